Source: an optimization exercise on an open RTL-to-GDS flow (aim: a short achievable clock period and few clock cycles). Production flows keep margins and buffers that such runs may drop.
At most, simulation tests tie the RTL to the original design; equivalence was not proved.
The runs stand in the order in which they began. Some may have run side by side, so a run need not build on the results above it, and the first need not be the original design.
Some runs may be left out. An edit can pass the tests and still lose a function that they never use.
The RTL of run 2 was laid out without a check of its function.
Power and IR drop assume default switching activity.

$ cat design/flow/design.v
module CPU(
    input clk,
    input reset,reset_btb,
    input [31:0] idata,    
    output [31:0] iaddr,   
    input [31:0] drdata,   
    output [31:0] daddr,   
    output [31:0] dwdata,  
    output [3:0] we,       
    output [31:0] x31,
    output [31:0] pc    
);  
wire stall;
wire [2:0] pc_sel_ex;
    wire [95:0] wire1;
    wire [193:0] wire2;
    wire [142:0] wire3;
    wire [37:0] wire4;
    reg [95:0] buf1;
    reg [193:0] buf2;
    reg [109:0] buf3;
    reg [37:0] buf4;
assign daddr = buf3[102:71];
    stage1 I1(.clk(clk),.reset(reset),.idata(idata),.idata_out(wire1[63:32]),.reset_btb(reset_btb), 
        .address_predicted(wire1[95:64]),.branch_taken(wire3[110]),.pc_ex(buf2[150:119]),
        .branch_addr(wire3[142:111]),.iaddr(iaddr),.pc(wire1[31:0]),.stall(stall),
        .pc_sel_ex(buf2[153:151]));
    stage2 I2 (.idata(buf1[63:32]),.branch_taken(wire3[110]),.state1(buf2[0]),
        .rd_sel(wire2[155:154]),.pc_sel(wire2[153:151]),.alu_in2_sel(wire2[7]),.op(wire2[6:1]),
        .imm(wire2[39:8]),.ld_st(wire2[161:157]),.rs1(wire2[108:104]),.rs2(wire2[113:109]),.rd(wire2[118:114]),
        .we_rf(wire2[156]),.next_state1(wire2[0]),
        .we_rf_prev(buf2[156]),.rd_sel_prev(buf2[155:154]),.rd_prev(buf2[118:114]),.stall(stall));
    RF R1(.rs1(wire2[108:104]),.rs2(wire2[113:109]),
        .clk(clk),.rv1(wire2[71:40]),.rv2(wire2[103:72]),.x31(x31),
        .rd(wire4[4:0]),.we(wire4[37]),.rwdata(wire4[36:5]));
    stage3 I3(.op(buf2[6:1]),
              .alu_in2_sel(buf2[7]),
              .imm(buf2[39:8]),
              .alu_out(wire3[102:71]),
              .rv1(buf2[71:40]),
              .rv2(buf2[103:72]),
              .rs1(buf2[108:104]),
              .rs2(buf2[113:109]),
              .rd_em(buf3[4:0]),
              .rwdata_em(buf3[36:5]),
              .rd_valid_em(buf3[37]),
              .rd_mw(buf4[4:0]),
              .rwdata_mw(buf4[36:5]),
              .rd_valid_mw(buf4[37]),
              .frv2(wire3[70:39]),
              .we_rf(buf2[156]),
              .rd_sel(buf2[155:154]),
              .rd_valid(wire3[37]),
              .rwdata(wire3[36:5]),
              .pc(buf2[150:119]),
              .pc_sel(buf2[153:151]),
              .branch_taken(wire3[110]),
              .branch_address(wire3[142:111]),
              .address_predicted(buf2[193:162])
              );
    stage4 I4(.rd_sel(buf3[109:108]),
              .rwdata_em(buf3[36:5]),
              .rv2(buf3[70:39]),
              .rwdata(wire4[36:5]),
              .ld_st(buf3[107:103]),
              .drdata(drdata),
              .we(we),
              .daddr(buf3[102:71]),
              .dwdata(dwdata)
              );
assign pc = wire1[31:0];
assign wire2[193:162] = buf1[95:64]; 
assign wire2[150:119] = buf1[31:0]; 
assign wire3[4:0] = buf2[118:114]; 
assign wire3[38] = buf2[156]; 
assign wire3[107:103] = buf2[161:157]; 
assign wire3[109:108] = buf2[155:154]; 
assign wire4[4:0] = buf3[4:0]; 
assign wire4[37] = buf3[38]; 
always @(posedge clk) begin
    if(reset) begin
        buf1 <= 96'd4 << 64;
        buf2 <= 194'd7 << 151;
        buf3 <= 0;
        buf4 <= 0;
    end else begin
        if(stall) begin 
            buf1 <= wire1;
        end
            buf2 <= wire2;
            buf3 <= wire3[109:0];
            buf4 <= wire4;
    end
end
endmodule
module stage1(
    input clk,reset,reset_btb,
    input stall, 
    input [31:0] idata, 
    output [31:0] idata_out, 
    input branch_taken, 
    input [31:0] branch_addr, 
    input [31:0] pc_ex,
    input [2:0] pc_sel_ex,
    output [31:0] iaddr,
    output reg [31:0] pc,
    output [31:0] address_predicted 
);
    reg [31:0] imm;
    wire instr_found;
    wire [31:0] btb_prediction;
    cam btb(
    .clk(clk),
    .reset(reset_btb),
    .we(branch_taken&&(pc_sel_ex==3'b011)), 
    .rkey(pc),
    .wkey(pc_ex),
    .wvalue(branch_addr),
    .instr_found(instr_found),
    .rvalue(btb_prediction)
);
    assign iaddr = pc;
    assign idata_out = idata;
    assign address_predicted = (instr_found&&idata[6:0]==7'b1100011) ? btb_prediction : pc + imm;
    always @(*) begin
        case(idata[6:0])
            7'b1101111 : imm <= {{12{idata[31]}},idata[19:12],idata[20],idata[30:21],1'b0}; 
            7'b1100011 : imm <= {{20{idata[31]}},idata[7],idata[30:25],idata[11:8],1'b0}; 
            default : imm <= 32'h00000004;
        endcase
    end
    always @(posedge clk) begin
        if(reset) begin
            pc <= 0;
        end else begin
            casez ({stall,branch_taken})
                2'b0z : pc <= pc;                
                2'b11 : pc <= branch_addr;       
                2'b10 : pc <= address_predicted; 
            endcase
        end
    end
endmodule
module stage2(
	input [31:0] idata, 
	input branch_taken, state1,  
    output [1:0] rd_sel,
    output reg [2:0] pc_sel,
	output alu_in2_sel,
	output [5:0] op,
	output [31:0] imm,
	output reg [4:0] ld_st,
  	output [4:0] rs1,rs2,rd,
    output reg we_rf,            
	output reg next_state1,
	input we_rf_prev,
	input [1:0] rd_sel_prev,
	input [4:0] rd_prev,
	output reg stall
);
	reg set_nop;
	wire [4:0] ld_st_d; 
	wire we_rf_d;	    
	wire [1:0] pc_sel_d; 
	Decoder dut(.idata(idata),.op(op),.alu_in2_sel(alu_in2_sel),.imm(imm),
			.ld_st(ld_st_d),.rd_sel(rd_sel),.pc_sel(pc_sel_d),.we_rf(we_rf_d));
	assign rs1 = idata[19:15];
	assign rs2 = idata[24:20];
	assign rd  = idata[11:7];
	always @ (*) begin
		case((rd_sel_prev==1)&&(we_rf_prev)&&((rs1==rd_prev)||((alu_in2_sel==0||ld_st_d[1:0]!=0)&&(rs2==rd_prev))))
			1'b0 : stall <= 1;  
			1'b1 : stall <= 0;  
		endcase
		casez({branch_taken,state1}) 
			2'b1z : begin next_state1 <= 1; set_nop <= 1; end
			2'b01 : begin next_state1 <= 0; set_nop <= 1; end
			2'b00 : begin next_state1 <= 0; set_nop <= 0; end		
		endcase
		case({set_nop,stall}) 
			2'b01: begin we_rf<=we_rf_d; ld_st<=ld_st_d;pc_sel<=pc_sel_d; end
			default: begin we_rf<=0; ld_st<=0;pc_sel<=7; end
		endcase
	end
endmodule
module stage3(
    input [5:0] op,
    input alu_in2_sel,
    input [31:0] imm,  
    output [31:0] alu_out,
    input [31:0] rv1, rv2,
    input [4:0] rs1,rs2,
    input [4:0] rd_em,
    input [31:0] rwdata_em,
    input rd_valid_em,  
    input [4:0] rd_mw,
    input [31:0] rwdata_mw,
    input rd_valid_mw,
    output reg [31:0] frv2, 
    input we_rf, 
    input [1:0] rd_sel,
    output reg rd_valid,
    output reg [31:0] rwdata,
    input [31:0] pc,
    input [2:0] pc_sel,
    input [31:0] address_predicted,
    output reg branch_taken,
    output reg [31:0] branch_address
);
    reg [31:0] in2;
    reg [31:0] frv1;
    wire [1:0] rv1_sel,rv2_sel;
    ALU32 a1(.in1(frv1),.in2(in2),.op(op),.out(alu_out));
    forwarder alu_f1(.rs1(rs1),.rs2(rs2),.rd1(rd_em),.rd2(rd_mw),
        .rd_valid1(rd_valid_em),.rd_valid2(rd_valid_mw),
        .rv1_sel(rv1_sel),.rv2_sel(rv2_sel));
    always @(*) begin
        case(rv1_sel)
            1: frv1 <= rwdata_em;
            2: frv1 <= rwdata_mw;
            default: frv1 <= rv1;
        endcase
        case(rv2_sel)
            1: frv2 <= rwdata_em;
            2: frv2 <= rwdata_mw;
            default: frv2 <= rv2;
        endcase
        case(alu_in2_sel)
            1'b0: in2<=frv2;
            1'b1: in2<=imm;
        endcase
        rd_valid <= 0;
        rwdata <= 0;
            case({we_rf,rd_sel})
                3'b100 : begin rd_valid<=1; rwdata<=alu_out; end           
                3'b110 : begin rd_valid<=1; rwdata<=pc+4; end  
                3'b111 : begin rd_valid<=1; rwdata<=pc+imm; end  
            endcase
        branch_taken <= 0;  
        casez(pc_sel)
            3'b000 : begin branch_address <= pc+4; end 
            3'b001 : begin branch_address <= pc+imm; end 
            3'b010 : begin branch_address <= (alu_out)&32'hfffffffe; end  
            default : begin branch_address <= pc+4; end
            3'b011 : case (alu_out[0])
                        1'b0: branch_address <= pc+4;
                        1'b1: branch_address <= pc + imm;
                    endcase
        endcase
        branch_taken <= (pc_sel!=7)&&(branch_address!=address_predicted);
    end
endmodule
module stage4(
	input [1:0] rd_sel,
	input [31:0] rwdata_em,
	input [31:0] rv2,
	output reg [31:0] rwdata,
	input [31:0] daddr,
    input [4:0] ld_st,
	input [31:0] drdata,
	output [3:0] we,
	output [31:0] dwdata
);
	wire [31:0] mod_drdata;
	shifter s1(.rv2(rv2),.mod_drdata(mod_drdata),.ld_st(ld_st),.daddr(daddr),
			   .drdata(drdata),.we(we),.dwdata(dwdata));
	always @(*) begin
		casez(rd_sel)
			2'b01 : rwdata <= mod_drdata;
			default : rwdata <= rwdata_em;
		endcase
	end
endmodule
module cam(
	input clk,
	input reset,
	input we,
	input [31:0] wkey, rkey,
	input [31:0] wvalue,
	output reg instr_found, 
	output reg [31:0] rvalue 
);
parameter ADDR_WIDTH = 3;
parameter LENGTH = 1<<ADDR_WIDTH;
reg instr_found_w;
reg [0:0] is_valid [0:LENGTH-1];
reg [31:0] cam_key [0:LENGTH-1];
reg [31:0] cam_val [0:LENGTH-1];
reg [ADDR_WIDTH-1:0] write_ptr,hit_addr_w;
wire [ADDR_WIDTH-1:0] write_addr;
assign write_addr = (instr_found_w)? hit_addr_w : write_ptr;
integer i;
always @(*) begin
	instr_found <= 0;
	rvalue <= 0;
	for (i = 0; i < LENGTH; i = i + 1) begin
		if(is_valid[i]&&(cam_key[i] == rkey)) begin
			instr_found <= 1;
			rvalue <= cam_val[i];
		end
	end
	instr_found_w <=0;
	hit_addr_w <= 0;
	for (i = 0; i < LENGTH; i = i + 1) begin
		if(is_valid[i]&&(cam_key[i] == wkey)) begin
			instr_found_w <= 1;
			hit_addr_w <= i;
		end
	end
end
always @(posedge clk) begin
	casez ({reset,we})
		2'b1z: begin
				for(i=0;i<LENGTH;i=i+1) begin
					is_valid[i] <=0 ;
				end
				write_ptr <= 1;
			end 
		2'b01: begin
				cam_key[write_addr] <= wkey;
				cam_val[write_addr] <= wvalue;
				is_valid[write_addr] <= 1;
				if(!instr_found_w) begin 
					write_ptr <= write_ptr + 1;
				end
			end
	endcase
end
endmodule
module Decoder (
    input [31:0] idata,
    output reg [5:0] op,         
    output reg alu_in2_sel,
    output reg [31:0] imm,
    output reg [4:0] ld_st,     
    output reg [1:0] rd_sel,
    output we_rf,            
    output reg [1:0] pc_sel     
);
    reg rf_we;
    assign we_rf = rf_we&(idata[11:7]!=0);
    always @(*) begin
        imm<=0;
        op<=0;
        alu_in2_sel<=1; 
        rd_sel<=0;   
        rf_we<=0;    
        pc_sel<=0;   
        ld_st<=0;
        casez (idata[6:0])
            7'b0110111: begin  
                            imm <= idata&32'hfffff000;
                            op <= 15;
                            rf_we<=1;
                        end
            7'b0010111: begin  
                            imm <= idata&32'hfffff000;
                            rd_sel <= 3;
                            rf_we<=1;
                        end 
            7'b1101111: begin   
                            rf_we <= 1;
                            rd_sel <= 2;
                            pc_sel <= 1;
                            imm <= {{12{idata[31]}},idata[19:12],idata[20],idata[30:21],1'b0};
                        end
            7'b1100111: begin  
                            rf_we <= 1;
                            rd_sel <= 2;
                            pc_sel <= 2;  
                            op<=1;        
                            imm <= {{20{idata[31]}},idata[31:20]};
                        end
            7'b1100011: begin
                            imm <= {{20{idata[31]}},idata[7],idata[30:25],idata[11:8],1'b0};
                            case (idata[14:12])
                                3'b000 : op<=11;     
                                3'b001 : op<=12;     
                                3'b100 : op<=9;      
                                3'b101 : op<=13;     
                                3'b110 : op<=10;      
                                3'b111 : op<=14;     
                                default: op<=0;
                            endcase
                            alu_in2_sel<=0;  
                            pc_sel <=3;  
                        end
            7'b0000011: begin 
                        imm <= {{20{idata[31]}},idata[31:20]}; 
                        op<=1 ;  
                        rd_sel<=1;
                        ld_st[4]<=idata[14];  
                        rf_we<=1;  
                        casez (idata[14:12])
                            3'bz00: ld_st[3:2]<=1;  
                            3'bz01: ld_st[3:2]<=2;  
                            3'b010: ld_st[3:2]<=3;    
                            default: begin ld_st[3:2]<=0;
                                        rf_we<=0; 
                                     end
                        endcase
                        end
            7'b0100011: begin  
                        imm <= {{20{idata[31]}},idata[31:25],idata[11:7]};
                        op<=1;
                        case (idata[14:12])
                            3'b000: ld_st[1:0]<=1;
                            3'b001: ld_st[1:0]<=2;
                            3'b010: ld_st[1:0]<=3;
                            default: begin ld_st[1:0]<=0;
                                     end
                        endcase                     
                        end
            7'b0010011: begin
                rf_we <= 1;  
                rd_sel <= 0;  
                alu_in2_sel <=1; 
                casez({idata[31:25],idata[14:12]})
                    10'bzzzzzzz000: begin op<=1;  
                                        imm <= {{20{idata[31]}},idata[31:20]};
                                    end
                    10'bzzzzzzz010: begin op<=9;  
                                        imm <= {{20{idata[31]}},idata[31:20]};
                                    end
                    10'bzzzzzzz011: begin op<=10;  
                                        imm <= {20'b0,idata[31:20]};  
                                    end
                    10'bzzzzzzz100: begin op<=5;  
                                        imm <= {20'b0,idata[31:20]};  
                                    end
                    10'bzzzzzzz110: begin op<=4;  
                                        imm <= {20'b0,idata[31:20]};
                                    end
                    10'bzzzzzzz111: begin op<=3;  
                                        imm <= {20'b0,idata[31:20]};
                                    end
                    10'b0000000001: begin op<=6;  
                                        imm <= {27'b0,idata[24:20]};
                                    end 
                    10'b0000000101: begin op<=7;  
                                        imm <= {27'b0,idata[24:20]};
                                    end
                    10'b0100000101: begin op<=8;  
                                        imm <= {27'b0,idata[24:20]};
                                    end
                    default: rf_we <= 0; 
                endcase
                end
            7'b0110011: begin
                rf_we <= 1;
                rd_sel <= 0;  
                alu_in2_sel <=0;
                case({idata[31:25],idata[14:12]})
                    10'b0000000000: op<=1;  
                    10'b0100000000: op<=2;  
                    17'b0000000001: op<=6;  
                    17'b0000000010: op<=9;  
                    17'b0000000011: op<=10;  
                    17'b0000000100: op<=5;  
                    17'b0000000101: op<=7;  
                    17'b0100000101: op<=8;  
                    17'b0000000110: op<=4;  
                    17'b0000000111: op<=3;  
                    default: rf_we<=0;
                endcase
                end
            default: op<=0;
        endcase
    end
endmodule
module ALU32 (
    in1, in2, op, out
);
    input wire [31:0] in1, in2;
    input wire [5:0] op;
    output reg [31:0] out;
    always @(*) begin
        case(op)
				1: out <= in1+in2;							 
				2: out <= in1-in2;							 
				3: out <= in1&in2;							 
				4: out <= in1|in2;							 
				5: out <= in1^in2;							 
				6: out <= in1<<in2[4:0];					 
				7: out <= in1>>in2[4:0];					 
				8: out <= $signed(in1)>>>in2[4:0];			 
				9: out <= ($signed(in1)<$signed(in2))? 1:0;	 
				10: out <= (in1<in2)? 1:0;					 
				11: out <= (in1==in2) ? 1:0; 					 
				12: out <= (in1!=in2) ? 1:0; 					 
				13: out <= ($signed(in1)>=$signed(in2))? 1:0;	 
				14: out <= (in1>=in2)? 1:0;					 
				15: out <= in2;
				default: out <= 0;
		  endcase
    end
endmodule
module forwarder(
	input [4:0] rs1,rs2,   
	input [4:0] rd1,rd2,		 
	input rd_valid1,rd_valid2,	
	output reg [1:0] rv1_sel,rv2_sel
);
	always @(*) begin
		if (rs1==rd1 && rd_valid1==1)
			rv1_sel<=1;
		else if (rs1==rd2 && rd_valid2==1) 
			rv1_sel<=2;	
		else
			rv1_sel<=0;
		if (rs2==rd1 && rd_valid1==1)
			rv2_sel<=1; 
		else if (rs2==rd2 && rd_valid2==1) 
			rv2_sel<=2; 
		else
			rv2_sel<=0; 
	end
endmodule
module shifter(
    input [31:0] rv2,
    output reg [31:0] mod_drdata,
    input [4:0] ld_st,
    input [31:0] daddr,
    input [31:0] drdata,
    output reg [3:0] we,
    output reg [31:0] dwdata
);
    always @(*) begin
    dwdata<=0;
    mod_drdata<=0;
    we<=0;
    casez({ld_st[1:0],daddr[1:0]}) 
        4'b0100: begin dwdata[7:0]  <=rv2[7:0];  we<=1; end
        4'b0101: begin dwdata[15:8] <=rv2[7:0];  we<=2; end
        4'b0110: begin dwdata[23:16]<=rv2[7:0];  we<=4; end
        4'b0111: begin dwdata[31:24]<=rv2[7:0];  we<=8; end
        4'b100z: begin dwdata[15:0] <=rv2[15:0]; we<=3; end
        4'b101z: begin dwdata[31:16]<=rv2[15:0]; we<=12; end
        4'b11zz: begin dwdata<=rv2; we<=15; end
    endcase
    casez({ld_st[3:2],daddr[1:0]}) 
        4'b0100: mod_drdata <= {{24{ld_st[4]? 1'b0:drdata[7]}},drdata[7:0]};
        4'b0101: mod_drdata <= {{24{ld_st[4]? 1'b0:drdata[15]}},drdata[15:8]};
        4'b0110: mod_drdata <= {{24{ld_st[4]? 1'b0:drdata[23]}},drdata[23:16]};
        4'b0111: mod_drdata <= {{24{ld_st[4]? 1'b0:drdata[31]}},drdata[31:24]};
        4'b100z: mod_drdata <= {{16{ld_st[4]? 1'b0:drdata[15]}},drdata[15:0]};
        4'b101z: mod_drdata <= {{16{ld_st[4]? 1'b0:drdata[31]}},drdata[31:16]};
        4'b11zz: mod_drdata <= drdata;
    endcase
    end
endmodule
module RF (
    input wire [4:0] rs1,rs2,rd,
    input wire we,
    input clk,
    input wire [31:0] rwdata,
    output wire [31:0] rv1,rv2,x31
);
    reg[31:0] rf_mem [0:31];
    assign x31 = rf_mem[5'b11111];
    assign rv1 = (rs1 == 0) ? 32'd0 : rf_mem[rs1];
    assign rv2 = (rs2 == 0) ? 32'd0 : rf_mem[rs2];
    always @(posedge clk) begin
        if (we==1) begin
            if(rd)
                rf_mem[rd]<=rwdata;
            else
                rf_mem[rd]<=0;
        end
    end
endmodule
$ cat design/flow/run.sh
#!/bin/bash
# synth_recipe.tcl (not shown) runs the flow's synth.tcl, then flattens the netlist and writes it again
# the make line also repeats each setting of config.mk as NAME=value (left out here)
make -C /OpenROAD-flow-scripts/flow DESIGN_CONFIG=/design/flow/config.mk WORK_HOME=/design/flow/orfs CLKGATE_MAP_FILE= SYNTH_SCRIPT=/design/flow/synth_recipe.tcl finish
$ cat design/flow/config.mk
export PLATFORM = sky130hd
export DESIGN_NAME = CPU
export DESIGN_NICKNAME = CPU
export VERILOG_FILES = /design/flow/design.v
export SDC_FILE = /design/flow/constraint.sdc
export NUM_CORES = 4
export LEC_CHECK = 0
export CAP_MARGIN = 20
export CORE_MARGIN = 2
export CORE_UTILIZATION = 40
export SLEW_MARGIN = 20
$ cat design/flow/constraint.sdc
create_clock -name core_clock -period 10.0 [get_ports {clk}]
set_input_delay 2.0000 -clock core_clock [delete_from_list [all_inputs] [get_ports {clk}]]
set_output_delay 2.0000 -clock core_clock [all_outputs]
set_load 0.01 [all_outputs]
==> results.py, run 1 <==
metrics = {
    "outcome": {
        "status": "no timing/DRC/antenna violations",
    },
    "drt": {
        "final_antenna_net_count": 0,
        "initialDrtViolationCount": 11200,
        "vias": 81900,
        "drt_wl_total_um": 471000,
        "drc": 0,
        "post_drt_wl_per_cell_um": 37.5,
        "firstDrtPassIters": 9,
        "vias_per_cell": 6.52,
    },
    "place": {
        "gp_congestion": 1.09,
        "io_buffers": 230,
        "place_ws_ps": 556,
        "placed_area_um2": 114000,
        "dpl.hpwl_um": 327000,
        "place_inst": 12100,
    },
    "pwr": {
        "total_power_mw": 19.9,
        "power.density_nw_per_um2": 164,
        "leakage_nw": 40.6,
        "peakVddDrop_mv": 0.141,
    },
    "global_route": {
        "grt_pass1_wl_um": 649000,
        "grt_max_degree": 103,
        "overflow": 0,
        "grt_pass1_vias": 79600,
        "antenna_found_initial": 40,
        "grt_util_all_layers": 0.341,
    },
    "setup_path": {
        "cp.arrival_ps": 10130,
        "crit_path_frequent_cell": "buf_4",
        "crit_type": "flip-flop to flip-flop",
        "crit_path_start_kind": "flip-flop",
        "r2r-start": "buf4[2]$_SDFF_PP0_",
        "crit_required_ps": 10550,
        "max_stage_delay_ps": 610,
        "r2r_cells": 30,
        "crit_fanout": 26,
        "critPathLaunch": "buf4[2]$_SDFF_PP0_",
        "cp-endpoint": "I1.btb.cam_key[4][21]$_DFFE_PP_",
        "reg2reg_slack_ps": 420,
        "worstSetupEndpointType": "flip-flop",
        "slowest_stage": "mux2i_1",
        "r2r-end": "I1.btb.cam_key[4][21]$_DFFE_PP_",
    },
    "sta": {
        "finalSetupTns_ps": 0,
        "final_max_slew_viol_count": 0,
        "hold_viol": 0,
        "worst_slew_pin_slew_ps": 1290,
        "rsz0062_at_grt": "no",
        "slew_headroom": 0.130,
        "period_minus_slack_ps": 9580,
        "fin_crit_sh": 0.958,
        "fmax_mhz": 104,
        "whs_ps": 392,
        "fin_skew_ps": 139,
        "finalSetupViolations": 0,
        "finalWorstSetupSlack_ps": 420,
    },
    "synthesis": {
        "syn_area_per_cell_um2": 12.2,
        "synth_top_cell_area_share": 0.438,
        "synth.most_common_cell": "edfxtp_1",
        "syn-cell-area_um2": 106000,
        "synth_edf_count": 1539,
        "synth_commonest_cells": "edfxtp_1, nor2_1, xnor2_1",
        "yosys-top-cells-area": "edfxtp_1, mux4_2, dfxtp_1",
        "ys_types": 102,
        "yosysTopAreaCell": "edfxtp_1",
        "synth_async_sr_flop_share": 0,
        "synth_flop_cell": "edfxtp_1",
        "synthCells": 8642,
        "ys_ff_latch": 2015,
        "synth-seq-area-share": 0.528,
        "synth_warnings": 11,
    },
    "clock_tree": {
        "cts_sinks": 2015,
        "postCtsSetupRepairBufs": 0,
        "clock_tree.root_cell": "clkbuf_16",
        "cts_buffer_depth": 4,
        "cts_tree": "built",
        "worstSkewPairLatency_ps": 920,
        "cts_buffers": 219,
        "htreeDepth": 4,
        "cts.clk_slew.worst_paths_ps": 60,
    },
    "floorplan": {
        "die_x_um": 518,
        "die-area_um2": 268000,
        "num_rows": 188,
        "die_h_um": 518,
        "pin_count": 231,
        "initial_utilization": 0.402,
        "coreArea_um2": 263000,
    },
    "cells_and_area": {
        "area_delta_synth_final_pct": 14.5,
        "num-nets-final": 9081,
        "drive_gt1_frac": 0.175,
        "utilization": 0.461,
        "fin_area_um2": 121000,
        "stdcell_count": 12600,
    },
    "run": {
        "cap_violations": 0,
    },
    "worst_hold_path": {
        "hp-class": "flip-flop to flip-flop",
    },
}
==> area by class of cell <==
class	instances	area, µm²
Fill cell	23700	142000
Sequential cell	2015	55800
Multi-Input combinational cell	5794	47300
Clock buffer	314	6300
Timing Repair Buffer	661	5830
Tap cell	3515	4400
Clock inverter	79	644
Inverter	159	597
Antenna cell	15	37.5
==> layer usage <==
layer / vias up / track usage / routed length [µm]
met4: 28 / 0.188 / 31100
met3: 1184 / 0.0753 / 46900
met2: 5046 / 0.526 / 210000
met1: 41900 / 0.447 / 182000
li1: 33700 / - / -
met5: - / 0 / 180
==> power by group <==
group | total [mW] | leakage [nW] | switching, mW | internal (mW)
Combinational | 2.67 | 18.9 | 1.84 | 0.837
Sequential | 9.25 | 18.3 | 0.174 | 9.07
Clock | 7.95 | 3.42 | 3.39 | 4.56
==> logic make-up (layout without fill, tap and decap cells) <==
family          count (synthesis)  count (layout)  synth area share
compound gates               1795            1795             0.115
xor+xnor                      648             648            0.0538
fa+ha+maj                     164             164            0.0197
buf+inv                       833            1213            0.0317
flops                        2015            2015             0.528
mux                           908             908             0.147
other cells                     0              15                 0
simple gates                 2279            2279             0.105
==> registers in the layout, summed over array words and instances, names as in the netlist <==
name	cells
buf4	38
buf2	192
I1.pc	32
I1.btb.is_valid	8
buf1	96
I1.btb.cam_val	256
buf3	110
I1.btb.cam_key	256
R1.rf_mem	1024
I1.btb.write_ptr	3
==> worst min-delay path by stage <==
stage / end / depth (start not counted) / slack (ps) / start
floorplan: buf3[103]$_SDFF_PP0_ / 1 / 410 / buf2[157]$_SDFF_PP0_
global placement: buf1[16]$_SDFFE_PP0N_ / 2 / 430 / buf1[16]$_SDFFE_PP0N_
detailed placement: buf3[104]$_SDFF_PP0_ / 1 / 440 / buf2[158]$_SDFF_PP0_
CTS: buf2[177]$_SDFF_PP0_ / 1 / 390 / buf1[79]$_SDFFE_PP0N_
global route: buf2[177]$_SDFF_PP0_ / 1 / 400 / buf1[79]$_SDFFE_PP0N_
finish: buf2[177]$_SDFF_PP0_ / 1 / 390 / buf1[79]$_SDFFE_PP0N_
==> critical path: cells and delay by family (launching register included) <==
kind                     cells  cell delay [ps]
adder cells (fa/ha/maj)      1              420
buffers and inverters        5             1080
AO/OA/AOI/OAI                8             2470
XOR/XNOR                     1              220
multiplexers                 2              890
AND/OR/NAND/NOR             13             3770
flip-flops                   1              330
==> layout by cell type (no fill, tap or decap), drive strengths merged, types with 47 or more instances in the layout <==
cell,count
nor4,75
nor3,169
a221oi,74
xnor2,514
nand2,471
clkinv,59
nor2,685
a21o,51
and2,78
inv,164
ha,160
or3,47
a21oi,501
nor2b,131
a211oi,93
a31oi,120
mux2i,314
xor2,134
clkdlybuf4s50,229
o211ai,79
mux4,506
buf,432
nand3,246
clkbuf,314
edfxtp,1539
o221ai,68
dfxtp,476
nand4,161
o22ai,86
o21ai,286
mux2,88
==> what timing repair did <==
item                                    in CTS  in global routing
hold buffers                                 0                  0
resized for setup                            0                  2
endpoints found under the setup margin       0                 76
Testbench counts, summed over its fixed seeds: cycles 80,726.
==> inputs of run 2 (changes only) <==
==> design/flow/design.v (replaced) <==
module CPU(
    input clk,
    input reset, reset_btb,
    input [31:0] idata,
    output [31:0] iaddr,
    input [31:0] drdata,
    output [31:0] daddr,
    output [31:0] dwdata,
    output [3:0] we,
    output [31:0] x31,
    output [31:0] pc
);
    localparam NB = 16;       
    localparam NBL = 4;
    localparam TW = 12;       
    reg [31:0] pc_f;
    reg        d_v;
    reg [31:0] d_ins;
    reg [31:0] d_pc;
    reg [31:0] d_pn;         
    reg        d_hit;        
    reg [NBL-1:0] d_hidx;
    reg [1:0]  d_ctr;
    reg        e_v;
    reg        e_wen;
    reg [4:0]  e_rd;
    reg        e_ld, e_st, e_br, e_jal, e_jalr;
    reg [2:0]  e_f3;
    reg        e_useimm;
    reg [31:0] e_a, e_b, e_i, e_pre;
    reg        e_fa_em, e_fa_mw, e_fb_em, e_fb_mw;
    reg        e_s_add, e_s_sub, e_s_and, e_s_or, e_s_xor, e_s_sll, e_s_srl, e_s_sra, e_s_slt, e_s_sltu, e_s_pre;
    reg [31:0] e_seq, e_tgt;
    reg        e_m_t, e_m_nt;
    reg [31:0] e_pn;
    reg [31:0] e_pc;
    reg        e_hit;
    reg [NBL-1:0] e_hidx;
    reg [1:0]  e_ctr;
    reg        m_wen;
    reg [4:0]  m_rd;
    reg        m_ld;
    reg [2:0]  m_f3;
    reg [31:0] m_res;
    reg [31:0] m_addr;
    reg [31:0] m_wd;
    reg [3:0]  m_we;
    reg        u_v;
    reg        u_br;
    reg        u_ctl;
    reg        u_tk;
    reg        u_alloc;
    reg [31:0] u_pc;
    reg [31:0] u_tgt;
    reg        u_hit;
    reg [NBL-1:0] u_hidx;
    reg [1:0]  u_ctr;
    reg        w_wen;
    reg [4:0]  w_rd;
    reg [31:0] w_res;
    reg [31:0] rf [1:31];
    assign iaddr = pc_f;
    assign pc = pc_f;
    assign daddr = m_addr;
    assign dwdata = m_wd;
    assign we = m_we;
    assign x31 = rf[31];
    reg [NB-1:0]  b_val;
    reg [TW-1:0]  b_tag [0:NB-1];
    reg [31:0]    b_tgt [0:NB-1];
    reg [1:0]     b_ctr [0:NB-1];
    reg [NBL-1:0] b_ptr;
    reg [NB-1:0] f_hv;
    reg          f_hit;
    reg [NBL-1:0] f_hidx;
    reg [31:0]   f_btgt;
    reg [1:0]    f_ctr;
    integer k;
    always @(*) begin
        f_hit = 1'b0;
        f_hidx = 0;
        f_btgt = 32'd0;
        f_ctr = 2'd0;
        for (k = 0; k < NB; k = k + 1) begin
            f_hv[k] = b_val[k] && (b_tag[k] == pc_f[TW+1:2]);
            if (f_hv[k]) begin
                f_hit = 1'b1;
                f_hidx = k;
            end
            f_btgt = f_btgt | ({32{f_hv[k]}} & b_tgt[k]);
            f_ctr = f_ctr | ({2{f_hv[k]}} & b_ctr[k]);
        end
    end
    wire f_take = f_hit & f_ctr[1];
    wire [31:0] f_seq = pc_f + 32'd4;
    wire [31:0] f_pn = f_take ? f_btgt : f_seq;
    wire [31:0] ins = d_ins;
    wire [6:0] opc = ins[6:0];
    wire [2:0] f3 = ins[14:12];
    wire [6:0] f7 = ins[31:25];
    wire [4:0] rs1 = ins[19:15];
    wire [4:0] rs2 = ins[24:20];
    wire [4:0] rd  = ins[11:7];
    wire o_lui   = opc == 7'b0110111;
    wire o_auipc = opc == 7'b0010111;
    wire o_jal   = opc == 7'b1101111;
    wire o_jalr  = opc == 7'b1100111;
    wire o_br    = opc == 7'b1100011;
    wire o_ld    = opc == 7'b0000011;
    wire o_st    = opc == 7'b0100011;
    wire o_imm   = opc == 7'b0010011;
    wire o_op    = opc == 7'b0110011;
    wire [31:0] imm_i = {{20{ins[31]}}, ins[31:20]};
    wire [31:0] imm_iz = {20'd0, ins[31:20]};
    wire [31:0] imm_s = {{20{ins[31]}}, ins[31:25], ins[11:7]};
    wire [31:0] imm_b = {{20{ins[31]}}, ins[7], ins[30:25], ins[11:8], 1'b0};
    wire [31:0] imm_j = {{12{ins[31]}}, ins[19:12], ins[20], ins[30:21], 1'b0};
    wire [31:0] imm_u = {ins[31:12], 12'd0};
    reg s_add, s_sub, s_and, s_or, s_xor, s_sll, s_srl, s_sra, s_slt, s_sltu, s_pre;
    reg wr, useimm;
    reg [31:0] ialu;
    always @(*) begin
        s_add = 0; s_sub = 0; s_and = 0; s_or = 0; s_xor = 0; s_sll = 0; s_srl = 0; s_sra = 0;
        s_slt = 0; s_sltu = 0; s_pre = 0;
        wr = 0; useimm = 1; ialu = imm_i;
        if (o_lui | o_auipc | o_jal | o_jalr) begin
            s_pre = 1; wr = 1;
        end
        if (o_ld) begin
            s_add = 1;
            wr = (f3 == 3'd0) | (f3 == 3'd1) | (f3 == 3'd2) | (f3 == 3'd4) | (f3 == 3'd5);
        end
        if (o_st) ialu = imm_s;
        if (o_br) useimm = 0;
        if (o_imm) begin
            wr = 1;
            case (f3)
                3'd0: s_add = 1;
                3'd2: s_slt = 1;
                3'd3: begin s_sltu = 1; ialu = imm_iz; end
                3'd4: begin s_xor = 1; ialu = imm_iz; end
                3'd6: begin s_or = 1; ialu = imm_iz; end
                3'd7: begin s_and = 1; ialu = imm_iz; end
                3'd1: begin s_sll = 1; wr = (f7 == 7'h00); end
                default: begin
                    s_srl = (f7 == 7'h00); s_sra = (f7 == 7'h20);
                    wr = (f7 == 7'h00) | (f7 == 7'h20);
                end
            endcase
        end
        if (o_op) begin
            useimm = 0;
            wr = 1;
            case (f3)
                3'd0: begin
                    s_add = (f7 == 7'h00); s_sub = (f7 == 7'h20);
                    wr = (f7 == 7'h00) | (f7 == 7'h20);
                end
                3'd5: begin
                    s_srl = (f7 == 7'h00); s_sra = (f7 == 7'h20);
                    wr = (f7 == 7'h00) | (f7 == 7'h20);
                end
                3'd1: begin s_sll = 1; wr = (f7 == 7'h00); end
                3'd2: begin s_slt = 1; wr = (f7 == 7'h00); end
                3'd3: begin s_sltu = 1; wr = (f7 == 7'h00); end
                3'd4: begin s_xor = 1; wr = (f7 == 7'h00); end
                3'd6: begin s_or = 1; wr = (f7 == 7'h00); end
                default: begin s_and = 1; wr = (f7 == 7'h00); end
            endcase
        end
    end
    wire wen_d = wr & (rd != 5'd0);
    wire use1 = ~(o_lui | o_auipc | o_jal);
    wire use2 = o_br | o_st | o_op;
    wire [31:0] d_seq = d_pc + 32'd4;
    wire [31:0] timm = o_jal ? imm_j : o_br ? imm_b : imm_u;
    wire [31:0] d_tg = d_pc + timm;
    wire [31:0] pre_d = o_lui ? imm_u : o_auipc ? d_tg : d_seq;
    wire stall = d_v & e_v & e_ld & e_wen &
                 ((use1 & (rs1 == e_rd)) | (use2 & (rs2 == e_rd)));
    reg st_take;
    always @(*) begin
        st_take = 1'b0;
        if (o_jal) st_take = 1'b1;
        if (o_br) begin
            if (rs1 == rs2)
                st_take = (f3 == 3'd0) | (f3 == 3'd5) | (f3 == 3'd7);
            else
                st_take = ins[31] | (f3 == 3'd1);
        end
    end
    wire id_redir_c = d_v & ~d_hit & st_take;
    wire ex_mis;
    wire [31:0] ex_tgt;
    wire id_redir = id_redir_c & ~stall & ~ex_mis;
    wire [31:0] pn_d = (~d_hit & st_take) ? d_tg : d_pn;
    wire [31:0] rv1 = (rs1 == 5'd0) ? 32'd0 : (w_wen && w_rd == rs1) ? w_res : rf[rs1];
    wire [31:0] rv2 = (rs2 == 5'd0) ? 32'd0 : (w_wen && w_rd == rs2) ? w_res : rf[rs2];
    wire fa_em = e_v & e_wen & (e_rd == rs1);
    wire fa_mw = ~fa_em & m_wen & (m_rd == rs1);
    wire fb_em = e_v & e_wen & (e_rd == rs2);
    wire fb_mw = ~fb_em & m_wen & (m_rd == rs2);
    wire [31:0] fa = e_fa_em ? m_res : e_fa_mw ? w_res : e_a;
    wire [31:0] fb = e_fb_em ? m_res : e_fb_mw ? w_res : e_b;
    wire [31:0] in2 = e_useimm ? e_i : fb;
    wire [31:0] sum = fa + in2;
    wire [31:0] dif = fa - in2;
    wire lt  = $signed(fa) < $signed(in2);
    wire ltu = fa < in2;
    wire eq  = fa == in2;
    wire [31:0] sh_l = fa << in2[4:0];
    wire [31:0] sh_r = fa >> in2[4:0];
    wire [31:0] sh_a = $signed(fa) >>> in2[4:0];
    wire [31:0] res = ({32{e_s_add}} & sum) | ({32{e_s_sub}} & dif) |
                      ({32{e_s_and}} & (fa & in2)) | ({32{e_s_or}} & (fa | in2)) |
                      ({32{e_s_xor}} & (fa ^ in2)) |
                      ({32{e_s_sll}} & sh_l) | ({32{e_s_srl}} & sh_r) | ({32{e_s_sra}} & sh_a) |
                      {31'd0, (e_s_slt & lt) | (e_s_sltu & ltu)} |
                      ({32{e_s_pre}} & e_pre);
    reg cond;
    always @(*) begin
        case (e_f3)
            3'd0: cond = eq;
            3'd1: cond = ~eq;
            3'd4: cond = lt;
            3'd5: cond = ~lt;
            3'd6: cond = ltu;
            3'd7: cond = ~ltu;
            default: cond = 1'b0;
        endcase
    end
    wire take = e_jal | (e_br & cond);
    wire [31:0] jp = {e_pn[31:1], fa[0] ^ e_i[0]};
    wire [31:0] jk = {(fa[30:0] & e_i[30:0]) | ((fa[30:0] | e_i[30:0]) & ~jp[30:0]), 1'b0};
    wire jalr_ok = ((fa ^ e_i ^ jp) == jk);
    assign ex_mis = e_v & (e_jalr ? ~jalr_ok : (take ? e_m_t : e_m_nt));
    assign ex_tgt = e_jalr ? {sum[31:1], 1'b0} : (take ? e_tgt : e_seq);
    reg [31:0] wd;
    reg [3:0] wm;
    always @(*) begin
        wd = fb;
        wm = 4'd0;
        case (e_f3[1:0])
            2'd0: begin wd = {4{fb[7:0]}}; wm = 4'b0001 << sum[1:0]; end
            2'd1: begin wd = {2{fb[15:0]}}; wm = sum[1] ? 4'b1100 : 4'b0011; end
            2'd2: begin wd = fb; wm = 4'b1111; end
            default: begin wd = fb; wm = 4'b0000; end
        endcase
        if (!(e_v & e_st) | e_f3[2]) wm = 4'd0;
    end
    reg [31:0] ldv;
    always @(*) begin
        case (m_f3[1:0])
            2'd0: begin
                case (m_addr[1:0])
                    2'd0: ldv = {{24{~m_f3[2] & drdata[7]}}, drdata[7:0]};
                    2'd1: ldv = {{24{~m_f3[2] & drdata[15]}}, drdata[15:8]};
                    2'd2: ldv = {{24{~m_f3[2] & drdata[23]}}, drdata[23:16]};
                    default: ldv = {{24{~m_f3[2] & drdata[31]}}, drdata[31:24]};
                endcase
            end
            2'd1: ldv = m_addr[1] ? {{16{~m_f3[2] & drdata[31]}}, drdata[31:16]}
                                  : {{16{~m_f3[2] & drdata[15]}}, drdata[15:0]};
            default: ldv = drdata;
        endcase
    end
    wire [31:0] m_out = m_ld ? ldv : m_res;
    wire [31:0] pc_next = ex_mis ? ex_tgt : stall ? pc_f : id_redir ? d_tg : f_pn;
    always @(posedge clk) begin
        if (reset) begin
            pc_f <= 32'd0;
            d_v <= 1'b0;
            e_v <= 1'b0;
            e_wen <= 1'b0;
            m_wen <= 1'b0;
            m_we <= 4'd0;
            w_wen <= 1'b0;
            u_v <= 1'b0;
        end else begin
            pc_f <= pc_next;
            if (ex_mis | id_redir) d_v <= 1'b0;
            else if (!stall) d_v <= 1'b1;
            e_v <= d_v & ~stall & ~ex_mis;
            e_wen <= d_v & ~stall & ~ex_mis & wen_d;
            m_wen <= e_v & e_wen;
            m_we <= wm;
            w_wen <= m_wen;
            u_v <= e_v & (e_br | e_jal | e_jalr | e_hit);
        end
        if (!stall) begin
            d_ins <= idata;
            d_pc <= pc_f;
            d_pn <= f_pn;
            d_hit <= f_hit;
            d_hidx <= f_hidx;
            d_ctr <= f_ctr;
        end
        e_rd <= rd;
        e_ld <= o_ld;
        e_st <= o_st;
        e_br <= o_br;
        e_jal <= o_jal;
        e_jalr <= o_jalr;
        e_f3 <= f3;
        e_useimm <= useimm;
        e_a <= rv1;
        e_b <= rv2;
        e_i <= ialu;
        e_pre <= pre_d;
        e_fa_em <= fa_em & use1;
        e_fa_mw <= fa_mw & use1;
        e_fb_em <= fb_em & use2;
        e_fb_mw <= fb_mw & use2;
        e_s_add <= s_add; e_s_sub <= s_sub; e_s_and <= s_and; e_s_or <= s_or; e_s_xor <= s_xor;
        e_s_sll <= s_sll; e_s_srl <= s_srl; e_s_sra <= s_sra; e_s_slt <= s_slt; e_s_sltu <= s_sltu;
        e_s_pre <= s_pre;
        e_seq <= d_seq;
        e_tgt <= d_tg;
        e_m_t <= pn_d != d_tg;
        e_m_nt <= o_jal ? (pn_d != d_tg) : (pn_d != d_seq);
        e_pn <= pn_d;
        e_pc <= d_pc;
        e_hit <= d_hit;
        e_hidx <= d_hidx;
        e_ctr <= d_ctr;
        m_rd <= e_rd;
        m_ld <= e_ld;
        m_f3 <= e_f3;
        m_res <= res;
        m_addr <= sum;
        m_wd <= wd;
        u_br <= e_br;
        u_ctl <= e_br | e_jal | e_jalr;
        u_tk <= take | e_jalr;
        u_alloc <= ~e_hit & (take | e_jalr | ex_mis);
        u_pc <= e_pc;
        u_tgt <= e_jalr ? {sum[31:1], 1'b0} : e_tgt;
        u_hit <= e_hit;
        u_hidx <= e_hidx;
        u_ctr <= e_ctr;
        w_rd <= m_rd;
        w_res <= m_out;
        if (w_wen) rf[w_rd] <= w_res;
    end
    wire [1:0] ctr_inc = (u_ctr == 2'd3) ? 2'd3 : u_ctr + 2'd1;
    wire [1:0] ctr_dec = (u_ctr == 2'd0) ? 2'd0 : u_ctr - 2'd1;
    always @(posedge clk) begin
        if (reset_btb) begin
            b_val <= 0;
            b_ptr <= 0;
        end else if (u_v & ~reset) begin
            if (u_hit) begin
                if (!u_ctl) b_val[u_hidx] <= 1'b0;
                else begin
                    b_ctr[u_hidx] <= !u_br ? 2'd3 : u_tk ? ctr_inc : ctr_dec;
                    if (u_tk) b_tgt[u_hidx] <= u_tgt;
                end
            end else if (u_alloc) begin
                b_val[b_ptr] <= 1'b1;
                b_tag[b_ptr] <= u_pc[TW+1:2];
                b_tgt[b_ptr] <= u_tgt;
                b_ctr[b_ptr] <= !u_br ? 2'd3 : u_tk ? 2'd2 : 2'd1;
                b_ptr <= b_ptr + 1'b1;
            end
        end
    end
endmodule
==> run 2 against run 1 <==
Against the previous run:
- sequential power grew about 20%
- total power grew 19%
- via count shrank 4.1%
- combinational power grew 15%
- wire length shrank 8.5%
- maximum frequency grew 30%
- final cell count shrank 0.29%
- global-route usage shrank 4.3 points
- hold slack lost 87 ps
- sequential share of layout area grew 5.5 points
==> results.py, run 2 <==
metrics = {
    "floorplan": {
        "num_rows": 193,
        "coreArea_um2": 276000,
        "initial_utilization": 0.401,
        "die_x_um": 530,
        "die-area_um2": 281000,
        "die_h_um": 530,
        "pin_count": 231,
    },
    "drt": {
        "post_drt_wl_per_cell_um": 34.4,
        "drc": 0,
        "firstDrtPassIters": 6,
        "initialDrtViolationCount": 10700,
        "vias_per_cell": 6.27,
        "vias": 78500,
        "final_antenna_net_count": 0,
        "drt_wl_total_um": 430000,
    },
    "clock_tree": {
        "cts_hold_buf": 0,
        "postCtsSetupRepairBufs": 0,
        "cts_buffer_depth": 4,
        "clock_tree.root_cell": "clkbuf_16",
        "cts_resized": 0,
        "cts.clk_slew.worst_paths_ps": 70,
        "cts_buffers": 244,
        "htreeDepth": 4,
        "cts_tree": "built",
        "worstSkewPairLatency_ps": 940,
        "cts_sinks": 2343,
    },
    "setup_path": {
        "crit_path_frequent_cell": "a21oi_1",
        "crit_required_ps": 10830,
        "critPathLaunch": "d_ins[5]$_DFFE_PN_",
        "cp.depth": 18,
        "worstSetupEndpointType": "flip-flop",
        "r2r-start": "d_ins[5]$_DFFE_PN_",
        "crit_type": "flip-flop to flip-flop",
        "max_stage_delay_ps": 930,
        "slowest_stage": "a211oi_1",
        "crit_path_start_kind": "flip-flop",
        "crit_fanout": 52,
        "r2r_cells": 18,
        "path_delay_family": "simple AND/OR/NAND/NOR gates",
        "crit_chain": "buf_4 -> and3b_1 -> nand3_1 -> clkinv_1 -> and2_1 -> a21o_1 -> ha_1 -> nand2_1 -> nor2_1 -> a21oi_1 -> a21oi_1 -> o21ai_0 -> a211oi_1 -> xor2_1 -> or4_1 -> nor3_1 -> a41oi_1 -> o21a_1",
        "critPathBufInv": 2,
        "cp.arrival_ps": 8210,
    },
    "sta": {
        "hold_viol": 0,
        "slew_headroom": 0.151,
        "whs_ps": 306,
        "finalSetupTns_ps": 0,
        "rsz0062_at_grt": "no",
        "fin_skew_ps": 79.6,
        "finalSetupViolations": 0,
        "worst_slew_pin_slew_ps": 1270,
        "final_max_slew_viol_count": 0,
        "period_minus_slack_ps": 7380,
        "fin_crit_sh": 0.738,
        "fmax_mhz": 135,
    },
    "synthesis": {
        "synth.most_common_cell": "edfxtp_1",
        "synth_commonest_cells": "edfxtp_1, nor2_1, dfxtp_1",
        "synth_async_sr_flop_share": 0,
        "yosys-top-cells-area": "edfxtp_1, dfxtp_1, mux4_2",
        "syn_area_per_cell_um2": 13.1,
        "ys_ff_latch": 2343,
        "synth_edf_count": 1831,
        "ys_types": 99,
        "synth-seq-area-share": 0.589,
        "synth_warnings": 1,
        "yosysTopAreaCell": "edfxtp_1",
        "synth_top_cell_area_share": 0.496,
        "syn-cell-area_um2": 111000,
        "synth_flop_cell": "edfxtp_1",
        "synthCells": 8432,
    },
    "global_route": {
        "top_usage_layer": "met2",
        "grt_pass1_vias": 74500,
        "use_met1": 0.407,
        "grt.met2_usage": 0.462,
        "grt_max_degree": 94,
        "grt_pass1_wl_um": 594000,
        "antenna_found_initial": 32,
        "grt_util_all_layers": 0.298,
        "met3_usage": 0.0467,
        "overflow": 0,
    },
    "cells_and_area": {
        "fill_cells": 24400,
        "top_regs": "rf (992), b_tgt (512), b_tag (192)",
        "final_common_cell": "edfxtp_1",
        "regMostFlops": "rf",
        "final_cell_mix": "edfxtp_1, nor2_1, nand2_1",
        "num-nets-final": 8828,
        "drive_gt1_frac": 0.149,
        "largest_reg_flops": 992,
        "stdcell_count": 12500,
        "area_delta_synth_final_pct": 14.1,
    },
    "run": {
        "cap_violations": 0,
    },
    "place": {
        "place_inst": 12000,
        "dpl.hpwl_um": 290000,
        "gp_congestion": 1.00,
        "io_buffers": 230,
    },
    "pwr": {
        "peakVddDrop_mv": 0.169,
        "power.density_nw_per_um2": 186,
        "leakage_nw": 43.9,
    },
    "outcome": {
        "status": "no timing/DRC/antenna violations",
    },
    "worst_hold_path": {
        "hp-class": "flip-flop to flip-flop",
        "hold_start": "d_ctr[1]$_DFFE_PN_",
        "holdPathStages": 0,
    },
}
[run 2: logic make-up after synthesis]
kind of cell	Yosys count	share of synthesized area
flops	2343	0.589
compound gates	1879	0.114
simple gates	1814	0.0759
mux	939	0.134
buf+inv	835	0.0299
xor+xnor	451	0.0361
fa+ha+maj	171	0.0214
[run 2: area by class of cell]
type / count / area [µm²] / area share
Antenna cell: 10 / 25.0 / 0.000198
Clock buffer: 328 / 6820 / 0.0539
Clock inverter: 127 / 1410 / 0.0112
Inverter: 230 / 866 / 0.00685
Multi-Input combinational cell: 5254 / 42900 / 0.339
Sequential cell: 2343 / 65300 / 0.516
Tap cell: 3705 / 4640 / 0.0367
Timing Repair Buffer: 518 / 4580 / 0.0362
[run 2: through the flow]
| stage | utilization | power, mW | worst slack (ps) | instance area (µm²) |
|---|---|---|---|---|
| final | 0.458 | 23.6 | 2620 | 126000 |
| after global routing | 0.458 | 24.2 | 2370 | 126000 |
| after CTS | 0.458 | 23.6 | 2790 | 126000 |
| after detailed placement | 0.428 | 14.3 | 2780 | 118000 |
| after global placement | 0.428 | 14.3 | 2860 | 118000 |
| after floorplan | - | 12.8 | 4270 | 111000 |
[run 2: path summary, 6_finish.rpt]
kind	slack (ps)	endpoint
max reg2reg	2620	e_m_nt$_DFF_P_
min reg2reg	310	e_ctr[1]$_DFF_P_
max	2620	e_m_nt$_DFF_P_
min	310	e_ctr[1]$_DFF_P_
[run 2: power breakdown]
group	total, mW	internal (mW)	switching, mW	leakage, nW
registers	11.1	10.8	0.350	21.7
clock network	9.38	5.39	3.99	4.00
logic	3.06	1.06	2.00	18.2
[run 2: per-layer routing]
layer,share of wire,vias up
met4,0.057,22
met1,0.40,40200
li1,-,32800
met3,0.087,882
met2,0.45,4543
met5,0.00037,-
==> inputs of run 3 (changes only) <==
--- a/design/flow/design.v
+++ b/design/flow/design.v
@@ -11,6 +11,6 @@
     output [31:0] pc
 );
-    localparam NB = 16;       
-    localparam NBL = 4;
+    localparam NB = 8;        
+    localparam NBL = 3;
     localparam TW = 12;       
     reg [31:0] pc_f;
@@ -19,5 +19,8 @@
     reg [31:0] d_pc;
     reg [31:0] d_pn;         
-    reg        d_hit;        
+    reg [21:0] d_jlo;        
+    reg [13:0] d_blo;        
+    reg [31:0] d_seq;        
+    reg        d_hit;
     reg [NBL-1:0] d_hidx;
     reg [1:0]  d_ctr;
@@ -27,7 +30,5 @@
     reg        e_ld, e_st, e_br, e_jal, e_jalr;
     reg [2:0]  e_f3;
-    reg        e_useimm;
-    reg [31:0] e_a, e_b, e_i, e_pre;
-    reg        e_fa_em, e_fa_mw, e_fb_em, e_fb_mw;
+    reg [31:0] e_a, e_b, e_sd, e_i, e_pre;
     reg        e_s_add, e_s_sub, e_s_and, e_s_or, e_s_xor, e_s_sll, e_s_srl, e_s_sra, e_s_slt, e_s_sltu, e_s_pre;
     reg [31:0] e_seq, e_tgt;
@@ -92,7 +93,9 @@
         end
     end
-    wire f_take = f_hit & f_ctr[1];
+    wire [21:0] f_jlo;
+    wire [13:0] f_blo;
+    ifadd u_ifadd(.pc(pc_f[20:0]), .ins(idata), .jlo(f_jlo), .blo(f_blo));
     wire [31:0] f_seq = pc_f + 32'd4;
-    wire [31:0] f_pn = f_take ? f_btgt : f_seq;
+    wire [31:0] f_pn = (f_hit & f_ctr[1]) ? f_btgt : f_seq;
     wire [31:0] ins = d_ins;
     wire [6:0] opc = ins[6:0];
@@ -114,6 +117,4 @@
     wire [31:0] imm_iz = {20'd0, ins[31:20]};
     wire [31:0] imm_s = {{20{ins[31]}}, ins[31:25], ins[11:7]};
-    wire [31:0] imm_b = {{20{ins[31]}}, ins[7], ins[30:25], ins[11:8], 1'b0};
-    wire [31:0] imm_j = {{12{ins[31]}}, ins[19:12], ins[20], ins[30:21], 1'b0};
     wire [31:0] imm_u = {ins[31:12], 12'd0};
     reg s_add, s_sub, s_and, s_or, s_xor, s_sll, s_srl, s_sra, s_slt, s_sltu, s_pre;
@@ -173,77 +174,52 @@
     wire use1 = ~(o_lui | o_auipc | o_jal);
     wire use2 = o_br | o_st | o_op;
-    wire [31:0] d_seq = d_pc + 32'd4;
-    wire [31:0] timm = o_jal ? imm_j : o_br ? imm_b : imm_u;
-    wire [31:0] d_tg = d_pc + timm;
-    wire [31:0] pre_d = o_lui ? imm_u : o_auipc ? d_tg : d_seq;
+    wire [31:0] d_au = {d_pc[31:12] + ins[31:12], d_pc[11:0]};
+    wire [31:0] d_tgj, d_tgb;
+    hisel #(11) u_hj(.hi(d_pc[31:21]), .c(d_jlo[21]), .s(ins[31]), .o(d_tgj[31:21]));
+    hisel #(19) u_hb(.hi(d_pc[31:13]), .c(d_blo[13]), .s(ins[31]), .o(d_tgb[31:13]));
+    assign d_tgj[20:0] = d_jlo[20:0];
+    assign d_tgb[12:0] = d_blo[12:0];
+    wire [31:0] d_tg = o_jal ? d_tgj : d_tgb;
+    wire [31:0] pre_d = o_lui ? imm_u : o_auipc ? d_au : d_seq;
+    wire d_st = o_jal | (o_br & ((rs1 == rs2) ? ((f3 == 3'd0) | (f3 == 3'd5) | (f3 == 3'd7))
+                                              : (ins[31] | (f3 == 3'd1))));
+    wire d_red = ~d_hit & d_st;
     wire stall = d_v & e_v & e_ld & e_wen &
                  ((use1 & (rs1 == e_rd)) | (use2 & (rs2 == e_rd)));
-    reg st_take;
-    always @(*) begin
-        st_take = 1'b0;
-        if (o_jal) st_take = 1'b1;
-        if (o_br) begin
-            if (rs1 == rs2)
-                st_take = (f3 == 3'd0) | (f3 == 3'd5) | (f3 == 3'd7);
-            else
-                st_take = ins[31] | (f3 == 3'd1);
-        end
-    end
-    wire id_redir_c = d_v & ~d_hit & st_take;
-    wire ex_mis;
-    wire [31:0] ex_tgt;
-    wire id_redir = id_redir_c & ~stall & ~ex_mis;
-    wire [31:0] pn_d = (~d_hit & st_take) ? d_tg : d_pn;
-    wire [31:0] rv1 = (rs1 == 5'd0) ? 32'd0 : (w_wen && w_rd == rs1) ? w_res : rf[rs1];
-    wire [31:0] rv2 = (rs2 == 5'd0) ? 32'd0 : (w_wen && w_rd == rs2) ? w_res : rf[rs2];
-    wire fa_em = e_v & e_wen & (e_rd == rs1);
-    wire fa_mw = ~fa_em & m_wen & (m_rd == rs1);
-    wire fb_em = e_v & e_wen & (e_rd == rs2);
-    wire fb_mw = ~fb_em & m_wen & (m_rd == rs2);
-    wire [31:0] fa = e_fa_em ? m_res : e_fa_mw ? w_res : e_a;
-    wire [31:0] fb = e_fb_em ? m_res : e_fb_mw ? w_res : e_b;
-    wire [31:0] in2 = e_useimm ? e_i : fb;
-    wire [31:0] sum = fa + in2;
-    wire [31:0] dif = fa - in2;
-    wire lt  = $signed(fa) < $signed(in2);
-    wire ltu = fa < in2;
-    wire eq  = fa == in2;
-    wire [31:0] sh_l = fa << in2[4:0];
-    wire [31:0] sh_r = fa >> in2[4:0];
-    wire [31:0] sh_a = $signed(fa) >>> in2[4:0];
-    wire [31:0] res = ({32{e_s_add}} & sum) | ({32{e_s_sub}} & dif) |
-                      ({32{e_s_and}} & (fa & in2)) | ({32{e_s_or}} & (fa | in2)) |
-                      ({32{e_s_xor}} & (fa ^ in2)) |
-                      ({32{e_s_sll}} & sh_l) | ({32{e_s_srl}} & sh_r) | ({32{e_s_sra}} & sh_a) |
-                      {31'd0, (e_s_slt & lt) | (e_s_sltu & ltu)} |
-                      ({32{e_s_pre}} & e_pre);
-    reg cond;
-    always @(*) begin
-        case (e_f3)
-            3'd0: cond = eq;
-            3'd1: cond = ~eq;
-            3'd4: cond = lt;
-            3'd5: cond = ~lt;
-            3'd6: cond = ltu;
-            3'd7: cond = ~ltu;
-            default: cond = 1'b0;
-        endcase
-    end
+    wire [31:0] m_out;
+    wire [31:0] rv1 = (rs1 == 5'd0) ? 32'd0 :
+                      (m_wen && m_rd == rs1) ? m_out :
+                      (w_wen && w_rd == rs1) ? w_res : rf[rs1];
+    wire [31:0] rv2 = (rs2 == 5'd0) ? 32'd0 :
+                      (m_wen && m_rd == rs2) ? m_out :
+                      (w_wen && w_rd == rs2) ? w_res : rf[rs2];
+    wire fa_em = e_v & e_wen & (e_rd == rs1) & use1;
+    wire fb_em = e_v & e_wen & (e_rd == rs2) & use2;
+    wire [31:0] res;
+    wire [31:0] fa = e_a;
+    wire [31:0] in2 = e_b;
+    wire [31:0] sd = e_sd;
+    wire [31:0] sum;
+    wire cond;
+    alu u_alu(.a(fa), .b(in2), .f3(e_f3),
+              .s_add(e_s_add), .s_sub(e_s_sub), .s_and(e_s_and), .s_or(e_s_or), .s_xor(e_s_xor),
+              .s_sll(e_s_sll), .s_srl(e_s_srl), .s_sra(e_s_sra), .s_slt(e_s_slt), .s_sltu(e_s_sltu),
+              .s_pre(e_s_pre), .pre(e_pre), .res(res), .sum(sum), .cond(cond));
     wire take = e_jal | (e_br & cond);
     wire [31:0] jp = {e_pn[31:1], fa[0] ^ e_i[0]};
     wire [31:0] jk = {(fa[30:0] & e_i[30:0]) | ((fa[30:0] | e_i[30:0]) & ~jp[30:0]), 1'b0};
     wire jalr_ok = ((fa ^ e_i ^ jp) == jk);
-    assign ex_mis = e_v & (e_jalr ? ~jalr_ok : (take ? e_m_t : e_m_nt));
-    assign ex_tgt = e_jalr ? {sum[31:1], 1'b0} : (take ? e_tgt : e_seq);
+    wire ex_mis = e_v & (e_jalr ? ~jalr_ok : (take ? e_m_t : e_m_nt));
+    wire [31:0] ex_tgt = e_jalr ? {sum[31:1], 1'b0} : (take ? e_tgt : e_seq);
     reg [31:0] wd;
     reg [3:0] wm;
     always @(*) begin
-        wd = fb;
+        wd = sd;
         wm = 4'd0;
         case (e_f3[1:0])
-            2'd0: begin wd = {4{fb[7:0]}}; wm = 4'b0001 << sum[1:0]; end
-            2'd1: begin wd = {2{fb[15:0]}}; wm = sum[1] ? 4'b1100 : 4'b0011; end
-            2'd2: begin wd = fb; wm = 4'b1111; end
-            default: begin wd = fb; wm = 4'b0000; end
+            2'd0: begin wd = {4{sd[7:0]}}; wm = 4'b0001 << sum[1:0]; end
+            2'd1: begin wd = {2{sd[15:0]}}; wm = sum[1] ? 4'b1100 : 4'b0011; end
+            2'd2: begin wd = sd; wm = 4'b1111; end
+            default: begin wd = sd; wm = 4'b0000; end
         endcase
         if (!(e_v & e_st) | e_f3[2]) wm = 4'd0;
@@ -265,5 +241,6 @@
         endcase
     end
-    wire [31:0] m_out = m_ld ? ldv : m_res;
+    assign m_out = m_ld ? ldv : m_res;
+    wire id_redir = d_v & d_red & ~stall & ~ex_mis;
     wire [31:0] pc_next = ex_mis ? ex_tgt : stall ? pc_f : id_redir ? d_tg : f_pn;
     always @(posedge clk) begin
@@ -292,4 +269,7 @@
             d_pc <= pc_f;
             d_pn <= f_pn;
+            d_jlo <= f_jlo;
+            d_blo <= f_blo;
+            d_seq <= f_seq;
             d_hit <= f_hit;
             d_hidx <= f_hidx;
@@ -303,13 +283,9 @@
         e_jalr <= o_jalr;
         e_f3 <= f3;
-        e_useimm <= useimm;
-        e_a <= rv1;
-        e_b <= rv2;
+        e_a <= fa_em ? res : rv1;
+        e_b <= useimm ? ialu : fb_em ? res : rv2;
+        e_sd <= fb_em ? res : rv2;
         e_i <= ialu;
         e_pre <= pre_d;
-        e_fa_em <= fa_em & use1;
-        e_fa_mw <= fa_mw & use1;
-        e_fb_em <= fb_em & use2;
-        e_fb_mw <= fb_mw & use2;
         e_s_add <= s_add; e_s_sub <= s_sub; e_s_and <= s_and; e_s_or <= s_or; e_s_xor <= s_xor;
         e_s_sll <= s_sll; e_s_srl <= s_srl; e_s_sra <= s_sra; e_s_slt <= s_slt; e_s_sltu <= s_sltu;
@@ -317,7 +293,7 @@
         e_seq <= d_seq;
         e_tgt <= d_tg;
-        e_m_t <= pn_d != d_tg;
-        e_m_nt <= o_jal ? (pn_d != d_tg) : (pn_d != d_seq);
-        e_pn <= pn_d;
+        e_m_t <= ~d_red & (d_pn != d_tg);
+        e_m_nt <= o_jal ? ~d_red & (d_pn != d_tg) : d_red ? (d_tg != d_seq) : (d_pn != d_seq);
+        e_pn <= d_pn;
         e_pc <= d_pc;
         e_hit <= d_hit;
@@ -349,5 +325,5 @@
             b_val <= 0;
             b_ptr <= 0;
-        end else if (u_v & ~reset) begin
+        end else if (u_v) begin
             if (u_hit) begin
                 if (!u_ctl) b_val[u_hidx] <= 1'b0;
@@ -366,2 +342,57 @@
     end
 endmodule
+module hisel #(parameter W = 8) (
+    input [W-1:0] hi,
+    input c, s,
+    output [W-1:0] o
+);
+    wire [W-1:0] hp = hi + 1'b1;
+    wire [W-1:0] hm = hi - 1'b1;
+    wire p = c & ~s;
+    wire m = ~c & s;
+    assign o = ({W{p}} & hp) | ({W{m}} & hm) | ({W{~(p | m)}} & hi);
+endmodule
+module ifadd(
+    input [20:0] pc,
+    input [31:0] ins,
+    output [21:0] jlo,
+    output [13:0] blo
+);
+    assign jlo = {1'b0, pc[20:0]} + {1'b0, ins[31], ins[19:12], ins[20], ins[30:21], 1'b0};
+    assign blo = {1'b0, pc[12:0]} + {1'b0, ins[31], ins[7], ins[30:25], ins[11:8], 1'b0};
+endmodule
+module alu(
+    input [31:0] a, b,
+    input [2:0] f3,
+    input s_add, s_sub, s_and, s_or, s_xor, s_sll, s_srl, s_sra, s_slt, s_sltu, s_pre,
+    input [31:0] pre,
+    output [31:0] res,
+    output [31:0] sum,
+    output reg cond
+);
+    assign sum = a + b;
+    wire [31:0] dif = a - b;
+    wire lt  = $signed(a) < $signed(b);
+    wire ltu = a < b;
+    wire eq  = a == b;
+    wire [31:0] sh_l = a << b[4:0];
+    wire [31:0] sh_r = a >> b[4:0];
+    wire [31:0] sh_a = $signed(a) >>> b[4:0];
+    assign res = ({32{s_add}} & sum) | ({32{s_sub}} & dif) |
+                 ({32{s_and}} & (a & b)) | ({32{s_or}} & (a | b)) |
+                 ({32{s_xor}} & (a ^ b)) |
+                 ({32{s_sll}} & sh_l) | ({32{s_srl}} & sh_r) | ({32{s_sra}} & sh_a) |
+                 {31'd0, (s_slt & lt) | (s_sltu & ltu)} |
+                 ({32{s_pre}} & pre);
+    always @(*) begin
+        case (f3)
+            3'd0: cond = eq;
+            3'd1: cond = ~eq;
+            3'd4: cond = lt;
+            3'd5: cond = ~lt;
+            3'd6: cond = ltu;
+            3'd7: cond = ~ltu;
+            default: cond = 1'b0;
+        endcase
+    end
+endmodule
==> design/flow/flow/run.sh (new file) <==
#!/bin/bash
set -euo pipefail
cd "$(dirname "$0")/.."
MARGIN=6.5
bash standard.sh synth > synth.log 2>&1
sed "s/\"\${@:-finish}\"/SETUP_SLACK_MARGIN=$MARGIN \"\${@:-finish}\"/" standard.sh > standard_margin.sh
grep -q "SETUP_SLACK_MARGIN=$MARGIN" standard_margin.sh
bash standard_margin.sh finish > layout.log 2>&1
test -f out/final.def
==> design/flow/standard.sh (new file) <==
#!/bin/bash
# synth_recipe.tcl (not shown) runs the flow's synth.tcl, then flattens the netlist and writes it again
# the make line also repeats each setting of config.mk as NAME=value (left out here)
make -C /OpenROAD-flow-scripts/flow DESIGN_CONFIG=/design/flow/config.mk WORK_HOME=/design/flow/orfs CLKGATE_MAP_FILE= SYNTH_SCRIPT=/design/flow/synth_recipe.tcl "${@:-finish}"
--- a/design/flow/config.mk
+++ b/design/flow/config.mk
@@ -10,2 +10,3 @@
 export CORE_UTILIZATION = 40
 export SLEW_MARGIN = 20
+export SYNTH_HIERARCHICAL = 1
removed: design/flow/run.sh
==> run 3 against run 2 <==
Against the previous run:
- via count fell by 8.0%
- first-iteration DRC count fell by 8.1%
- largest power group unchanged
- die area fell by 9.5%
- clock-buffer cell count fell by 66
- clock power fell by 9.9%
- total power fell by 7.1%
- critical path depth rose by 1
- design area fell by 2.6%
- hold slack got worse by 12 ps
- worst setup slack improved by 3300 ps
- still clean
==> results.py, run 3 <==
metrics = {
    "outcome": {
        "status": "no timing/DRC/antenna violations",
    },
    "worst_hold_path": {
        "holdPathStages": 0,
        "hp-class": "flip-flop to flip-flop",
        "hold_start": "e_pc[5]$_DFF_P_",
        "holdPathEnd": "u_pc[5]$_DFF_P_",
    },
    "pwr": {
        "total_power_mw": 21.9,
        "leakage_nw": 43.3,
        "power.density_nw_per_um2": 178,
        "peakVddDrop_mv": 0.168,
    },
    "floorplan": {
        "num_rows": 183,
        "die_x_um": 505,
        "die_h_um": 505,
        "die-area_um2": 255000,
        "initial_utilization": 0.403,
        "coreArea_um2": 249000,
        "pin_count": 231,
    },
    "setup_path": {
        "r2r_cells": 19,
        "crit_fanout": 7,
        "worstSetupEndpointType": "flip-flop",
        "crit_required_ps": 10810,
        "critPathLaunch": "e_a[0]$_DFF_P_",
        "cp.arrival_ps": 4930,
        "r2r-start": "e_a[0]$_DFF_P_",
        "crit_path_start_kind": "flip-flop",
        "r2r-end": "e_wen$_SDFF_PP0_",
        "crit_type": "flip-flop to flip-flop",
        "reg2reg_slack_ps": 5880,
    },
    "synthesis": {
        "synthCells": 7391,
        "synth_flop_cell": "edfxtp_1",
        "synth_commonest_cells": "edfxtp_1, mux4_2, dfxtp_1",
        "syn-cell-area_um2": 100000,
        "synth-seq-area-share": 0.566,
        "synth_warnings": 8,
        "synth.most_common_cell": "edfxtp_1",
        "ys_types": 125,
        "syn_area_per_cell_um2": 13.6,
        "synth_async_sr_flop_share": 0,
        "synth_edf_count": 1528,
        "synth_top_cell_area_share": 0.458,
        "yosysTopAreaCell": "edfxtp_1",
        "ys_ff_latch": 2067,
        "yosys-top-cells-area": "edfxtp_1, mux4_2, dfxtp_1",
    },
    "drt": {
        "post_drt_wl_per_cell_um": 33.7,
        "firstDrtPassIters": 8,
        "initialDrtViolationCount": 9820,
        "final_antenna_net_count": 0,
        "vias": 72200,
        "drc": 0,
        "drt_wl_total_um": 389000,
        "vias_per_cell": 6.26,
    },
    "clock_tree": {
        "clock_tree.root_cell": "clkbuf_16",
        "cts_sinks": 2067,
        "htreeDepth": 4,
        "cts.clk_slew.worst_paths_ps": 60,
        "worstSkewPairLatency_ps": 910,
        "cts_tree": "built",
        "cts_buffers": 214,
        "cts_hold_buf": 0,
        "cts_buffer_depth": 3,
    },
    "cells_and_area": {
        "top_regs": "rf (992), b_tgt (256), b_tag (96)",
        "num-nets-final": 8254,
        "stdcell_count": 11500,
        "seqCellArea_um2": 57000,
        "final_cell_mix": "edfxtp_1, mux4_2, buf_4",
        "largest_reg_flops": 992,
        "utilization": 0.495,
        "fill_cells": 21200,
        "area_delta_synth_final_pct": 23.0,
        "drive_gt1_frac": 0.314,
        "multi_input_area_um2": 43800,
        "regMostFlops": "rf",
        "final_common_cell": "edfxtp_1",
    },
    "sta": {
        "fin_crit_sh": 0.412,
        "hold_viol": 0,
        "finalSetupViolations": 0,
        "period_minus_slack_ps": 4120,
        "worst_slew_pin_slew_ps": 1380,
        "slew_headroom": 0.0718,
        "fmax_mhz": 243,
        "rsz0062_at_grt": "yes",
        "fin_skew_ps": 103,
        "finalSetupTns_ps": 0,
        "final_max_slew_viol_count": 0,
    },
    "place": {
        "io_buffers": 230,
        "gp_congestion": 1.05,
        "place_inst": 10600,
        "dpl.hpwl_um": 251000,
    },
    "global_route": {
        "antenna_found_initial": 26,
        "grt_max_degree": 82,
        "grt_pass1_vias": 69400,
        "overflow": 0,
        "grt_util_all_layers": 0.295,
        "grt_pass1_wl_um": 537000,
    },
    "run": {
        "cap_violations": 0,
    },
}
[run 3: cell types whose count changed in the layout (fill, tap and decap cells not counted), sizes merged, moves of 53 or more]
cell	before	now
nand3	164	87
inv	230	283
mux2	47	101
xnor2	367	234
buf	287	781
mux4	430	559
clkbuf	329	275
mux2i	462	268
nand2	505	406
nor2	601	477
edfxtp	1831	1528
o21a	70	15
a211oi	163	216
clkdlybuf4s50	230	45
[run 3: critical path: stages (launching register included)]
cell and delay, ps:
dfxtp_4 390, clkinvlp_4 150, buf_4 180, ha_4 310, or4_4 540, nor4_4 310
xnor2_1 160, o31ai_1 110, a21oi_2 200, nand3_4 160, a21o_4 250, buf_12 130
nor2_4 70, nor2_2 40, o21ai_2 200, a31oi_4 70, buf_12 200, nor3_4 210
and2_4 230, o311a_1 160
[run 3: Yosys stat by module (local to each module, per instance), a selection]
module / cells / cell area [µm²] / flops+latches / copies in the design
alu: 1359 / 9350 / 0 / 1
ifadd: 184 / 1360 / 0 / 1
CPU: 5595 / 87800 / 2067 / 1
[run 3: cells by family after synthesis]
family / Yosys count / synth area share
AO/OA/AOI/OAI: 1648 / 0.112
XOR/XNOR: 347 / 0.0303
buffers and inverters: 826 / 0.0360
AND/OR/NAND/NOR: 1379 / 0.0654
multiplexers: 928 / 0.164
adder cells (fa/ha/maj): 196 / 0.0271
flip-flops: 2067 / 0.566
[run 3: how the worst max path moves through the flow]
stage | endpoint | slack [ps] | cells past startpoint
after detailed placement | pc_f[6]$_SDFFE_PP0P_ | 3550 | 19
after floorplan | pc_f[26]$_SDFFE_PP0P_ | 5980 | 24
after global routing | pc_f[25]$_SDFFE_PP0P_ | 5820 | 20
after CTS | e_wen$_SDFF_PP0_ | 5910 | 21
after global placement | pc_f[8]$_SDFFE_PP0P_ | 3630 | 20
final | e_wen$_SDFF_PP0_ | 5880 | 19
[run 3: timing repair]
action,CTS,global route
cloned,28,8
hold endpoints to repair,0,0
resized for setup,1332,359
setup buffers,292,184
pin swaps,117,126
setup endpoints to repair,957,630
[run 3: area by class of cell]
| class | instances | area share |
|---|---|---|
| diodes | 15 | 0.000305 |
| clock buffers | 262 | 0.0464 |
| clock inverters | 146 | 0.0145 |
| inverters | 282 | 0.00954 |
| multi-input cells | 4501 | 0.355 |
| flip-flops and latches | 2067 | 0.462 |
| well taps | 3330 | 0.0338 |
| repair buffers | 924 | 0.0775 |
| repair inverters | 2 | 0.000112 |
[run 3: layer usage]
metal	GRT usage	wire length, µm	vias up
li1	-	-	30000
met1	0.393	150000	37000
met2	0.445	173000	4267
met3	0.0631	38900	885
met4	0.171	26500	14
met5	0	112	-
[run 3: per-stage QoR]
step / setup slack, ps / hold WS [ps] / cell area, µm²
2_1_floorplan: 5980 / 310 / 101000
3_3_place_gp: 3630 / 312 / 106000
3_5_place_dp: 3550 / 313 / 107000
4_1_cts: 5910 / 304 / 120000
5_1_grt: 5820 / 304 / 123000
6_report: 5880 / 293 / 123000
[run 3: power by group]
group	leakage (nW)	switching [mW]	internal, mW
clock network	3.64	3.61	4.84
registers	18.9	0.432	9.57
logic	20.8	2.02	1.43
total	43.3	6.07	15.8
Testbench counts for the RTL of run 3, summed over its fixed seeds: cycles 80,066.
==> inputs of run 4 (changes only) <==
--- a/design/flow/design.v
+++ b/design/flow/design.v
@@ -61,10 +61,15 @@
     reg [31:0] w_res;
     reg [31:0] rf [1:31];
-    assign iaddr = pc_f;
-    assign pc = pc_f;
-    assign daddr = m_addr;
+    wire [31:0] pc_next, sum;
+    wire [31:0] pc_q, daddr_q, x31_q;
+    oreg u_opc(.clk(clk), .d(reset ? 32'd0 : pc_next), .q(pc_q));
+    oreg u_odaddr(.clk(clk), .d(sum), .q(daddr_q));
+    oreg u_ox31(.clk(clk), .d((w_wen && w_rd == 5'd31) ? w_res : x31_q), .q(x31_q));
+    assign iaddr = pc_q;
+    assign pc = pc_q;
+    assign daddr = daddr_q;
     assign dwdata = m_wd;
     assign we = m_we;
-    assign x31 = rf[31];
+    assign x31 = x31_q;
     reg [NB-1:0]  b_val;
     reg [TW-1:0]  b_tag [0:NB-1];
@@ -200,16 +205,27 @@
     wire [31:0] in2 = e_b;
     wire [31:0] sd = e_sd;
-    wire [31:0] sum;
-    wire cond;
-    alu u_alu(.a(fa), .b(in2), .f3(e_f3),
+    wire z_src = o_br & (f3[2:1] == 2'b00) & (rs2 == 5'd0) & (rs1 != 5'd0) &
+                 e_v & e_wen & (e_rd == rs1) & e_s_add & ~e_ld;
+    wire z_zero = ((e_a ^ e_b) == {e_a[30:0] | e_b[30:0], 1'b0});
+    wire z_tk = f3[0] ? ~z_zero : z_zero;
+    wire pn_tg = d_pn == d_tg;
+    wire pn_seq = d_pn == d_seq;
+    wire d_redir = z_src ? (z_tk ? ~pn_tg : ~pn_seq) : d_red;
+    wire [31:0] d_rtgt = (z_src & ~z_tk) ? d_seq : d_tg;
+    wire id_redir_c = d_v & d_redir & ~stall;
+    wire [31:0] pc_early = stall ? pc_f : id_redir_c ? d_rtgt : f_pn;
+    wire dv_early = ~id_redir_c & (stall ? d_v : 1'b1);
+    wire ev_early = d_v & ~stall;
+    wire ewen_early = d_v & ~stall & wen_d;
+    wire take, ex_mis, dv_next, ev_next, ewen_next;
+    exu u_exu(.a(fa), .b(in2), .f3(e_f3),
               .s_add(e_s_add), .s_sub(e_s_sub), .s_and(e_s_and), .s_or(e_s_or), .s_xor(e_s_xor),
               .s_sll(e_s_sll), .s_srl(e_s_srl), .s_sra(e_s_sra), .s_slt(e_s_slt), .s_sltu(e_s_sltu),
-              .s_pre(e_s_pre), .pre(e_pre), .res(res), .sum(sum), .cond(cond));
-    wire take = e_jal | (e_br & cond);
-    wire [31:0] jp = {e_pn[31:1], fa[0] ^ e_i[0]};
-    wire [31:0] jk = {(fa[30:0] & e_i[30:0]) | ((fa[30:0] | e_i[30:0]) & ~jp[30:0]), 1'b0};
-    wire jalr_ok = ((fa ^ e_i ^ jp) == jk);
-    wire ex_mis = e_v & (e_jalr ? ~jalr_ok : (take ? e_m_t : e_m_nt));
-    wire [31:0] ex_tgt = e_jalr ? {sum[31:1], 1'b0} : (take ? e_tgt : e_seq);
+              .s_pre(e_s_pre), .pre(e_pre),
+              .v(e_v), .br(e_br), .jal(e_jal), .jalr(e_jalr), .m_t(e_m_t), .m_nt(e_m_nt),
+              .imm(e_i), .pn(e_pn), .tgt(e_tgt), .seq(e_seq),
+              .pc_early(pc_early), .dv_early(dv_early), .ev_early(ev_early), .ewen_early(ewen_early),
+              .res(res), .sum(sum), .take(take), .mis(ex_mis), .pc_next(pc_next),
+              .dv_next(dv_next), .ev_next(ev_next), .ewen_next(ewen_next));
     reg [31:0] wd;
     reg [3:0] wm;
@@ -242,6 +258,4 @@
     end
     assign m_out = m_ld ? ldv : m_res;
-    wire id_redir = d_v & d_red & ~stall & ~ex_mis;
-    wire [31:0] pc_next = ex_mis ? ex_tgt : stall ? pc_f : id_redir ? d_tg : f_pn;
     always @(posedge clk) begin
         if (reset) begin
@@ -256,8 +270,7 @@
         end else begin
             pc_f <= pc_next;
-            if (ex_mis | id_redir) d_v <= 1'b0;
-            else if (!stall) d_v <= 1'b1;
-            e_v <= d_v & ~stall & ~ex_mis;
-            e_wen <= d_v & ~stall & ~ex_mis & wen_d;
+            d_v <= dv_next;
+            e_v <= ev_next;
+            e_wen <= ewen_next;
             m_wen <= e_v & e_wen;
             m_we <= wm;
@@ -293,6 +306,6 @@
         e_seq <= d_seq;
         e_tgt <= d_tg;
-        e_m_t <= ~d_red & (d_pn != d_tg);
-        e_m_nt <= o_jal ? ~d_red & (d_pn != d_tg) : d_red ? (d_tg != d_seq) : (d_pn != d_seq);
+        e_m_t <= ~z_src & ~d_red & ~pn_tg;
+        e_m_nt <= ~z_src & (o_jal ? ~d_red & ~pn_tg : d_red ? (d_tg != d_seq) : ~pn_seq);
         e_pn <= d_pn;
         e_pc <= d_pc;
@@ -362,12 +375,19 @@
     assign blo = {1'b0, pc[12:0]} + {1'b0, ins[31], ins[7], ins[30:25], ins[11:8], 1'b0};
 endmodule
-module alu(
+module exu(
     input [31:0] a, b,
     input [2:0] f3,
     input s_add, s_sub, s_and, s_or, s_xor, s_sll, s_srl, s_sra, s_slt, s_sltu, s_pre,
     input [31:0] pre,
+    input v, br, jal, jalr, m_t, m_nt,
+    input [31:0] imm, pn, tgt, seq,
+    input [31:0] pc_early,
+    input dv_early, ev_early, ewen_early,
     output [31:0] res,
     output [31:0] sum,
-    output reg cond
+    output take,
+    output mis,
+    output [31:0] pc_next,
+    output dv_next, ev_next, ewen_next
 );
     assign sum = a + b;
@@ -385,4 +405,5 @@
                  {31'd0, (s_slt & lt) | (s_sltu & ltu)} |
                  ({32{s_pre}} & pre);
+    reg cond;
     always @(*) begin
         case (f3)
@@ -396,3 +417,20 @@
         endcase
     end
+    assign take = jal | (br & cond);
+    wire [31:0] jp = {pn[31:1], a[0] ^ imm[0]};
+    wire [31:0] jk = {(a[30:0] & imm[30:0]) | ((a[30:0] | imm[30:0]) & ~jp[30:0]), 1'b0};
+    wire jalr_ok = ((a ^ imm ^ jp) == jk);
+    assign mis = v & (jalr ? ~jalr_ok : (take ? m_t : m_nt));
+    wire [31:0] ex_tgt = jalr ? {sum[31:1], 1'b0} : (take ? tgt : seq);
+    assign pc_next = mis ? ex_tgt : pc_early;
+    assign dv_next = ~mis & dv_early;
+    assign ev_next = ~mis & ev_early;
+    assign ewen_next = ~mis & ewen_early;
+endmodule
+module oreg(
+    input clk,
+    input [31:0] d,
+    output reg [31:0] q
+);
+    always @(posedge clk) q <= d;
 endmodule
==> run 4 against run 3 <==
Against the previous run:
- global-route usage decreased by 0.67 points
- clock power grew 2.4%
- sequential share of layout area rose by 0.38 points
- die area is 3.5% higher
- hold slack got worse by 3.3 ps
- utilization fell by 0.90 points
- via count increased by 2.9%
- worst setup slack lost 490 ps
- final cell count grew 2.6%
- clock skew is 8.2 ps lower
- maximum frequency fell by 11%
- highest routed layer unchanged
==> results.py, run 4 <==
metrics = {
    "drt": {
        "post_drt_wl_per_cell_um": 33.2,
        "final_antenna_net_count": 0,
        "drt_wl_total_um": 392000,
        "drc": 0,
        "initialDrtViolationCount": 10100,
        "firstDrtPassIters": 6,
        "vias_per_cell": 6.29,
        "vias": 74300,
    },
    "cells_and_area": {
        "final_cell_mix": "edfxtp_1, mux4_2, dfxtp_1",
        "drive_gt1_frac": 0.300,
        "fill_cells": 22000,
        "largest_reg_flops": 992,
        "area_delta_synth_final_pct": 20.6,
        "seqCellArea_um2": 58300,
        "multi_input_area_um2": 45700,
        "stdcell_count": 11800,
        "top_regs": "rf (992), b_tgt (256), b_tag (96)",
        "final_common_cell": "edfxtp_1",
        "regMostFlops": "rf",
        "num-nets-final": 8526,
    },
    "pwr": {
        "leakage_nw": 45.1,
        "power.density_nw_per_um2": 179,
        "peakVddDrop_mv": 0.188,
    },
    "synthesis": {
        "syn_area_per_cell_um2": 13.4,
        "synthCells": 7772,
        "syn-cell-area_um2": 104000,
        "synth_warnings": 9,
    },
    "setup_path": {
        "worstSetupEndpointType": "flip-flop",
        "crit_required_ps": 10720,
        "crit_path_start_kind": "flip-flop",
        "crit_type": "flip-flop to flip-flop",
        "crit_fanout": 8,
        "cp.arrival_ps": 5330,
    },
    "global_route": {
        "overflow": 0,
        "antenna_found_initial": 24,
        "grt_max_degree": 113,
        "grt_pass1_wl_um": 544000,
        "grt_pass1_vias": 71600,
        "grt_util_all_layers": 0.288,
    },
    "place": {
        "place_inst": 11000,
        "dpl.hpwl_um": 248000,
        "place_ws_ps": 4600,
        "io_buffers": 230,
        "gp_congestion": 1.04,
    },
    "sta": {
        "whs_ps": 290,
        "period_minus_slack_ps": 4610,
        "slew_headroom": 0.114,
        "worst_slew_pin_slew_ps": 1330,
        "fin_crit_sh": 0.461,
        "finalSetupTns_ps": 0,
        "rsz0062_at_grt": "yes",
        "finalWorstSetupSlack_ps": 5390,
        "fin_skew_ps": 95.2,
        "hold_viol": 0,
        "final_max_slew_viol_count": 0,
        "fmax_mhz": 217,
        "finalSetupViolations": 0,
    },
    "clock_tree": {
        "clock_tree.root_cell": "clkbuf_16",
        "cts_buffers": 219,
        "cts_sinks": 2133,
        "cts.clk_slew.worst_paths_ps": 60,
        "htreeDepth": 4,
        "cts_tree": "built",
        "cts_buffer_depth": 3,
        "worstSkewPairLatency_ps": 910,
    },
    "run": {
        "cap_violations": 0,
    },
    "outcome": {
        "status": "no timing/DRC/antenna violations",
    },
    "floorplan": {
        "num_rows": 186,
        "initial_utilization": 0.403,
        "die-area_um2": 263000,
        "die_x_um": 513,
        "coreArea_um2": 257000,
        "die_h_um": 513,
        "pin_count": 231,
    },
    "worst_hold_path": {
        "hp-class": "flip-flop to flip-flop",
    },
}
[run 4: cell types whose count changed in the layout (fill, tap and decap cells not counted), moves of 32 or more]
cell / change
nand2_1: +43
a21oi_1: -100
dfxtp_1: +57
o21ai_1: +42
nand3_1: +54
mux2_2: +72
dlygate4sd2_1: +37
o22ai_1: -32
buf_4: -97
xor2_1: +77
inv_1: +41
[run 4: repair_timing]
action | CTS | global route
pin swaps | 147 | 135
hold buffers | 0 | 0
endpoints found under the setup margin | 986 | 418
setup buffers | 263 | 89
resized for setup | 1162 | 321
gates cloned | 22 | 5
[run 4: final timing paths]
path | start | to | slack (ps) | cells after the start
max | d_pc[13]$_DFFE_PN_ | u_opc.q[28]$_DFF_P_ | 5390 | 17
min reg2reg | e_pc[12]$_DFF_P_ | u_pc[12]$_DFF_P_ | 290 | 0
max reg2reg | d_pc[13]$_DFFE_PN_ | u_opc.q[28]$_DFF_P_ | 5390 | 17
min | e_pc[12]$_DFF_P_ | u_pc[12]$_DFF_P_ | 290 | 0
[run 4: layer usage]
metal	global-route usage	wire length, µm	vias up
li1	-	-	30800
met1	0.390	153000	38100
met2	0.440	176000	4495
met3	0.0539	38000	974
met4	0.156	25100	10
met5	0	58	-
[run 4: where the power goes]
part	switching, mW	total, mW	internal (mW)
combinational	2.04	3.47	1.43
sequential	0.443	10.3	9.82
clock	3.69	8.65	4.96
[run 4: area by class of cell]
cell class / count / area share
clock buffer: 292 / 0.0503
sequential: 2133 / 0.466
timing repair buffer: 789 / 0.0617
clock inverter: 126 / 0.0119
tap: 3384 / 0.0338
multi-input combinational: 4768 / 0.366
timing repair inverter: 3 / 0.000200
inverter: 320 / 0.0102
antenna: 8 / 0.000160
[run 4: per-stage QoR]
stage,area (µm²),total power [mW],util
2_1_floorplan,104000,11.9,-
3_5_place_dp,110000,13.2,0.429
6_report,125000,22.4,0.486
3_3_place_gp,110000,13.2,0.429
5_1_grt,125000,23.0,0.486
4_1_cts,123000,22.2,0.478
[run 4: critical path: stages (launching register included)]
cell      delay [ps]
edfxtp_1         500
buf_4            190
ha_4             150
nand3_1          120
nor3_2           290
nand3_1          130
xor2_1           180
o221ai_1         400
mux2i_1          320
xnor2_1          380
nor4_4           120
o31a_4           310
buf_12           140
buf_4            140
a21bo_2          340
a221o_1          330
mux2_4           260
nor2b_4          130
Testbench counts for the RTL of run 4, summed over its fixed seeds: cycles 79,097.
==> inputs of run 5 (changes only) <==
--- a/design/flow/design.v
+++ b/design/flow/design.v
@@ -205,14 +205,6 @@
     wire [31:0] in2 = e_b;
     wire [31:0] sd = e_sd;
-    wire z_src = o_br & (f3[2:1] == 2'b00) & (rs2 == 5'd0) & (rs1 != 5'd0) &
-                 e_v & e_wen & (e_rd == rs1) & e_s_add & ~e_ld;
-    wire z_zero = ((e_a ^ e_b) == {e_a[30:0] | e_b[30:0], 1'b0});
-    wire z_tk = f3[0] ? ~z_zero : z_zero;
-    wire pn_tg = d_pn == d_tg;
-    wire pn_seq = d_pn == d_seq;
-    wire d_redir = z_src ? (z_tk ? ~pn_tg : ~pn_seq) : d_red;
-    wire [31:0] d_rtgt = (z_src & ~z_tk) ? d_seq : d_tg;
-    wire id_redir_c = d_v & d_redir & ~stall;
-    wire [31:0] pc_early = stall ? pc_f : id_redir_c ? d_rtgt : f_pn;
+    wire id_redir_c = d_v & d_red & ~stall;
+    wire [31:0] pc_early = stall ? pc_f : id_redir_c ? d_tg : f_pn;
     wire dv_early = ~id_redir_c & (stall ? d_v : 1'b1);
     wire ev_early = d_v & ~stall;
@@ -306,6 +298,6 @@
         e_seq <= d_seq;
         e_tgt <= d_tg;
-        e_m_t <= ~z_src & ~d_red & ~pn_tg;
-        e_m_nt <= ~z_src & (o_jal ? ~d_red & ~pn_tg : d_red ? (d_tg != d_seq) : ~pn_seq);
+        e_m_t <= ~d_red & (d_pn != d_tg);
+        e_m_nt <= o_jal ? ~d_red & (d_pn != d_tg) : d_red ? (d_tg != d_seq) : (d_pn != d_seq);
         e_pn <= d_pn;
         e_pc <= d_pc;
==> run 5 against run 4 <==
Against the previous run:
- non-clock buffer count is 35 lower
- critical endpoint is now u_opc.q[23]$_DFF_P_
- synthesized cell count shrank 4.2%
- sequential share of layout area up 0.91 points
- still clean
- combinational power is 2% lower
==> results.py, run 5 <==
metrics = {
    "drt": {
        "drt_wl_total_um": 396000,
        "vias_per_cell": 6.30,
        "firstDrtPassIters": 8,
        "initialDrtViolationCount": 9072,
        "drc": 0,
        "post_drt_wl_per_cell_um": 34.6,
        "vias": 72100,
        "final_antenna_net_count": 0,
    },
    "sta": {
        "fin_crit_sh": 0.405,
        "rsz0062_at_grt": "yes",
        "finalSetupViolations": 0,
        "fin_skew_ps": 116,
        "hold_viol": 0,
        "finalSetupTns_ps": 0,
        "finalWorstSetupSlack_ps": 5950,
        "slew_headroom": 0.167,
        "worst_slew_pin_slew_ps": 1250,
        "period_minus_slack_ps": 4050,
        "final_max_slew_viol_count": 0,
        "fmax_mhz": 247,
    },
    "outcome": {
        "status": "no timing/DRC/antenna violations",
    },
    "setup_path": {
        "worstSetupEndpointType": "flip-flop",
        "crit_path_frequent_cell": "buf_12",
        "r2r_cells": 15,
        "r2r-end": "u_opc.q[23]$_DFF_P_",
        "crit_chain": "buf_12 -> inv_1 -> ha_1 -> nor4_1 -> nand3_2 -> xor2_2 -> nor4b_2 -> a311o_2 -> buf_12 -> mux2i_4 -> a21oi_4 -> buf_8 -> buf_16 -> mux2_4 -> nor2b_1",
        "reg2reg_slack_ps": 5950,
        "crit_type": "flip-flop to flip-flop",
        "cp.depth": 15,
        "crit_fanout": 7,
        "crit_required_ps": 10750,
        "r2r-start": "e_b[0]$_DFF_P_",
        "cp.arrival_ps": 4800,
        "crit_path_start_kind": "flip-flop",
        "slowest_stage": "nor4_1",
        "critPathBufInv": 5,
        "max_stage_delay_ps": 550,
        "path_delay_family": "simple AND/OR/NAND/NOR gates",
    },
    "clock_tree": {
        "clock_tree.root_cell": "clkbuf_16",
        "cts_buffer_depth": 3,
        "worstSkewPairLatency_ps": 930,
        "cts_hold_buf": 0,
        "htreeDepth": 4,
        "cts.clk_slew.worst_paths_ps": 60,
        "cts_tree": "built",
        "cts_buffers": 218,
        "cts_sinks": 2133,
    },
    "floorplan": {
        "pin_count": 231,
        "die-area_um2": 259000,
        "num_rows": 185,
        "die_x_um": 509,
        "coreArea_um2": 254000,
        "initial_utilization": 0.402,
        "die_h_um": 509,
    },
    "cells_and_area": {
        "multi_input_area_um2": 44000,
        "area_delta_synth_final_pct": 20.3,
        "final_cell_mix": "edfxtp_1, mux4_2, dfxtp_1",
        "drive_gt1_frac": 0.306,
        "final_common_cell": "edfxtp_1",
        "top_regs": "rf (992), b_tgt (256), b_tag (96)",
        "fin_area_um2": 123000,
        "fill_cells": 21800,
        "num-nets-final": 8142,
        "regMostFlops": "rf",
        "largest_reg_flops": 992,
        "seqCellArea_um2": 58300,
    },
    "pwr": {
        "leakage_nw": 42.9,
        "total_power_mw": 22.3,
        "power.density_nw_per_um2": 182,
        "peakVddDrop_mv": 0.167,
    },
    "run": {
        "cap_violations": 0,
    },
    "place": {
        "io_buffers": 230,
        "place_ws_ps": 4190,
        "dpl.hpwl_um": 253000,
        "gp_congestion": 0.989,
        "placed_area_um2": 108000,
    },
    "worst_hold_path": {
        "holdPathEnd": "u_pc[2]$_DFF_P_",
        "hold_start": "e_pc[2]$_DFF_P_",
        "hp-class": "flip-flop to flip-flop",
        "holdPathStages": 0,
    },
    "global_route": {
        "antenna_found_initial": 21,
        "grt_util_all_layers": 0.298,
        "grt_pass1_vias": 69700,
        "grt_max_degree": 81,
        "overflow": 0,
        "grt_pass1_wl_um": 546000,
    },
    "synthesis": {
        "synth_warnings": 9,
        "synthCells": 7444,
        "syn_area_per_cell_um2": 13.7,
        "syn-cell-area_um2": 102000,
    },
}
==> run 5: area by class of cell <==
type                    instances  share of cell area
flip-flops and latches       2133               0.475
multi-input cells            4506               0.359
repair buffers                754              0.0591
clock buffers                 295              0.0499
well taps                    3366              0.0343
clock inverters               119              0.0132
inverters                     265             0.00887
repair inverters                3            0.000336
diodes                         14            0.000286
==> run 5: per-stage QoR <==
step | util | cells | hold WS (ps)
after detailed placement | 0.427 | 10700 | 312
after CTS | 0.476 | 11300 | 327
after floorplan | - | 7444 | 310
after global placement | 0.427 | 10700 | 313
after global routing | 0.483 | 11400 | 330
final | 0.483 | 11500 | 325
==> run 5: what timing repair did <==
action	in CTS	in global routing
setup buffers	222	87
setup endpoints to repair	921	439
pin swaps	137	131
cloned	24	5
resized for setup	1299	242
==> run 5: per-layer routing <==
layer  vias up  routed length [µm]  share of wire  GRT usage
met5         -                  46        0.00012          0
met4         8               24200          0.061      0.160
met3       792               34300          0.087     0.0529
met2      3959              181000           0.46      0.460
met1     37600              157000           0.40      0.401
li1      29800                   -              -          -
==> run 5: how the worst max path moves through the flow <==
stage,end,from
global route,u_opc.q[1]$_DFF_P_,e_a[31]$_DFF_P_
detailed placement,u_opc.q[3]$_DFF_P_,e_b[2]$_DFF_P_
global placement,pc_f[2]$_DFF_P_,e_b[2]$_DFF_P_
CTS,pc_f[23]$_DFF_P_,e_a[3]$_DFF_P_
floorplan,d_jlo[21]$_DFFE_PN_,idata[21]
finish,u_opc.q[23]$_DFF_P_,e_b[0]$_DFF_P_
==> run 5: power by group <==
| part | total, mW | switching, mW | internal [mW] |
|---|---|---|---|
| logic | 3.39 | 2.04 | 1.35 |
| clock network | 8.68 | 3.67 | 5.01 |
| registers | 10.2 | 0.396 | 9.84 |
Testbench counts for the RTL of run 5, summed over its fixed seeds: cycles 80,066.
==> inputs of run 6 (changes only) <==
--- a/design/flow/design.v
+++ b/design/flow/design.v
@@ -21,4 +21,6 @@
     reg [21:0] d_jlo;        
     reg [13:0] d_blo;        
+    reg [10:0] d_jhp, d_jhm;  
+    reg [18:0] d_bhp, d_bhm;  
     reg [31:0] d_seq;        
     reg        d_hit;
@@ -63,5 +65,5 @@
     wire [31:0] pc_next, sum;
     wire [31:0] pc_q, daddr_q, x31_q;
-    oreg u_opc(.clk(clk), .d(reset ? 32'd0 : pc_next), .q(pc_q));
+    oreg u_opc(.clk(clk), .d(pc_next), .q(pc_q));
     oreg u_odaddr(.clk(clk), .d(sum), .q(daddr_q));
     oreg u_ox31(.clk(clk), .d((w_wen && w_rd == 5'd31) ? w_res : x31_q), .q(x31_q));
@@ -100,7 +102,13 @@
     wire [21:0] f_jlo;
     wire [13:0] f_blo;
-    ifadd u_ifadd(.pc(pc_f[20:0]), .ins(idata), .jlo(f_jlo), .blo(f_blo));
+    addw #(21) u_fja(.a(pc_f[20:0]), .b({idata[31], idata[19:12], idata[20], idata[30:21], 1'b0}), .s(f_jlo));
+    addw #(13) u_fba(.a(pc_f[12:0]), .b({idata[31], idata[7], idata[30:25], idata[11:8], 1'b0}), .s(f_blo));
     wire [31:0] f_seq = pc_f + 32'd4;
-    wire [31:0] f_pn = (f_hit & f_ctr[1]) ? f_btgt : f_seq;
+    wire [31:0] f_pn0 = (f_hit & f_ctr[1]) ? f_btgt : f_seq;
+    wire [18:0] f_bhp, f_bhm;
+    incdec #(19) u_fbh(.x(pc_f[31:13]), .p(f_bhp), .m(f_bhm));
+    wire [10:0] f_jhp, f_jhm;
+    incdec #(11) u_fjh(.x(pc_f[31:21]), .p(f_jhp), .m(f_jhm));
+    wire [31:0] f_pn = f_pn0;
     wire [31:0] ins = d_ins;
     wire [6:0] opc = ins[6:0];
@@ -181,6 +189,6 @@
     wire [31:0] d_au = {d_pc[31:12] + ins[31:12], d_pc[11:0]};
     wire [31:0] d_tgj, d_tgb;
-    hisel #(11) u_hj(.hi(d_pc[31:21]), .c(d_jlo[21]), .s(ins[31]), .o(d_tgj[31:21]));
-    hisel #(19) u_hb(.hi(d_pc[31:13]), .c(d_blo[13]), .s(ins[31]), .o(d_tgb[31:13]));
+    sel3 #(11) u_hj(.x(d_pc[31:21]), .p(d_jhp), .m(d_jhm), .c(d_jlo[21]), .s(ins[31]), .o(d_tgj[31:21]));
+    sel3 #(19) u_hb(.x(d_pc[31:13]), .p(d_bhp), .m(d_bhm), .c(d_blo[13]), .s(ins[31]), .o(d_tgb[31:13]));
     assign d_tgj[20:0] = d_jlo[20:0];
     assign d_tgb[12:0] = d_blo[12:0];
@@ -205,19 +213,43 @@
     wire [31:0] in2 = e_b;
     wire [31:0] sd = e_sd;
+    wire [31:0] imm_b = {{20{ins[31]}}, ins[7], ins[30:25], ins[11:8], 1'b0};
+    wire [31:0] imm_j = {{12{ins[31]}}, ins[19:12], ins[20], ins[30:21], 1'b0};
+    wire pn_tg;
+    eqsum u_pntg(.a(d_pc), .b(o_jal ? imm_j : imm_b), .c(d_pn), .eq(pn_tg));
+    wire pn_seq = d_pn == d_seq;
     wire id_redir_c = d_v & d_red & ~stall;
-    wire [31:0] pc_early = stall ? pc_f : id_redir_c ? d_tg : f_pn;
+    wire [31:0] pc_rest = reset ? 32'd0 : stall ? pc_f : f_pn0;
+    wire [31:0] pc_e;
+    mux2w u_pce(.s(id_redir_c & ~reset), .a(d_tg), .b(pc_rest), .o(pc_e));
     wire dv_early = ~id_redir_c & (stall ? d_v : 1'b1);
     wire ev_early = d_v & ~stall;
     wire ewen_early = d_v & ~stall & wen_d;
-    wire take, ex_mis, dv_next, ev_next, ewen_next;
-    exu u_exu(.a(fa), .b(in2), .f3(e_f3),
+    wire [31:0] a_d, b_d, sd_d;
+    wire [31:0] e_ash;
+    wire [4:0] e_bsh;
+    regw #(32) u_ash(.clk(clk), .d(a_d), .q(e_ash));
+    regw #(5) u_bsh(.clk(clk), .d(b_d[4:0]), .q(e_bsh));
+    wire cond, jalr_ok;
+    exalu u_exalu(.a(fa), .b(in2), .f3(e_f3),
               .s_add(e_s_add), .s_sub(e_s_sub), .s_and(e_s_and), .s_or(e_s_or), .s_xor(e_s_xor),
               .s_sll(e_s_sll), .s_srl(e_s_srl), .s_sra(e_s_sra), .s_slt(e_s_slt), .s_sltu(e_s_sltu),
-              .s_pre(e_s_pre), .pre(e_pre),
-              .v(e_v), .br(e_br), .jal(e_jal), .jalr(e_jalr), .m_t(e_m_t), .m_nt(e_m_nt),
-              .imm(e_i), .pn(e_pn), .tgt(e_tgt), .seq(e_seq),
-              .pc_early(pc_early), .dv_early(dv_early), .ev_early(ev_early), .ewen_early(ewen_early),
-              .res(res), .sum(sum), .take(take), .mis(ex_mis), .pc_next(pc_next),
-              .dv_next(dv_next), .ev_next(ev_next), .ewen_next(ewen_next));
+              .s_pre(e_s_pre), .pre(e_pre), .imm(e_i), .pn(e_pn), .ash(e_ash), .bsh(e_bsh),
+              .rv1(rv1), .rv2(rv2), .ialu(ialu), .fa_em(fa_em), .fb_em(fb_em), .useimm(useimm),
+              .res(res), .sum(sum), .cond(cond), .jalr_ok(jalr_ok),
+              .a_d(a_d), .b_d(b_d), .sd_d(sd_d));
+    wire mis_t = e_v & e_m_t;
+    wire mis_nt = e_v & e_m_nt;
+    wire mis_o = e_v & (e_jal ? e_m_t : e_m_nt);
+    wire [31:0] pc_a, pc_b, pc_o;
+    mux2w u_pca(.s(mis_t & ~reset), .a(e_tgt), .b(pc_e), .o(pc_a));
+    mux2w u_pcb(.s(mis_nt & ~reset), .a(e_seq), .b(pc_e), .o(pc_b));
+    mux2w u_pco(.s(mis_o & ~reset), .a(e_jal ? e_tgt : e_seq), .b(pc_e), .o(pc_o));
+    wire ex_mis, dv_next, ev_next, ewen_next, take_j, alloc;
+    pcfin u_pcfin(.br(e_br), .jalr(e_jalr), .cond(cond), .jok(jalr_ok), .v(e_v), .reset(reset),
+                  .pc_a(pc_a), .pc_b(pc_b), .pc_o(pc_o), .pc_e(pc_e), .sum(sum),
+                  .mis_t(mis_t), .mis_nt(mis_nt), .mis_o(mis_o),
+                  .dv_early(dv_early), .ev_early(ev_early), .ewen_early(ewen_early),
+                  .jal(e_jal), .hit(e_hit), .take_j(take_j), .alloc(alloc),
+                  .pc_next(pc_next), .mis(ex_mis), .dv_next(dv_next), .ev_next(ev_next), .ewen_next(ewen_next));
     reg [31:0] wd;
     reg [3:0] wm;
@@ -252,5 +284,4 @@
     always @(posedge clk) begin
         if (reset) begin
-            pc_f <= 32'd0;
             d_v <= 1'b0;
             e_v <= 1'b0;
@@ -261,5 +292,4 @@
             u_v <= 1'b0;
         end else begin
-            pc_f <= pc_next;
             d_v <= dv_next;
             e_v <= ev_next;
@@ -270,4 +300,5 @@
             u_v <= e_v & (e_br | e_jal | e_jalr | e_hit);
         end
+        pc_f <= pc_next;
         if (!stall) begin
             d_ins <= idata;
@@ -276,4 +307,8 @@
             d_jlo <= f_jlo;
             d_blo <= f_blo;
+            d_jhp <= f_jhp;
+            d_jhm <= f_jhm;
+            d_bhp <= f_bhp;
+            d_bhm <= f_bhm;
             d_seq <= f_seq;
             d_hit <= f_hit;
@@ -288,7 +323,7 @@
         e_jalr <= o_jalr;
         e_f3 <= f3;
-        e_a <= fa_em ? res : rv1;
-        e_b <= useimm ? ialu : fb_em ? res : rv2;
-        e_sd <= fb_em ? res : rv2;
+        e_a <= a_d;
+        e_b <= b_d;
+        e_sd <= sd_d;
         e_i <= ialu;
         e_pre <= pre_d;
@@ -298,6 +333,6 @@
         e_seq <= d_seq;
         e_tgt <= d_tg;
-        e_m_t <= ~d_red & (d_pn != d_tg);
-        e_m_nt <= o_jal ? ~d_red & (d_pn != d_tg) : d_red ? (d_tg != d_seq) : (d_pn != d_seq);
+        e_m_t <= ~d_red & ~pn_tg;
+        e_m_nt <= o_jal ? ~d_red & ~pn_tg : d_red ? (imm_b != 32'd4) : ~pn_seq;
         e_pn <= d_pn;
         e_pc <= d_pc;
@@ -313,6 +348,6 @@
         u_br <= e_br;
         u_ctl <= e_br | e_jal | e_jalr;
-        u_tk <= take | e_jalr;
-        u_alloc <= ~e_hit & (take | e_jalr | ex_mis);
+        u_tk <= take_j;
+        u_alloc <= alloc;
         u_pc <= e_pc;
         u_tgt <= e_jalr ? {sum[31:1], 1'b0} : e_tgt;
@@ -347,39 +382,24 @@
     end
 endmodule
-module hisel #(parameter W = 8) (
-    input [W-1:0] hi,
-    input c, s,
-    output [W-1:0] o
+module addw #(parameter W = 8) (
+    input [W-1:0] a, b,
+    output [W:0] s
 );
-    wire [W-1:0] hp = hi + 1'b1;
-    wire [W-1:0] hm = hi - 1'b1;
-    wire p = c & ~s;
-    wire m = ~c & s;
-    assign o = ({W{p}} & hp) | ({W{m}} & hm) | ({W{~(p | m)}} & hi);
-endmodule
-module ifadd(
-    input [20:0] pc,
-    input [31:0] ins,
-    output [21:0] jlo,
-    output [13:0] blo
-);
-    assign jlo = {1'b0, pc[20:0]} + {1'b0, ins[31], ins[19:12], ins[20], ins[30:21], 1'b0};
-    assign blo = {1'b0, pc[12:0]} + {1'b0, ins[31], ins[7], ins[30:25], ins[11:8], 1'b0};
+    assign s = {1'b0, a} + {1'b0, b};
 endmodule
-module exu(
+module exalu(
     input [31:0] a, b,
     input [2:0] f3,
     input s_add, s_sub, s_and, s_or, s_xor, s_sll, s_srl, s_sra, s_slt, s_sltu, s_pre,
-    input [31:0] pre,
-    input v, br, jal, jalr, m_t, m_nt,
-    input [31:0] imm, pn, tgt, seq,
-    input [31:0] pc_early,
-    input dv_early, ev_early, ewen_early,
+    input [31:0] pre, imm, pn,
+    input [31:0] ash,
+    input [4:0] bsh,
+    input [31:0] rv1, rv2, ialu,
+    input fa_em, fb_em, useimm,
     output [31:0] res,
     output [31:0] sum,
-    output take,
-    output mis,
-    output [31:0] pc_next,
-    output dv_next, ev_next, ewen_next
+    output cond,
+    output jalr_ok,
+    output [31:0] a_d, b_d, sd_d
 );
     assign sum = a + b;
@@ -387,8 +407,7 @@
     wire lt  = $signed(a) < $signed(b);
     wire ltu = a < b;
-    wire eq  = a == b;
-    wire [31:0] sh_l = a << b[4:0];
-    wire [31:0] sh_r = a >> b[4:0];
-    wire [31:0] sh_a = $signed(a) >>> b[4:0];
+    wire [31:0] sh_l = ash << bsh;
+    wire [31:0] sh_r = ash >> bsh;
+    wire [31:0] sh_a = $signed(ash) >>> bsh;
     assign res = ({32{s_add}} & sum) | ({32{s_sub}} & dif) |
                  ({32{s_and}} & (a & b)) | ({32{s_or}} & (a | b)) |
@@ -397,5 +416,99 @@
                  {31'd0, (s_slt & lt) | (s_sltu & ltu)} |
                  ({32{s_pre}} & pre);
-    reg cond;
+    bcond u_bc(.a(a), .b(b), .f3(f3), .cond(cond));
+    jalrchk u_jc(.a(a), .imm(imm), .pn(pn), .ok(jalr_ok));
+    assign a_d = fa_em ? res : rv1;
+    assign b_d = useimm ? ialu : fb_em ? res : rv2;
+    assign sd_d = fb_em ? res : rv2;
+endmodule
+module pcfin(
+    input br, jalr, cond, jok, v, reset,
+    input [31:0] pc_a, pc_b, pc_o, pc_e, sum,
+    input mis_t, mis_nt, mis_o,
+    input dv_early, ev_early, ewen_early,
+    input jal, hit,
+    output take_j, alloc,
+    output [31:0] pc_next,
+    output mis,
+    output dv_next, ev_next, ewen_next
+);
+    wire mis_j = v & ~jok;
+    wire [31:0] pc_j;
+    mux2w u_pcj(.s(mis_j & ~reset), .a({sum[31:1], 1'b0}), .b(pc_e), .o(pc_j));
+    ao4w u_pcn(.s0(br & cond), .s1(br & ~cond), .s2(~br & jalr), .s3(~br & ~jalr),
+               .d0(pc_a), .d1(pc_b), .d2(pc_j), .d3(pc_o), .o(pc_next));
+    wire mis_x = jalr ? mis_j : mis_o;
+    csel u_mis(.br(br), .c(cond), .t(mis_t), .n(mis_nt), .x(mis_x), .o(mis));
+    csel u_tk(.br(br), .c(cond), .t(1'b1), .n(1'b0), .x(jal | jalr), .o(take_j));
+    csel u_al(.br(br), .c(cond), .t(~hit), .n(~hit & mis_nt), .x(~hit & (jal | jalr | mis_x)), .o(alloc));
+    csel u_dv(.br(br), .c(cond), .t(~mis_t & dv_early), .n(~mis_nt & dv_early), .x(~mis_x & dv_early), .o(dv_next));
+    csel u_ev(.br(br), .c(cond), .t(~mis_t & ev_early), .n(~mis_nt & ev_early), .x(~mis_x & ev_early), .o(ev_next));
+    csel u_ew(.br(br), .c(cond), .t(~mis_t & ewen_early), .n(~mis_nt & ewen_early), .x(~mis_x & ewen_early), .o(ewen_next));
+endmodule
+module oreg(
+    input clk,
+    input [31:0] d,
+    output reg [31:0] q
+);
+    always @(posedge clk) q <= d;
+endmodule
+module mux2w #(parameter W = 32) (
+    input s,
+    input [W-1:0] a, b,
+    output [W-1:0] o
+);
+    assign o = s ? a : b;
+endmodule
+module ao4w #(parameter W = 32) (
+    input s0, s1, s2, s3,
+    input [W-1:0] d0, d1, d2, d3,
+    output [W-1:0] o
+);
+    assign o = ({W{s0}} & d0) | ({W{s1}} & d1) | ({W{s2}} & d2) | ({W{s3}} & d3);
+endmodule
+module incdec #(parameter W = 8) (
+    input [W-1:0] x,
+    output [W-1:0] p, m
+);
+    assign p = x + 1'b1;
+    assign m = x - 1'b1;
+endmodule
+module sel3 #(parameter W = 8) (
+    input [W-1:0] x, p, m,
+    input c, s,
+    output [W-1:0] o
+);
+    wire up = c & ~s;
+    wire dn = ~c & s;
+    assign o = ({W{up}} & p) | ({W{dn}} & m) | ({W{~(up | dn)}} & x);
+endmodule
+module eqsum(
+    input [31:0] a, b, c,
+    output eq
+);
+    wire [31:0] k = {(a[30:0] & b[30:0]) | ((a[30:0] | b[30:0]) & ~c[30:0]), 1'b0};
+    assign eq = (a ^ b ^ c) == k;
+endmodule
+module regw #(parameter W = 32) (
+    input clk,
+    input [W-1:0] d,
+    output reg [W-1:0] q
+);
+    always @(posedge clk) q <= d;
+endmodule
+module csel(
+    input br, c, t, n, x,
+    output o
+);
+    assign o = br ? (c ? t : n) : x;
+endmodule
+module bcond(
+    input [31:0] a, b,
+    input [2:0] f3,
+    output reg cond
+);
+    wire lt  = $signed(a) < $signed(b);
+    wire ltu = a < b;
+    wire eq  = a == b;
     always @(*) begin
         case (f3)
@@ -409,20 +522,11 @@
         endcase
     end
-    assign take = jal | (br & cond);
-    wire [31:0] jp = {pn[31:1], a[0] ^ imm[0]};
-    wire [31:0] jk = {(a[30:0] & imm[30:0]) | ((a[30:0] | imm[30:0]) & ~jp[30:0]), 1'b0};
-    wire jalr_ok = ((a ^ imm ^ jp) == jk);
-    assign mis = v & (jalr ? ~jalr_ok : (take ? m_t : m_nt));
-    wire [31:0] ex_tgt = jalr ? {sum[31:1], 1'b0} : (take ? tgt : seq);
-    assign pc_next = mis ? ex_tgt : pc_early;
-    assign dv_next = ~mis & dv_early;
-    assign ev_next = ~mis & ev_early;
-    assign ewen_next = ~mis & ewen_early;
 endmodule
-module oreg(
-    input clk,
-    input [31:0] d,
-    output reg [31:0] q
+module jalrchk(
+    input [31:0] a, imm, pn,
+    output ok
 );
-    always @(posedge clk) q <= d;
+    wire [31:0] jp = {pn[31:1], a[0] ^ imm[0]};
+    wire [31:0] jk = {(a[30:0] & imm[30:0]) | ((a[30:0] | imm[30:0]) & ~jp[30:0]), 1'b0};
+    assign ok = ((a ^ imm ^ jp) == jk);
 endmodule
==> run 6 against run 5 <==
Against the previous run:
- design area grew 6.6%
- synthesized area increased by 8.8%
- register-to-register slack better by 450 ps
- first-iteration DRC count grew 14%
- largest power group unchanged
- worst setup slack gained 420 ps
- die area is 8.8% higher
- flip-flop and latch count is 97 higher
- sequential share of layout area down 0.99 points
- synthesized cell count grew 9.6%
- non-clock buffer count fell by 97
- via count is 6.8% higher
- utilization is 0.99 points lower
==> results.py, run 6 <==
metrics = {
    "floorplan": {
        "pin_count": 231,
        "initial_utilization": 0.402,
        "coreArea_um2": 276000,
        "die-area_um2": 282000,
        "num_rows": 193,
        "die_h_um": 531,
        "die_x_um": 531,
    },
    "setup_path": {
        "worstSetupEndpointType": "flip-flop",
        "cp.arrival_ps": 4440,
        "crit_type": "primary input to flip-flop",
        "crit_required_ps": 10800,
        "crit_fanout": 2,
        "r2r_cells": 20,
        "crit_path_start_kind": "primary input",
    },
    "drt": {
        "final_antenna_net_count": 0,
        "post_drt_wl_per_cell_um": 32.9,
        "drt_wl_total_um": 409000,
        "vias": 77100,
        "vias_per_cell": 6.21,
        "drc": 0,
        "firstDrtPassIters": 9,
        "initialDrtViolationCount": 10300,
    },
    "synthesis": {
        "syn_area_per_cell_um2": 13.6,
        "synth_warnings": 11,
        "synthCells": 8162,
        "syn-cell-area_um2": 111000,
    },
    "place": {
        "place_ws_ps": 4220,
        "dpl.hpwl_um": 263000,
        "gp_congestion": 0.970,
        "io_buffers": 230,
    },
    "cells_and_area": {
        "final_common_cell": "edfxtp_1",
        "fill_cells": 24100,
        "regMostFlops": "rf",
        "final_cell_mix": "edfxtp_1, mux4_2, dfxtp_1",
        "top_regs": "rf (992), b_tgt (256), b_tag (96)",
        "num-nets-final": 8824,
        "largest_reg_flops": 992,
        "utilization": 0.473,
        "area_delta_synth_final_pct": 17.8,
        "drive_gt1_frac": 0.294,
    },
    "global_route": {
        "grt_max_degree": 85,
        "overflow": 0,
        "grt_pass1_wl_um": 569000,
        "grt_util_all_layers": 0.282,
        "grt_pass1_vias": 75000,
        "antenna_found_initial": 28,
    },
    "pwr": {
        "peakVddDrop_mv": 0.148,
        "leakage_nw": 46.8,
        "power.density_nw_per_um2": 177,
    },
    "clock_tree": {
        "cts.clk_slew.worst_paths_ps": 60,
        "cts_tree": "built",
        "htreeDepth": 4,
        "cts_sinks": 2230,
        "cts_buffers": 235,
        "worstSkewPairLatency_ps": 950,
        "clock_tree.root_cell": "clkbuf_16",
        "cts_buffer_depth": 4,
    },
    "worst_hold_path": {
        "hp-class": "flip-flop to flip-flop",
        "holdPathStages": 0,
    },
    "sta": {
        "finalSetupTns_ps": 0,
        "rsz0062_at_grt": "yes",
        "finalWorstSetupSlack_ps": 6370,
        "worst_slew_pin_slew_ps": 1330,
        "finalSetupViolations": 0,
        "fmax_mhz": 275,
        "slew_headroom": 0.114,
        "fin_skew_ps": 123,
        "period_minus_slack_ps": 3630,
        "final_max_slew_viol_count": 0,
        "fin_crit_sh": 0.363,
        "hold_viol": 0,
    },
    "outcome": {
        "status": "no timing/DRC/antenna violations",
    },
    "run": {
        "cap_violations": 0,
    },
}
==> run 6: power breakdown <==
| part | switching (mW) | internal (mW) |
|---|---|---|
| clock network | 3.78 | 5.25 |
| registers | 0.496 | 10.3 |
| logic | 2.02 | 1.34 |
==> run 6: metrics by stage <==
step	hold slack (ps)	area [µm²]	instances	power, mW
4_1_cts	322	129000	12300	23.1
3_5_place_dp	312	117000	11700	14.0
6_report	314	131000	12400	23.2
3_3_place_gp	314	117000	11700	13.9
2_1_floorplan	310	111000	8165	12.5
5_1_grt	329	131000	12400	23.8
==> run 6: worst paths after layout <==
check / startpoint / end / slack (ps)
hold reg to reg: e_pc[8]$_DFF_P_ / u_pc[8]$_DFF_P_ / 310
setup / recovery: drdata[4] / u_bsh.q[4]$_DFF_P_ / 6370
setup reg to reg: d_ins[5]$_DFFE_PN_ / u_opc.q[18]$_DFF_P_ / 6400
hold / removal: e_pc[8]$_DFF_P_ / u_pc[8]$_DFF_P_ / 310
==> run 6: area by class of cell <==
type	count	area [µm²]	share of cell area
timing repair inverter	2	32.5	0.000249
inverter	367	1420	0.0108
timing repair buffer	657	6910	0.0528
tap	3705	4640	0.0355
sequential	2230	60900	0.465
multi-input combinational	5000	48800	0.374
clock inverter	100	1050	0.00806
clock buffer	342	6990	0.0534
antenna	15	37.5	0.000287
==> run 6: routing by layer <==
layer  vias to the layer above  GRT usage  wire [µm]
li1                      32100          -          -
met1                     39800      0.378     159000
met2                      4329      0.438     186000
met3                       892     0.0502      38500
met4                        10      0.147      24600
met5                         -          0         73
==> run 6: timing repair <==
item / CTS / global route
buffers inserted: 121 / 78
pin swaps: 72 / 99
resized for setup: 1109 / 269
endpoints found under the hold margin: 0 / 0
cloned: 30 / 10
hold buffers: 0 / 0
endpoints found under the setup margin: 1030 / 234
==> run 6: worst max-delay path, cell delays in order <==
cell and delay [ps]:
clkdlybuf4s50_1 450, a222oi_1 950, nor2_1 170, a21oi_2 190
o22ai_1 130, nor2_1 150, a21oi_1 70, mux2_4 320
Testbench counts for the RTL of run 6, summed over its fixed seeds: cycles 80,066.
==> inputs of run 7 (changes only) <==
--- a/design/flow/design.v
+++ b/design/flow/design.v
@@ -25,4 +25,6 @@
     reg [31:0] d_seq;        
     reg        d_hit;
+    reg        d_use1, d_use2;   
+    reg        d_stp;        
     reg [NBL-1:0] d_hidx;
     reg [1:0]  d_ctr;
@@ -111,4 +113,13 @@
     incdec #(11) u_fjh(.x(pc_f[31:21]), .p(f_jhp), .m(f_jhm));
     wire [31:0] f_pn = f_pn0;
+    wire [6:0] f_op = idata[6:0];
+    wire f_jal = f_op == 7'b1101111;
+    wire f_br = f_op == 7'b1100011;
+    wire [2:0] f_f3 = idata[14:12];
+    wire f_use1 = ~((f_op == 7'b0110111) | (f_op == 7'b0010111) | f_jal);
+    wire f_use2 = f_br | (f_op == 7'b0100011) | (f_op == 7'b0110011);
+    wire f_stp = f_jal | (f_br & ((idata[19:15] == idata[24:20]) ?
+                                  ((f_f3 == 3'd0) | (f_f3 == 3'd5) | (f_f3 == 3'd7)) :
+                                  (idata[31] | (f_f3 == 3'd1))));
     wire [31:0] ins = d_ins;
     wire [6:0] opc = ins[6:0];
@@ -185,6 +196,6 @@
     end
     wire wen_d = wr & (rd != 5'd0);
-    wire use1 = ~(o_lui | o_auipc | o_jal);
-    wire use2 = o_br | o_st | o_op;
+    wire use1 = d_use1;
+    wire use2 = d_use2;
     wire [31:0] d_au = {d_pc[31:12] + ins[31:12], d_pc[11:0]};
     wire [31:0] d_tgj, d_tgb;
@@ -195,8 +206,6 @@
     wire [31:0] d_tg = o_jal ? d_tgj : d_tgb;
     wire [31:0] pre_d = o_lui ? imm_u : o_auipc ? d_au : d_seq;
-    wire d_st = o_jal | (o_br & ((rs1 == rs2) ? ((f3 == 3'd0) | (f3 == 3'd5) | (f3 == 3'd7))
-                                              : (ins[31] | (f3 == 3'd1))));
-    wire d_red = ~d_hit & d_st;
-    wire stall = d_v & e_v & e_ld & e_wen &
+    wire d_red = ~d_hit & d_stp;
+    wire stall = d_v & e_ld & e_wen &
                  ((use1 & (rs1 == e_rd)) | (use2 & (rs2 == e_rd)));
     wire [31:0] m_out;
@@ -313,4 +322,7 @@
             d_seq <= f_seq;
             d_hit <= f_hit;
+            d_use1 <= f_use1;
+            d_use2 <= f_use2;
+            d_stp <= f_stp;
             d_hidx <= f_hidx;
             d_ctr <= f_ctr;
==> run 7 against run 6 <==
Against the previous run:
- still clean on timing, DRC and antenna
- flip-flop and latch count up 3
- worst setup slack worse by 17 ps
- die area shrank 0.59%
- synthesized area decreased by 0.60%
- register-to-register slack worse by 50 ps
- clock-buffer cell count down 32
- sequential share of layout area is 0.25 points higher
- clock skew shrank 18 ps
- sequential power about the same
- critical path type is now flip-flop to flip-flop
- critical endpoint is now u_opc.q[25]$_DFF_P_
==> results.py, run 7 <==
metrics = {
    "outcome": {
        "status": "no timing/DRC/antenna violations",
    },
    "clock_tree": {
        "clock_tree.root_cell": "clkbuf_16",
        "cts_sinks": 2233,
        "cts_tree": "built",
        "htreeDepth": 4,
        "cts_buffers": 235,
        "cts.clk_slew.worst_paths_ps": 60,
        "worstSkewPairLatency_ps": 970,
        "cts_buffer_depth": 4,
    },
    "sta": {
        "hold_viol": 0,
        "finalWorstSetupSlack_ps": 6350,
        "fin_skew_ps": 105,
        "finalSetupViolations": 0,
        "fmax_mhz": 274,
        "worst_slew_pin_slew_ps": 1380,
        "rsz0062_at_grt": "yes",
        "slew_headroom": 0.0770,
        "fin_crit_sh": 0.365,
        "finalSetupTns_ps": 0,
        "period_minus_slack_ps": 3650,
        "final_max_slew_viol_count": 0,
    },
    "pwr": {
        "switchingPower_mw": 6.33,
        "power_frac_seq": 0.462,
        "leakage_nw": 46.9,
        "p_int_mw": 17.0,
        "p_comb_frac": 0.143,
        "clock_power_share": 0.395,
        "power.density_nw_per_um2": 179,
        "peakVddDrop_mv": 0.159,
        "swShare": 0.271,
    },
    "global_route": {
        "overflow": 0,
        "grt_pass1_vias": 73000,
        "grt_max_degree": 87,
        "grt_util_all_layers": 0.279,
        "grt_pass1_wl_um": 558000,
        "antenna_found_initial": 20,
    },
    "drt": {
        "initialDrtViolationCount": 10100,
        "final_antenna_net_count": 0,
        "vias_per_cell": 6.17,
        "drt_wl_total_um": 406000,
        "drc": 0,
        "vias": 75700,
        "post_drt_wl_per_cell_um": 33.1,
        "firstDrtPassIters": 10,
    },
    "floorplan": {
        "num_rows": 192,
        "initial_utilization": 0.403,
        "die_h_um": 529,
        "die_x_um": 529,
        "pin_count": 231,
        "die-area_um2": 280000,
        "coreArea_um2": 274000,
    },
    "place": {
        "gp_congestion": 0.983,
        "io_buffers": 230,
        "place_inst": 11600,
        "dpl.hpwl_um": 255000,
        "place_ws_ps": 4860,
    },
    "cells_and_area": {
        "final_common_cell": "edfxtp_1",
        "final_cell_mix": "edfxtp_1, mux4_2, nor2_1",
        "num-nets-final": 8711,
        "drive_gt1_frac": 0.303,
        "regMostFlops": "rf",
        "area_delta_synth_final_pct": 18.2,
        "top_regs": "rf (992), b_tgt (256), b_tag (96)",
        "largest_reg_flops": 992,
        "stdcell_count": 12300,
        "fill_cells": 23700,
    },
    "setup_path": {
        "crit_fanout": 8,
        "crit_path_start_kind": "flip-flop",
        "slowest_stage": "dfxtp_4",
        "crit_type": "flip-flop to flip-flop",
        "cp.arrival_ps": 4450,
        "crit_chain": "buf_12 -> xnor2_2 -> nand4_1 -> nor4_4 -> buf_12 -> a22oi_2 -> nand4_4 -> buf_16 -> buf_12 -> buf_6 -> mux2_4 -> mux2i_1 -> nor2_1 -> mux2_4 -> mux2_4 -> a22oi_1 -> nand2_1",
        "max_stage_delay_ps": 430,
        "crit_required_ps": 10800,
        "worstSetupEndpointType": "flip-flop",
    },
    "synthesis": {
        "syn_area_per_cell_um2": 13.7,
        "synth_warnings": 11,
        "syn-cell-area_um2": 110000,
        "synthCells": 8064,
    },
    "worst_hold_path": {
        "hp-class": "flip-flop to flip-flop",
    },
    "run": {
        "cap_violations": 0,
    },
}
==> run 7: path summary, 6_finish.rpt <==
kind	start	slack, ps	endpoint	cells past startpoint
worst max-delay path	pc_f[10]$_DFF_P_	6350	u_opc.q[25]$_DFF_P_	17
worst min-delay path	e_hidx[2]$_DFF_P_	270	u_hidx[2]$_DFF_P_	0
worst max register to register	pc_f[10]$_DFF_P_	6350	u_opc.q[25]$_DFF_P_	17
worst min register to register	e_hidx[2]$_DFF_P_	270	u_hidx[2]$_DFF_P_	0
==> run 7: per-stage QoR <==
step,area (µm²),power [mW],utilization,hold slack (ps)
floorplan,111000,12.5,-,310
global placement,116000,13.8,0.425,312
detailed placement,116000,13.9,0.425,314
CTS,128000,23.2,0.467,273
global route,130000,23.9,0.476,288
finish,130000,23.3,0.476,275
==> run 7: layer usage <==
metal,share of wire,GRT usage,up-vias
met5,0.000027,0,-
met1,0.39,0.375,39000
met3,0.093,0.0527,814
li1,-,-,31700
met4,0.059,0.142,2
met2,0.46,0.432,4218
==> run 7: cell type report <==
cell class | count | area, µm² | share of cell area
Clock inverter | 132 | 1530 | 0.0117
Inverter | 344 | 1300 | 0.00996
Clock buffer | 310 | 6640 | 0.0510
Tap cell | 3686 | 4610 | 0.0354
Timing Repair Buffer | 646 | 6940 | 0.0532
Antenna cell | 10 | 25.0 | 0.000192
Sequential cell | 2233 | 61000 | 0.468
Multi-Input combinational cell | 4920 | 48300 | 0.371
==> run 7: power by group through the flow <==
| stage | combinational, mW | sequential (mW) | clock [mW] |
|---|---|---|---|
| 2_1_floorplan | 1.75 | 10.8 | 0 |
| 3_3_place_gp | 2.86 | 11.0 | 0 |
| 3_5_place_dp | 2.89 | 11.0 | 0 |
| 4_1_cts | 3.10 | 10.8 | 9.31 |
| 5_1_grt | 3.46 | 10.8 | 9.68 |
| 6_report | 3.33 | 10.8 | 9.22 |
==> run 7: critical path, delay by kind of cell (launching register included) <==
kind	cells	cell delay (ps)
AO/OA/AOI/OAI	2	270
XOR/XNOR	1	110
buffers and inverters	5	740
flip-flops	1	430
multiplexers	4	1010
AND/OR/NAND/NOR	5	940
==> run 7: repair_timing <==
item | in CTS | in global routing
buffers inserted | 108 | 74
hold buffers | 0 | 0
endpoints found under the setup margin | 913 | 220
pin swaps | 81 | 164
gates resized for setup | 1221 | 284
cloned | 28 | 15
Testbench counts for the RTL of run 7, summed over its fixed seeds: cycles 80,066.
==> inputs of run 8 (changes only) <==
--- a/design/flow/design.v
+++ b/design/flow/design.v
@@ -210,12 +210,16 @@
                  ((use1 & (rs1 == e_rd)) | (use2 & (rs2 == e_rd)));
     wire [31:0] m_out;
-    wire [31:0] rv1 = (rs1 == 5'd0) ? 32'd0 :
-                      (m_wen && m_rd == rs1) ? m_out :
-                      (w_wen && w_rd == rs1) ? w_res : rf[rs1];
-    wire [31:0] rv2 = (rs2 == 5'd0) ? 32'd0 :
-                      (m_wen && m_rd == rs2) ? m_out :
-                      (w_wen && w_rd == rs2) ? w_res : rf[rs2];
+    reg [31:0] ldv;
+    wire m_f1 = m_wen & (m_rd == rs1);
+    wire m_f2 = m_wen & (m_rd == rs2);
+    wire w_f1 = w_wen & (w_rd == rs1);
+    wire w_f2 = w_wen & (w_rd == rs2);
     wire fa_em = e_v & e_wen & (e_rd == rs1) & use1;
     wire fb_em = e_v & e_wen & (e_rd == rs2) & use2;
+    wire [4:0] sa = {fa_em, ~fa_em & m_f1 & m_ld, ~fa_em & m_f1 & ~m_ld, ~fa_em & ~m_f1 & w_f1,
+                     ~fa_em & ~m_f1 & ~w_f1 & (rs1 != 5'd0)};
+    wire [4:0] ss = {fb_em, ~fb_em & m_f2 & m_ld, ~fb_em & m_f2 & ~m_ld, ~fb_em & ~m_f2 & w_f2,
+                     ~fb_em & ~m_f2 & ~w_f2 & (rs2 != 5'd0)};
+    wire [4:0] sb = useimm ? 5'd0 : ss;
     wire [31:0] res;
     wire [31:0] fa = e_a;
@@ -228,7 +232,7 @@
     wire pn_seq = d_pn == d_seq;
     wire id_redir_c = d_v & d_red & ~stall;
-    wire [31:0] pc_rest = reset ? 32'd0 : stall ? pc_f : f_pn0;
     wire [31:0] pc_e;
-    mux2w u_pce(.s(id_redir_c & ~reset), .a(d_tg), .b(pc_rest), .o(pc_e));
+    ao4w u_pce(.s0(~reset & stall), .s1(~reset & id_redir_c), .s2(~reset & ~stall & ~id_redir_c), .s3(1'b0),
+               .d0(pc_f), .d1(d_tg), .d2(f_pn0), .d3(32'd0), .o(pc_e));
     wire dv_early = ~id_redir_c & (stall ? d_v : 1'b1);
     wire ev_early = d_v & ~stall;
@@ -244,5 +248,6 @@
               .s_sll(e_s_sll), .s_srl(e_s_srl), .s_sra(e_s_sra), .s_slt(e_s_slt), .s_sltu(e_s_sltu),
               .s_pre(e_s_pre), .pre(e_pre), .imm(e_i), .pn(e_pn), .ash(e_ash), .bsh(e_bsh),
-              .rv1(rv1), .rv2(rv2), .ialu(ialu), .fa_em(fa_em), .fb_em(fb_em), .useimm(useimm),
+              .ldv(ldv), .m_res(m_res), .w_res(w_res), .rf1(rf[rs1]), .rf2(rf[rs2]), .ialu(ialu),
+              .sa(sa), .sb(sb), .ss(ss), .useimm(useimm),
               .res(res), .sum(sum), .cond(cond), .jalr_ok(jalr_ok),
               .a_d(a_d), .b_d(b_d), .sd_d(sd_d));
@@ -274,5 +279,4 @@
         if (!(e_v & e_st) | e_f3[2]) wm = 4'd0;
     end
-    reg [31:0] ldv;
     always @(*) begin
         case (m_f3[1:0])
@@ -407,6 +411,7 @@
     input [31:0] ash,
     input [4:0] bsh,
-    input [31:0] rv1, rv2, ialu,
-    input fa_em, fb_em, useimm,
+    input [31:0] ldv, m_res, w_res, rf1, rf2, ialu,
+    input [4:0] sa, sb, ss,
+    input useimm,
     output [31:0] res,
     output [31:0] sum,
@@ -430,7 +435,10 @@
     bcond u_bc(.a(a), .b(b), .f3(f3), .cond(cond));
     jalrchk u_jc(.a(a), .imm(imm), .pn(pn), .ok(jalr_ok));
-    assign a_d = fa_em ? res : rv1;
-    assign b_d = useimm ? ialu : fb_em ? res : rv2;
-    assign sd_d = fb_em ? res : rv2;
+    assign a_d = ({32{sa[4]}} & res) | ({32{sa[3]}} & ldv) | ({32{sa[2]}} & m_res) |
+                 ({32{sa[1]}} & w_res) | ({32{sa[0]}} & rf1);
+    assign b_d = ({32{sb[4]}} & res) | ({32{sb[3]}} & ldv) | ({32{sb[2]}} & m_res) |
+                 ({32{sb[1]}} & w_res) | ({32{sb[0]}} & rf2) | ({32{useimm}} & ialu);
+    assign sd_d = ({32{ss[4]}} & res) | ({32{ss[3]}} & ldv) | ({32{ss[2]}} & m_res) |
+                  ({32{ss[1]}} & w_res) | ({32{ss[0]}} & rf2);
 endmodule
 module pcfin(
==> run 8 against run 7 <==
Against the previous run:
- critical path type unchanged
- via count decreased by 0.74%
- largest cell class unchanged
- non-clock buffer count is 42 lower
- still clean on timing, DRC and antenna
- clock power rose by 3.3%
==> results.py, run 8 <==
metrics = {
    "pwr": {
        "power.density_nw_per_um2": 199,
        "peakVddDrop_mv": 0.170,
        "total_power_mw": 25.8,
        "leakage_nw": 46.6,
    },
    "cells_and_area": {
        "utilization": 0.473,
        "fin_area_um2": 129000,
        "final_common_cell": "edfxtp_1",
        "num-nets-final": 8472,
        "regMostFlops": "rf",
        "final_cell_mix": "edfxtp_1, mux4_2, dfxtp_1",
        "area_delta_synth_final_pct": 17.6,
        "drive_gt1_frac": 0.306,
        "top_regs": "rf (992), b_tgt (256), b_tag (96)",
        "largest_reg_flops": 992,
    },
    "place": {
        "dpl.hpwl_um": 261000,
        "place_ws_ps": 5040,
        "io_buffers": 230,
        "placed_area_um2": 116000,
        "gp_congestion": 0.993,
    },
    "setup_path": {
        "crit_path_start_kind": "flip-flop",
        "crit_type": "flip-flop to flip-flop",
        "reg2reg_slack_ps": 6420,
        "max_stage_delay_ps": 740,
        "crit_required_ps": 10770,
        "crit_fanout": 41,
        "cp.arrival_ps": 4360,
        "slowest_stage": "nand2b_1",
        "worstSetupEndpointType": "flip-flop",
        "crit_chain": "buf_4 -> nand2b_1 -> nor2_1 -> o311ai_0 -> o211ai_1 -> a31oi_1 -> nand2_1 -> a221o_2 -> a21o_1",
    },
    "floorplan": {
        "num_rows": 192,
        "coreArea_um2": 274000,
        "die_x_um": 529,
        "die-area_um2": 279000,
        "initial_utilization": 0.402,
        "pin_count": 231,
        "die_h_um": 529,
    },
    "drt": {
        "drt_wl_total_um": 402000,
        "initialDrtViolationCount": 10600,
        "drc": 0,
        "final_antenna_net_count": 0,
        "firstDrtPassIters": 9,
        "post_drt_wl_per_cell_um": 33.6,
        "vias": 75200,
        "vias_per_cell": 6.29,
    },
    "synthesis": {
        "syn-cell-area_um2": 110000,
        "synth_warnings": 11,
        "synthCells": 7794,
        "syn_area_per_cell_um2": 14.1,
    },
    "global_route": {
        "grt_util_all_layers": 0.278,
        "antenna_found_initial": 30,
        "overflow": 0,
        "grt_pass1_vias": 72500,
        "grt_max_degree": 160,
        "grt_pass1_wl_um": 556000,
    },
    "sta": {
        "fin_skew_ps": 98.9,
        "hold_viol": 0,
        "finalWorstSetupSlack_ps": 6420,
        "period_minus_slack_ps": 3580,
        "fmax_mhz": 279,
        "rsz0062_at_grt": "yes",
        "finalSetupTns_ps": 0,
        "fin_crit_sh": 0.358,
        "worst_slew_pin_slew_ps": 1110,
        "slew_headroom": 0.257,
        "final_max_slew_viol_count": 0,
        "finalSetupViolations": 0,
    },
    "clock_tree": {
        "cts_tree": "built",
        "cts_buffers": 238,
        "clock_tree.root_cell": "clkbuf_16",
        "worstSkewPairLatency_ps": 930,
        "cts_buffer_depth": 4,
        "cts_sinks": 2233,
        "cts_hold_buf": 0,
        "cts.clk_slew.worst_paths_ps": 60,
        "htreeDepth": 4,
    },
    "run": {
        "cap_violations": 0,
    },
    "worst_hold_path": {
        "hp-class": "flip-flop to flip-flop",
    },
    "outcome": {
        "status": "no timing/DRC/antenna violations",
    },
}
## run 8: critical path, delay by kind of cell, from the launching register on
kind	cells	cell delay, ps
buffers and inverters	1	430
flip-flops	1	310
AND/OR/NAND/NOR	3	1200
AO/OA/AOI/OAI	5	1450
## run 8: routing by layer
| metal | up-vias | track usage | share of wire |
|---|---|---|---|
| met4 | 2 | 0.150 | 0.063 |
| met3 | 895 | 0.0526 | 0.093 |
| met1 | 38800 | 0.372 | 0.39 |
| met5 | - | 0 | 0.000032 |
| li1 | 31100 | - | - |
| met2 | 4367 | 0.429 | 0.45 |
## run 8: final cells by class
| type | count | area, µm² |
|---|---|---|
| sequential | 2233 | 60900 |
| timing repair inverter | 2 | 10.0 |
| clock inverter | 125 | 1600 |
| clock buffer | 324 | 6930 |
| tap | 3589 | 4490 |
| antenna | 19 | 47.5 |
| fill | 23400 | 144000 |
| timing repair buffer | 604 | 6050 |
| multi-input combinational | 4770 | 48300 |
| inverter | 292 | 1130 |
## run 8: timing repair
action	4_1_cts	5_1_grt
gates cloned	18	7
gates resized for setup	1041	293
buffers inserted	69	91
endpoints found under the hold margin	0	0
setup endpoints to repair	818	521
pin swaps	43	183
## run 8: metrics by stage
stage          hold WS, ps  std cells
3_3_place_gp           312      11300
4_1_cts                313      11800
3_5_place_dp           312      11300
5_1_grt                320      11900
6_report               307      12000
2_1_floorplan          310       7834
## run 8: worst paths after layout
check,startpoint,endpoint,cells after the start
max,u_bsh.q[4]$_DFF_P_,u_ash.q[30]$_DFF_P_,9
min,e_pc[7]$_DFF_P_,u_pc[7]$_DFF_P_,0
max reg2reg,u_bsh.q[4]$_DFF_P_,u_ash.q[30]$_DFF_P_,9
min reg2reg,e_pc[7]$_DFF_P_,u_pc[7]$_DFF_P_,0
## run 8: power breakdown
group          internal [mW]  switching, mW  leakage (nW)
clock network           5.62           3.90          4.18
registers               10.7          0.836          20.3
logic                   1.92           2.76          22.1
total                   18.3           7.50          46.6
Testbench counts for the RTL of run 8, summed over its fixed seeds: cycles 80,066.
==> inputs of run 9 (changes only) <==
--- a/design/flow/design.v
+++ b/design/flow/design.v
@@ -27,4 +27,5 @@
     reg        d_use1, d_use2;   
     reg        d_stp;        
+    reg [31:1] d_oh1;        
     reg [NBL-1:0] d_hidx;
     reg [1:0]  d_ctr;
@@ -35,4 +36,5 @@
     reg [2:0]  e_f3;
     reg [31:0] e_a, e_b, e_sd, e_i, e_pre;
+    reg        e_zok, e_zz;  
     reg        e_s_add, e_s_sub, e_s_and, e_s_or, e_s_xor, e_s_sll, e_s_srl, e_s_sra, e_s_slt, e_s_sltu, e_s_pre;
     reg [31:0] e_seq, e_tgt;
@@ -114,4 +116,8 @@
     wire [31:0] f_pn = f_pn0;
     wire [6:0] f_op = idata[6:0];
+    reg [31:1] f_oh1;
+    integer q;
+    always @(*)
+        for (q = 1; q < 32; q = q + 1) f_oh1[q] = idata[19:15] == q;
     wire f_jal = f_op == 7'b1101111;
     wire f_br = f_op == 7'b1100011;
@@ -231,8 +237,23 @@
     eqsum u_pntg(.a(d_pc), .b(o_jal ? imm_j : imm_b), .c(d_pn), .eq(pn_tg));
     wire pn_seq = d_pn == d_seq;
-    wire id_redir_c = d_v & d_red & ~stall;
+    wire zp_ok = o_imm & (f3 == 3'd0) & ~fa_em & ~(m_f1 & m_ld);
+    reg [31:0] rf1_oh;
+    always @(*) begin
+        rf1_oh = 32'd0;
+        for (q = 1; q < 32; q = q + 1) rf1_oh = rf1_oh | ({32{d_oh1[q]}} & rf[q]);
+    end
+    wire [31:0] zp_a = ({32{sa[2]}} & m_res) | ({32{sa[1]}} & w_res) | ({32{sa[0]}} & rf1_oh);
+    wire [31:0] zp_neg = 32'd0 - imm_i;
+    wire zp_zero = zp_a == zp_neg;
+    wire z_src = o_br & (f3[2:1] == 2'b00) & (rs2 == 5'd0) & (rs1 != 5'd0) &
+                 e_wen & (e_rd == rs1) & e_zok;
+    wire z_tk = f3[0] ? ~e_zz : e_zz;
+    wire z_red = z_src & (z_tk ^ (d_hit & d_ctr[1]));
+    wire d_redir = z_src ? z_red : d_red;
+    wire [31:0] d_rtgt = (z_src & ~z_tk) ? d_seq : d_tg;
+    wire id_redir_c = d_v & d_redir & ~stall;
     wire [31:0] pc_e;
     ao4w u_pce(.s0(~reset & stall), .s1(~reset & id_redir_c), .s2(~reset & ~stall & ~id_redir_c), .s3(1'b0),
-               .d0(pc_f), .d1(d_tg), .d2(f_pn0), .d3(32'd0), .o(pc_e));
+               .d0(pc_f), .d1(d_rtgt), .d2(f_pn0), .d3(32'd0), .o(pc_e));
     wire dv_early = ~id_redir_c & (stall ? d_v : 1'b1);
     wire ev_early = d_v & ~stall;
@@ -248,5 +269,5 @@
               .s_sll(e_s_sll), .s_srl(e_s_srl), .s_sra(e_s_sra), .s_slt(e_s_slt), .s_sltu(e_s_sltu),
               .s_pre(e_s_pre), .pre(e_pre), .imm(e_i), .pn(e_pn), .ash(e_ash), .bsh(e_bsh),
-              .ldv(ldv), .m_res(m_res), .w_res(w_res), .rf1(rf[rs1]), .rf2(rf[rs2]), .ialu(ialu),
+              .ldv(ldv), .m_res(m_res), .w_res(w_res), .rf1(rf1_oh), .rf2(rf[rs2]), .ialu(ialu),
               .sa(sa), .sb(sb), .ss(ss), .useimm(useimm),
               .res(res), .sum(sum), .cond(cond), .jalr_ok(jalr_ok),
@@ -327,4 +348,5 @@
             d_hit <= f_hit;
             d_use1 <= f_use1;
+            d_oh1 <= f_oh1;
             d_use2 <= f_use2;
             d_stp <= f_stp;
@@ -349,6 +371,8 @@
         e_seq <= d_seq;
         e_tgt <= d_tg;
-        e_m_t <= ~d_red & ~pn_tg;
-        e_m_nt <= o_jal ? ~d_red & ~pn_tg : d_red ? (imm_b != 32'd4) : ~pn_seq;
+        e_m_t <= ~z_red & ~(d_red & ~z_src) & ~pn_tg;
+        e_m_nt <= ~z_red & (o_jal ? ~d_red & ~pn_tg : (d_red & ~z_src) ? (imm_b != 32'd4) : ~pn_seq);
+        e_zok <= zp_ok;
+        e_zz <= zp_zero;
         e_pn <= d_pn;
         e_pc <= d_pc;
==> run 9 against run 8 <==
Against the previous run:
- register-to-register slack better by 50 ps
- first-iteration DRC count grew 41%
- clock power decreased by 2.2%
- combinational power is 7.5% higher
- critical path depth increased by 2
- wire length increased by 19%
- clock skew decreased by 5.3 ps
- design area is 2.8% higher
- total power rose by 1.6%
- critical path type unchanged
- critical endpoint is now e_zz$_DFF_P_
- largest power group unchanged
==> results.py, run 9 <==
metrics = {
    "synthesis": {
        "synthCells": 8364,
        "syn_area_per_cell_um2": 13.3,
        "syn-cell-area_um2": 111000,
        "synth_warnings": 11,
    },
    "cells_and_area": {
        "num-nets-final": 9168,
        "largest_reg_flops": 1024,
        "drive_gt1_frac": 0.282,
        "final_cell_mix": "edfxtp_1, a22oi_1, dfxtp_1",
        "top_regs": "rf (1024), b_tgt (256), b_tag (96)",
        "stdcell_count": 12800,
        "regMostFlops": "rf",
        "fill_cells": 23900,
        "final_common_cell": "edfxtp_1",
        "area_delta_synth_final_pct": 19.6,
    },
    "setup_path": {
        "cp.arrival_ps": 4330,
        "crit_fanout": 20,
        "reg2reg_slack_ps": 6460,
        "crit_path_start_kind": "flip-flop",
        "crit_type": "flip-flop to flip-flop",
        "crit_required_ps": 10790,
        "worstSetupEndpointType": "flip-flop",
    },
    "pwr": {
        "leakage_nw": 48.0,
        "power.density_nw_per_um2": 197,
        "peakVddDrop_mv": 0.144,
    },
    "floorplan": {
        "die-area_um2": 282000,
        "die_h_um": 531,
        "initial_utilization": 0.402,
        "die_x_um": 531,
        "coreArea_um2": 276000,
        "pin_count": 231,
        "num_rows": 193,
    },
    "clock_tree": {
        "worstSkewPairLatency_ps": 950,
        "cts_buffers": 240,
        "cts_hold_buf": 0,
        "clock_tree.root_cell": "clkbuf_16",
        "cts_tree": "built",
        "cts.clk_slew.worst_paths_ps": 70,
        "cts_buffer_depth": 4,
        "htreeDepth": 4,
        "cts_sinks": 2293,
    },
    "global_route": {
        "grt_util_all_layers": 0.322,
        "met3_usage": 0.0813,
        "use_met1": 0.412,
        "grt_pass1_wl_um": 646000,
        "grt_max_degree": 74,
        "overflow": 0,
        "grt_pass1_vias": 81000,
        "top_usage_layer": "met2",
        "grt.met2_usage": 0.482,
        "antenna_found_initial": 27,
    },
    "sta": {
        "rsz0062_at_grt": "yes",
        "worst_slew_pin_slew_ps": 1230,
        "final_max_slew_viol_count": 0,
        "hold_viol": 0,
        "slew_headroom": 0.171,
        "fin_skew_ps": 93.5,
        "fmax_mhz": 283,
        "period_minus_slack_ps": 3540,
        "finalSetupViolations": 0,
        "finalSetupTns_ps": 0,
        "fin_crit_sh": 0.354,
    },
    "place": {
        "gp_congestion": 0.998,
        "io_buffers": 230,
        "dpl.hpwl_um": 295000,
        "place_inst": 12000,
    },
    "drt": {
        "initialDrtViolationCount": 15000,
        "drt_wl_total_um": 478000,
        "vias": 85100,
        "vias_per_cell": 6.67,
        "drc": 0,
        "final_antenna_net_count": 0,
        "post_drt_wl_per_cell_um": 37.5,
        "firstDrtPassIters": 9,
    },
    "outcome": {
        "status": "no timing/DRC/antenna violations",
    },
    "worst_hold_path": {
        "hp-class": "flip-flop to flip-flop",
    },
    "run": {
        "cap_violations": 0,
    },
}
-- run 9: path summary, 6_finish.rpt --
| path | startpoint | endpoint | cells after the start |
|---|---|---|---|
| hold reg to reg | e_ctr[0]$_DFF_P_ | u_ctr[0]$_DFF_P_ | 0 |
| setup / recovery | d_oh1[4]$_DFFE_PN_ | e_zz$_DFF_P_ | 11 |
| setup reg to reg | d_oh1[4]$_DFFE_PN_ | e_zz$_DFF_P_ | 11 |
| hold / removal | e_ctr[0]$_DFF_P_ | u_ctr[0]$_DFF_P_ | 0 |
-- run 9: critical path, stage by stage, from the launching register on --
cell and delay (ps):
edfxtp_1 440, buf_12 230, buf_8 220, a222oi_1 410, nand3_1 140, or4_1 790, a22oi_1 280, nand2_1 150
nor2_1 110, nand3_1 90, o31a_1 190, nor4_2 300
-- run 9: layout make-up --
class / count / area, µm² / area share
timing repair inverter: 2 / 20.0 / 0.000150
multi-input combinational: 5212 / 48200 / 0.362
clock buffer: 319 / 6730 / 0.0506
sequential: 2293 / 62800 / 0.472
antenna: 13 / 32.5 / 0.000244
timing repair buffer: 764 / 8110 / 0.0610
inverter: 322 / 1270 / 0.00952
tap: 3705 / 4640 / 0.0348
clock inverter: 127 / 1340 / 0.0101
-- run 9: stage by stage --
stage / cell area, µm² / power [mW] / setup WS, ps / utilization / hold slack [ps]
final: 133000 / 26.2 / 6460 / 0.481 / 324
after global routing: 133000 / 26.8 / 6330 / 0.481 / 331
after CTS: 130000 / 25.8 / 6390 / 0.469 / 325
after detailed placement: 118000 / 16.4 / 4970 / 0.427 / 313
after global placement: 118000 / 16.4 / 4920 / 0.427 / 311
after floorplan: 112000 / 14.3 / 3670 / - / 310
-- run 9: per-layer routing --
layer	part of all wire	routed length [µm]
met1	0.36	173000
met2	0.43	207000
met3	0.12	59000
met4	0.082	39100
met5	0.00027	128
-- run 9: repair_timing --
item,4_1_cts,5_1_grt
buffers inserted,129,124
endpoints found under the hold margin,0,0
gates resized for setup,1123,434
endpoints found under the setup margin,1036,516
cloned,22,18
pin swaps,61,179
-- run 9: power by group --
group          internal, mW  leakage, nW  total (mW)  switching, mW
clock                  5.34         3.95        9.31           3.97
combinational          2.02         23.0        5.04           3.02
sequential             11.0         21.0        11.9          0.850
total                  18.4         48.0        26.2           7.84
Testbench counts for the RTL of run 9, summed over its fixed seeds: cycles 79,097.

[static timing again, ports no longer ideal]
The results above use ideal ports. As a check the final layouts listed here were re-extracted and re-timed, cells and wires unchanged. Step 1 assumes that a clkbuf_16 drives the clock port and a buf_2 every other input. Step 2 moves the port delays by t, midway between the first and last clock arrival at a register: inputs arrive t later, outputs are due t later. That takes back most of the time a late clock gives input paths. Three values: ideal, step 1, step 2; two values: the first two.
run	shift t [ns]	setup slack, ns	latest minus earliest clock arrival (ns)
run 1	0.951	0.420 / 0.420 / 0.420	0.147 / 0.147
run 2	1.003	2.617 / 2.617 / 2.617	0.083 / 0.083
run 3	0.956	5.881 / 5.881 / 5.398	0.106 / 0.106
run 4	0.960	5.390 / 5.390 / 5.390	0.096 / 0.096
run 5	0.965	5.949 / 5.949 / 5.513	0.117 / 0.116
run 6	0.986	6.368 / 6.401 / 5.458	0.127 / 0.127
run 7	0.998	6.351 / 6.351 / 5.450	0.129 / 0.129
run 8	0.986	6.417 / 6.391 / 5.547	0.105 / 0.106
run 9	1.000	6.463 / 6.414 / 5.460	0.095 / 0.095
After both steps setup and hold are still met in every run listed. For run 9, which loses most, drivers alone change the setup slack by -0.049 ns; drivers and shift together by -1.003 ns.
